What follows belongs to an exercise in optimizing a design on an open flow for a short achievable clock period; a production flow would make more cautious choices. RTL that was checked went through simulation tests only; none was proved equivalent to the original. Runs are listed by start time; runs that overlapped did not see each other's results, and the first one shown may already differ from the original design. The series may have gaps, and a smaller design here may also do less where the tests do not look. No functional check of the RTL was part of runs 1, 3 to 7, 9 to 13, 21, 24 and 25. No activity file was given, so power comes from the tool's default toggle rates.

==> flow/design.v <==
`timescale 1 ps / 1 ps
module new_component (
		input  wire [7:0]  	s0_address,     
		input  wire        	s0_read,        
		output reg  [31:0] 	s0_readdata,    
		input  wire        	s0_write,       
		input  wire [31:0] 	s0_writedata,   
		input  wire        	clk,          	 
		input  wire        	reset,			 
		output wire	[7:0]		led				 
	);
	reg [31:0] count;
	reg [31:0] duty;
	reg [31:0] period;
	always @(posedge clk)
	begin
		case(s0_address)
			8'h00   : s0_readdata <= period;
			8'h01   : s0_readdata <= duty;
			8'h02   : s0_readdata <= count;
			default : s0_readdata <= 0;
		endcase
	end
	always @(posedge clk)
	begin
		if(reset)
		begin
			duty  <= 0;
			period <= 0;
		end
		else if(s0_write)
		begin
			case(s0_address)
				8'h00   : period <= s0_writedata;
				8'h01   : duty   <= s0_writedata;
			endcase
		end
	end
	always @(posedge clk)
	begin
		if(reset)
			count <= 0;
		else if(s0_write && s0_address==8'h02)
			count <= s0_writedata;
		else if(count>=period)
			count <= 0;
		else
			count <= count+1;
	end
	assign led = (count<=duty) ? 8'hff : 8'h00;
endmodule
==> flow/run.sh <==
#!/bin/bash
# synth_recipe.tcl (not shown) runs the flow's synth.tcl, then flattens the netlist and writes it again
# the make line also repeats each setting of config.mk as NAME=value (left out here)
make -C /OpenROAD-flow-scripts/flow DESIGN_CONFIG=/design/flow/config.mk WORK_HOME=/design/flow/orfs CLKGATE_MAP_FILE= SYNTH_SCRIPT=/design/flow/synth_recipe.tcl finish
==> flow/config.mk <==
export PLATFORM = sky130hd
export DESIGN_NAME = new_component
export DESIGN_NICKNAME = new_component
export VERILOG_FILES = /design/flow/design.v
export SDC_FILE = /design/flow/constraint.sdc
export NUM_CORES = 4
export LEC_CHECK = 0
export CAP_MARGIN = 20
export CORE_MARGIN = 2
export CORE_UTILIZATION = 40
export SLEW_MARGIN = 20
==> flow/constraint.sdc <==
create_clock -name core_clock -period 3.2 [get_ports {clk}]
set_input_delay 0.6400 -clock core_clock [delete_from_list [all_inputs] [get_ports {clk}]]
set_output_delay 0.6400 -clock core_clock [all_outputs]
set_load 0.01 [all_outputs]
==> results of run 1 <==
-- cells by family (layout without fill, tap and decap cells) --
logic type,Yosys count,after routing,synth area share
AND/OR/NAND/NOR,305,305,0.195
adder cells (fa/ha/maj),65,65,0.117
AO/OA/AOI/OAI,145,145,0.118
XOR/XNOR,30,30,0.0379
flip-flops,128,128,0.370
multiplexers,64,64,0.0925
buffers and inverters,111,225,0.0696
-- per-layer routing --
layer / GRT usage / part of all wire
met5: 0 / 0
met1: 0.292 / 0.50
met4: 0.0689 / 0.014
met2: 0.326 / 0.45
met3: 0.0352 / 0.042
-- state kept, by name (all words and copies together) (netlist names) --
register,count
count,32
duty,32
period,32
s0_readdata,32
-- worst max-delay path: stages (launching register included) --
cell       delay [ns]
dfxtp_1          0.35
inv_1            0.05
ha_1             0.30
a21oi_1          0.16
nor2_1           0.09
a2111oi_4        0.31
buf_4            0.17
o221ai_2         0.09
o21ai_2          0.23
buf_6            0.18
buf_6            0.11
-- where the power goes --
part	total [mW]	internal, mW	leakage [nW]	switching, mW
sequential	1.60	1.60	1.03	0.00113
clock	1.85	1.14	0.278	0.709
combinational	0.183	0.0860	2.37	0.0969
total	3.63	2.83	3.68	0.807
-- stage by stage --
step	util	instances	setup WS (ns)	instance area, um2	hold WS [ns]
after detailed placement	0.477	1155	-0.334	8160	0.463
after global placement	0.477	1155	-0.319	8160	0.458
after CTS	0.510	1187	0.0427	8730	0.471
after floorplan	-	848	0.184	6930	0.450
after global routing	0.517	1187	0.0103	8850	0.491
final	0.517	1187	0.0897	8850	0.466
-- cell usage in the layout, fill, tap and decap left out, types with 2 or more instances in the layout --
master / Yosys / layout
o21ai_1: 8 / 8
and3_1: 9 / 8
a21oi_1: 78 / 77
buf_12: 0 / 2
buf_4: 8 / 43
nor3_1: 3 / 2
clkbuf_1: 25 / 5
a21o_1: 4 / 4
clkinv_2: 0 / 5
nand2_1: 119 / 119
o21ai_2: 2 / 3
inv_1: 65 / 64
a211oi_1: 5 / 4
clkbuf_8: 0 / 4
o21ai_0: 32 / 31
nand3_1: 19 / 18
and3_2: 3 / 3
and4_1: 3 / 3
mux2i_1: 64 / 64
ha_4: 0 / 3
xor2_1: 20 / 20
buf_2: 10 / 2
clkdlybuf4s50_1: 0 / 72
dfxtp_1: 128 / 121
nand4_1: 16 / 16
nor2_1: 120 / 119
clkbuf_16: 0 / 17
o21a_1: 4 / 4
dfxtp_2: 0 / 7
buf_6: 3 / 9
xnor2_1: 10 / 10
ha_1: 65 / 62
-- final cells by class --
| cell class | count | area, um2 | share of cell area |
|---|---|---|---|
| multi-input cells | 609 | 4000 | 0.452 |
| flip-flops and latches | 128 | 2570 | 0.291 |
| repair buffers | 128 | 1190 | 0.135 |
| clock buffers | 26 | 499 | 0.0564 |
| well taps | 225 | 282 | 0.0318 |
| inverters | 65 | 244 | 0.0276 |
| clock inverters | 6 | 55.1 | 0.00622 |
-- timing repair --
item / 4_1_cts / 5_1_grt
gates resized for setup: 47 / 22
setup endpoints to repair: 8 / 8
cloned: 0 / 0
pin swaps: 3 / 10
-- worst paths after layout --
| path | end | slack [ns] | depth (start not counted) |
|---|---|---|---|
| max | led[2] | 0.09 | 10 |
| min | duty[31] | 0.47 | 2 |
| max reg2reg | count[23] | 0.61 | 8 |
| min reg2reg | duty[31] | 0.47 | 2 |
==> impl_metrics.ini, run 1 <==
[status]
outcome = complete, no violations

[global_route]
first_global_vias = 5749
overflow = 0
first_pass_grt_wire_length_um = 29900
number_of_antenna_violations_at_the_first_check_in_global_routing = 0
pin_count_of_the_biggest_net_entering_global_routing = 66
track_usage = 0.209

[clocking]
max_buffers_root_to_sink = 2
cts_tree = built
postCtsSetupBuffers = 0
cts.reportedPaths.clkPinSlew_ns = 0.06
post_cts_hold_buffer_count = 0
clock_tree.root_cell = clkbuf_16
worst_skew_pair.late_latency_ns = 0.43
cts_made_buffers = 17
htreeDepth = 4
tritoncts_num_sinks = 128

[logic_synthesis]
ys_seq_area_frac = 0.370
ys_top_cells_by_area = dfxtp_1 37%, ha_1 12%, mux2i_1 9.3%, nor2_1 6.5%, nand2_1 6.4%
synth_top_area_cell = dfxtp_1
async_reset_ff_frac = 0
post-synth-top-count-cell = dfxtp_1
synth.ff_latch_count = 128
synth_ff_type = dfxtp_1
synthTopCellsByCount = 128 x dfxtp_1, 120 x nor2_1, 119 x nand2_1
synth.net_count = 957
synth.avg_cell_area_um2 = 8.17
synth_cells = 848
syn_area_um2 = 6930
synth_enable_flop_cells = 0
number_of_distinct_library_cells_after_synthesis = 47
synthesis_warning_total = 1
synth_largest_type_area_fraction = 0.370

[power]
power_density_nw_per_um2 = 410
overall_power_mw = 3.63
power.leakage_nw = 3.68
peakVddDrop_mv = 0.375

[detailed_routing]
finalWirelength_um = 18500
drt.antenna.violating_nets = 0
routed_via_density = 5.10
routedWlPerCell_um = 15.6
drc = 0
drt-pass1-iter-count = 5
drtIter0Drc = 297
vias = 6058

[placement]
dp_hpwl_um = 12800
gp_congestion = 0.829
io_buffers = 82

[timing]
finalSetupViolCount = 0
timing.clock.skew_ns = 0.00913
totalNegativeSetupSlack_ns = 0
max_clock_freq_mhz = 322
max_slew_margin = 0.477
hold_violations = 0
tightest_slew_ns = 0.785
post-route-period-util = 0.972
timing.final.max_slew_violations = 0
final_critical_period_ns = 3.11
rsz_0062_raised_after_global_routing = false

[floorplanning]
design.die.area_um2 = 18400
die_width_um = 136
fp.coreArea_um2 = 17100
floorplan.initialDensity = 0.405
rows = 48
io_pins = 84
die_height_um = 136

[worst_hold_path]
worstHoldPathType = flop to flop
hold_path_startpoint = duty[31]

[layout]
finish.net_count = 1058
proportion_of_layout_cells_with_a_drive_suffix_above_1 = 0.125
area.growth.synth_to_final_pct = 27.8
fillerInstances = 1687
antenna_cells = 0

[job]
drv.max_cap_violation_count = 0

[critical_path]
critPathRequiredTime_ns = 2.56
worstSetupEndpointType = primary output
cp-startpoint = duty[25]
worstSetupStartpointType = flop
worst_r2r_startpoint = count[29]
cp_data_arrival_time_ns = 2.47
crit_path_max_fanout = 8
path_class = flop to primary output
==> run 2: changes to the inputs <==
--- a/flow/design.v
+++ b/flow/design.v
@@ -12,6 +12,34 @@
 	reg [31:0] count;
 	reg [31:0] duty;
 	reg [31:0] period;
+	reg        wrap;	 
+	reg        le;		 
+	wire [31:0] wd  = s0_writedata;
+	wire        wr0 = s0_write && s0_address == 8'h00;
+	wire        wr1 = s0_write && s0_address == 8'h01;
+	wire        wr2 = s0_write && s0_address == 8'h02;
+	function inc_eq;
+		input [31:0] a;
+		input [31:0] b;
+		reg   [32:0] d;
+		reg          ok;
+		integer      i;
+		begin
+			d  = {1'b0, a ^ b};
+			ok = d[0];
+			for (i = 0; i < 32; i = i + 1)
+				ok = ok & (~d[i+1] | d[i]) & (~d[i] | (a[i] == d[i+1]));
+			inc_eq = ok;
+		end
+	endfunction
+	wire wd_ge_p  = wd >= period;
+	wire wd_le_d  = wd <= duty;
+	wire c_ge_wd  = count >= wd;
+	wire wd_zero  = wd == 32'd0;
+	wire c1_eq_wd = inc_eq(count, wd);
+	wire c1_eq_p  = inc_eq(count, period);
+	wire p_zero   = period == 32'd0;
+	wire c_ne_d   = count != duty;
 	always @(posedge clk)
 	begin
 		case(s0_address)
@@ -25,27 +53,44 @@
 	begin
 		if(reset)
 		begin
-			duty  <= 0;
+			duty   <= 0;
 			period <= 0;
 		end
-		else if(s0_write)
+		else
 		begin
-			case(s0_address)
-				8'h00   : period <= s0_writedata;
-				8'h01   : duty   <= s0_writedata;
-			endcase
+			if(wr0) period <= wd;
+			if(wr1) duty   <= wd;
 		end
 	end
 	always @(posedge clk)
 	begin
 		if(reset)
+		begin
 			count <= 0;
-		else if(s0_write && s0_address==8'h02)
-			count <= s0_writedata;
-		else if(count>=period)
-			count <= 0;
+			wrap  <= 1'b1;
+			le    <= 1'b1;
+		end
 		else
-			count <= count+1;
+		begin
+			if(wr2)
+				count <= wd;
+			else if(wrap)
+				count <= 0;
+			else
+				count <= count + 32'd1;
+			if(wr2)
+				wrap <= wd_ge_p;
+			else if(wr0)
+				wrap <= wrap ? wd_zero : (c_ge_wd | c1_eq_wd);
+			else
+				wrap <= wrap ? p_zero : c1_eq_p;
+			if(wr2)
+				le <= wd_le_d;
+			else if(wr1)
+				le <= wrap | ~c_ge_wd;
+			else
+				le <= wrap | (le & c_ne_d);
+		end
 	end
-	assign led = (count<=duty) ? 8'hff : 8'h00;
+	assign led = {8{le}};
 endmodule
==> impl_metrics.ini, run 2 <==
[status]
outcome = complete, no violations

[critical_path]
critPathRequiredTime_ns = 3.56
path_class = primary input to flop
setup.reg_to_reg.worst_slack_ns = 0.57
worstSetupStartpointType = primary input
critical_path.cell_chain = clkdlybuf4s50_1 -> inv_1 -> ha_1 -> a21o_1 -> a221o_1 -> a221oi_1 -> a21oi_1 -> a31oi_1 -> o31a_1 -> buf_4 -> a21oi_1 -> a31oi_1
crit_slowest_cell = clkdlybuf4s50_1
cp_data_arrival_time_ns = 3.33
worst_r2r_startpoint = count[9]
crit_path_max_fanout = 3
cp_num_buf_inv = 3
reg2reg_to = le
path_delay_family = compound AO/OA/AOI/OAI gates
reg2reg_path_depth = 10
worstSetupEndpointType = flop
worst_path_max_stage_delay_ns = 0.47

[worst_hold_path]
hold_path_startpoint = duty[12]
min_delay_worst_endpoint = duty[12]
worstHoldPathType = flop to flop
timing.hold.worst_path_depth = 2

[floorplanning]
rows = 57
floorplan.initialDensity = 0.406
fp.coreArea_um2 = 24200
die_width_um = 161
io_pins = 84
design.die.area_um2 = 25900
die_height_um = 161

[detailed_routing]
finalWirelength_um = 35600
drtIter0Drc = 872
drt.antenna.violating_nets = 0
routedWlPerCell_um = 20.1
routed_via_density = 5.62
drt-pass1-iter-count = 5
vias = 9944
drc = 0

[timing]
post-route-period-util = 0.929
timing.clock.skew_ns = 0.00611
final_critical_period_ns = 2.97
hold_violations = 0
timing.hold.ws_ns = 0.499
rsz_0062_raised_after_global_routing = false
crit_path_setup_slack_layout_ns = 0.226
tightest_slew_ns = 0.638
max_clock_freq_mhz = 336
max_slew_margin = 0.571
totalNegativeSetupSlack_ns = 0
timing.final.max_slew_violations = 0
finalSetupViolCount = 0

[logic_synthesis]
synthTopCellsByCount = 184 x nand2_1, 138 x a21oi_1, 130 x dfxtp_1
synth_compound_gate_area_share = 0.171
synthesis_warning_total = 1
post_synth_fa_ha_maj_area_fraction = 0.125
dominant_combinational_cell_family_by_area_after_synthesis = simple AND/OR/NAND/NOR gates
ys_seq_area_frac = 0.264
number_of_distinct_library_cells_after_synthesis = 67
synth.avg_cell_area_um2 = 7.54
synth_largest_type_area_fraction = 0.264
synth-simple-area-share = 0.227
synth_cells = 1306
post-synth-top-count-cell = nand2_1
ys_top_cells_by_area = dfxtp_1 26%, ha_1 12%, a21oi_1 7.0%, nand2_1 7.0%, xnor2_1 5.9%
async_reset_ff_frac = 0
synth_enable_flop_cells = 0
synth.area.mux_share = 0.0358
synth.ff_latch_count = 130
synth_top_area_cell = dfxtp_1
synth_ff_type = dfxtp_1
synth.net_count = 1448
yosys.area_share.xor_xnor = 0.0872
syn_area_um2 = 9850

[layout]
multiInputGateArea_um2 = 6370
proportion_of_layout_cells_with_a_drive_suffix_above_1 = 0.115
layoutNonFillerInstCount = 1770
final_core_util = 0.496
finish.net_count = 1575
antenna_cells = 0
register_area_um2 = 2600
layout_common_cells = 184 x nand2_1, 138 x a21oi_1, 130 x dfxtp_1, 114 x nor2_1, 114 x buf_4
fillerInstances = 2398
mostFrequentLayoutCell = nand2_1
area.growth.synth_to_final_pct = 22.2

[global_route]
pin_count_of_the_biggest_net_entering_global_routing = 47
number_of_antenna_violations_at_the_first_check_in_global_routing = 0
overflow = 0
first_pass_grt_wire_length_um = 55000
track_usage = 0.277
first_global_vias = 9392

[placement]
dp_hpwl_um = 27600
placement.setup.worst_slack_ns = -0.206
place.detailed.instances = 1738
io_buffers = 82
gp_congestion = 0.991

[clocking]
cts.reportedPaths.clkPinSlew_ns = 0.06
max_buffers_root_to_sink = 2
tritoncts_num_sinks = 130
worst_skew_pair.late_latency_ns = 0.43
cts_tree = built
cts_resized = 0
htreeDepth = 4
post_cts_hold_buffer_count = 0
cts_made_buffers = 17
postCtsSetupBuffers = 0
clock_tree.root_cell = clkbuf_16

[job]
drv.max_cap_violation_count = 0

[power]
power_density_nw_per_um2 = 341
peakVddDrop_mv = 0.306
power.leakage_nw = 4.67
run 2: changes by cell type after synthesis, moves of 18 or more:
| cell | previous run | this run |
|---|---|---|
| nor4_1 | 1 | 20 |
| nand2_1 | 119 | 184 |
| clkbuf_1 | 25 | 43 |
| nor3_1 | 3 | 26 |
| inv_1 | 65 | 102 |
| ha_1 | 65 | 98 |
| a21oi_1 | 78 | 138 |
| xnor2_1 | 10 | 66 |
| mux2i_1 | 64 | 33 |
run 2: worst max-delay path by stage:
stage	slack (ns)	cells after the start	to	from
floorplan	0.74	9	wrap	s0_writedata[17]
global placement	-0.15	12	le	s0_writedata[2]
detailed placement	-0.21	12	le	s0_writedata[2]
CTS	0.24	12	le	s0_writedata[2]
global route	0.11	12	le	s0_writedata[2]
finish	0.23	12	le	s0_writedata[2]
run 2: report_power, final:
part	switching [mW]	internal, mW	total (mW)
Sequential	0.00363	1.62	1.62
Clock	0.885	1.11	2.00
Combinational	0.275	0.212	0.487
run 2: layout make-up:
| type | count | share of cell area |
|---|---|---|
| Timing Repair Buffer | 197 | 0.140 |
| Clock buffer | 18 | 0.0365 |
| Multi-Input combinational cell | 985 | 0.530 |
| Inverter | 102 | 0.0318 |
| Sequential cell | 130 | 0.216 |
| Tap cell | 324 | 0.0337 |
| Clock inverter | 14 | 0.0118 |
run 2: layer usage:
metal  vias to the layer above  global-route usage  wire (um)
met4                         0               0.115       1310
met5                         -                   0          0
met2                       408               0.433      15800
li1                       4765                   -          -
met1                      4699               0.383      15800
met3                        72              0.0393       2640
run 2: kinds of logic after synthesis:
kind of cell,Yosys count
xor gates and xnor gates,98
DFF,130
AOI/OAI and AO/OA,278
adders and majority gates,98
and+or+nand+nor,476
muxes,35
buffers and inverters,191
run 2: metrics by stage:
stage	power (mW)	cell area, um2
floorplan	1.88	9850
global placement	2.13	11400
detailed placement	2.14	11400
CTS	4.11	12000
global route	4.23	12000
finish	4.11	12000
run 2: worst min-delay path, stage by stage (launching register included):
cell and delay (ns):
dfxtp_1 0.34, nand2_1 0.06, a21oi_1 0.05
==> run 3: changes to the inputs <==
--- a/flow/design.v
+++ b/flow/design.v
@@ -32,9 +32,28 @@
 			inc_eq = ok;
 		end
 	endfunction
-	wire wd_ge_p  = wd >= period;
-	wire wd_le_d  = wd <= duty;
-	wire c_ge_wd  = count >= wd;
+	function ge;
+		input [31:0] a;
+		input [31:0] b;
+		reg   [31:0] g;
+		reg   [31:0] e;
+		integer      w;
+		integer      i;
+		begin
+			g = a & ~b;
+			e = ~(g | (~a & b));
+			for (w = 16; w >= 1; w = w / 2)
+				for (i = 0; i < w; i = i + 1)
+				begin
+					g[i] = g[2*i+1] | (e[2*i+1] & g[2*i]);
+					e[i] = e[2*i+1] & e[2*i];
+				end
+			ge = g[0] | e[0];
+		end
+	endfunction
+	wire wd_ge_p  = ge(wd, period);
+	wire wd_le_d  = ge(duty, wd);
+	wire c_ge_wd  = ge(count, wd);
 	wire wd_zero  = wd == 32'd0;
 	wire c1_eq_wd = inc_eq(count, wd);
 	wire c1_eq_p  = inc_eq(count, period);
--- a/flow/config.mk
+++ b/flow/config.mk
@@ -5,7 +5,9 @@
 export SDC_FILE = /design/flow/constraint.sdc
 export NUM_CORES = 4
 export LEC_CHECK = 0
+export ABC_CLOCK_PERIOD_IN_PS = 1000
 export CAP_MARGIN = 20
 export CORE_MARGIN = 2
 export CORE_UTILIZATION = 40
+export SETUP_SLACK_MARGIN = 2.2
 export SLEW_MARGIN = 20
==> impl_metrics.ini, run 3 <==
[status]
outcome = complete, no violations

[logic_synthesis]
ys_top_cells_by_area = dfxtp_1 27%, ha_1 13%, nor2_1 8.4%, xnor2_1 6.9%, mux2i_1 6.3%
post-synth-top-count-cell = nor2_1
syn_area_um2 = 9660
synth_top_area_cell = dfxtp_1
number_of_distinct_library_cells_after_synthesis = 65
synth.avg_cell_area_um2 = 7.78
synth_ff_type = dfxtp_1
synth_cells = 1241
synth.net_count = 1383
synth_enable_flop_cells = 0
synthesis_warning_total = 1
ys_seq_area_frac = 0.269
synth_largest_type_area_fraction = 0.269
synthTopCellsByCount = 217 x nor2_1, 130 x dfxtp_1, 116 x a21oi_1
synth.ff_latch_count = 130
async_reset_ff_frac = 0

[worst_hold_path]
timing.hold.worst_path_depth = 3
worstHoldPathType = primary input to flop

[critical_path]
crit_path_frequent_cell = buf_4
path_depth = 13
crit_path_max_fanout = 2
cp_data_arrival_time_ns = 2.85
worstSetupEndpointType = flop
worst_path_max_stage_delay_ns = 0.35
path_delay_family = compound AO/OA/AOI/OAI gates
critical_path.cell_chain = buf_6 -> buf_6 -> buf_4 -> buf_4 -> ha_4 -> nand2_2 -> a2111oi_4 -> o41ai_2 -> o211a_1 -> o41ai_2 -> buf_4 -> a21oi_4 -> o221ai_2
reg2reg_path_depth = 10
cp_num_buf_inv = 5
worstSetupStartpointType = primary input
critPathRequiredTime_ns = 3.57
path_class = primary input to flop
crit_slowest_cell = a2111oi_4
setup.reg_to_reg.worst_slack_ns = 0.72

[detailed_routing]
routed_via_density = 5.80
drt.antenna.violating_nets = 0
drc = 0
routedWlPerCell_um = 23.3
vias = 10400
drtIter0Drc = 894
drt-pass1-iter-count = 5
finalWirelength_um = 41900

[power]
power.leakage_nw = 6.04
peakVddDrop_mv = 0.214
power_density_nw_per_um2 = 267

[global_route]
overflow = 0
pin_count_of_the_biggest_net_entering_global_routing = 36
first_global_vias = 9900
track_usage = 0.303
number_of_antenna_violations_at_the_first_check_in_global_routing = 0
first_pass_grt_wire_length_um = 59000

[floorplanning]
fp.coreArea_um2 = 23600
design.die.area_um2 = 25400
floorplan.initialDensity = 0.409
rows = 56
io_pins = 84
die_height_um = 159
die_width_um = 159

[clocking]
htreeDepth = 4
cts.reportedPaths.clkPinSlew_ns = 0.06
tritoncts_num_sinks = 130
max_buffers_root_to_sink = 2
cts_tree = built
worst_skew_pair.late_latency_ns = 0.44
cts_made_buffers = 17
post_cts_hold_buffer_count = 0
clock_tree.root_cell = clkbuf_16

[job]
drv.max_cap_violation_count = 0

[timing]
hold_violations = 0
rsz_0062_raised_after_global_routing = true
max_clock_freq_mhz = 402
tightest_slew_ns = 0.652
max_slew_margin = 0.562
post-route-period-util = 0.777
timing.hold.ws_ns = 0.460
timing.final.max_slew_violations = 0
finalSetupViolCount = 0
final_critical_period_ns = 2.49
timing.clock.skew_ns = 0.0104

[layout]
mostFrequentLayoutCell = nor2_1
proportion_of_layout_cells_with_a_drive_suffix_above_1 = 0.429
layout_common_cells = 136 x nor2_1, 130 x buf_4, 88 x dfxtp_1, 71 x xnor2_1, 66 x ha_1
area.growth.synth_to_final_pct = 57.0
antenna_cells = 0
fillerInstances = 1935
finish.net_count = 1605
layoutNonFillerInstCount = 1795
final_core_util = 0.642

[placement]
dp_hpwl_um = 26400
io_buffers = 82
gp_congestion = 0.954
place.detailed.instances = 1663
==> run 3: cell type report <==
class                           instances  area (um2)  area share
Sequential cell                       130        2690       0.178
Inverter                               79         317      0.0209
Timing Repair Buffer                  286        3060       0.202
Clock inverter                          9        58.8     0.00388
Multi-Input combinational cell        949        8170       0.539
Tap cell                              319         399      0.0263
Clock buffer                           23         468      0.0309
==> run 3: final timing paths <==
path                                       from         end
worst max-delay path            s0_writedata[6]        wrap
worst min-delay path            s0_writedata[3]   period[3]
worst max register to register        period[9]        wrap
worst min register to register       period[12]  period[12]
==> run 3: kinds of logic after synthesis <==
family,share of synthesized area
AND/OR/NAND/NOR,0.207
buffers and inverters,0.0702
multiplexers,0.0671
adder cells (fa/ha/maj),0.127
flip-flops,0.269
XOR/XNOR,0.0934
AO/OA/AOI/OAI,0.166
==> run 3: per-stage QoR <==
| step | area [um2] | TNS [ns] | power, mW | worst slack (ns) |
|---|---|---|---|---|
| 2_1_floorplan | 10500 | 0 | 1.90 | 0.787 |
| 3_3_place_gp | 11800 | -0.0345 | 2.11 | -0.0282 |
| 3_5_place_dp | 11800 | -0.120 | 2.12 | -0.0653 |
| 4_1_cts | 13500 | 0 | 3.99 | 0.763 |
| 5_1_grt | 15200 | 0 | 4.16 | 0.628 |
| 6_report | 15200 | 0 | 4.05 | 0.714 |
==> run 3: worst min-delay path: stages <==
cell and delay [ns]:
buf_6 0.09, mux2i_1 0.06, nor2_1 0.07
==> run 3: per-layer routing <==
layer  track usage  wire [um]  vias up
met3        0.0518       2890      137
met5             0          0        -
met2         0.502      19500      465
li1              -          -     4770
met1         0.385      17100     5034
met4         0.138       2410        0
==> run 3: what timing repair did <==
action,4_1_cts,5_1_grt
setup buffers,30,50
gates cloned,16,4
pin swaps,30,92
setup endpoints to repair,170,170
resized for setup,419,319
==> run 3: power breakdown <==
group          internal [mW]  switching [mW]  leakage, nW  total (mW)
combinational          0.270           0.338         4.72       0.608
sequential              1.61         0.00396         1.07        1.61
clock                   1.02           0.804        0.249        1.83
total                   2.90            1.15         6.04        4.05
==> run 4: changes to the inputs <==
--- a/flow/config.mk
+++ b/flow/config.mk
@@ -9,5 +9,7 @@
 export CAP_MARGIN = 20
 export CORE_MARGIN = 2
 export CORE_UTILIZATION = 40
+export CTS_CLUSTER_DIAMETER = 300
+export CTS_CLUSTER_SIZE = 60
 export SETUP_SLACK_MARGIN = 2.2
 export SLEW_MARGIN = 20
==> impl_metrics.ini, run 4 <==
[status]
outcome = complete, no violations

[detailed_routing]
drc = 0
vias = 10400
routed_via_density = 5.80
drt-pass1-iter-count = 5
drtIter0Drc = 894
routedWlPerCell_um = 23.3
drt.antenna.violating_nets = 0
finalWirelength_um = 41900

[layout]
mostFrequentLayoutCell = nor2_1
antenna_cells = 0
proportion_of_layout_cells_with_a_drive_suffix_above_1 = 0.429
finish.net_count = 1605
layout_common_cells = 136 x nor2_1, 130 x buf_4, 88 x dfxtp_1, 71 x xnor2_1, 66 x ha_1
area.growth.synth_to_final_pct = 57.0
layoutNonFillerInstCount = 1795

[logic_synthesis]
synth.ff_latch_count = 130
ys_top_cells_by_area = dfxtp_1 27%, ha_1 13%, nor2_1 8.4%, xnor2_1 6.9%, mux2i_1 6.3%
synth_compound_gate_area_share = 0.166
yosys.area_share.xor_xnor = 0.0934
synthesis_warning_total = 1
synth_cells = 1241
synth_enable_flop_cells = 0
synth-simple-area-share = 0.207
post_synth_fa_ha_maj_area_fraction = 0.127
synth.area.mux_share = 0.0671
post-synth-top-count-cell = nor2_1
async_reset_ff_frac = 0
ys_seq_area_frac = 0.269
synth.net_count = 1383
synth_top_area_cell = dfxtp_1
synth_ff_type = dfxtp_1
syn_area_um2 = 9660
dominant_combinational_cell_family_by_area_after_synthesis = simple AND/OR/NAND/NOR gates
synth_largest_type_area_fraction = 0.269
synthTopCellsByCount = 217 x nor2_1, 130 x dfxtp_1, 116 x a21oi_1
synth.avg_cell_area_um2 = 7.78
number_of_distinct_library_cells_after_synthesis = 65

[floorplanning]
fp.coreArea_um2 = 23600
floorplan.initialDensity = 0.409
die_height_um = 159
design.die.area_um2 = 25400
io_pins = 84
rows = 56
die_width_um = 159

[critical_path]
worst_path_max_stage_delay_ns = 0.35
cp-startpoint = s0_writedata[6]
cp_num_buf_inv = 5
crit_path_frequent_cell = buf_4
worstSetupStartpointType = primary input
crit_path_max_fanout = 2
crit_slowest_cell = a2111oi_4
path_class = primary input to flop
cp_data_arrival_time_ns = 2.85
path_delay_family = compound AO/OA/AOI/OAI gates
setup.reg_to_reg.worst_slack_ns = 0.72
worst_r2r_startpoint = period[9]
worstSetupEndpointType = flop
critical_path.cell_chain = buf_6 -> buf_6 -> buf_4 -> buf_4 -> ha_4 -> nand2_2 -> a2111oi_4 -> o41ai_2 -> o211a_1 -> o41ai_2 -> buf_4 -> a21oi_4 -> o221ai_2
critPathRequiredTime_ns = 3.57

[global_route]
track_usage = 0.303
pin_count_of_the_biggest_net_entering_global_routing = 36
overflow = 0
first_pass_grt_wire_length_um = 59000
first_global_vias = 9900
number_of_antenna_violations_at_the_first_check_in_global_routing = 0

[worst_hold_path]
hold_path_startpoint = s0_writedata[3]
worstHoldPathType = primary input to flop

[clocking]
cts.reportedPaths.clkPinSlew_ns = 0.06
tritoncts_num_sinks = 130
cts_tree = built
cts_made_buffers = 17
clock_tree.root_cell = clkbuf_16
htreeDepth = 4
worst_skew_pair.late_latency_ns = 0.44
max_buffers_root_to_sink = 2

[timing]
tightest_slew_ns = 0.652
crit_path_setup_slack_layout_ns = 0.714
final_critical_period_ns = 2.49
timing.clock.skew_ns = 0.0104
totalNegativeSetupSlack_ns = 0
max_slew_margin = 0.562
hold_violations = 0
rsz_0062_raised_after_global_routing = true
post-route-period-util = 0.777
finalSetupViolCount = 0
max_clock_freq_mhz = 402
timing.final.max_slew_violations = 0

[placement]
place.detailed.instances = 1663
gp_congestion = 0.954
dp_hpwl_um = 26400
io_buffers = 82
placement.setup.worst_slack_ns = -0.0653

[power]
intPower_mw = 2.90
power_density_nw_per_um2 = 267
power.share.sequential = 0.398
p_clk_frac = 0.452
peakVddDrop_mv = 0.214
comb_power_share = 0.150
power.leakage_nw = 6.04
switching_power_mw = 1.15
p_sw_frac = 0.283

[job]
drv.max_cap_violation_count = 0
## run 4: cell counts after synthesis
Identical to the previous run, type by type.
## run 4: final timing paths
kind | end | cells after the start
worst min-delay path | period[3] | 3
worst min register to register | period[12] | 2
worst max register to register | wrap | 10
worst max-delay path | wrap | 13
## run 4: timing repair
item / 4_1_cts / 5_1_grt
buffers inserted: 30 / 50
hold buffers: 0 / 0
resized for setup: 419 / 319
gates cloned: 16 / 4
pin swaps: 30 / 92
endpoints found under the setup margin: 170 / 170
## run 4: layer usage
metal / track usage / vias up / part of all wire
met2: 0.502 / 465 / 0.46
met4: 0.138 / 0 / 0.057
li1: - / 4770 / -
met5: 0 / - / 0
met3: 0.0518 / 137 / 0.069
met1: 0.385 / 5034 / 0.41
## run 4: power by group through the flow
stage / Sequential, mW / Combinational, mW / Clock, mW
2_1_floorplan: 1.66 / 0.245 / 0
3_3_place_gp: 1.66 / 0.454 / 0
3_5_place_dp: 1.66 / 0.455 / 0
4_1_cts: 1.62 / 0.544 / 1.82
5_1_grt: 1.61 / 0.638 / 1.91
6_report: 1.61 / 0.608 / 1.83
## run 4: per-stage QoR
stage               instance area (um2)  power, mW  utilization  hold WS [ns]
global route                      15200       4.16        0.642         0.476
floorplan                         10500       1.90            -         0.505
detailed placement                11800       2.12        0.500         0.553
global placement                  11800       2.11        0.500         0.537
finish                            15200       4.05        0.642         0.460
CTS                               13500       3.99        0.572         0.555
## run 4: kinds of logic after synthesis
group	after synthesis
adder cells (fa/ha/maj)	98
AO/OA/AOI/OAI	258
buffers and inverters	162
XOR/XNOR	103
flip-flops	130
multiplexers	64
AND/OR/NAND/NOR	426
## run 4: final cells by class
type / count / area (um2)
clock buffers: 23 / 468
clock inverters: 9 / 58.8
fillers: 1935 / 8450
inverters: 79 / 317
multi-input cells: 949 / 8170
flip-flops and latches: 130 / 2690
well taps: 319 / 399
repair buffers: 286 / 3060
## run 4: tightest hold or removal path, stage by stage
cell,delay [ns]
buf_6,0.09
mux2i_1,0.06
nor2_1,0.07
==> run 5: changes to the inputs <==
==> flow/design.v (replaced) <==
`timescale 1 ps / 1 ps
module new_component (
		input  wire [7:0]  	s0_address,     
		input  wire        	s0_read,        
		output reg  [31:0] 	s0_readdata,    
		input  wire        	s0_write,       
		input  wire [31:0] 	s0_writedata,   
		input  wire        	clk,          	 
		input  wire        	reset,			 
		output wire	[7:0]		led				 
	);
	reg [31:0] count;
	reg [31:0] duty;
	reg [31:0] period;
	reg        wrap;	 
	reg        le;		 
	wire [31:0] wd  = s0_writedata;
	wire        hi0 = s0_address[7:2] == 6'd0;
	wire        wr0 = s0_write && hi0 && s0_address[1:0] == 2'd0;
	wire        wr1 = s0_write && hi0 && s0_address[1:0] == 2'd1;
	wire        wr2 = s0_write && hi0 && s0_address[1:0] == 2'd2;
	function [2:0] cmp;
		input [31:0] a;
		input [31:0] b;
		reg   [31:0] g;
		reg   [31:0] l;
		reg   [31:0] m;
		reg   [31:0] o;
		integer      w;
		integer      i;
		begin
			g = a & ~b;
			l = ~a & b;
			m = l;
			o = g;
			for (w = 16; w >= 1; w = w / 2)
				for (i = 0; i < w; i = i + 1)
				begin
					m[i] = (~g[2*i+1] & ~l[2*i+1] & m[2*i]) | (m[2*i+1] & o[2*i]);
					o[i] = o[2*i+1] & o[2*i];
					g[i] = g[2*i+1] | (~l[2*i+1] & g[2*i]);
					l[i] = l[2*i+1] | (~g[2*i+1] & l[2*i]);
				end
			cmp = {g[0], l[0], m[0]};
		end
	endfunction
	wire [2:0] c_wp = cmp(wd, period);
	wire [2:0] c_dw = cmp(duty, wd);
	wire [2:0] c_cw = cmp(count, wd);
	wire [2:0] c_cp = cmp(count, period);
	wire wd_lt_p  = c_wp[1];	 
	wire d_lt_wd  = c_dw[1];	 
	wire c_lt_wd  = c_cw[1];	 
	wire c1_eq_wd = c_cw[0];	 
	wire c1_eq_p  = c_cp[0];	 
	wire wd_zero  = wd == 32'd0;
	wire p_zero   = period == 32'd0;
	wire c_ne_d   = count != duty;
	always @(posedge clk)
	begin
		case(s0_address)
			8'h00   : s0_readdata <= period;
			8'h01   : s0_readdata <= duty;
			8'h02   : s0_readdata <= count;
			default : s0_readdata <= 0;
		endcase
	end
	always @(posedge clk)
	begin
		if(reset)
		begin
			duty   <= 0;
			period <= 0;
		end
		else
		begin
			if(wr0) period <= wd;
			if(wr1) duty   <= wd;
		end
	end
	always @(posedge clk)
	begin
		if(reset)
		begin
			count <= 0;
			wrap  <= 1'b1;
			le    <= 1'b1;
		end
		else
		begin
			if(wr2)
				count <= wd;
			else if(wrap)
				count <= 0;
			else
				count <= count + 32'd1;
			if(wr2)
				wrap <= ~wd_lt_p;
			else if(wr0)
				wrap <= wrap ? wd_zero : (~c_lt_wd | c1_eq_wd);
			else
				wrap <= wrap ? p_zero : c1_eq_p;
			if(wr2)
				le <= ~d_lt_wd;
			else if(wr1)
				le <= wrap | c_lt_wd;
			else
				le <= wrap | (le & c_ne_d);
		end
	end
	assign led = {8{le}};
endmodule
--- a/flow/config.mk
+++ b/flow/config.mk
@@ -9,7 +9,5 @@
 export CAP_MARGIN = 20
 export CORE_MARGIN = 2
 export CORE_UTILIZATION = 40
-export CTS_CLUSTER_DIAMETER = 300
-export CTS_CLUSTER_SIZE = 60
 export SETUP_SLACK_MARGIN = 2.2
 export SLEW_MARGIN = 20
==> impl_metrics.ini, run 5 <==
[status]
outcome = complete, no violations

[floorplanning]
io_pins = 84
design.die.area_um2 = 27200
die_width_um = 165
fp.coreArea_um2 = 25300
rows = 58
floorplan.initialDensity = 0.410
die_height_um = 165

[critical_path]
worstSetupEndpointType = flop
cp-startpoint = count[7]
reg2reg_path_depth = 11
setup.reg_to_reg.worst_slack_ns = 0.61
critPathRequiredTime_ns = 3.56
critical_path.endpoint = wrap
worstSetupStartpointType = flop
path_class = flop to flop
cp_data_arrival_time_ns = 2.96
crit_path_max_fanout = 5
reg2reg_to = wrap
worst_r2r_startpoint = count[7]

[logic_synthesis]
synth.ff_latch_count = 130
synth_top_area_cell = dfxtp_1
async_reset_ff_frac = 0
synth_largest_type_area_fraction = 0.252
synth_ff_type = dfxtp_1
synth.net_count = 1515
synth.avg_cell_area_um2 = 7.36
synth_cells = 1405
syn_area_um2 = 10300
ys_seq_area_frac = 0.252
synth_enable_flop_cells = 0
synthTopCellsByCount = 175 x nand2_1, 145 x nor2_1, 142 x a21oi_1
number_of_distinct_library_cells_after_synthesis = 83
post-synth-top-count-cell = nand2_1
ys_top_cells_by_area = dfxtp_1 25%, ha_1 8.0%, a21oi_1 6.9%, nand2_1 6.4%, nor2_1 5.3%
synthesis_warning_total = 1

[layout]
layout_common_cells = 156 x buf_4, 108 x nand2_1, 107 x nor2_1, 94 x dfxtp_1, 80 x a21oi_1
finish.net_count = 1747
antenna_cells = 0
mostFrequentLayoutCell = buf_4
final_core_util = 0.630
area.growth.synth_to_final_pct = 53.9
proportion_of_layout_cells_with_a_drive_suffix_above_1 = 0.410
finish.instance_area_um2 = 15900

[job]
drv.max_cap_violation_count = 0

[global_route]
number_of_antenna_violations_at_the_first_check_in_global_routing = 0
track_usage = 0.313
first_global_vias = 11100
first_pass_grt_wire_length_um = 64300
overflow = 0
pin_count_of_the_biggest_net_entering_global_routing = 74

[clocking]
max_buffers_root_to_sink = 2
worst_skew_pair.late_latency_ns = 0.44
cts_tree = built
clock_tree.root_cell = clkbuf_16
htreeDepth = 4
cts.reportedPaths.clkPinSlew_ns = 0.06
tritoncts_num_sinks = 130
cts_made_buffers = 17
post_cts_hold_buffer_count = 0

[power]
overall_power_mw = 4.63
power.leakage_nw = 5.99
power_density_nw_per_um2 = 291
peakVddDrop_mv = 0.317

[timing]
max_slew_margin = 0.294
finalSetupViolCount = 0
timing.hold.ws_ns = 0.514
timing.clock.skew_ns = 0.0145
hold_violations = 0
rsz_0062_raised_after_global_routing = true
tightest_slew_ns = 1.06
final_critical_period_ns = 2.59
timing.final.max_slew_violations = 0
post-route-period-util = 0.810
max_clock_freq_mhz = 386

[worst_hold_path]
worstHoldPathType = flop to flop

[placement]
placedInstanceArea_um2 = 12400
gp_congestion = 0.942
io_buffers = 82
dp_hpwl_um = 27200

[detailed_routing]
vias = 11800
drt.antenna.violating_nets = 0
drtIter0Drc = 1124
drc = 0
routedWlPerCell_um = 22.9
finalWirelength_um = 45300
drt-pass1-iter-count = 7
routed_via_density = 5.98
## run 5: changes by cell type after synthesis, moves of 18 or more
cell,delta
clkbuf_1,+26
nand3b_1,+42
nor2_1,-72
mux2i_1,-29
a21oi_1,+26
xnor2_1,-18
maj3_1,+21
ha_1,-32
nand2_1,+123
## run 5: logic make-up (layout without fill, tap and decap cells)
family                   Yosys count  count (layout)  share of synthesized area
AO/OA/AOI/OAI                    315             315                      0.196
XOR/XNOR                          76              76                     0.0644
adder cells (fa/ha/maj)           95              95                      0.109
buffers and inverters            187             432                     0.0757
flip-flops                       130             130                      0.252
multiplexers                      32              32                     0.0310
AND/OR/NAND/NOR                  570             570                      0.273
## run 5: final cells by class
class                      instances  area, um2
clock buffer                      21        482
clock inverter                    11        151
fill                            2121       9340
inverter                          80        319
multi-input combinational       1088       8520
sequential                       130       2690
tap                              330        413
timing repair buffer             320       3340
## run 5: routing by layer
metal	GRT usage	up-vias	share of wire
met4	0.149	0	0.056
li1	-	5394	-
met5	0	-	0
met3	0.0633	182	0.088
met2	0.492	614	0.45
met1	0.411	5643	0.40
## run 5: report_power, final
part / switching (mW) / internal (mW) / total, mW
clock: 0.845 / 1.32 / 2.16
combinational: 0.439 / 0.389 / 0.828
sequential: 0.0274 / 1.61 / 1.64
## run 5: through the flow
stage               std cells  setup TNS [ns]  setup WS, ns
floorplan                1405               0         0.643
global placement         1839          -0.237        -0.171
detailed placement       1839          -0.267        -0.166
CTS                      1929               0         0.724
global route             1980               0         0.455
finish                   1980               0         0.607
## run 5: worst min-delay path by stage
stage,from,end,slack (ns),cells past startpoint
CTS,duty[10],duty[10],0.51,2
global placement,duty[22],duty[22],0.49,2
floorplan,duty[0],duty[0],0.47,2
detailed placement,duty[0],duty[0],0.49,2
finish,duty[5],duty[5],0.51,2
global route,duty[8],duty[8],0.54,2
## run 5: timing repair
action	in CTS	in global routing
hold endpoints to repair	0	0
gates cloned	14	9
gates resized for setup	488	276
pin swaps	69	124
endpoints found under the setup margin	170	170
buffers inserted	44	42
## run 5: worst max-delay path, cell delays in order (launching register included)
cell and delay [ns]:
dfxtp_4 0.39, inv_1 0.10, ha_2 0.21, buf_4 0.15, nor4_1 0.52, nand3_1 0.16, o22ai_1 0.31, o21ai_1 0.12
buf_4 0.16, a31oi_1 0.17, o31ai_1 0.11, nand4b_1 0.12
==> run 6: changes to the inputs <==
--- a/flow/design.v
+++ b/flow/design.v
@@ -13,7 +13,7 @@
 	reg [31:0] duty;
 	reg [31:0] period;
 	reg        wrap;	 
-	reg        le;		 
+	reg  [7:0] le;		 
 	wire [31:0] wd  = s0_writedata;
 	wire        hi0 = s0_address[7:2] == 6'd0;
 	wire        wr0 = s0_write && hi0 && s0_address[1:0] == 2'd0;
@@ -84,7 +84,7 @@
 		begin
 			count <= 0;
 			wrap  <= 1'b1;
-			le    <= 1'b1;
+			le    <= 8'hff;
 		end
 		else
 		begin
@@ -101,12 +101,12 @@
 			else
 				wrap <= wrap ? p_zero : c1_eq_p;
 			if(wr2)
-				le <= ~d_lt_wd;
+				le <= {8{~d_lt_wd}};
 			else if(wr1)
-				le <= wrap | c_lt_wd;
+				le <= {8{wrap | c_lt_wd}};
 			else
-				le <= wrap | (le & c_ne_d);
+				le <= {8{wrap}} | (le & {8{c_ne_d}});
 		end
 	end
-	assign led = {8{le}};
+	assign led = le;
 endmodule
==> flow/flow/run.sh (new file) <==
#!/bin/bash
# Own flow: the standard layout (standard.sh), with the synthesis script swapped for
# flow/my_synth.tcl (standard synthesis with a different ABC mapping script).
set -euo pipefail
W=$PWD
export FLOW_SYNTH_TCL=$W/synth_recipe.tcl
export ABC_SCRIPT_OVERRIDE=$W/flow/abc.script
sed "s|SYNTH_SCRIPT=[^ ]*|SYNTH_SCRIPT=$W/flow/my_synth.tcl|" standard.sh > my_standard.sh
grep -q "SYNTH_SCRIPT=$W/flow/my_synth.tcl" my_standard.sh
bash my_standard.sh finish > $W/make_finish.log 2>&1
==> flow/flow/abc.script (new file) <==
strash
dch
map
buffer -c
topo
stime -c
upsize -c
dnsize -c
==> flow/flow/my_synth.tcl (new file) <==
# The standard synthesis (synth_recipe.tcl), with two changes to the mapping of the logic
# between the registers: Yosys's adder extraction is skipped, so ABC sees every gate, and the
# final ABC run uses the script in ABC_SCRIPT_OVERRIDE. Registers are mapped as in the
# standard synthesis.
proc extract_fa {args} { puts "extract_fa skipped" }
proc abc {args} {
  set i [lsearch -exact $args -script]
  if { $i >= 0 } { lset args [expr { $i + 1 }] $::env(ABC_SCRIPT_OVERRIDE) }
  yosys abc {*}$args
}
source $::env(FLOW_SYNTH_TCL)
==> flow/standard.sh (new file) <==
#!/bin/bash
# synth_recipe.tcl (not shown) runs the flow's synth.tcl, then flattens the netlist and writes it again
# the make line also repeats each setting of config.mk as NAME=value (left out here)
make -C /OpenROAD-flow-scripts/flow DESIGN_CONFIG=/design/flow/config.mk WORK_HOME=/design/flow/orfs CLKGATE_MAP_FILE= SYNTH_SCRIPT=/design/flow/synth_recipe.tcl "${@:-finish}"
removed: flow/run.sh
==> impl_metrics.ini, run 6 <==
[layout]
area.growth.synth_to_final_pct = 56.6
layout_common_cells = 275 x nand2_1, 126 x buf_4, 110 x a21oi_1, 95 x inv_1, 92 x dfxtp_1
fillerInstances = 1977
mostFrequentLayoutCell = nand2_1
final_core_util = 0.636
layoutNonFillerInstCount = 2076
finish.net_count = 1787
proportion_of_layout_cells_with_a_drive_suffix_above_1 = 0.379

[logic_synthesis]
synthTopCellsByCount = 327 x nand2_1, 158 x o21ai_0, 150 x a21oi_1
ys_seq_area_frac = 0.288
synthesis_warning_total = 1
post-synth-top-count-cell = nand2_1
ys_top_cells_by_area = dfxtp_1 29%, nand2_1 13%, o21ai_0 8.3%, a21oi_1 7.9%, inv_1 5.5%
syn_area_um2 = 9510
synth_largest_type_area_fraction = 0.288
synth_cells = 1497
synth_enable_flop_cells = 0
synth_ff_type = dfxtp_1
synth_top_area_cell = dfxtp_1
synth.ff_latch_count = 137
synth.net_count = 1541
async_reset_ff_frac = 0
number_of_distinct_library_cells_after_synthesis = 52
synth.avg_cell_area_um2 = 6.35

[clocking]
cts_tree = built
post_cts_hold_buffer_count = 0
worst_skew_pair.late_latency_ns = 0.44
cts_made_buffers = 17
tritoncts_num_sinks = 137
cts.reportedPaths.clkPinSlew_ns = 0.06
htreeDepth = 4
clock_tree.root_cell = clkbuf_16
max_buffers_root_to_sink = 2

[status]
outcome = complete, no violations

[timing]
post-route-period-util = 0.814
hold_violations = 0
timing.clock.skew_ns = 0.0117
tightest_slew_ns = 0.893
max_slew_margin = 0.404
final_critical_period_ns = 2.61
max_clock_freq_mhz = 384
finalSetupViolCount = 0
rsz_0062_raised_after_global_routing = true
timing.final.max_slew_violations = 0

[critical_path]
critPathRequiredTime_ns = 3.58
reg2reg_path_depth = 10
setup.reg_to_reg.worst_slack_ns = 0.72
cp_num_buf_inv = 2
worst_r2r_startpoint = count[25]
cp_data_arrival_time_ns = 2.99
path_class = primary input to flop
worstSetupEndpointType = flop
path_delay_family = compound AO/OA/AOI/OAI gates
crit_path_max_fanout = 4
reg2reg_to = wrap
worstSetupStartpointType = primary input
worst_path_max_stage_delay_ns = 0.46
critical_path.cell_chain = dlygate4sd2_1 -> inv_1 -> nand2_1 -> nor2_1 -> nand3_1 -> a21oi_1 -> o2111ai_1 -> a21oi_2 -> o21bai_1 -> a41oi_2 -> a21oi_1 -> nand2_1
crit_slowest_cell = o2111ai_1

[placement]
place.detailed.instances = 1905
dp_hpwl_um = 28300
gp_congestion = 0.960
io_buffers = 82

[global_route]
track_usage = 0.360
first_pass_grt_wire_length_um = 68000
first_global_vias = 11800
overflow = 0
pin_count_of_the_biggest_net_entering_global_routing = 34
number_of_antenna_violations_at_the_first_check_in_global_routing = 1

[detailed_routing]
finalWirelength_um = 46800
drc = 0
routed_via_density = 6.26
drt-pass1-iter-count = 7
routedWlPerCell_um = 22.5
drtIter0Drc = 1697
drt.antenna.violating_nets = 0
vias = 13000

[floorplanning]
design.die.area_um2 = 25000
io_pins = 84
die_height_um = 158
rows = 56
fp.coreArea_um2 = 23400
floorplan.initialDensity = 0.406
die_width_um = 158

[power]
power.leakage_nw = 5.97
power_density_nw_per_um2 = 291
peakVddDrop_mv = 0.302

[job]
drv.max_cap_violation_count = 0

[worst_hold_path]
min_delay_worst_endpoint = s0_readdata[8]
hold_path_startpoint = period[8]
worstHoldPathType = flop to flop
timing.hold.worst_path_depth = 2
-- run 6: cells by family after synthesis --
| logic type | synth area share |
|---|---|
| compound gates | 0.300 |
| xor+xnor | 0.0193 |
| buf+inv | 0.0863 |
| flops | 0.288 |
| simple gates | 0.306 |
-- run 6: worst min-delay path, stage by stage (launching register included) --
cell and delay (ns):
dfxtp_1 0.34, nand2_2 0.07, o221ai_4 0.05
-- run 6: layer usage --
layer,vias to the layer above,GRT usage,share of wire
li1,5844,-,-
met1,6020,0.453,0.38
met2,864,0.565,0.44
met3,271,0.0723,0.11
met4,0,0.224,0.075
met5,-,0,0
-- run 6: final cells by class --
type	instances	area, um2	area share
multi-input cells	1148	7400	0.497
repair buffers	290	3010	0.202
flip-flops and latches	137	2830	0.190
inverters	146	613	0.0412
clock buffers	19	433	0.0291
well taps	319	399	0.0268
clock inverters	13	169	0.0113
repair inverters	3	37.5	0.00252
diodes	1	2.50	0.000168
-- run 6: power by group --
group / total [mW] / internal (mW) / switching, mW / leakage, nW
logic: 0.514 / 0.198 / 0.315 / 4.55
registers: 1.71 / 1.70 / 0.0112 / 1.12
clock network: 2.11 / 1.24 / 0.876 / 0.292
total: 4.34 / 3.14 / 1.20 / 5.97
-- run 6: how the worst max path moves through the flow --
stage | startpoint | end | slack [ns] | cells after the start
detailed placement | s0_writedata[1] | wrap | -0.008 | 14
global placement | s0_writedata[1] | wrap | 0.005 | 14
CTS | count[3] | wrap | 0.90 | 13
floorplan | s0_writedata[7] | le[0] | 1.02 | 13
global route | s0_writedata[24] | wrap | 0.58 | 12
finish | s0_writedata[24] | wrap | 0.59 | 12
-- run 6: per-stage QoR --
stage / setup slack (ns) / hold slack (ns) / TNS, ns / total power, mW / area (um2)
2_1_floorplan: 1.02 / 0.436 / 0 / 1.97 / 9900
3_3_place_gp: 0.00495 / 0.478 / 0 / 2.16 / 11300
3_5_place_dp: -0.00759 / 0.478 / -0.00759 / 2.17 / 11300
4_1_cts: 0.903 / 0.488 / 0 / 4.31 / 14000
5_1_grt: 0.584 / 0.529 / 0 / 4.45 / 14900
6_report: 0.594 / 0.497 / 0 / 4.34 / 14900
-- run 6: timing repair --
item                                    in CTS  in global routing
cloned                                      19                  0
pin swaps                                   74                 58
gates resized for setup                    590                168
endpoints found under the setup margin     177                177
setup buffers                               83                 36
==> run 7: changes to the inputs <==
==> flow/run.sh (new file) <==
#!/bin/bash
# synth_recipe.tcl (not shown) runs the flow's synth.tcl, then flattens the netlist and writes it again
# the make line also repeats each setting of config.mk as NAME=value (left out here)
make -C /OpenROAD-flow-scripts/flow DESIGN_CONFIG=/design/flow/config.mk WORK_HOME=/design/flow/orfs CLKGATE_MAP_FILE= SYNTH_SCRIPT=/design/flow/synth_recipe.tcl finish
--- a/flow/config.mk
+++ b/flow/config.mk
@@ -5,9 +5,9 @@
 export SDC_FILE = /design/flow/constraint.sdc
 export NUM_CORES = 4
 export LEC_CHECK = 0
-export ABC_CLOCK_PERIOD_IN_PS = 1000
 export CAP_MARGIN = 20
 export CORE_MARGIN = 2
 export CORE_UTILIZATION = 40
-export SETUP_SLACK_MARGIN = 2.2
+export SETUP_SLACK_MARGIN = 1.6
 export SLEW_MARGIN = 20
+export TNS_END_PERCENT = 10
removed: flow/flow/run.sh
removed: flow/flow/abc.script
removed: flow/flow/my_synth.tcl
removed: flow/standard.sh
==> impl_metrics.ini, run 7 <==
[layout]
proportion_of_layout_cells_with_a_drive_suffix_above_1 = 0.234
mostFrequentLayoutCell = nand2_1
area.growth.synth_to_final_pct = 35.7
layoutNonFillerInstCount = 1950
finish.net_count = 1718
fillerInstances = 2371
register_area_um2 = 2800
multiInputGateArea_um2 = 7460
finish.instance_area_um2 = 14000
layout_common_cells = 202 x nand2_1, 164 x buf_4, 152 x nor2_1, 128 x a21oi_1, 111 x dfxtp_1

[floorplanning]
die_width_um = 164
die_height_um = 164
design.die.area_um2 = 27000
rows = 58
fp.coreArea_um2 = 25300
floorplan.initialDensity = 0.408
io_pins = 84

[critical_path]
worstSetupEndpointType = flop
worst_r2r_startpoint = count[5]
reg2reg_to = le[5]
worstSetupStartpointType = flop
reg2reg_path_depth = 10
critPathRequiredTime_ns = 3.58
path_class = flop to flop
critical_path.endpoint = le[5]
cp_data_arrival_time_ns = 2.95
cp-startpoint = count[5]
crit_path_max_fanout = 8
setup.reg_to_reg.worst_slack_ns = 0.63

[logic_synthesis]
ys_top_cells_by_area = dfxtp_1 27%, ha_1 8.0%, nand2_1 7.6%, a21oi_1 6.6%, nor2_1 5.8%
synth_top_area_cell = dfxtp_1
synthesis_warning_total = 1
synthTopCellsByCount = 208 x nand2_1, 160 x nor2_1, 137 x dfxtp_1
synth_ff_type = dfxtp_1
synth.ff_latch_count = 137
syn_area_um2 = 10300
synth_cells = 1419
ys_seq_area_frac = 0.266
async_reset_ff_frac = 0
number_of_distinct_library_cells_after_synthesis = 72
synth.net_count = 1529
post-synth-top-count-cell = nand2_1
synth_enable_flop_cells = 0
synth.avg_cell_area_um2 = 7.26
synth_largest_type_area_fraction = 0.266

[clocking]
cts.reportedPaths.clkPinSlew_ns = 0.06
post_cts_hold_buffer_count = 0
cts_tree = built
clock_tree.root_cell = clkbuf_16
htreeDepth = 4
worst_skew_pair.late_latency_ns = 0.44
max_buffers_root_to_sink = 2
tritoncts_num_sinks = 137
cts_made_buffers = 17

[detailed_routing]
routedWlPerCell_um = 20.2
drtIter0Drc = 957
drt-pass1-iter-count = 8
drc = 0
routed_via_density = 5.74
drt.antenna.violating_nets = 0
vias = 11200
finalWirelength_um = 39500

[timing]
post-route-period-util = 0.804
timing.final.max_slew_violations = 0
tightest_slew_ns = 0.602
hold_violations = 0
final_critical_period_ns = 2.57
max_slew_margin = 0.595
timing.hold.ws_ns = 0.503
rsz_0062_raised_after_global_routing = true
finalSetupViolCount = 0
max_clock_freq_mhz = 388
timing.clock.skew_ns = 0.0102

[power]
peakVddDrop_mv = 0.237
power_density_nw_per_um2 = 321
power.leakage_nw = 5.31

[global_route]
pin_count_of_the_biggest_net_entering_global_routing = 47
first_global_vias = 10800
track_usage = 0.286
overflow = 0
first_pass_grt_wire_length_um = 59500
number_of_antenna_violations_at_the_first_check_in_global_routing = 0

[worst_hold_path]
worstHoldPathType = flop to flop

[placement]
gp_congestion = 0.917
placedInstanceArea_um2 = 12300
dp_hpwl_um = 27200
place.detailed.instances = 1872
io_buffers = 82

[status]
outcome = complete, no violations

[job]
drv.max_cap_violation_count = 0
-- run 7: cell count changes after synthesis, sizes merged, moves of 25 or more --
cell	change
nor2b	+48
xnor2	+38
nand3	-52
nand2	-122
mux2i	+32
o221ai	-29
inv	-54
ha	+66
clkbuf	+31
nand4	-48
a22oi	+25
o21ai	-153
nor2	+48
-- run 7: what timing repair did --
item	4_1_cts	5_1_grt
setup endpoints to repair	164	177
gates cloned	1	4
resized for setup	147	99
buffers inserted	29	13
pin swaps	46	28
-- run 7: worst min path at each step --
stage,to,depth (start not counted),slack (ns),from
2_1_floorplan,duty[0],2,0.47,duty[0]
3_3_place_gp,duty[1],2,0.49,duty[1]
3_5_place_dp,duty[1],2,0.50,duty[1]
4_1_cts,period[29],3,0.49,s0_writedata[29]
5_1_grt,period[29],3,0.52,s0_writedata[29]
6_report,duty[1],2,0.50,duty[1]
-- run 7: logic make-up after synthesis --
kind of cell	synth area share
and+or+nand+nor	0.269
adders and majority gates	0.101
DFF	0.266
muxes	0.0311
xor gates and xnor gates	0.0595
AOI/OAI and AO/OA	0.202
buffers and inverters	0.0704
-- run 7: final cells by class --
type | instances | area share
Timing Repair Buffer | 264 | 0.163
Antenna cell | 1 | 0.000179
Inverter | 91 | 0.0253
Sequential cell | 137 | 0.201
Clock buffer | 19 | 0.0317
Multi-Input combinational cell | 1097 | 0.534
Tap cell | 330 | 0.0295
Clock inverter | 11 | 0.0158
-- run 7: power by group --
| part | internal, mW | total, mW | leakage (nW) | switching [mW] |
|---|---|---|---|---|
| Clock | 1.48 | 2.30 | 0.315 | 0.822 |
| Sequential | 1.70 | 1.71 | 1.12 | 0.00516 |
| Combinational | 0.200 | 0.481 | 3.88 | 0.281 |
-- run 7: metrics by stage --
| stage | util | setup TNS [ns] | power (mW) | worst slack, ns |
|---|---|---|---|---|
| floorplan | - | 0 | 1.98 | 0.548 |
| global placement | 0.487 | -1.80 | 2.20 | -0.214 |
| detailed placement | 0.487 | -2.42 | 2.20 | -0.282 |
| CTS | 0.535 | 0 | 4.48 | 0.663 |
| global route | 0.553 | 0 | 4.60 | 0.572 |
| finish | 0.553 | 0 | 4.49 | 0.626 |
-- run 7: critical path: stages, from the launching register on --
cell	delay, ns
dfxtp_4	0.36
ha_4	0.15
or4_4	0.53
a221oi_2	0.21
a221oi_2	0.08
buf_4	0.16
a41oi_2	0.16
a41oi_2	0.16
o2111a_2	0.33
nor2_4	0.23
a21o_1	0.14
-- run 7: routing by layer --
metal,global-route usage,part of all wire,vias to the layer above
li1,-,-,5312
met1,0.374,0.43,5269
met2,0.461,0.45,506
met3,0.0522,0.079,104
met4,0.125,0.043,0
met5,0,0,-
==> run 8: changes to the inputs <==
==> flow/design.v (replaced) <==
`timescale 1 ps / 1 ps
module new_component (
		input  wire [7:0]  	s0_address,     
		input  wire        	s0_read,        
		output reg  [31:0] 	s0_readdata,    
		input  wire        	s0_write,       
		input  wire [31:0] 	s0_writedata,   
		input  wire        	clk,          	 
		input  wire        	reset,			 
		output wire	[7:0]		led				 
	);
	reg [31:0] count;
	reg [31:0] duty;
	reg [31:0] period;
	reg        wrap;	 
	reg        le;		 
	wire [31:0] wd  = s0_writedata;
	wire        wr0 = s0_write && s0_address == 8'h00;
	wire        wr1 = s0_write && s0_address == 8'h01;
	wire        wr2 = s0_write && s0_address == 8'h02;
	function inc_eq;
		input [31:0] a;
		input [31:0] b;
		reg   [32:0] d;
		reg          ok;
		integer      i;
		begin
			d  = {1'b0, a ^ b};
			ok = d[0];
			for (i = 0; i < 32; i = i + 1)
				ok = ok & (~d[i+1] | d[i]) & (~d[i] | (a[i] == d[i+1]));
			inc_eq = ok;
		end
	endfunction
	wire wd_ge_p  = wd >= period;
	wire wd_le_d  = wd <= duty;
	wire c_ge_wd  = count >= wd;
	wire wd_zero  = wd == 32'd0;
	wire c1_eq_wd = inc_eq(count, wd);
	wire c1_eq_p  = inc_eq(count, period);
	wire p_zero   = period == 32'd0;
	wire c_ne_d   = count != duty;
	always @(posedge clk)
	begin
		case(s0_address)
			8'h00   : s0_readdata <= period;
			8'h01   : s0_readdata <= duty;
			8'h02   : s0_readdata <= count;
			default : s0_readdata <= 0;
		endcase
	end
	always @(posedge clk)
	begin
		if(reset)
		begin
			duty   <= 0;
			period <= 0;
		end
		else
		begin
			if(wr0) period <= wd;
			if(wr1) duty   <= wd;
		end
	end
	always @(posedge clk)
	begin
		if(reset)
		begin
			count <= 0;
			wrap  <= 1'b1;
			le    <= 1'b1;
		end
		else
		begin
			if(wr2)
				count <= wd;
			else if(wrap)
				count <= 0;
			else
				count <= count + 32'd1;
			if(wr2)
				wrap <= wd_ge_p;
			else if(wr0)
				wrap <= wrap ? wd_zero : (c_ge_wd | c1_eq_wd);
			else
				wrap <= wrap ? p_zero : c1_eq_p;
			if(wr2)
				le <= wd_le_d;
			else if(wr1)
				le <= wrap | ~c_ge_wd;
			else
				le <= wrap | (le & c_ne_d);
		end
	end
	assign led = {8{le}};
endmodule
--- a/flow/config.mk
+++ b/flow/config.mk
@@ -5,9 +5,9 @@
 export SDC_FILE = /design/flow/constraint.sdc
 export NUM_CORES = 4
 export LEC_CHECK = 0
+export ABC_CLOCK_PERIOD_IN_PS = 1000
 export CAP_MARGIN = 20
 export CORE_MARGIN = 2
 export CORE_UTILIZATION = 40
-export SETUP_SLACK_MARGIN = 1.6
+export SETUP_SLACK_MARGIN = 2.2
 export SLEW_MARGIN = 20
-export TNS_END_PERCENT = 10
==> impl_metrics.ini, run 8 <==
[logic_synthesis]
synth_ff_type = dfxtp_1
synthesis_warning_total = 1
number_of_distinct_library_cells_after_synthesis = 67
synth.net_count = 1448
synth_top_area_cell = dfxtp_1
syn_area_um2 = 9850
post-synth-top-count-cell = nand2_1
synth.avg_cell_area_um2 = 7.54
synth_cells = 1306
synthTopCellsByCount = 184 x nand2_1, 138 x a21oi_1, 130 x dfxtp_1
ys_top_cells_by_area = dfxtp_1 26%, ha_1 12%, a21oi_1 7.0%, nand2_1 7.0%, xnor2_1 5.9%
ys_seq_area_frac = 0.264
async_reset_ff_frac = 0
synth_largest_type_area_fraction = 0.264
synth_enable_flop_cells = 0
synth.ff_latch_count = 130

[timing]
timing.final.max_slew_violations = 0
hold_violations = 0
finalSetupViolCount = 0
rsz_0062_raised_after_global_routing = true
final_critical_period_ns = 2.40
timing.clock.skew_ns = 0.00859
totalNegativeSetupSlack_ns = 0
tightest_slew_ns = 0.569
post-route-period-util = 0.750
timing.hold.ws_ns = 0.492
max_slew_margin = 0.611
max_clock_freq_mhz = 416

[floorplanning]
io_pins = 84
design.die.area_um2 = 25900
die_width_um = 161
rows = 57
fp.coreArea_um2 = 24200
die_height_um = 161
floorplan.initialDensity = 0.406

[clocking]
tritoncts_num_sinks = 130
cts_made_buffers = 17
max_buffers_root_to_sink = 2
clock_tree.root_cell = clkbuf_16
htreeDepth = 4
cts_tree = built
cts.reportedPaths.clkPinSlew_ns = 0.07
post_cts_hold_buffer_count = 0
worst_skew_pair.late_latency_ns = 0.44

[worst_hold_path]
timing.hold.worst_path_depth = 2
hold_path_startpoint = duty[17]
worstHoldPathType = flop to flop
min_delay_worst_endpoint = duty[17]

[critical_path]
path_class = primary input to flop
reg2reg_to = wrap
worstSetupStartpointType = primary input
worstSetupEndpointType = flop
critPathRequiredTime_ns = 3.52
setup.reg_to_reg.worst_slack_ns = 0.83
cp_data_arrival_time_ns = 2.72
reg2reg_path_depth = 7
worst_r2r_startpoint = count[28]
crit_path_max_fanout = 5

[detailed_routing]
finalWirelength_um = 43300
routedWlPerCell_um = 23.5
routed_via_density = 5.90
drtIter0Drc = 1061
vias = 10900
drt.antenna.violating_nets = 0
drt-pass1-iter-count = 5
drc = 0

[power]
power_density_nw_per_um2 = 287
peakVddDrop_mv = 0.341
power.leakage_nw = 5.81

[layout]
mostFrequentLayoutCell = nand2_1
finish.net_count = 1647
layout_common_cells = 123 x nand2_1, 108 x buf_4, 106 x nor2_1, 87 x inv_1, 87 x dfxtp_1
register_area_um2 = 2680
antenna_cells = 0
proportion_of_layout_cells_with_a_drive_suffix_above_1 = 0.402
area.growth.synth_to_final_pct = 51.1
finish.instance_area_um2 = 14900
fillerInstances = 2032
multiInputGateArea_um2 = 7970
layoutNonFillerInstCount = 1842

[placement]
io_buffers = 82
dp_hpwl_um = 27300
place.detailed.instances = 1719
placedInstanceArea_um2 = 11800
gp_congestion = 0.970

[global_route]
first_global_vias = 10300
global_route.usage.met1 = 0.417
grt_busiest_layer = met2
grt_use_met2 = 0.507
pin_count_of_the_biggest_net_entering_global_routing = 75
track_usage = 0.314
overflow = 0
number_of_antenna_violations_at_the_first_check_in_global_routing = 0
first_pass_grt_wire_length_um = 61600
grt_util_met3 = 0.0511

[job]
drv.max_cap_violation_count = 0

[status]
outcome = complete, no violations
-- run 8: changes by cell type after synthesis, sizes merged, moves of 21 or more --
cell and delta:
ha +32, a22oi -25, nand2 -23, nor2 -46, nor2b -35, maj3 -21, clkbuf -25
-- run 8: kinds of logic (layout without fill, tap and decap cells) --
logic type	Yosys count	after routing	synth area share
AND/OR/NAND/NOR	476	476	0.227
multiplexers	35	35	0.0358
adder cells (fa/ha/maj)	98	98	0.125
XOR/XNOR	98	98	0.0872
flip-flops	130	130	0.264
AO/OA/AOI/OAI	278	278	0.171
buffers and inverters	191	403	0.0899
-- run 8: worst max-delay path by stage --
stage,startpoint,end,slack [ns],depth (start not counted)
finish,s0_writedata[9],wrap,0.80,11
global route,s0_writedata[9],wrap,0.71,11
CTS,count[0],wrap,0.89,10
detailed placement,s0_writedata[17],wrap,-0.06,11
global placement,s0_writedata[17],wrap,-0.07,11
floorplan,s0_writedata[17],wrap,0.91,9
-- run 8: routing by layer --
metal,wire length (um),vias up
met3,4090,139
li1,-,4929
met1,17200,5187
met5,0,-
met2,19700,604
met4,2320,0
-- run 8: layout make-up --
class,instances,share of cell area
multi-input cells,985,0.536
repair buffers,269,0.192
flip-flops and latches,130,0.180
clock buffers,18,0.0295
well taps,324,0.0272
inverters,102,0.0259
clock inverters,14,0.00967
-- run 8: where the power goes --
group / switching [mW] / internal, mW
logic: 0.353 / 0.289
registers: 0.00625 / 1.61
clock network: 0.900 / 1.12
-- run 8: through the flow --
stage                util  worst slack (ns)  total power [mW]
floorplan               -             0.907              1.91
global placement    0.485           -0.0729              2.15
detailed placement  0.485           -0.0603              2.15
CTS                 0.570             0.887              4.22
global route        0.614             0.707              4.39
finish              0.614             0.798              4.28
-- run 8: worst max-delay path, cell delays in order --
cell             delay [ns]
clkdlybuf4s15_1        0.22
buf_6                  0.17
ha_1                   0.33
a21oi_2                0.16
nor2_1                 0.08
a211oi_1               0.24
o21ai_0                0.11
a21o_1                 0.21
a31o_2                 0.26
a311oi_2               0.20
o21ai_1                0.09
-- run 8: timing repair --
| item | CTS | global route |
|---|---|---|
| endpoints found under the setup margin | 170 | 170 |
| cloned | 15 | 4 |
| setup buffers | 42 | 30 |
| pin swaps | 47 | 87 |
| resized for setup | 464 | 205 |
==> run 9: changes to the inputs <==
==> flow/design.v: back to that of run 6 <==
==> flow/flow/run.sh (new file) <==
#!/bin/bash
# Own flow: the standard layout (standard.sh), with the synthesis script swapped for
# flow/my_synth.tcl (standard synthesis with a different ABC mapping script).
set -euo pipefail
W=$PWD
export FLOW_SYNTH_TCL=$W/synth_recipe.tcl
export ABC_SCRIPT_OVERRIDE=$W/flow/abc.script
sed "s|SYNTH_SCRIPT=[^ ]*|SYNTH_SCRIPT=$W/flow/my_synth.tcl|" standard.sh > my_standard.sh
grep -q "SYNTH_SCRIPT=$W/flow/my_synth.tcl" my_standard.sh
bash my_standard.sh finish > $W/make_finish.log 2>&1
==> flow/flow/abc.script (new file) <==
strash
dch
map
buffer -c
topo
stime -c
upsize -c
dnsize -c
==> flow/flow/my_synth.tcl (new file) <==
# The standard synthesis (synth_recipe.tcl), with two changes to the mapping of the logic
# between the registers: Yosys's adder extraction is skipped, so ABC sees every gate, and the
# final ABC run uses the script in ABC_SCRIPT_OVERRIDE. Registers are mapped as in the
# standard synthesis.
proc extract_fa {args} { puts "extract_fa skipped" }
proc abc {args} {
  set i [lsearch -exact $args -script]
  if { $i >= 0 } { lset args [expr { $i + 1 }] $::env(ABC_SCRIPT_OVERRIDE) }
  yosys abc {*}$args
}
source $::env(FLOW_SYNTH_TCL)
==> flow/standard.sh (new file) <==
#!/bin/bash
# synth_recipe.tcl (not shown) runs the flow's synth.tcl, then flattens the netlist and writes it again
# the make line also repeats each setting of config.mk as NAME=value (left out here)
make -C /OpenROAD-flow-scripts/flow DESIGN_CONFIG=/design/flow/config.mk WORK_HOME=/design/flow/orfs CLKGATE_MAP_FILE= SYNTH_SCRIPT=/design/flow/synth_recipe.tcl "${@:-finish}"
--- a/flow/config.mk
+++ b/flow/config.mk
@@ -5,9 +5,9 @@
 export SDC_FILE = /design/flow/constraint.sdc
 export NUM_CORES = 4
 export LEC_CHECK = 0
-export ABC_CLOCK_PERIOD_IN_PS = 1000
 export CAP_MARGIN = 20
 export CORE_MARGIN = 2
 export CORE_UTILIZATION = 40
-export SETUP_SLACK_MARGIN = 2.2
+export SETUP_SLACK_MARGIN = 1.6
 export SLEW_MARGIN = 20
+export TNS_END_PERCENT = 10
removed: flow/run.sh
==> impl_metrics.ini, run 9 <==
[detailed_routing]
routed_via_density = 5.87
drt-pass1-iter-count = 5
routedWlPerCell_um = 19.7
drc = 0
drtIter0Drc = 1367
vias = 11900
drt.antenna.violating_nets = 0
finalWirelength_um = 39800

[floorplanning]
die_width_um = 158
die_height_um = 158
io_pins = 84
floorplan.initialDensity = 0.406
fp.coreArea_um2 = 23400
rows = 56
design.die.area_um2 = 25000

[placement]
io_buffers = 82
placedInstanceArea_um2 = 11100
dp_hpwl_um = 28300
gp_congestion = 0.961

[power]
switching_power_mw = 1.10
peakVddDrop_mv = 0.306
comb_power_share = 0.102
power_density_nw_per_um2 = 331
power.share.sequential = 0.392
p_sw_frac = 0.252
power.leakage_nw = 5.04
p_clk_frac = 0.506
intPower_mw = 3.27

[logic_synthesis]
ys_top_cells_by_area = dfxtp_1 29%, nand2_1 13%, o21ai_0 8.3%, a21oi_1 7.9%, inv_1 5.5%
synthesis_warning_total = 1
synth.net_count = 1541
synth_cells = 1497
synth_ff_type = dfxtp_1
synth.ff_latch_count = 137
synth_largest_type_area_fraction = 0.288
number_of_distinct_library_cells_after_synthesis = 52
syn_area_um2 = 9510
synth.avg_cell_area_um2 = 6.35
async_reset_ff_frac = 0
synthTopCellsByCount = 327 x nand2_1, 158 x o21ai_0, 150 x a21oi_1
synth_enable_flop_cells = 0
ys_seq_area_frac = 0.288
synth_top_area_cell = dfxtp_1
post-synth-top-count-cell = nand2_1

[layout]
proportion_of_layout_cells_with_a_drive_suffix_above_1 = 0.253
antenna_cells = 0
mostFrequentLayoutCell = nand2_1
final_core_util = 0.564
finish.net_count = 1732
area.growth.synth_to_final_pct = 38.8
fillerInstances = 2318
finish.instance_area_um2 = 13200
layout_common_cells = 308 x nand2_1, 130 x a21oi_1, 129 x buf_4, 124 x o21ai_0, 108 x dfxtp_1

[critical_path]
path_class = flop to flop
crit_slowest_cell = dfxtp_4
cp-startpoint = count[1]
worstSetupStartpointType = flop
critPathRequiredTime_ns = 3.55
worstSetupEndpointType = flop
cp_data_arrival_time_ns = 2.53
critical_path.cell_chain = nand2_8 -> nor4_4 -> nand2_2 -> nor2_4 -> nand3_4 -> nor3_4 -> nand2_4 -> buf_6 -> nor4_4 -> o21ai_1 -> a21oi_1
worst_r2r_startpoint = count[1]
crit_path_max_fanout = 5
crit_path_frequent_cell = nor4_4
worst_path_max_stage_delay_ns = 0.40

[timing]
finalSetupViolCount = 0
totalNegativeSetupSlack_ns = 0
rsz_0062_raised_after_global_routing = true
timing.final.max_slew_violations = 0
hold_violations = 0
post-route-period-util = 0.682
max_slew_margin = 0.546
timing.hold.ws_ns = 0.510
tightest_slew_ns = 0.674
final_critical_period_ns = 2.18
timing.clock.skew_ns = 0.00877
max_clock_freq_mhz = 458

[clocking]
cts.reportedPaths.clkPinSlew_ns = 0.06
cts_made_buffers = 17
tritoncts_num_sinks = 137
clock_tree.root_cell = clkbuf_16
max_buffers_root_to_sink = 2
cts_tree = built
htreeDepth = 4
worst_skew_pair.late_latency_ns = 0.43
post_cts_hold_buffer_count = 0

[global_route]
grt_busiest_layer = met2
first_pass_grt_wire_length_um = 60400
grt_util_met3 = 0.0591
track_usage = 0.315
pin_count_of_the_biggest_net_entering_global_routing = 42
first_global_vias = 10800
grt_use_met2 = 0.504
global_route.usage.met1 = 0.415
overflow = 0
number_of_antenna_violations_at_the_first_check_in_global_routing = 0

[worst_hold_path]
hold_path_startpoint = period[16]
worstHoldPathType = flop to flop

[job]
drv.max_cap_violation_count = 0

[status]
outcome = complete, no violations
## run 9: worst paths after layout
check	end	slack, ns	depth (start not counted)
hold / removal	s0_readdata[16]	0.51	2
hold reg to reg	s0_readdata[16]	0.51	2
setup reg to reg	count[30]	1.02	11
setup / recovery	count[30]	1.02	11
## run 9: cells by family (layout without fill, tap and decap cells)
kind of cell	count (synthesis)	count (layout)	synth area share
and+or+nand+nor	643	643	0.306
xor gates and xnor gates	21	21	0.0193
AOI/OAI and AO/OA	484	484	0.300
buffers and inverters	212	415	0.0863
DFF	137	137	0.288
## run 9: layout make-up
type / count / area (um2) / share of cell area
clock inverter: 13 / 201 / 0.0153
timing repair buffer: 238 / 2070 / 0.157
sequential: 137 / 2810 / 0.213
tap: 319 / 399 / 0.0302
multi-input combinational: 1148 / 6680 / 0.506
inverter: 146 / 599 / 0.0454
clock buffer: 18 / 439 / 0.0333
## run 9: critical path: cells and delay by family (launching register included)
kind                   cells  cell delay [ns]
flip-flops                 1             0.40
AND/OR/NAND/NOR            8             1.27
buffers and inverters      1             0.13
AO/OA/AOI/OAI              2             0.29
## run 9: power groups by stage
stage	logic, mW	clock network, mW	registers (mW)
global route	0.480	2.31	1.71
finish	0.445	2.21	1.71
detailed placement	0.398	0	1.76
global placement	0.397	0	1.76
CTS	0.416	2.24	1.72
floorplan	0.195	0	1.76
## run 9: per-layer routing
layer	share of wire	wire length, um
met3	0.073	2910
met1	0.43	16900
met5	0	0
met2	0.46	18300
met4	0.042	1680
## run 9: through the flow
step	setup slack, ns	std cells	power, mW
floorplan	0.996	1497	1.95
CTS	0.873	1982	4.37
global route	0.876	2019	4.50
global placement	0.0861	1915	2.16
detailed placement	0.0848	1915	2.16
finish	1.02	2019	4.37
## run 9: timing repair
item	4_1_cts	5_1_grt
gates cloned	2	0
endpoints found under the setup margin	177	177
resized for setup	198	172
setup buffers	34	37
pin swaps	46	54
==> run 10: changes to the inputs <==
--- a/flow/design.v
+++ b/flow/design.v
@@ -13,6 +13,9 @@
 	reg [31:0] duty;
 	reg [31:0] period;
 	reg        wrap;	 
+	reg [31:0] pm1;		 
+	reg        pz;		 
+	reg  [2:0] ones;	 
 	reg  [7:0] le;		 
 	wire [31:0] wd  = s0_writedata;
 	wire        hi0 = s0_address[7:2] == 6'd0;
@@ -47,15 +50,26 @@
 	wire [2:0] c_wp = cmp(wd, period);
 	wire [2:0] c_dw = cmp(duty, wd);
 	wire [2:0] c_cw = cmp(count, wd);
-	wire [2:0] c_cp = cmp(count, period);
 	wire wd_lt_p  = c_wp[1];	 
 	wire d_lt_wd  = c_dw[1];	 
 	wire c_lt_wd  = c_cw[1];	 
 	wire c1_eq_wd = c_cw[0];	 
-	wire c1_eq_p  = c_cp[0];	 
+	wire c1_eq_p  = count == pm1;	 
 	wire wd_zero  = wd == 32'd0;
-	wire p_zero   = period == 32'd0;
+	wire p_zero   = pz;
 	wire c_ne_d   = count != duty;
+	wire [3:0]  cin = {&ones[2:0], &ones[1:0], ones[0], 1'b1};
+	reg  [31:0] inc;
+	reg  [3:0]  inc_ones;	 
+	integer     k;
+	always @*
+	begin
+		for (k = 0; k < 4; k = k + 1)
+		begin
+			inc[8*k +: 8] = count[8*k +: 8] + {7'd0, cin[k]};
+			inc_ones[k]   = cin[k] ? (count[8*k +: 8] == 8'hfe) : (count[8*k +: 8] == 8'hff);
+		end
+	end
 	always @(posedge clk)
 	begin
 		case(s0_address)
@@ -71,10 +85,17 @@
 		begin
 			duty   <= 0;
 			period <= 0;
+			pm1    <= 32'hffffffff;
+			pz     <= 1'b1;
 		end
 		else
 		begin
-			if(wr0) period <= wd;
+			if(wr0)
+			begin
+				period <= wd;
+				pm1    <= wd - 32'd1;
+				pz     <= wd_zero;
+			end
 			if(wr1) duty   <= wd;
 		end
 	end
@@ -83,17 +104,27 @@
 		if(reset)
 		begin
 			count <= 0;
+			ones  <= 3'b000;
 			wrap  <= 1'b1;
 			le    <= 8'hff;
 		end
 		else
 		begin
 			if(wr2)
+			begin
 				count <= wd;
+				ones  <= {wd[23:16] == 8'hff, wd[15:8] == 8'hff, wd[7:0] == 8'hff};
+			end
 			else if(wrap)
+			begin
 				count <= 0;
+				ones  <= 3'b000;
+			end
 			else
-				count <= count + 32'd1;
+			begin
+				count <= inc;
+				ones  <= inc_ones[2:0];
+			end
 			if(wr2)
 				wrap <= ~wd_lt_p;
 			else if(wr0)
==> flow/flow/run.sh (replaced) <==
#!/bin/bash
# Own flow: the standard layout (standard.sh), with
#  - the synthesis script swapped for flow/my_synth.tcl (standard synthesis, but no adder
#    extraction and a delay-oriented ABC mapping script, flow/abc.script);
#  - ports buffered with buf_4 instead of the smallest buffer, and repair allowed to change a
#    cell's footprint when it resizes.
set -euo pipefail
W=$PWD
export FLOW_SYNTH_TCL=$W/synth_recipe.tcl
export ABC_SCRIPT_OVERRIDE=$W/flow/abc.script
sed "s|SYNTH_SCRIPT=[^ ]*|SYNTH_SCRIPT=$W/flow/my_synth.tcl|" standard.sh > my_standard.sh
grep -q "SYNTH_SCRIPT=$W/flow/my_synth.tcl" my_standard.sh
bash my_standard.sh "BUFFER_PORTS_ARGS=-buffer_cell sky130_fd_sc_hd__buf_4" MATCH_CELL_FOOTPRINT=0 finish > $W/make_finish.log 2>&1
==> impl_metrics.ini, run 10 <==
[logic_synthesis]
synth_cells = 1587
syn_area_um2 = 10700
synth.avg_cell_area_um2 = 6.72
async_reset_ff_frac = 0
number_of_distinct_library_cells_after_synthesis = 56
synth_largest_type_area_fraction = 0.325
post-synth-top-count-cell = nand2_1
synth.net_count = 1631
synth.ff_latch_count = 173
synthTopCellsByCount = 260 x nand2_1, 173 x dfxtp_1, 169 x nor2_1
synthesis_warning_total = 1
synth_top_area_cell = dfxtp_1
synth_enable_flop_cells = 0
ys_seq_area_frac = 0.325
ys_top_cells_by_area = dfxtp_1 32%, nand2_1 9.1%, o21ai_0 6.1%, a21oi_1 6.0%, nor2_1 5.9%
synth_ff_type = dfxtp_1

[critical_path]
worst_r2r_startpoint = count[0]
critical_path.cell_chain = buf_4 -> inv_1 -> nor2_1 -> inv_1 -> nor2_4 -> buf_4 -> inv_1 -> o221ai_1
critPathRequiredTime_ns = 3.52
crit_path_frequent_cell = inv_1
cp-startpoint = s0_address[1]
reg2reg_path_depth = 10
cp_data_arrival_time_ns = 2.46
path_class = primary input to flop
crit_slowest_cell = buf_4
worstSetupStartpointType = primary input
crit_path_max_fanout = 26
worst_path_max_stage_delay_ns = 0.42
worstSetupEndpointType = flop

[worst_hold_path]
worstHoldPathType = flop to flop
timing.hold.worst_path_depth = 2
hold_path_startpoint = pm1[0]

[timing]
timing.clock.skew_ns = 0.00946
timing.final.max_slew_violations = 0
max_clock_freq_mhz = 467
final_critical_period_ns = 2.14
finalSetupViolCount = 0
max_slew_margin = 0.358
post-route-period-util = 0.670
rsz_0062_raised_after_global_routing = true
tightest_slew_ns = 0.961
totalNegativeSetupSlack_ns = 0
hold_violations = 0

[clocking]
tritoncts_num_sinks = 173
clock_tree.root_cell = clkbuf_16
htreeDepth = 4
worst_skew_pair.late_latency_ns = 0.44
max_buffers_root_to_sink = 2
cts.reportedPaths.clkPinSlew_ns = 0.07
cts_made_buffers = 17
cts_tree = built

[detailed_routing]
routed_via_density = 5.97
finalWirelength_um = 42600
drt-pass1-iter-count = 17
drt.antenna.violating_nets = 0
drtIter0Drc = 1466
vias = 12200
routedWlPerCell_um = 20.8
drc = 0

[global_route]
first_global_vias = 11200
number_of_antenna_violations_at_the_first_check_in_global_routing = 1
overflow = 0
pin_count_of_the_biggest_net_entering_global_routing = 86
track_usage = 0.299
first_pass_grt_wire_length_um = 65200

[floorplanning]
io_pins = 84
fp.coreArea_um2 = 26100
die_width_um = 167
design.die.area_um2 = 28000
rows = 59
die_height_um = 167
floorplan.initialDensity = 0.408

[layout]
fillerInstances = 2663
layout_common_cells = 227 x nand2_1, 173 x buf_4, 156 x nor2_1, 139 x dfxtp_1, 104 x a21oi_1
mostFrequentLayoutCell = nand2_1
finish.net_count = 1748
final_core_util = 0.527
proportion_of_layout_cells_with_a_drive_suffix_above_1 = 0.266
area.growth.synth_to_final_pct = 29.2

[power]
peakVddDrop_mv = 0.327
power.leakage_nw = 4.97
power_density_nw_per_um2 = 338

[placement]
gp_congestion = 0.990
io_buffers = 82
dp_hpwl_um = 29800

[job]
drv.max_cap_violation_count = 0

[status]
outcome = complete, no violations
-- run 10: cell count changes in the layout (fill, tap and decap cells not counted), sizes merged, moves of 33 or more --
| cell | previous run | this run |
|---|---|---|
| nor2 | 113 | 178 |
| clkdlybuf4s50 | 44 | 0 |
| nand3 | 69 | 106 |
| a211oi | 5 | 40 |
| dfxtp | 137 | 173 |
| o21ai | 172 | 139 |
| nand2 | 330 | 263 |
-- run 10: metal layers --
metal / routed length, um / global-route usage
met2: 18700 / 0.459
met4: 1360 / 0.105
met1: 18400 / 0.419
met3: 4170 / 0.0572
met5: 0 / 0
-- run 10: final timing paths --
| path | end | slack (ns) |
|---|---|---|
| max | s0_readdata[15] | 1.06 |
| min reg2reg | pm1[0] | 0.48 |
| max reg2reg | wrap | 1.13 |
| min | pm1[0] | 0.48 |
-- run 10: area by class of cell --
| cell class | instances | area [um2] | share of cell area |
|---|---|---|---|
| Timing Repair Buffer | 189 | 1530 | 0.111 |
| Multi-Input combinational cell | 1168 | 6980 | 0.506 |
| Sequential cell | 173 | 3570 | 0.259 |
| Clock inverter | 10 | 120 | 0.00872 |
| Antenna cell | 1 | 2.50 | 0.000182 |
| Tap cell | 335 | 419 | 0.0304 |
| Clock buffer | 19 | 443 | 0.0321 |
| Inverter | 155 | 713 | 0.0518 |
-- run 10: worst max-delay path: cells and delay by family --
| family | cells | cell delay (ns) |
|---|---|---|
| buffers and inverters | 5 | 1.16 |
| AO/OA/AOI/OAI | 1 | 0.39 |
| AND/OR/NAND/NOR | 2 | 0.25 |
-- run 10: cells by family (layout without fill, tap and decap cells) --
logic type      after synthesis  after routing  synth area share
other cells                   0              1                 0
simple gates                660            660             0.281
compound gates              468            468             0.270
buf+inv                     246            373            0.0917
flops                       173            173             0.325
xor+xnor                     40             40            0.0328
-- run 10: what timing repair did --
action                                  in CTS  in global routing
setup buffers                               54                 28
hold buffers                                 0                  0
gates cloned                                 0                  0
endpoints found under the setup margin     173                165
pin swaps                                   40                 33
gates resized for setup                    182                 76
-- run 10: stage by stage --
stage	std cells	instance area (um2)	hold WS, ns	worst slack, ns	power, mW
6_report	2050	13800	0.477	1.06	4.66
5_1_grt	2049	13800	0.501	1.02	4.80
4_1_cts	2021	13300	0.472	1.04	4.66
3_5_place_dp	1938	11800	0.460	0.367	2.58
3_3_place_gp	1938	11800	0.456	0.358	2.57
2_1_floorplan	1587	11000	0.442	0.981	2.45
-- run 10: where the power goes --
| group | total, mW | switching (mW) | internal [mW] |
|---|---|---|---|
| Combinational | 0.436 | 0.299 | 0.137 |
| Sequential | 2.14 | 0.00409 | 2.13 |
| Clock | 2.09 | 0.931 | 1.16 |
| Total | 4.66 | 1.23 | 3.43 |
==> run 11: changes to the inputs <==
--- a/flow/design.v
+++ b/flow/design.v
@@ -17,6 +17,9 @@
 	reg        pz;		 
 	reg  [2:0] ones;	 
 	reg  [7:0] le;		 
+	reg        ceq;		 
+	reg [31:0] dm1;		 
+	reg        dz;		 
 	wire [31:0] wd  = s0_writedata;
 	wire        hi0 = s0_address[7:2] == 6'd0;
 	wire        wr0 = s0_write && hi0 && s0_address[1:0] == 2'd0;
@@ -57,7 +60,8 @@
 	wire c1_eq_p  = count == pm1;	 
 	wire wd_zero  = wd == 32'd0;
 	wire p_zero   = pz;
-	wire c_ne_d   = count != duty;
+	wire wd_eq_d  = ~c_dw[2] & ~c_dw[1];	 
+	wire c1_eq_d  = count == dm1;	 
 	wire [3:0]  cin = {&ones[2:0], &ones[1:0], ones[0], 1'b1};
 	reg  [31:0] inc;
 	reg  [3:0]  inc_ones;	 
@@ -87,6 +91,8 @@
 			period <= 0;
 			pm1    <= 32'hffffffff;
 			pz     <= 1'b1;
+			dm1    <= 32'hffffffff;
+			dz     <= 1'b1;
 		end
 		else
 		begin
@@ -96,7 +102,12 @@
 				pm1    <= wd - 32'd1;
 				pz     <= wd_zero;
 			end
-			if(wr1) duty   <= wd;
+			if(wr1)
+			begin
+				duty   <= wd;
+				dm1    <= wd - 32'd1;
+				dz     <= wd_zero;
+			end
 		end
 	end
 	always @(posedge clk)
@@ -107,6 +118,7 @@
 			ones  <= 3'b000;
 			wrap  <= 1'b1;
 			le    <= 8'hff;
+			ceq   <= 1'b1;
 		end
 		else
 		begin
@@ -136,7 +148,13 @@
 			else if(wr1)
 				le <= {8{wrap | c_lt_wd}};
 			else
-				le <= {8{wrap}} | (le & {8{c_ne_d}});
+				le <= {8{wrap}} | (le & {8{~ceq}});
+			if(wr2)
+				ceq <= wd_eq_d;
+			else if(wr1)
+				ceq <= wrap ? wd_zero : c1_eq_wd;
+			else
+				ceq <= wrap ? dz : c1_eq_d;
 		end
 	end
 	assign led = le;
==> impl_metrics.ini, run 11 <==
[status]
outcome = complete, no violations

[logic_synthesis]
ys_seq_area_frac = 0.349
synth_enable_flop_cells = 0
synth-simple-area-share = 0.237
synth.net_count = 1786
syn_area_um2 = 11900
synth.area.mux_share = 0
synth.avg_cell_area_um2 = 6.82
synth_largest_type_area_fraction = 0.349
post_synth_fa_ha_maj_area_fraction = 0
synth_top_area_cell = dfxtp_1
number_of_distinct_library_cells_after_synthesis = 69
synthesis_warning_total = 1
ys_top_cells_by_area = dfxtp_1 35%, nand2_1 11%, a21oi_1 8.8%, o21ai_0 7.8%, inv_1 5.0%
synth_cells = 1742
dominant_combinational_cell_family_by_area_after_synthesis = compound AO/OA/AOI/OAI gates
synth.ff_latch_count = 207
post-synth-top-count-cell = nand2_1
synth_compound_gate_area_share = 0.287
yosys.area_share.xor_xnor = 0.0250
async_reset_ff_frac = 0
synth_ff_type = dfxtp_1
synthTopCellsByCount = 337 x nand2_1, 210 x a21oi_1, 207 x dfxtp_1

[timing]
finalSetupViolCount = 0
max_clock_freq_mhz = 477
final_critical_period_ns = 2.10
post-route-period-util = 0.656
timing.final.max_slew_violations = 0
tightest_slew_ns = 0.949
totalNegativeSetupSlack_ns = 0
timing.clock.skew_ns = 0.00709
hold_violations = 0
rsz_0062_raised_after_global_routing = true
max_slew_margin = 0.367

[placement]
placedInstanceArea_um2 = 12800
dp_hpwl_um = 28300
gp_congestion = 0.948
io_buffers = 82

[clocking]
cts_made_buffers = 26
htreeDepth = 1
clock_tree.root_cell = clkbuf_16
tritoncts_num_sinks = 207
worst_skew_pair.late_latency_ns = 0.53
cts.reportedPaths.clkPinSlew_ns = 0.06
max_buffers_root_to_sink = 3
cts_tree = built

[floorplanning]
io_pins = 84
rows = 63
design.die.area_um2 = 31100
die_width_um = 176
die_height_um = 176
floorplan.initialDensity = 0.403
fp.coreArea_um2 = 29500

[layout]
fillerInstances = 2893
antenna_cells = 0
layout_common_cells = 314 x nand2_1, 190 x a21oi_1, 173 x dfxtp_1, 163 x o21ai_0, 147 x buf_4
finish.net_count = 1892
finish.instance_area_um2 = 15100
area.growth.synth_to_final_pct = 27.1
final_core_util = 0.512
mostFrequentLayoutCell = nand2_1
proportion_of_layout_cells_with_a_drive_suffix_above_1 = 0.240

[critical_path]
path_class = flop to flop
cp_data_arrival_time_ns = 2.54
worstSetupStartpointType = flop
critPathRequiredTime_ns = 3.64
reg2reg_to = ceq
setup.reg_to_reg.worst_slack_ns = 1.10
reg2reg_path_depth = 10
cp-startpoint = count[16]
worst_r2r_startpoint = count[16]
crit_path_max_fanout = 7
worstSetupEndpointType = flop

[detailed_routing]
drtIter0Drc = 1089
drt.antenna.violating_nets = 0
finalWirelength_um = 42500
routedWlPerCell_um = 18.9
vias = 12900
drc = 0
routed_via_density = 5.72
drt-pass1-iter-count = 6

[power]
power_density_nw_per_um2 = 379
overall_power_mw = 5.72
power.leakage_nw = 5.68
peakVddDrop_mv = 0.353

[global_route]
number_of_antenna_violations_at_the_first_check_in_global_routing = 0
first_pass_grt_wire_length_um = 66300
overflow = 0
pin_count_of_the_biggest_net_entering_global_routing = 87
first_global_vias = 12100
track_usage = 0.269

[job]
drv.max_cap_violation_count = 0

[worst_hold_path]
min_delay_worst_endpoint = count[0]
hold_path_startpoint = s0_writedata[0]
timing.hold.worst_path_depth = 3
worstHoldPathType = primary input to flop
run 11: cell types whose count changed after synthesis, moves of 19 or more:
cell      delta
o21ai_1     +19
nand2_1     +77
o21ai_0     +55
nand3_1     -39
nor2_1      -51
a21oi_1     +83
dfxtp_1     +34
a211oi_1    -38
run 11: cells by family (layout without fill, tap and decap cells):
group           count (synthesis)  after routing
compound gates                592            592
xor+xnor                       34             34
buf+inv                       282            402
flops                         207            207
simple gates                  627            627
run 11: worst max-delay path: stages (launching register included):
cell and delay, ns:
dfxtp_4 0.38, inv_2 0.08, nand2_1 0.07, o21ai_0 0.12, a221oi_2 0.25, nand4_1 0.22
nor4_4 0.22, nand4_1 0.18, o32ai_2 0.24, a21oi_1 0.08, o22ai_1 0.18
run 11: repair_timing:
action,4_1_cts,5_1_grt
endpoints found under the setup margin,240,246
resized for setup,195,85
buffers inserted,63,8
gates cloned,3,0
endpoints found under the hold margin,0,0
pin swaps,46,34
hold buffers,0,0
run 11: layer usage:
metal | track usage | share of wire
met1 | 0.363 | 0.44
met2 | 0.432 | 0.45
met3 | 0.0398 | 0.065
met4 | 0.107 | 0.037
met5 | 0 | 0
run 11: worst max-delay path by stage:
| stage | end | depth (start not counted) |
|---|---|---|
| after floorplan | dm1[29] | 13 |
| after global placement | wrap | 12 |
| after detailed placement | wrap | 12 |
| after CTS | wrap | 12 |
| after global routing | wrap | 12 |
| final | ceq | 10 |
run 11: area by class of cell:
cell class,instances,area (um2),share of cell area
Timing Repair Buffer,180,1610,0.107
Multi-Input combinational cell,1253,7240,0.479
Clock inverter,9,45.0,0.00298
Tap cell,390,488,0.0323
Inverter,178,779,0.0516
Timing Repair inverter,2,17.5,0.00116
Clock buffer,33,708,0.0469
Sequential cell,207,4220,0.279
run 11: where the power goes:
part,switching [mW],internal (mW)
logic,0.302,0.158
clock network,1.15,1.54
registers,0.00410,2.57
run 11: metrics by stage:
stage	cells	worst slack [ns]	hold slack, ns
6_report	2252	1.10	0.392
5_1_grt	2252	1.02	0.398
4_1_cts	2244	1.10	0.377
3_5_place_dp	2136	0.273	0.468
3_3_place_gp	2136	0.305	0.462
2_1_floorplan	1742	1.05	0.431
==> run 12: changes to the inputs <==
==> flow/flow/abc.script (replaced) <==
strash
&get -n
&st
&syn2
&if -g -K 6
&synch2
&put
dch
map
buffer -c
topo
stime -c
upsize -c
dnsize -c
==> impl_metrics.ini, run 12 <==
[status]
outcome = complete, no violations

[layout]
layout_common_cells = 243 x nand2_1, 223 x a21oi_1, 185 x buf_4, 172 x dfxtp_1, 167 x o21ai_0
mostFrequentLayoutCell = nand2_1
proportion_of_layout_cells_with_a_drive_suffix_above_1 = 0.264
finish.net_count = 1841
finish.instance_area_um2 = 14900
antenna_cells = 0
area.growth.synth_to_final_pct = 30.8

[logic_synthesis]
synth_compound_gate_area_share = 0.295
yosys.area_share.xor_xnor = 0.0376
syn_area_um2 = 11400
synth_ff_type = dfxtp_1
ys_top_cells_by_area = dfxtp_1 36%, a21oi_1 11%, nand2_1 8.6%, o21ai_0 8.4%, nor2_1 4.8%
synth.avg_cell_area_um2 = 6.89
synth.ff_latch_count = 207
synth_enable_flop_cells = 0
post_synth_fa_ha_maj_area_fraction = 0
synth-simple-area-share = 0.220
synth_top_area_cell = dfxtp_1
synthTopCellsByCount = 263 x nand2_1, 249 x a21oi_1, 207 x dfxtp_1
synth_cells = 1659
synth.net_count = 1703
synth.area.mux_share = 0
synth_largest_type_area_fraction = 0.363
number_of_distinct_library_cells_after_synthesis = 62
post-synth-top-count-cell = nand2_1
synthesis_warning_total = 1
dominant_combinational_cell_family_by_area_after_synthesis = compound AO/OA/AOI/OAI gates
async_reset_ff_frac = 0
ys_seq_area_frac = 0.363

[critical_path]
crit_path_max_fanout = 8
setup.reg_to_reg.worst_slack_ns = 1.11
worstSetupEndpointType = flop
worstSetupStartpointType = primary input
critPathRequiredTime_ns = 3.66
reg2reg_path_depth = 9
path_class = primary input to flop
cp_data_arrival_time_ns = 2.61

[global_route]
pin_count_of_the_biggest_net_entering_global_routing = 70
overflow = 0
number_of_antenna_violations_at_the_first_check_in_global_routing = 0
first_pass_grt_wire_length_um = 66500
first_global_vias = 11800
track_usage = 0.276

[worst_hold_path]
worstHoldPathType = primary input to flop
timing.hold.worst_path_depth = 2

[timing]
tightest_slew_ns = 0.864
final_critical_period_ns = 2.14
finalSetupViolCount = 0
max_slew_margin = 0.418
timing.clock.skew_ns = 0.0152
post-route-period-util = 0.669
totalNegativeSetupSlack_ns = 0
timing.hold.ws_ns = 0.349
rsz_0062_raised_after_global_routing = true
hold_violations = 0
timing.final.max_slew_violations = 0
max_clock_freq_mhz = 467

[job]
drv.max_cap_violation_count = 0

[power]
power_density_nw_per_um2 = 396
intPower_mw = 4.44
peakVddDrop_mv = 0.439
power.leakage_nw = 5.67
power.share.sequential = 0.435
p_sw_frac = 0.249
p_clk_frac = 0.482
switching_power_mw = 1.47
comb_power_share = 0.083

[floorplanning]
io_pins = 84
die_height_um = 173
rows = 61
fp.coreArea_um2 = 27900
floorplan.initialDensity = 0.409
die_width_um = 173
design.die.area_um2 = 29900

[clocking]
max_buffers_root_to_sink = 3
worst_skew_pair.late_latency_ns = 0.53
htreeDepth = 1
clock_tree.root_cell = clkbuf_16
cts_tree = built
cts.reportedPaths.clkPinSlew_ns = 0.06
cts_made_buffers = 24
tritoncts_num_sinks = 207

[placement]
io_buffers = 82
gp_congestion = 0.960
dp_hpwl_um = 29900
placedInstanceArea_um2 = 12500

[detailed_routing]
vias = 12700
finalWirelength_um = 43000
routedWlPerCell_um = 19.6
routed_via_density = 5.79
drtIter0Drc = 1181
drt-pass1-iter-count = 5
drc = 0
drt.antenna.violating_nets = 0
[run 12: changes by cell type after synthesis, sizes merged, moves of 9 or more]
cell,delta
xnor2,+9
a21oi,+35
o21ai,-14
o21bai,+11
a31oi,-9
nand2,-76
or2,+11
buf,-20
nand4,-18
inv,-35
clkbuf,+13
nor2,+22
a22oi,-25
[run 12: cells by family (layout without fill, tap and decap cells)]
| kind of cell | count (synthesis) | after routing |
|---|---|---|
| compound gates | 595 | 595 |
| xor+xnor | 49 | 49 |
| flops | 207 | 207 |
| simple gates | 566 | 566 |
| buf+inv | 242 | 398 |
[run 12: repair_timing]
item / 4_1_cts / 5_1_grt
endpoints found under the setup margin: 214 / 215
buffers inserted: 58 / 28
gates resized for setup: 157 / 135
hold buffers: 0 / 0
pin swaps: 45 / 57
hold endpoints to repair: 0 / 0
cloned: 3 / 0
[run 12: path summary, 6_finish.rpt]
path,startpoint,end
setup / recovery,s0_writedata[2],pm1[26]
hold / removal,reset,count[31]
setup reg to reg,ones[0],count[21]
hold reg to reg,pm1[1],pm1[1]
[run 12: metrics by stage]
| step | worst slack [ns] | cells | total power, mW | utilization |
|---|---|---|---|---|
| floorplan | 0.890 | 1659 | 2.88 | - |
| global placement | 0.290 | 2060 | 3.04 | 0.446 |
| detailed placement | 0.245 | 2060 | 3.04 | 0.446 |
| CTS | 1.03 | 2165 | 5.91 | 0.510 |
| global route | 0.925 | 2193 | 6.10 | 0.535 |
| finish | 1.06 | 2193 | 5.91 | 0.535 |
[run 12: area by class of cell]
cell class | count | area, um2
fill | 2776 | 13000
multi-input combinational | 1210 | 7070
sequential | 207 | 4220
timing repair buffer | 207 | 1740
clock buffer | 36 | 717
inverter | 147 | 634
tap | 378 | 473
clock inverter | 8 | 93.8
[run 12: layer usage]
metal / track usage / vias up / routed length (um)
met1: 0.359 / 6057 / 18000
met3: 0.0418 / 100 / 2760
met5: 0 / - / 0
li1: - / 6031 / -
met2: 0.461 / 505 / 20700
met4: 0.105 / 0 / 1550
[run 12: worst max-delay path, cell delays in order]
cell     delay [ns]
buf_4          0.16
inv_8          0.09
nand2_4        0.07
nor4_4         0.34
nand4_4        0.15
nor2_4         0.16
nand2_4        0.08
nor3_4         0.21
buf_4          0.15
nand4_1        0.17
nor2_2         0.18
a21oi_2        0.07
o21ai_1        0.13
[run 12: power by group through the flow]
stage / Combinational, mW / Clock [mW] / Sequential (mW)
after floorplan: 0.233 / 0 / 2.64
after global placement: 0.394 / 0 / 2.64
after detailed placement: 0.398 / 0 / 2.64
after CTS: 0.438 / 2.89 / 2.58
after global routing: 0.524 / 3.01 / 2.57
final: 0.490 / 2.85 / 2.57
==> run 13: changes to the inputs <==
==> flow/design.v (replaced) <==
`timescale 1 ps / 1 ps
module new_component (
		input  wire [7:0]  	s0_address,     
		input  wire        	s0_read,        
		output reg  [31:0] 	s0_readdata,    
		input  wire        	s0_write,       
		input  wire [31:0] 	s0_writedata,   
		input  wire        	clk,          	 
		input  wire        	reset,			 
		output wire	[7:0]		led				 
	);
	reg [31:0] count;
	reg [31:0] duty;
	reg [31:0] period;
	reg        wrap;	 
	reg        ceq;		 
	reg  [7:0] lx;		 
	reg        ly;
	reg        lz;
	reg  [2:0] ones;	 
	reg        pz;		 
	reg        dz;		 
	reg [31:0] pm1;		 
	reg [31:0] dm1;		 
	reg        fp;		 
	reg        fd;		 
	reg        nx;		 
	wire [31:0] wd  = s0_writedata;
	wire        hi0 = s0_address[7:2] == 6'd0;
	wire        wr0 = s0_write && hi0 && s0_address[1:0] == 2'd0;
	wire        wr1 = s0_write && hi0 && s0_address[1:0] == 2'd1;
	wire        wr2 = s0_write && hi0 && s0_address[1:0] == 2'd2;
	function [1:0] cmp16;
		input [15:0] a;
		input [15:0] b;
		reg   [15:0] g;
		reg   [15:0] l;
		integer      w;
		integer      i;
		begin
			g = a & ~b;
			l = ~a & b;
			for (w = 8; w >= 1; w = w / 2)
				for (i = 0; i < w; i = i + 1)
				begin
					g[i] = g[2*i+1] | (~l[2*i+1] & g[2*i]);
					l[i] = l[2*i+1] | (~g[2*i+1] & l[2*i]);
				end
			cmp16 = {g[0], l[0]};
		end
	endfunction
	function inc_eq;
		input [31:0] a;
		input [31:0] b;
		reg   [31:0] e;
		reg   [31:0] m;
		reg   [31:0] o;
		integer      w;
		integer      i;
		begin
			e = ~(a ^ b);
			m = ~a & b;
			o = a & ~b;
			for (w = 16; w >= 1; w = w / 2)
				for (i = 0; i < w; i = i + 1)
				begin
					m[i] = (e[2*i+1] & m[2*i]) | (m[2*i+1] & o[2*i]);
					o[i] = o[2*i+1] & o[2*i];
					e[i] = e[2*i+1] & e[2*i];
				end
			inc_eq = m[0];
		end
	endfunction
	wire [1:0] wp_h = cmp16(wd[31:16], period[31:16]);
	wire [1:0] wp_l = cmp16(wd[15:0],  period[15:0]);
	wire [1:0] wd_h = cmp16(wd[31:16], duty[31:16]);
	wire [1:0] wd_l = cmp16(wd[15:0],  duty[15:0]);
	wire [1:0] cw_h = cmp16(count[31:16], wd[31:16]);
	wire [1:0] cw_l = cmp16(count[15:0],  wd[15:0]);
	wire wd_lt_p  = wp_h[0] | (~wp_h[1] & wp_l[0]);	 
	wire c_lt_wd  = cw_h[0] | (~cw_h[1] & cw_l[0]);	 
	wire wd_eq_d  = ~wd_h[1] & ~wd_h[0] & ~wd_l[1] & ~wd_l[0];
	wire c1_eq_wd = inc_eq(count, wd);			 
	wire c2_eq_wd = (count[0] == wd[0]) & inc_eq({1'b0, count[31:1]}, {1'b0, wd[31:1]});	 
	wire wd_zero  = wd == 32'd0;
	wire wd_one   = wd == 32'd1;
	wire c1_eq_p  = fp ? nx : (count == pm1);
	wire c1_eq_d  = fd ? nx : (count == dm1);
	wire [3:0]  cin = {&ones[2:0], &ones[1:0], ones[0], 1'b1};
	reg  [31:0] inc;
	reg  [3:0]  inc_ones;	 
	integer     k;
	always @*
	begin
		for (k = 0; k < 4; k = k + 1)
		begin
			inc[8*k +: 8] = count[8*k +: 8] + {7'd0, cin[k]};
			inc_ones[k]   = cin[k] ? (count[8*k +: 8] == 8'hfe) : (count[8*k +: 8] == 8'hff);
		end
	end
	wire [7:0] le = ~(lx | {8{ly & lz}});	 
	always @(posedge clk)
	begin
		case(s0_address)
			8'h00   : s0_readdata <= period;
			8'h01   : s0_readdata <= duty;
			8'h02   : s0_readdata <= count;
			default : s0_readdata <= 0;
		endcase
	end
	always @(posedge clk)
	begin
		pm1 <= period - 32'd1;
		dm1 <= duty - 32'd1;
		nx  <= wrap ? wd_one : c2_eq_wd;
	end
	always @(posedge clk)
	begin
		if(reset)
		begin
			duty   <= 0;
			period <= 0;
			pz     <= 1'b1;
			dz     <= 1'b1;
			fp     <= 1'b1;
			fd     <= 1'b1;
		end
		else
		begin
			if(wr0)
			begin
				period <= wd;
				pz     <= wd_zero;
			end
			if(wr1)
			begin
				duty   <= wd;
				dz     <= wd_zero;
			end
			fp <= wr0;
			fd <= wr1;
		end
	end
	always @(posedge clk)
	begin
		if(reset)
		begin
			count <= 0;
			ones  <= 3'b000;
			wrap  <= 1'b1;
			ceq   <= 1'b1;
			lx    <= 8'h00;
			ly    <= 1'b0;
			lz    <= 1'b0;
		end
		else
		begin
			if(wr2)
			begin
				count <= wd;
				ones  <= {wd[23:16] == 8'hff, wd[15:8] == 8'hff, wd[7:0] == 8'hff};
			end
			else if(wrap)
			begin
				count <= 0;
				ones  <= 3'b000;
			end
			else
			begin
				count <= inc;
				ones  <= inc_ones[2:0];
			end
			if(wr2)
				wrap <= ~wd_lt_p;
			else if(wr0)
				wrap <= wrap ? wd_zero : (~c_lt_wd | c1_eq_wd);
			else
				wrap <= wrap ? pz : c1_eq_p;
			if(wr2)
				ceq <= wd_eq_d;
			else if(wr1)
				ceq <= wrap ? wd_zero : c1_eq_wd;
			else
				ceq <= wrap ? dz : c1_eq_d;
			if(wr2)
			begin
				lx <= {8{wd_h[1]}};
				ly <= ~wd_h[1] & ~wd_h[0];
				lz <= wd_l[1];
			end
			else if(wr1)
			begin
				lx <= {8{~wrap & cw_h[1]}};
				ly <= ~wrap & ~cw_h[1] & ~cw_h[0];
				lz <= ~wrap & ~cw_l[0];
			end
			else
			begin
				lx <= ~({8{wrap}} | (le & {8{~ceq}}));
				ly <= 1'b0;
				lz <= 1'b0;
			end
		end
	end
	assign led = le;
endmodule
==> flow/flow/abc.script (replaced) <==
strash
dch
map
buffer -c
topo
stime -c
upsize -c
dnsize -c
==> impl_metrics.ini, run 13 <==
[global_route]
pin_count_of_the_biggest_net_entering_global_routing = 50
first_pass_grt_wire_length_um = 73200
number_of_antenna_violations_at_the_first_check_in_global_routing = 0
overflow = 0
track_usage = 0.308
first_global_vias = 12900

[critical_path]
worst_r2r_startpoint = count[23]
cp_data_arrival_time_ns = 2.46
worstSetupStartpointType = flop
crit_path_max_fanout = 5
worstSetupEndpointType = flop
reg2reg_to = ceq
critPathRequiredTime_ns = 3.60
reg2reg_path_depth = 8
setup.reg_to_reg.worst_slack_ns = 1.14
path_class = flop to flop

[logic_synthesis]
ys_top_cells_by_area = dfxtp_1 36%, nand2_1 13%, nor2_1 5.1%, inv_1 4.8%, o22ai_1 4.5%
ys_seq_area_frac = 0.362
async_reset_ff_frac = 0
synth.net_count = 1756
synth.avg_cell_area_um2 = 6.86
synth_top_area_cell = dfxtp_1
synth_largest_type_area_fraction = 0.362
syn_area_um2 = 11700
synthTopCellsByCount = 395 x nand2_1, 212 x dfxtp_1, 161 x nor2_1
synth.ff_latch_count = 212
synth_enable_flop_cells = 0
synthesis_warning_total = 1
synth_ff_type = dfxtp_1
post-synth-top-count-cell = nand2_1
number_of_distinct_library_cells_after_synthesis = 64
synth_cells = 1712

[timing]
finalSetupViolCount = 0
totalNegativeSetupSlack_ns = 0
hold_violations = 0
final_critical_period_ns = 2.06
max_clock_freq_mhz = 485
timing.hold.ws_ns = 0.400
post-route-period-util = 0.644
tightest_slew_ns = 0.712
timing.final.max_slew_violations = 0
rsz_0062_raised_after_global_routing = true
max_slew_margin = 0.526
timing.clock.skew_ns = 0.0105

[detailed_routing]
drt-pass1-iter-count = 5
finalWirelength_um = 48800
vias = 13600
drtIter0Drc = 1468
drt.antenna.violating_nets = 0
routed_via_density = 5.97
drc = 0
routedWlPerCell_um = 21.4

[floorplanning]
die_height_um = 175
design.die.area_um2 = 30700
fp.coreArea_um2 = 28800
floorplan.initialDensity = 0.408
die_width_um = 175
rows = 62
io_pins = 84

[layout]
antenna_cells = 0
finish.instance_area_um2 = 15600
area.growth.synth_to_final_pct = 32.6
mostFrequentLayoutCell = nand2_1
proportion_of_layout_cells_with_a_drive_suffix_above_1 = 0.271
layout_common_cells = 364 x nand2_1, 171 x buf_4, 170 x dfxtp_1, 133 x nor2_1, 112 x inv_1
finish.net_count = 1927
layoutNonFillerInstCount = 2282

[placement]
gp_congestion = 0.949
place.detailed.instances = 2143
dp_hpwl_um = 34700
io_buffers = 82
placedInstanceArea_um2 = 12800

[power]
peakVddDrop_mv = 0.379
power.leakage_nw = 6.18
power_density_nw_per_um2 = 392

[clocking]
cts.reportedPaths.clkPinSlew_ns = 0.06
worst_skew_pair.late_latency_ns = 0.54
cts_made_buffers = 26
post_cts_hold_buffer_count = 0
htreeDepth = 1
tritoncts_num_sinks = 212
max_buffers_root_to_sink = 3
clock_tree.root_cell = clkbuf_16
cts_tree = built

[status]
outcome = complete, no violations

[worst_hold_path]
worstHoldPathType = primary input to flop
min_delay_worst_endpoint = count[2]
hold_path_startpoint = s0_writedata[2]
timing.hold.worst_path_depth = 3

[job]
drv.max_cap_violation_count = 0
-- run 13: cell count changes in the layout (fill, tap and decap cells not counted), moves of 20 or more --
cell,delta
a21oi_1,-143
nand2_1,+121
o21ai_0,-102
o22ai_1,+68
nand4_1,+49
o221ai_1,+30
inv_2,+23
o211ai_1,-21
nand3_1,+20
xnor2_1,-20
-- run 13: per-stage QoR --
stage          power (mW)   util  worst slack, ns
6_report             6.10  0.541             1.14
5_1_grt              6.27  0.541             1.11
4_1_cts              6.11  0.520             1.20
3_5_place_dp         3.10  0.445            0.428
3_3_place_gp         3.10  0.445            0.487
2_1_floorplan        2.95      -             1.19
-- run 13: logic make-up (layout without fill, tap and decap cells) --
kind of cell           after synthesis  in the layout  share of synthesized area
AND/OR/NAND/NOR                    829            829                      0.320
AO/OA/AOI/OAI                      413            413                      0.220
buffers and inverters              230            416                     0.0778
flip-flops                         212            212                      0.362
XOR/XNOR                            28             28                     0.0209
-- run 13: critical path: stages, from the launching register on --
cell and delay [ns]:
dfxtp_4 0.38, nand2b_4 0.15, nand4_1 0.20, nor3_2 0.23
inv_1 0.10, nor4_4 0.35, o21ai_2 0.13, a21bo_1 0.20
o211ai_1 0.18
-- run 13: final cells by class --
class                   count  area [um2]
well taps                 384         480
inverters                 178         743
clock buffers              35         736
clock inverters             8         120
repair buffers            195        1690
flip-flops and latches    212        4360
multi-input cells        1270        7430
fillers                  2775       13200
-- run 13: worst max path at each step --
stage	startpoint	to	slack [ns]	cells after the start
after detailed placement	s0_address[5]	period[9]	0.43	9
after CTS	count[3]	ceq	1.20	9
after global routing	duty[0]	dm1[25]	1.11	12
final	count[23]	ceq	1.14	8
after global placement	s0_address[5]	period[9]	0.49	9
after floorplan	s0_address[5]	count[17]	1.19	10
-- run 13: power by group --
part | leakage [nW] | switching (mW) | internal, mW
sequential | 1.74 | 0.0153 | 2.64
clock | 0.415 | 1.17 | 1.83
combinational | 4.03 | 0.296 | 0.151
-- run 13: layer usage --
layer	up-vias	track usage	part of all wire	wire length, um
met2	590	0.509	0.47	22800
met3	140	0.0500	0.076	3710
li1	6374	-	-	-
met5	-	0	0	0
met4	0	0.148	0.050	2420
met1	6523	0.392	0.41	19900
-- run 13: repair_timing --
| action | CTS | global route |
|---|---|---|
| cloned | 4 | 0 |
| resized for setup | 227 | 101 |
| setup buffers | 58 | 34 |
| endpoints found under the setup margin | 185 | 231 |
| pin swaps | 52 | 49 |
==> run 14: changes to the inputs <==
==> flow/design.v (replaced) <==
`timescale 1 ps / 1 ps
module new_component (
		input  wire [7:0]  	s0_address,     
		input  wire        	s0_read,        
		output reg  [31:0] 	s0_readdata,    
		input  wire        	s0_write,       
		input  wire [31:0] 	s0_writedata,   
		input  wire        	clk,          	 
		input  wire        	reset,			 
		output wire	[7:0]		led				 
	);
	reg [31:0] count;
	reg [31:0] duty;
	reg [31:0] period;
	reg        wa, wb, wc;	 
	reg        ca, cb, cc;	 
	reg  [7:0] lp;		 
	reg  [7:0] lq;
	reg  [2:0] ones;	 
	reg        pz;		 
	reg        dz;		 
	reg  [2:0] pzb;		 
	reg  [2:0] dzb;		 
	reg [31:0] pm1;		 
	reg [31:0] dm1;		 
	reg        fp;		 
	reg        fd;		 
	reg        na, nb, nc;	 
	wire wrap = wa | (wb & wc);
	wire ceq  = ca | (cb & cc);
	wire nx   = na | (nb & nc);
	wire [31:0] wd  = s0_writedata;
	wire        hi0 = s0_address[7:2] == 6'd0;
	wire        wr0 = s0_write && hi0 && s0_address[1:0] == 2'd0;
	wire        wr1 = s0_write && hi0 && s0_address[1:0] == 2'd1;
	wire        wr2 = s0_write && hi0 && s0_address[1:0] == 2'd2;
	function [3:0] cmp;
		input [15:0] a;
		input [15:0] b;
		reg   [15:0] g;
		reg   [15:0] l;
		reg   [15:0] m;
		reg   [15:0] o;
		integer      w;
		integer      i;
		begin
			g = a & ~b;
			l = ~a & b;
			m = l;
			o = g;
			for (w = 8; w >= 1; w = w / 2)
				for (i = 0; i < w; i = i + 1)
				begin
					m[i] = (~g[2*i+1] & ~l[2*i+1] & m[2*i]) | (m[2*i+1] & o[2*i]);
					o[i] = o[2*i+1] & o[2*i];
					g[i] = g[2*i+1] | (~l[2*i+1] & g[2*i]);
					l[i] = l[2*i+1] | (~g[2*i+1] & l[2*i]);
				end
			cmp = {g[0], l[0], m[0], o[0]};
		end
	endfunction
	wire [3:0] wp_h = cmp(wd[31:16], period[31:16]);
	wire [3:0] wp_l = cmp(wd[15:0],  period[15:0]);
	wire [3:0] wd_h = cmp(wd[31:16], duty[31:16]);
	wire [3:0] wd_l = cmp(wd[15:0],  duty[15:0]);
	wire [3:0] cw_h = cmp(count[31:16], wd[31:16]);
	wire [3:0] cw_l = cmp(count[15:0],  wd[15:0]);
	wire [3:0] c2_h = cmp({1'b0, count[31:17]}, {1'b0, wd[31:17]});
	wire [3:0] c2_l = cmp(count[16:1], wd[16:1]);
	wire       c2_0 = count[0] == wd[0];
	wire wd_zero  = wd == 32'd0;
	wire [2:0] wzb = {wd[23:16] == 8'd0, wd[15:8] == 8'd0, wd[7:0] == 8'd0};
	wire wd_one   = wd == 32'd1;
	wire p1_h = count[31:16] == pm1[31:16];
	wire p1_l = count[15:0]  == pm1[15:0];
	wire d1_h = count[31:16] == dm1[31:16];
	wire d1_l = count[15:0]  == dm1[15:0];
	wire [3:0]  cin = {&ones[2:0], &ones[1:0], ones[0], 1'b1};
	reg  [31:0] inc;
	reg  [3:0]  inc_ones;	 
	integer     k;
	always @*
	begin
		for (k = 0; k < 4; k = k + 1)
		begin
			inc[8*k +: 8] = count[8*k +: 8] + {7'd0, cin[k]};
			inc_ones[k]   = cin[k] ? (count[8*k +: 8] == 8'hfe) : (count[8*k +: 8] == 8'hff);
		end
	end
	wire [7:0] le = ~(lp & lq);	 
	always @(posedge clk)
	begin
		case(s0_address)
			8'h00   : s0_readdata <= period;
			8'h01   : s0_readdata <= duty;
			8'h02   : s0_readdata <= count;
			default : s0_readdata <= 0;
		endcase
	end
	function [31:0] dec;
		input [31:0] x;
		input [2:0]  z;
		reg   [3:0]  bin;
		integer      j;
		begin
			bin = {&z[2:0], &z[1:0], z[0], 1'b1};
			for (j = 0; j < 4; j = j + 1)
				dec[8*j +: 8] = x[8*j +: 8] - {7'd0, bin[j]};
		end
	endfunction
	always @(posedge clk)
	begin
		pm1 <= dec(period, pzb);
		dm1 <= dec(duty, dzb);
		na  <= wrap ? wd_one : (c2_0 & c2_h[1] & c2_l[0]);
		nb  <= ~wrap & c2_0 & ~c2_h[3] & ~c2_h[2];
		nc  <= c2_l[1];
	end
	always @(posedge clk)
	begin
		if(reset)
		begin
			duty   <= 0;
			period <= 0;
			pz     <= 1'b1;
			dz     <= 1'b1;
			pzb    <= 3'b111;
			dzb    <= 3'b111;
			fp     <= 1'b1;
			fd     <= 1'b1;
		end
		else
		begin
			if(wr0)
			begin
				period <= wd;
				pz     <= wd_zero;
				pzb    <= wzb;
			end
			if(wr1)
			begin
				duty   <= wd;
				dz     <= wd_zero;
				dzb    <= wzb;
			end
			fp <= wr0;
			fd <= wr1;
		end
	end
	always @(posedge clk)
	begin
		if(reset)
		begin
			count <= 0;
			ones  <= 3'b000;
			wa    <= 1'b1;
			wb    <= 1'b0;
			wc    <= 1'b0;
			ca    <= 1'b1;
			cb    <= 1'b0;
			cc    <= 1'b0;
			lp    <= 8'h00;
			lq    <= 8'h00;
		end
		else
		begin
			if(wr2)
			begin
				count <= wd;
				ones  <= {wd[23:16] == 8'hff, wd[15:8] == 8'hff, wd[7:0] == 8'hff};
			end
			else if(wrap)
			begin
				count <= 0;
				ones  <= 3'b000;
			end
			else
			begin
				count <= inc;
				ones  <= inc_ones[2:0];
			end
			if(wr2)
			begin
				wa <= wp_h[3];
				wb <= ~wp_h[3] & ~wp_h[2];
				wc <= ~wp_l[2];
			end
			else if(wr0)
			begin
				wa <= wrap ? wd_zero : (cw_h[3] | (cw_h[1] & cw_l[0]));
				wb <= ~wrap & ~cw_h[3] & ~cw_h[2];
				wc <= ~cw_l[2] | cw_l[1];
			end
			else
			begin
				wa <= wrap ? pz : (fp & nx);
				wb <= ~wrap & ~fp & p1_h;
				wc <= p1_l;
			end
			if(wr2)
			begin
				ca <= 1'b0;
				cb <= ~wd_h[3] & ~wd_h[2];
				cc <= ~wd_l[3] & ~wd_l[2];
			end
			else if(wr1)
			begin
				ca <= wrap ? wd_zero : (cw_h[1] & cw_l[0]);
				cb <= ~wrap & ~cw_h[3] & ~cw_h[2];
				cc <= cw_l[1];
			end
			else
			begin
				ca <= wrap ? dz : (fd & nx);
				cb <= ~wrap & ~fd & d1_h;
				cc <= d1_l;
			end
			if(wr2)
			begin
				lp <= {8{~wd_h[2]}};
				lq <= {8{wd_h[3] | wd_l[3]}};
			end
			else if(wr1)
			begin
				lp <= {8{~wrap & ~cw_h[2]}};
				lq <= {8{~wrap & (cw_h[3] | ~cw_l[2])}};
			end
			else
			begin
				lp <= ~({8{wrap}} | (le & {8{~ceq}}));
				lq <= ~({8{wrap}} | (le & {8{~ceq}}));
			end
		end
	end
	assign led = le;
endmodule
==> impl_metrics.ini, run 14 <==
[worst_hold_path]
worstHoldPathType = primary input to flop
hold_path_startpoint = s0_writedata[10]
timing.hold.worst_path_depth = 3
min_delay_worst_endpoint = count[10]

[timing]
timing.clock.skew_ns = 0.0187
totalNegativeSetupSlack_ns = 0
tightest_slew_ns = 0.736
crit_path_setup_slack_layout_ns = 1.34
timing.final.max_slew_violations = 0
max_clock_freq_mhz = 537
hold_violations = 0
final_critical_period_ns = 1.86
max_slew_margin = 0.510
post-route-period-util = 0.582
rsz_0062_raised_after_global_routing = true
finalSetupViolCount = 0

[logic_synthesis]
synthTopCellsByCount = 394 x nand2_1, 230 x dfxtp_1, 194 x a21oi_1
synth.net_count = 1871
dominant_combinational_cell_family_by_area_after_synthesis = compound AO/OA/AOI/OAI gates
syn_area_um2 = 12600
synth_top_area_cell = dfxtp_1
ys_top_cells_by_area = dfxtp_1 37%, nand2_1 12%, a21oi_1 7.7%, o21ai_0 6.9%, nor2_1 4.5%
synth_compound_gate_area_share = 0.259
synth.avg_cell_area_um2 = 6.89
number_of_distinct_library_cells_after_synthesis = 63
yosys.area_share.xor_xnor = 0.0417
synth_largest_type_area_fraction = 0.366
ys_seq_area_frac = 0.366
post-synth-top-count-cell = nand2_1
async_reset_ff_frac = 0
synth.area.mux_share = 0
synth.ff_latch_count = 230
synth-simple-area-share = 0.254
synth_cells = 1827
synthesis_warning_total = 1
post_synth_fa_ha_maj_area_fraction = 0
synth_enable_flop_cells = 0
synth_ff_type = dfxtp_1

[critical_path]
crit_slowest_cell = dfxtp_4
critPathRequiredTime_ns = 3.68
path_delay_family = simple AND/OR/NAND/NOR gates
setup.reg_to_reg.worst_slack_ns = 1.34
crit_path_max_fanout = 7
worstSetupStartpointType = flop
worstSetupEndpointType = flop
cp_data_arrival_time_ns = 2.34
cp-startpoint = count[31]
path_class = flop to flop
reg2reg_to = wb
critical_path.cell_chain = inv_8 -> nor2_2 -> a21oi_2 -> nand4_1 -> nor4_2 -> nand4_1 -> a21oi_2 -> nand2_1 -> a21oi_1
cp_num_buf_inv = 1
worst_path_max_stage_delay_ns = 0.38
worst_r2r_startpoint = count[31]
reg2reg_path_depth = 9

[detailed_routing]
routed_via_density = 5.76
drtIter0Drc = 847
vias = 13700
drt.antenna.violating_nets = 0
finalWirelength_um = 45500
drt-pass1-iter-count = 5
drc = 0
routedWlPerCell_um = 19.1

[clocking]
cts.reportedPaths.clkPinSlew_ns = 0.06
post_cts_hold_buffer_count = 0
clock_tree.root_cell = clkbuf_16
cts_tree = built
htreeDepth = 1
tritoncts_num_sinks = 230
max_buffers_root_to_sink = 3
worst_skew_pair.late_latency_ns = 0.57
cts_made_buffers = 28

[global_route]
first_pass_grt_wire_length_um = 70400
pin_count_of_the_biggest_net_entering_global_routing = 59
track_usage = 0.268
overflow = 0
first_global_vias = 13000
number_of_antenna_violations_at_the_first_check_in_global_routing = 0

[floorplanning]
rows = 64
io_pins = 84
die_width_um = 181
floorplan.initialDensity = 0.408
die_height_um = 181
design.die.area_um2 = 32900
fp.coreArea_um2 = 30800

[placement]
dp_hpwl_um = 32200
io_buffers = 82
gp_congestion = 0.934
place.detailed.instances = 2244
placement.setup.worst_slack_ns = 0.420

[layout]
layout_common_cells = 360 x nand2_1, 188 x dfxtp_1, 169 x a21oi_1, 162 x buf_4, 139 x o21ai_0
mostFrequentLayoutCell = nand2_1
antenna_cells = 0
area.growth.synth_to_final_pct = 32.5
layoutNonFillerInstCount = 2376
proportion_of_layout_cells_with_a_drive_suffix_above_1 = 0.284
final_core_util = 0.541
finish.net_count = 2004

[job]
drv.max_cap_violation_count = 0

[power]
peakVddDrop_mv = 0.366
power_density_nw_per_um2 = 397
power.leakage_nw = 6.27

[status]
outcome = complete, no violations
[run 14: cell types whose count changed after synthesis, moves of 18 or more]
cell,previous run,this run
a21oi_1,96,194
xor2_1,12,45
nand3_1,95,75
o22ai_1,85,20
nand4_1,71,46
o21ai_0,84,173
nor3_1,33,15
dfxtp_1,212,230
[run 14: layout make-up]
class | count | area (um2)
Timing Repair Buffer | 184 | 1530
Inverter | 158 | 716
Sequential cell | 230 | 4730
Tap cell | 396 | 495
Multi-Input combinational cell | 1357 | 8260
Timing Repair inverter | 1 | 5.00
Clock buffer | 39 | 833
Fill cell | 2968 | 14100
Clock inverter | 11 | 111
[run 14: repair_timing]
action                                  in CTS  in global routing
setup buffers                               50                 31
endpoints found under the setup margin     194                179
gates resized for setup                    289                111
cloned                                       1                  0
pin swaps                                   40                 51
[run 14: worst max path at each step]
stage           endpoint  slack [ns]  depth (start not counted)
2_1_floorplan  count[31]        1.18                          9
3_3_place_gp       lp[1]        0.46                          8
3_5_place_dp       lp[7]        0.42                          8
4_1_cts               cb        1.41                          6
5_1_grt               wb        1.28                          8
6_report              wb        1.34                          9
[run 14: worst min-delay path: cells and delay by family]
kind                   cells  cell delay, ns
buffers and inverters      1            0.12
AOI/OAI and AO/OA          1            0.05
and+or+nand+nor            1            0.06
[run 14: kinds of logic (layout without fill, tap and decap cells)]
family          after synthesis  count (layout)
compound gates              556             556
xor+xnor                     60              60
buf+inv                     240             393
flops                       230             230
simple gates                741             741
[run 14: metal layers]
metal | vias up | part of all wire | GRT usage
met1 | 6494 | 0.41 | 0.333
met5 | - | 0 | 0
met4 | 0 | 0.044 | 0.112
met3 | 113 | 0.058 | 0.0335
li1 | 6610 | - | -
met2 | 471 | 0.48 | 0.469
[run 14: where the power goes]
group	internal [mW]	switching, mW	leakage, nW	total (mW)
clock network	1.96	1.31	0.471	3.28
logic	0.164	0.311	3.92	0.475
registers	2.85	0.0118	1.88	2.87
[run 14: metrics by stage]
stage / instance area (um2) / power [mW] / hold WS [ns]
floorplan: 12900 / 3.21 / 0.416
global route: 16700 / 6.83 / 0.371
detailed placement: 13700 / 3.33 / 0.428
finish: 16700 / 6.62 / 0.356
global placement: 13700 / 3.33 / 0.429
CTS: 16000 / 6.62 / 0.372
==> run 15: changes to the inputs <==
--- a/flow/config.mk
+++ b/flow/config.mk
@@ -7,7 +7,7 @@
 export LEC_CHECK = 0
 export CAP_MARGIN = 20
 export CORE_MARGIN = 2
-export CORE_UTILIZATION = 40
-export SETUP_SLACK_MARGIN = 1.6
+export CORE_UTILIZATION = 55
+export SETUP_SLACK_MARGIN = 1.5
 export SLEW_MARGIN = 20
-export TNS_END_PERCENT = 10
+export TNS_END_PERCENT = 5
==> impl_metrics.ini, run 15 <==
[timing]
totalNegativeSetupSlack_ns = 0
max_clock_freq_mhz = 528
timing.clock.skew_ns = 0.00892
tightest_slew_ns = 0.724
crit_path_setup_slack_layout_ns = 1.31
final_critical_period_ns = 1.89
post-route-period-util = 0.592
max_slew_margin = 0.517
timing.final.max_slew_violations = 0
hold_violations = 0
rsz_0062_raised_after_global_routing = true
finalSetupViolCount = 0

[floorplanning]
die_height_um = 155
io_pins = 84
design.die.area_um2 = 24100
rows = 55
die_width_um = 155
floorplan.initialDensity = 0.558
fp.coreArea_um2 = 22600

[logic_synthesis]
synth.ff_latch_count = 230
synth_cells = 1827
synth_largest_type_area_fraction = 0.366
number_of_distinct_library_cells_after_synthesis = 63
synthesis_warning_total = 1
synthTopCellsByCount = 394 x nand2_1, 230 x dfxtp_1, 194 x a21oi_1
synth_enable_flop_cells = 0
synth_ff_type = dfxtp_1
post-synth-top-count-cell = nand2_1
async_reset_ff_frac = 0
ys_seq_area_frac = 0.366
ys_top_cells_by_area = dfxtp_1 37%, nand2_1 12%, a21oi_1 7.7%, o21ai_0 6.9%, nor2_1 4.5%
syn_area_um2 = 12600
synth.net_count = 1871
synth.avg_cell_area_um2 = 6.89
synth_top_area_cell = dfxtp_1

[power]
peakVddDrop_mv = 0.420
power.leakage_nw = 6.06
power_density_nw_per_um2 = 390

[layout]
antenna_cells = 0
mostFrequentLayoutCell = nand2_1
register_area_um2 = 4710
finish.instance_area_um2 = 16200
area.growth.synth_to_final_pct = 28.3
proportion_of_layout_cells_with_a_drive_suffix_above_1 = 0.262
finish.net_count = 1985
final_core_util = 0.716
multiInputGateArea_um2 = 8140
layout_common_cells = 367 x nand2_1, 190 x dfxtp_1, 175 x a21oi_1, 146 x buf_4, 141 x o21ai_0
fillerInstances = 1869

[critical_path]
path_class = primary input to flop
path_delay_family = simple AND/OR/NAND/NOR gates
crit_path_max_fanout = 11
cp_data_arrival_time_ns = 2.38
worst_path_max_stage_delay_ns = 0.30
cp-startpoint = s0_address[2]
reg2reg_path_depth = 6
reg2reg_to = cb
worstSetupEndpointType = flop
crit_slowest_cell = or2_4
path_depth = 10
worstSetupStartpointType = primary input
setup.reg_to_reg.worst_slack_ns = 1.33
critical_path.endpoint = wa
worst_r2r_startpoint = count[22]
cp_num_buf_inv = 4
critPathRequiredTime_ns = 3.69
critical_path.cell_chain = buf_6 -> or2_0 -> or2_4 -> inv_4 -> nand4_1 -> buf_4 -> clkbuf_16 -> a21oi_1 -> o21ai_1 -> nand2_1

[global_route]
number_of_antenna_violations_at_the_first_check_in_global_routing = 0
first_pass_grt_wire_length_um = 68500
first_global_vias = 12800
pin_count_of_the_biggest_net_entering_global_routing = 59
track_usage = 0.358
overflow = 0

[detailed_routing]
finalWirelength_um = 45400
drc = 0
drt-pass1-iter-count = 7
routedWlPerCell_um = 20.3
drtIter0Drc = 1408
drt.antenna.violating_nets = 0
vias = 14000
routed_via_density = 6.23

[worst_hold_path]
worstHoldPathType = primary input to flop
timing.hold.worst_path_depth = 3

[clocking]
htreeDepth = 1
tritoncts_num_sinks = 230
post_cts_hold_buffer_count = 0
cts_made_buffers = 26
clock_tree.root_cell = clkbuf_16
max_buffers_root_to_sink = 3
cts_tree = built
worst_skew_pair.late_latency_ns = 0.54
cts.reportedPaths.clkPinSlew_ns = 0.06

[placement]
placement.setup.worst_slack_ns = 0.334
dp_hpwl_um = 30300
gp_congestion = 0.956
placedInstanceArea_um2 = 13500
io_buffers = 82

[status]
outcome = complete, no violations

[job]
drv.max_cap_violation_count = 0
run 15: cell counts after synthesis:
Identical to the previous run, type by type.
run 15: area by class of cell:
cell class                      count  share of cell area
Clock inverter                      5             0.00310
Inverter                          158              0.0435
Timing Repair inverter              1            0.000465
Multi-Input combinational cell   1357               0.504
Clock buffer                       39              0.0483
Timing Repair Buffer              167              0.0873
Tap cell                          285              0.0221
Sequential cell                   230               0.291
run 15: logic make-up (layout without fill, tap and decap cells):
family                 Yosys count  count (layout)  synth area share
AO/OA/AOI/OAI                  556             556             0.259
AND/OR/NAND/NOR                741             741             0.254
XOR/XNOR                        60              60            0.0417
buffers and inverters          240             370            0.0792
flip-flops                     230             230             0.366
run 15: metal layers:
metal	track usage	wire length, um
met1	0.455	17700
met3	0.0568	3690
met5	0	0
met4	0.185	2800
met2	0.589	21200
run 15: worst min-delay path by stage:
stage	startpoint	to	slack, ns
final	s0_writedata[11]	count[11]	0.41
after global routing	s0_writedata[24]	count[24]	0.41
after CTS	s0_writedata[13]	count[13]	0.39
after detailed placement	period[22]	pm1[22]	0.44
after global placement	duty[10]	dm1[10]	0.43
after floorplan	period[0]	pm1[0]	0.42
run 15: tightest hold or removal path, stage by stage:
cell	delay, ns
buf_6	0.11
a22oi_2	0.07
nor2_1	0.08
run 15: metrics by stage:
step	hold slack, ns	total power [mW]	instances
2_1_floorplan	0.416	3.21	1827
3_3_place_gp	0.427	3.32	2133
3_5_place_dp	0.439	3.32	2133
4_1_cts	0.390	6.25	2213
5_1_grt	0.414	6.44	2242
6_report	0.409	6.30	2242
run 15: where the power goes:
| group | internal (mW) | switching [mW] |
|---|---|---|
| Sequential | 2.86 | 0.0117 |
| Clock | 1.75 | 1.22 |
| Combinational | 0.151 | 0.310 |
run 15: what timing repair did:
| item | CTS | global route |
|---|---|---|
| cloned | 2 | 1 |
| setup endpoints to repair | 116 | 147 |
| pin swaps | 38 | 37 |
| setup buffers | 34 | 28 |
| gates resized for setup | 215 | 150 |
==> run 16: changes to the inputs <==
==> flow/flow/abc.script (replaced) <==
strash
&get -n
&st
&syn2
&if -g -K 6
&synch2
&put
dch
map
buffer -c
topo
stime -c
upsize -c
dnsize -c
--- a/flow/config.mk
+++ b/flow/config.mk
@@ -7,7 +7,7 @@
 export LEC_CHECK = 0
 export CAP_MARGIN = 20
 export CORE_MARGIN = 2
-export CORE_UTILIZATION = 55
-export SETUP_SLACK_MARGIN = 1.5
+export CORE_UTILIZATION = 40
+export SETUP_SLACK_MARGIN = 1.6
 export SLEW_MARGIN = 20
-export TNS_END_PERCENT = 5
+export TNS_END_PERCENT = 10
==> impl_metrics.ini, run 16 <==
[detailed_routing]
drtIter0Drc = 1162
finalWirelength_um = 44500
vias = 13200
routedWlPerCell_um = 19.0
drt.antenna.violating_nets = 0
drt-pass1-iter-count = 6
drc = 0
routed_via_density = 5.64

[timing]
timing.clock.skew_ns = 0.0125
totalNegativeSetupSlack_ns = 0
rsz_0062_raised_after_global_routing = true
finalSetupViolCount = 0
timing.hold.ws_ns = 0.394
max_clock_freq_mhz = 512
max_slew_margin = 0.514
timing.final.max_slew_violations = 0
hold_violations = 0
post-route-period-util = 0.610
tightest_slew_ns = 0.729
final_critical_period_ns = 1.95

[critical_path]
worstSetupStartpointType = flop
path_delay_family = compound AO/OA/AOI/OAI gates
cp_data_arrival_time_ns = 2.38
worst_path_max_stage_delay_ns = 0.38
path_class = flop to flop
critical_path.cell_chain = inv_4 -> o211ai_1 -> nand3_1 -> a31oi_4 -> a31oi_4 -> o211ai_1 -> nand4_1 -> nand2_4 -> a21oi_2
critPathRequiredTime_ns = 3.63
worstSetupEndpointType = flop
cp_num_buf_inv = 1
crit_slowest_cell = dfxtp_4
crit_path_max_fanout = 8

[layout]
layout_common_cells = 300 x nand2_1, 181 x dfxtp_1, 179 x a21oi_1, 176 x buf_4, 148 x o21ai_0
proportion_of_layout_cells_with_a_drive_suffix_above_1 = 0.268
final_core_util = 0.529
layoutNonFillerInstCount = 2347
antenna_cells = 0
area.growth.synth_to_final_pct = 30.1
finish.net_count = 1976
finish.instance_area_um2 = 16200
mostFrequentLayoutCell = nand2_1

[logic_synthesis]
yosys.area_share.xor_xnor = 0.0632
synth_largest_type_area_fraction = 0.369
post-synth-top-count-cell = nand2_1
synthesis_warning_total = 1
synth.area.mux_share = 0
async_reset_ff_frac = 0
synth-simple-area-share = 0.238
ys_top_cells_by_area = dfxtp_1 37%, nand2_1 10%, a21oi_1 8.0%, o21ai_0 6.7%, nor2_1 4.8%
synth_compound_gate_area_share = 0.243
post_synth_fa_ha_maj_area_fraction = 0
synth.ff_latch_count = 230
synth_enable_flop_cells = 0
synth.net_count = 1826
synth.avg_cell_area_um2 = 6.99
number_of_distinct_library_cells_after_synthesis = 63
synthTopCellsByCount = 336 x nand2_1, 230 x dfxtp_1, 198 x a21oi_1
synth_top_area_cell = dfxtp_1
synth_ff_type = dfxtp_1
synth_cells = 1782
ys_seq_area_frac = 0.369
syn_area_um2 = 12500
dominant_combinational_cell_family_by_area_after_synthesis = compound AO/OA/AOI/OAI gates

[floorplanning]
die_width_um = 181
io_pins = 84
floorplan.initialDensity = 0.406
die_height_um = 181
design.die.area_um2 = 32600
fp.coreArea_um2 = 30700
rows = 64

[power]
power.leakage_nw = 6.21
intPower_mw = 4.93
power.share.sequential = 0.439
power_density_nw_per_um2 = 402
peakVddDrop_mv = 0.373
p_sw_frac = 0.244
switching_power_mw = 1.59
comb_power_share = 0.077
p_clk_frac = 0.484

[placement]
dp_hpwl_um = 30900
placedInstanceArea_um2 = 13400
gp_congestion = 0.969
place.detailed.instances = 2209
io_buffers = 82

[job]
drv.max_cap_violation_count = 0

[global_route]
overflow = 0
pin_count_of_the_biggest_net_entering_global_routing = 63
track_usage = 0.260
number_of_antenna_violations_at_the_first_check_in_global_routing = 0
first_pass_grt_wire_length_um = 67900
first_global_vias = 12400

[worst_hold_path]
worstHoldPathType = primary input to flop

[clocking]
worst_skew_pair.late_latency_ns = 0.55
clock_tree.root_cell = clkbuf_16
tritoncts_num_sinks = 230
cts_made_buffers = 28
cts_tree = built
htreeDepth = 1
cts.reportedPaths.clkPinSlew_ns = 0.06
max_buffers_root_to_sink = 3
post_cts_hold_buffer_count = 0

[status]
outcome = complete, no violations
-- run 16: cell count changes after synthesis, sizes merged, moves of 11 or more --
cell	before	now
nand4	46	35
xnor2	15	27
xor2	45	63
a31oi	27	14
a22oi	22	11
nand2	396	337
o221ai	32	7
inv	152	174
-- run 16: power by group through the flow --
stage | logic [mW] | registers [mW] | clock network (mW)
after floorplan | 0.245 | 2.95 | 0
after global placement | 0.405 | 2.95 | 0
after detailed placement | 0.409 | 2.95 | 0
after CTS | 0.461 | 2.88 | 3.22
after global routing | 0.538 | 2.86 | 3.33
final | 0.502 | 2.86 | 3.15
-- run 16: area by class of cell --
type / count / area [um2]
repair buffers: 196 / 1610
multi-input cells: 1294 / 7690
clock inverters: 7 / 91.3
fillers: 2943 / 14500
clock buffers: 42 / 815
flip-flops and latches: 230 / 4740
inverters: 180 / 752
repair inverters: 2 / 17.5
well taps: 396 / 495
-- run 16: final timing paths --
check                       start        to  slack, ns  cells after the start
setup / recovery         duty[13]     lq[1]       1.25                      9
hold reg to reg         period[0]    pm1[0]       0.43                      1
setup reg to reg         duty[13]     lq[1]       1.25                      9
hold / removal    s0_writedata[3]  count[3]       0.39                      3
-- run 16: cells by family after synthesis --
| group | Yosys count |
|---|---|
| AOI/OAI and AO/OA | 527 |
| xor gates and xnor gates | 90 |
| buffers and inverters | 259 |
| DFF | 230 |
| and+or+nand+nor | 676 |
-- run 16: what timing repair did --
action                                  4_1_cts  5_1_grt
cloned                                        2        1
setup buffers                                61       25
resized for setup                           216      153
endpoints found under the setup margin      157      186
pin swaps                                    47       41
-- run 16: per-layer routing --
metal	GRT usage	wire length, um	up-vias
met2	0.441	21100	477
met4	0.101	1810	0
met5	0	0	-
li1	-	-	6393
met3	0.0299	2660	112
met1	0.337	18900	6259
-- run 16: worst min-delay path, stage by stage --
cell and delay (ns):
buf_4 0.13, nand2_1 0.07, o31ai_1 0.06
-- run 16: through the flow --
step / setup WS, ns / power, mW
floorplan: 1.17 / 3.19
global placement: 0.492 / 3.36
detailed placement: 0.488 / 3.36
CTS: 1.30 / 6.56
global route: 1.24 / 6.73
finish: 1.25 / 6.52
==> run 17: changes to the inputs <==
==> flow/flow/abc.script (replaced) <==
strash
&get -n
&st
&syn2
&if -g -K 6
&synch2
&put
dch
map -r
buffer -c
topo
stime -c
upsize -c
dnsize -c
==> impl_metrics.ini, run 17 <==
[logic_synthesis]
synth_top_area_cell = dfxtp_1
yosys.area_share.xor_xnor = 0.00373
post_synth_fa_ha_maj_area_fraction = 0
syn_area_um2 = 18800
synth_largest_type_area_fraction = 0.245
synth-simple-area-share = 0.367
synth.avg_cell_area_um2 = 6.89
synth_cells = 2724
synth_compound_gate_area_share = 0.292
synth_ff_type = dfxtp_1
ys_top_cells_by_area = dfxtp_1 25%, nand2_1 7.6%, nand2b_1 7.2%, nand4_1 6.7%, o2bb2ai_1 4.7%
synth.net_count = 2768
synth.area.mux_share = 0
dominant_combinational_cell_family_by_area_after_synthesis = simple AND/OR/NAND/NOR gates
synth_enable_flop_cells = 0
synthTopCellsByCount = 379 x nand2_1, 230 x dfxtp_1, 215 x nand2b_1
number_of_distinct_library_cells_after_synthesis = 65
post-synth-top-count-cell = nand2_1
synthesis_warning_total = 1
ys_seq_area_frac = 0.245
async_reset_ff_frac = 0
synth.ff_latch_count = 230

[floorplanning]
floorplan.initialDensity = 0.404
rows = 79
fp.coreArea_um2 = 46500
io_pins = 84
die_height_um = 221
die_width_um = 221
design.die.area_um2 = 48700

[critical_path]
cp-startpoint = count[22]
worstSetupEndpointType = flop
worst_path_max_stage_delay_ns = 0.42
cp_data_arrival_time_ns = 2.43
critical_path.endpoint = wa
crit_path_max_fanout = 12
setup.reg_to_reg.worst_slack_ns = 1.28
critPathRequiredTime_ns = 3.71
worstSetupStartpointType = flop
worst_r2r_startpoint = count[22]
path_class = flop to flop
reg2reg_to = wa
critical_path.cell_chain = buf_4 -> nand2_1 -> o31ai_1 -> nand4_1 -> a21oi_2 -> o21bai_1 -> a21oi_2 -> o21bai_1 -> a21oi_1
crit_slowest_cell = dfxtp_4
reg2reg_path_depth = 9

[layout]
proportion_of_layout_cells_with_a_drive_suffix_above_1 = 0.185
antenna_cells = 0
mostFrequentLayoutCell = nand2_1
fillerInstances = 4725
register_area_um2 = 4740
layoutNonFillerInstCount = 3357
multiInputGateArea_um2 = 13200
area.growth.synth_to_final_pct = 18.5
final_core_util = 0.479
layout_common_cells = 374 x nand2_1, 202 x nand4_1, 202 x buf_4, 200 x nand2b_1, 175 x dfxtp_1
finish.instance_area_um2 = 22200
finish.net_count = 2772

[timing]
tightest_slew_ns = 0.933
rsz_0062_raised_after_global_routing = true
timing.final.max_slew_violations = 0
post-route-period-util = 0.600
totalNegativeSetupSlack_ns = 0
crit_path_setup_slack_layout_ns = 1.28
finalSetupViolCount = 0
max_clock_freq_mhz = 521
hold_violations = 0
timing.clock.skew_ns = 0.0176
max_slew_margin = 0.370
final_critical_period_ns = 1.92
timing.hold.ws_ns = 0.397

[clocking]
htreeDepth = 1
tritoncts_num_sinks = 230
clock_tree.root_cell = clkbuf_16
worst_skew_pair.late_latency_ns = 0.58
cts_made_buffers = 29
cts.reportedPaths.clkPinSlew_ns = 0.06
max_buffers_root_to_sink = 3
cts_tree = built

[global_route]
number_of_antenna_violations_at_the_first_check_in_global_routing = 1
overflow = 0
first_pass_grt_wire_length_um = 116000
first_global_vias = 19500
pin_count_of_the_biggest_net_entering_global_routing = 89
track_usage = 0.302

[detailed_routing]
vias = 21200
finalWirelength_um = 75300
routed_via_density = 6.32
drt-pass1-iter-count = 6
routedWlPerCell_um = 22.4
drc = 0
drtIter0Drc = 2201
drt.antenna.violating_nets = 0

[power]
overall_power_mw = 7.36
power_density_nw_per_um2 = 331
peakVddDrop_mv = 0.403
power.leakage_nw = 8.44

[placement]
placement.setup.worst_slack_ns = 0.573
place.detailed.instances = 3226
io_buffers = 82
placedInstanceArea_um2 = 19900
gp_congestion = 0.937
dp_hpwl_um = 52800

[worst_hold_path]
worstHoldPathType = primary input to flop
timing.hold.worst_path_depth = 3

[status]
outcome = complete, no violations

[job]
drv.max_cap_violation_count = 0
## run 17: how the worst min path moves through the flow
stage / from / endpoint
floorplan: dz / dz
CTS: s0_writedata[17] / count[17]
detailed placement: dz / dz
finish: s0_writedata[1] / count[1]
global route: s0_writedata[1] / count[1]
global placement: dz / dz
## run 17: kinds of logic after synthesis
family                 Yosys count
AND/OR/NAND/NOR               1332
XOR/XNOR                         8
buffers and inverters          419
AO/OA/AOI/OAI                  735
flip-flops                     230
## run 17: critical path: cells and delay by family (launching register included)
kind / cells / cell delay, ns
AO/OA/AOI/OAI: 6 / 0.99
buffers and inverters: 1 / 0.18
flip-flops: 1 / 0.42
AND/OR/NAND/NOR: 2 / 0.25
## run 17: final cells by class
type | count | share of cell area
clock buffers | 35 | 0.0364
clock inverters | 18 | 0.0109
inverters | 170 | 0.0315
multi-input cells | 2075 | 0.592
flip-flops and latches | 230 | 0.213
well taps | 607 | 0.0342
repair buffers | 222 | 0.0822
## run 17: repair_timing
item                                    in CTS  in global routing
endpoints found under the setup margin     137                154
hold buffers                                 0                  0
pin swaps                                   34                 18
setup buffers                               59                 19
resized for setup                          171                 49
## run 17: power by group
part,switching (mW),internal [mW],total [mW]
logic,0.594,0.277,0.871
registers,0.0137,2.86,2.87
clock network,1.42,2.20,3.62
## run 17: metal layers
metal / part of all wire / wire length [um] / vias to the layer above / track usage
met5: 0.00017 / 13 / - / 0
met4: 0.047 / 3570 / 2 / 0.136
met3: 0.077 / 5820 / 206 / 0.0396
met2: 0.46 / 34900 / 1003 / 0.494
met1: 0.41 / 31000 / 10100 / 0.397
li1: - / - / 9885 / -
==> run 18: changes to the inputs <==
==> flow/flow/abc.script (replaced) <==
strash
dch
map -r
buffer -c
topo
stime -c
upsize -c
dnsize -c
==> impl_metrics.ini, run 18 <==
[status]
outcome = complete, no violations

[layout]
mostFrequentLayoutCell = nand4_1
finish.instance_area_um2 = 21900
area.growth.synth_to_final_pct = 17.1
finish.net_count = 2765
proportion_of_layout_cells_with_a_drive_suffix_above_1 = 0.171
layoutNonFillerInstCount = 3349
layout_common_cells = 371 x nand4_1, 279 x nand2_1, 239 x nand2b_1, 207 x a21oi_1, 174 x dfxtp_1

[worst_hold_path]
worstHoldPathType = primary input to flop
timing.hold.worst_path_depth = 3

[detailed_routing]
routedWlPerCell_um = 22.5
vias = 21400
drc = 0
drtIter0Drc = 2434
drt.antenna.violating_nets = 0
finalWirelength_um = 75200
routed_via_density = 6.38
drt-pass1-iter-count = 6

[critical_path]
worstSetupEndpointType = flop
critPathRequiredTime_ns = 3.70
crit_path_max_fanout = 11
reg2reg_path_depth = 8
cp_data_arrival_time_ns = 2.45
path_class = flop to flop
worstSetupStartpointType = flop

[power]
power.leakage_nw = 7.98
overall_power_mw = 7.10
power_density_nw_per_um2 = 324
peakVddDrop_mv = 0.353

[logic_synthesis]
synth.avg_cell_area_um2 = 6.83
synth_cells = 2743
synth_largest_type_area_fraction = 0.246
synthTopCellsByCount = 371 x nand4_1, 284 x nand2_1, 261 x nand2b_1
synth_top_area_cell = dfxtp_1
synth.ff_latch_count = 230
async_reset_ff_frac = 0
synth_ff_type = dfxtp_1
ys_top_cells_by_area = dfxtp_1 25%, nand4_1 12%, nand2b_1 8.7%, a21oi_1 5.9%, nand2_1 5.7%
synthesis_warning_total = 1
synth.net_count = 2787
synth_enable_flop_cells = 0
post-synth-top-count-cell = nand4_1
syn_area_um2 = 18700
ys_seq_area_frac = 0.246
number_of_distinct_library_cells_after_synthesis = 62

[floorplanning]
rows = 79
die_width_um = 220
floorplan.initialDensity = 0.404
design.die.area_um2 = 48600
fp.coreArea_um2 = 46400
io_pins = 84
die_height_um = 220

[timing]
post-route-period-util = 0.607
totalNegativeSetupSlack_ns = 0
timing.clock.skew_ns = 0.0340
max_slew_margin = 0.445
rsz_0062_raised_after_global_routing = true
timing.final.max_slew_violations = 0
hold_violations = 0
final_critical_period_ns = 1.94
timing.hold.ws_ns = 0.441
max_clock_freq_mhz = 515
tightest_slew_ns = 0.833
finalSetupViolCount = 0

[clocking]
cts_tree = built
cts.reportedPaths.clkPinSlew_ns = 0.06
cts_made_buffers = 28
max_buffers_root_to_sink = 3
post_cts_hold_buffer_count = 0
clock_tree.root_cell = clkbuf_16
tritoncts_num_sinks = 230
htreeDepth = 1
worst_skew_pair.late_latency_ns = 0.58

[global_route]
grt_busiest_layer = met2
grt_util_met3 = 0.0386
first_global_vias = 19700
grt_use_met2 = 0.488
first_pass_grt_wire_length_um = 113000
track_usage = 0.296
number_of_antenna_violations_at_the_first_check_in_global_routing = 1
global_route.usage.met1 = 0.390
pin_count_of_the_biggest_net_entering_global_routing = 129
overflow = 0

[placement]
place.detailed.instances = 3245
io_buffers = 82
gp_congestion = 0.943
placedInstanceArea_um2 = 19700
dp_hpwl_um = 51500

[job]
drv.max_cap_violation_count = 0
run 18: cell count changes after synthesis, moves of 38 or more:
| cell | before | now |
|---|---|---|
| nand4_1 | 202 | 371 |
| nand2_1 | 379 | 284 |
| a21oi_1 | 144 | 222 |
| o21ai_0 | 20 | 87 |
| o31a_1 | 66 | 0 |
| o41ai_1 | 63 | 0 |
| nand2b_1 | 215 | 261 |
| o21bai_1 | 57 | 102 |
| a22oi_1 | 67 | 29 |
| nor2_1 | 177 | 139 |
run 18: worst paths after layout:
check,startpoint,slack [ns],end
setup reg to reg,count[28],1.26,lq[5]
hold / removal,s0_write,0.44,period[3]
hold reg to reg,pz,0.48,pz
setup / recovery,count[28],1.26,lq[5]
run 18: through the flow:
step | utilization | worst slack (ns)
after floorplan | - | 1.26
after global placement | 0.425 | 0.576
after detailed placement | 0.425 | 0.554
after CTS | 0.460 | 1.24
after global routing | 0.473 | 1.15
final | 0.473 | 1.26
run 18: layout make-up:
class	count	area, um2
Timing Repair Buffer	191	1600
Fill cell	4711	24400
Tap cell	607	759
Clock inverter	12	171
Inverter	150	578
Sequential cell	230	4730
Multi-Input combinational cell	2120	13200
Clock buffer	38	828
Antenna cell	1	2.50
run 18: timing repair:
item                                    CTS  global route
gates cloned                              2             1
endpoints found under the setup margin  204           206
pin swaps                                22            24
buffers inserted                         24            26
resized for setup                       145           113
run 18: power breakdown:
part           switching (mW)  leakage (nW)  total, mW  internal, mW
Clock                    1.33         0.502       3.45          2.12
Sequential            0.00907          1.89       2.86          2.85
Combinational           0.562          5.58      0.778         0.216
Total                    1.90          7.98       7.10          5.19
run 18: worst max-delay path: stages (launching register included):
cell and delay [ns]:
dfxtp_4 0.43, and2b_1 0.24, a21oi_2 0.20, o22ai_2 0.13, a21oi_2 0.17, a21oi_2 0.11, a21oi_4 0.30, o22ai_1 0.11
a21oi_1 0.17
run 18: kinds of logic after synthesis:
kind of cell	count (synthesis)	share of synthesized area
AO/OA/AOI/OAI	707	0.252
XOR/XNOR	3	0.00140
buffers and inverters	395	0.0866
flip-flops	230	0.246
AND/OR/NAND/NOR	1408	0.414
run 18: metal layers:
layer / vias to the layer above / wire length [um]
li1: 9923 / -
met1: 10200 / 31200
met2: 1070 / 34900
met3: 171 / 6000
met4: 2 / 3110
met5: - / 13
==> run 19: changes to the inputs <==
==> flow/flow/abc.script (replaced) <==
strash
dch
map
buffer -c
topo
stime -c
upsize -c
dnsize -c
--- a/flow/config.mk
+++ b/flow/config.mk
@@ -8,6 +8,6 @@
 export CAP_MARGIN = 20
 export CORE_MARGIN = 2
 export CORE_UTILIZATION = 40
-export SETUP_SLACK_MARGIN = 1.6
+export SETUP_SLACK_MARGIN = 1.9
 export SLEW_MARGIN = 20
-export TNS_END_PERCENT = 10
+export TNS_END_PERCENT = 20
==> impl_metrics.ini, run 19 <==
[placement]
gp_congestion = 0.946
io_buffers = 82
dp_hpwl_um = 31800

[logic_synthesis]
synth-simple-area-share = 0.254
synth_ff_type = dfxtp_1
async_reset_ff_frac = 0
synth.ff_latch_count = 230
post-synth-top-count-cell = nand2_1
post_synth_fa_ha_maj_area_fraction = 0
synthesis_warning_total = 1
synth_cells = 1827
synth_top_area_cell = dfxtp_1
synth.avg_cell_area_um2 = 6.89
syn_area_um2 = 12600
yosys.area_share.xor_xnor = 0.0417
synth_enable_flop_cells = 0
synth.net_count = 1871
synth.area.mux_share = 0
synthTopCellsByCount = 394 x nand2_1, 230 x dfxtp_1, 194 x a21oi_1
synth_largest_type_area_fraction = 0.366
ys_top_cells_by_area = dfxtp_1 37%, nand2_1 12%, a21oi_1 7.7%, o21ai_0 6.9%, nor2_1 4.5%
synth_compound_gate_area_share = 0.259
dominant_combinational_cell_family_by_area_after_synthesis = compound AO/OA/AOI/OAI gates
ys_seq_area_frac = 0.366
number_of_distinct_library_cells_after_synthesis = 63

[critical_path]
crit_slowest_cell = dfxtp_4
cp_num_buf_inv = 2
critPathRequiredTime_ns = 3.69
path_delay_family = compound AO/OA/AOI/OAI gates
worstSetupEndpointType = flop
path_class = flop to flop
reg2reg_path_depth = 11
path_depth = 11
crit_path_frequent_cell = nor2_2
cp_data_arrival_time_ns = 2.41
crit_path_max_fanout = 4
worstSetupStartpointType = flop
critical_path.cell_chain = clkinvlp_4 -> buf_6 -> nor2_4 -> nand2_2 -> nor2_2 -> o211ai_1 -> a21oi_2 -> o21ai_2 -> a21oi_4 -> nor2_2 -> o21ai_1
worst_path_max_stage_delay_ns = 0.38

[timing]
final_critical_period_ns = 1.92
rsz_0062_raised_after_global_routing = true
post-route-period-util = 0.601
finalSetupViolCount = 0
timing.final.max_slew_violations = 0
totalNegativeSetupSlack_ns = 0
max_slew_margin = 0.488
timing.clock.skew_ns = 0.0175
tightest_slew_ns = 0.769
max_clock_freq_mhz = 520
hold_violations = 0

[detailed_routing]
drt.antenna.violating_nets = 0
drtIter0Drc = 1026
drc = 0
vias = 14000
drt-pass1-iter-count = 6
routed_via_density = 5.77
finalWirelength_um = 47200
routedWlPerCell_um = 19.5

[status]
outcome = complete, no violations

[layout]
final_core_util = 0.570
finish.net_count = 2043
antenna_cells = 0
area.growth.synth_to_final_pct = 39.7
layout_common_cells = 345 x nand2_1, 185 x buf_4, 181 x dfxtp_1, 160 x a21oi_1, 127 x o21ai_0
mostFrequentLayoutCell = nand2_1
proportion_of_layout_cells_with_a_drive_suffix_above_1 = 0.338

[clocking]
tritoncts_num_sinks = 230
cts_tree = built
max_buffers_root_to_sink = 3
cts.reportedPaths.clkPinSlew_ns = 0.06
clock_tree.root_cell = clkbuf_16
cts_made_buffers = 28
htreeDepth = 1
worst_skew_pair.late_latency_ns = 0.56

[global_route]
global_route.usage.met1 = 0.341
grt_busiest_layer = met2
first_global_vias = 13200
track_usage = 0.273
pin_count_of_the_biggest_net_entering_global_routing = 59
first_pass_grt_wire_length_um = 71900
number_of_antenna_violations_at_the_first_check_in_global_routing = 0
grt_use_met2 = 0.475
grt_util_met3 = 0.0391
overflow = 0

[floorplanning]
fp.coreArea_um2 = 30800
design.die.area_um2 = 32900
floorplan.initialDensity = 0.408
die_height_um = 181
rows = 64
die_width_um = 181
io_pins = 84

[power]
power.leakage_nw = 6.57
intPower_mw = 5.15
p_clk_frac = 0.509
p_sw_frac = 0.247
power.share.sequential = 0.419
power_density_nw_per_um2 = 389
comb_power_share = 0.072
peakVddDrop_mv = 0.360
switching_power_mw = 1.69

[worst_hold_path]
timing.hold.worst_path_depth = 3
worstHoldPathType = primary input to flop

[job]
drv.max_cap_violation_count = 0
[run 19: cell types whose count changed after synthesis, sizes merged, moves of 45 or more]
cell / delta
buf: -50
o21ai: +78
nor2b: -112
clkbuf: -113
nand4: -325
o21bai: -97
xor2: +45
nand2b: -262
nand2: +111
nand3b: -58
o2bb2ai: -78
[run 19: metal layers]
| metal | routed length, um | part of all wire | vias to the layer above |
|---|---|---|---|
| met5 | 0 | 0 | - |
| met1 | 19700 | 0.42 | 6655 |
| met2 | 22700 | 0.48 | 507 |
| met4 | 2240 | 0.047 | 0 |
| met3 | 2620 | 0.056 | 121 |
| li1 | - | - | 6675 |
[run 19: path summary, 6_finish.rpt]
kind	endpoint	start	slack, ns
worst max-delay path	ca	count[26]	1.28
worst min-delay path	count[13]	s0_writedata[13]	0.35
worst max register to register	ca	count[26]	1.28
worst min register to register	pm1[2]	period[2]	0.44
[run 19: kinds of logic after synthesis]
| family | count (synthesis) |
|---|---|
| AO/OA/AOI/OAI | 556 |
| flip-flops | 230 |
| AND/OR/NAND/NOR | 741 |
| XOR/XNOR | 60 |
| buffers and inverters | 240 |
[run 19: power by group through the flow]
stage | registers, mW | clock network (mW) | logic, mW
6_report | 2.86 | 3.48 | 0.494
2_1_floorplan | 2.95 | 0 | 0.261
4_1_cts | 2.87 | 3.52 | 0.434
3_5_place_dp | 2.95 | 0 | 0.379
5_1_grt | 2.86 | 3.65 | 0.533
3_3_place_gp | 2.95 | 0 | 0.376
[run 19: what timing repair did]
item / in CTS / in global routing
endpoints found under the setup margin: 229 / 236
gates cloned: 1 / 0
pin swaps: 69 / 100
resized for setup: 332 / 217
buffers inserted: 66 / 56
hold buffers: 0 / 0
[run 19: cell type report]
cell class,instances,area [um2]
inverters,158,769
repair inverters,1,7.51
multi-input cells,1357,8680
clock inverters,18,233
well taps,396,495
repair buffers,223,1890
flip-flops and latches,230,4750
fillers,2819,13200
clock buffers,34,774
[run 19: through the flow]
step	worst slack (ns)	std cells	hold slack, ns	instance area [um2]	power (mW)
after floorplan	1.19	1827	0.416	12900	3.21
after global routing	1.23	2417	0.338	17600	7.04
after CTS	1.34	2361	0.375	16300	6.83
after global placement	0.470	2242	0.427	13700	3.33
final	1.28	2417	0.352	17600	6.84
after detailed placement	0.445	2242	0.431	13700	3.33
[run 19: worst min-delay path, cell delays in order]
cell	delay (ns)
buf_6	0.12
nand2_2	0.06
a21oi_1	0.05
==> run 20: changes to the inputs <==
--- a/flow/config.mk
+++ b/flow/config.mk
@@ -8,6 +8,7 @@
 export CAP_MARGIN = 20
 export CORE_MARGIN = 2
 export CORE_UTILIZATION = 40
-export SETUP_SLACK_MARGIN = 1.9
+export PLACE_DENSITY = 0.85
+export SETUP_SLACK_MARGIN = 1.6
 export SLEW_MARGIN = 20
-export TNS_END_PERCENT = 20
+export TNS_END_PERCENT = 10
==> impl_metrics.ini, run 20 <==
[global_route]
pin_count_of_the_biggest_net_entering_global_routing = 74
first_pass_grt_wire_length_um = 70100
overflow = 0
first_global_vias = 13300
track_usage = 0.263
number_of_antenna_violations_at_the_first_check_in_global_routing = 0

[critical_path]
reg2reg_path_depth = 9
crit_path_max_fanout = 8
worst_path_max_stage_delay_ns = 0.36
worstSetupEndpointType = flop
crit_slowest_cell = dfxtp_4
critPathRequiredTime_ns = 3.61
cp_num_buf_inv = 1
critical_path.cell_chain = nor2b_2 -> o21ai_4 -> o21ai_2 -> a21oi_2 -> a21oi_4 -> a21oi_4 -> buf_12 -> o22ai_1 -> a21oi_1
path_class = flop to flop
path_depth = 9
crit_path_frequent_cell = a21oi_4
critical_path.endpoint = lq[2]
setup.reg_to_reg.worst_slack_ns = 1.26
cp-startpoint = count[31]
worst_r2r_startpoint = count[31]
reg2reg_to = lq[2]
cp_data_arrival_time_ns = 2.35
path_delay_family = compound AO/OA/AOI/OAI gates
worstSetupStartpointType = flop

[logic_synthesis]
synthesis_warning_total = 1
syn_area_um2 = 12600
synth.ff_latch_count = 230
synth.avg_cell_area_um2 = 6.89
post-synth-top-count-cell = nand2_1
synth_largest_type_area_fraction = 0.366
async_reset_ff_frac = 0
synth_ff_type = dfxtp_1
ys_top_cells_by_area = dfxtp_1 37%, nand2_1 12%, a21oi_1 7.7%, o21ai_0 6.9%, nor2_1 4.5%
synth_top_area_cell = dfxtp_1
synth-simple-area-share = 0.254
ys_seq_area_frac = 0.366
number_of_distinct_library_cells_after_synthesis = 63
synth_cells = 1827
synth_enable_flop_cells = 0
synth.net_count = 1871
dominant_combinational_cell_family_by_area_after_synthesis = compound AO/OA/AOI/OAI gates
yosys.area_share.xor_xnor = 0.0417
synth_compound_gate_area_share = 0.259
synthTopCellsByCount = 394 x nand2_1, 230 x dfxtp_1, 194 x a21oi_1
synth.area.mux_share = 0
post_synth_fa_ha_maj_area_fraction = 0

[worst_hold_path]
worstHoldPathType = primary input to flop

[timing]
totalNegativeSetupSlack_ns = 0
hold_violations = 0
timing.final.max_slew_violations = 0
timing.clock.skew_ns = 0.0235
final_critical_period_ns = 1.94
finalSetupViolCount = 0
post-route-period-util = 0.607
tightest_slew_ns = 0.791
max_slew_margin = 0.473
max_clock_freq_mhz = 515
rsz_0062_raised_after_global_routing = true

[floorplanning]
die_width_um = 181
fp.coreArea_um2 = 30800
io_pins = 84
floorplan.initialDensity = 0.408
die_height_um = 181
design.die.area_um2 = 32900
rows = 64

[layout]
antenna_cells = 0
proportion_of_layout_cells_with_a_drive_suffix_above_1 = 0.260
layout_common_cells = 365 x nand2_1, 192 x dfxtp_1, 172 x a21oi_1, 155 x buf_4, 143 x o21ai_0
area.growth.synth_to_final_pct = 29.1
finish.net_count = 1991
final_core_util = 0.527
mostFrequentLayoutCell = nand2_1
fillerInstances = 2758

[clocking]
cts_made_buffers = 27
worst_skew_pair.late_latency_ns = 0.56
max_buffers_root_to_sink = 3
tritoncts_num_sinks = 230
cts_tree = built
cts.reportedPaths.clkPinSlew_ns = 0.07
clock_tree.root_cell = clkbuf_16
htreeDepth = 1

[detailed_routing]
routed_via_density = 6.12
routedWlPerCell_um = 19.6
finalWirelength_um = 46200
drt-pass1-iter-count = 8
drc = 0
drtIter0Drc = 1768
drt.antenna.violating_nets = 0
vias = 14400

[placement]
io_buffers = 82
dp_hpwl_um = 30100
gp_congestion = 1.00

[power]
power_density_nw_per_um2 = 397
peakVddDrop_mv = 0.393
power.leakage_nw = 6.09

[job]
drv.max_cap_violation_count = 0

[status]
outcome = complete, no violations
==> run 20: final cells by class <==
type / count / area [um2] / area share
clock buffers: 34 / 742 / 0.0456
clock inverters: 12 / 145 / 0.00893
inverters: 158 / 696 / 0.0428
multi-input cells: 1359 / 8100 / 0.498
flip-flops and latches: 230 / 4710 / 0.290
well taps: 396 / 495 / 0.0305
repair buffers: 170 / 1360 / 0.0836
repair inverters: 1 / 7.51 / 0.000462
==> run 20: worst min-delay path: cells and delay by family <==
family | cells | cell delay (ns)
buffers and inverters | 1 | 0.16
and+or+nand+nor | 1 | 0.07
AOI/OAI and AO/OA | 1 | 0.05
==> run 20: through the flow <==
step | hold slack [ns] | instance area (um2) | power [mW] | std cells | worst slack, ns
5_1_grt | 0.406 | 16300 | 6.64 | 2360 | 1.21
4_1_cts | 0.393 | 15400 | 6.42 | 2331 | 1.39
2_1_floorplan | 0.416 | 12900 | 3.21 | 1827 | 1.18
3_3_place_gp | 0.426 | 13600 | 3.31 | 2241 | 0.266
6_report | 0.408 | 16300 | 6.46 | 2360 | 1.26
3_5_place_dp | 0.436 | 13600 | 3.32 | 2241 | 0.171
==> run 20: what timing repair did <==
item / 4_1_cts / 5_1_grt
pin swaps: 32 / 41
hold buffers: 0 / 0
buffers inserted: 41 / 29
cloned: 3 / 0
endpoints found under the setup margin: 161 / 197
resized for setup: 176 / 164
==> run 20: metal layers <==
layer	vias up	global-route usage	part of all wire
met4	0	0.135	0.060
met2	921	0.438	0.47
met1	6722	0.325	0.37
met5	-	0	0
li1	6573	-	-
met3	224	0.0475	0.10
==> run 20: how the worst min path moves through the flow <==
stage,depth (start not counted),start,endpoint
global route,3,s0_writedata[15],count[15]
global placement,2,duty[10],dm1[10]
CTS,3,s0_writedata[13],count[13]
finish,3,s0_writedata[18],count[18]
floorplan,1,period[0],pm1[0]
detailed placement,2,period[2],pm1[2]
==> run 20: cell families after synthesis <==
kind of cell	after synthesis
buf+inv	240
simple gates	741
xor+xnor	60
compound gates	556
flops	230
==> run 20: where the power goes <==
group          internal [mW]  leakage [nW]  switching (mW)
combinational          0.147          3.78           0.307
clock                   1.87         0.428            1.27
sequential              2.86          1.88          0.0116
total                   4.87          6.09            1.59
==> run 21: changes to the inputs <==
--- a/flow/design.v
+++ b/flow/design.v
@@ -14,8 +14,8 @@
 	reg [31:0] period;
 	reg        wa, wb, wc;	 
 	reg        ca, cb, cc;	 
-	reg  [7:0] lp;		 
-	reg  [7:0] lq;
+	reg  [3:0] lp;		 
+	reg  [3:0] lq;
 	reg  [2:0] ones;	 
 	reg        pz;		 
 	reg        dz;		 
@@ -87,7 +87,7 @@
 			inc_ones[k]   = cin[k] ? (count[8*k +: 8] == 8'hfe) : (count[8*k +: 8] == 8'hff);
 		end
 	end
-	wire [7:0] le = ~(lp & lq);	 
+	wire [3:0] le = ~(lp & lq);	 
 	always @(posedge clk)
 	begin
 		case(s0_address)
@@ -159,8 +159,8 @@
 			ca    <= 1'b1;
 			cb    <= 1'b0;
 			cc    <= 1'b0;
-			lp    <= 8'h00;
-			lq    <= 8'h00;
+			lp    <= 4'h0;
+			lq    <= 4'h0;
 		end
 		else
 		begin
@@ -217,20 +217,20 @@
 			end
 			if(wr2)
 			begin
-				lp <= {8{~wd_h[2]}};
-				lq <= {8{wd_h[3] | wd_l[3]}};
+				lp <= {4{~wd_h[2]}};
+				lq <= {4{wd_h[3] | wd_l[3]}};
 			end
 			else if(wr1)
 			begin
-				lp <= {8{~wrap & ~cw_h[2]}};
-				lq <= {8{~wrap & (cw_h[3] | ~cw_l[2])}};
-			end
-			else
-			begin
-				lp <= ~({8{wrap}} | (le & {8{~ceq}}));
-				lq <= ~({8{wrap}} | (le & {8{~ceq}}));
-			end
-		end
-	end
-	assign led = le;
+				lp <= {4{~wrap & ~cw_h[2]}};
+				lq <= {4{~wrap & (cw_h[3] | ~cw_l[2])}};
+			end
+			else
+			begin
+				lp <= ~({4{wrap}} | (le & {4{~ceq}}));
+				lq <= ~({4{wrap}} | (le & {4{~ceq}}));
+			end
+		end
+	end
+	assign led = {le[3], le[3], le[2], le[2], le[1], le[1], le[0], le[0]};
 endmodule
--- a/flow/config.mk
+++ b/flow/config.mk
@@ -8,7 +8,6 @@
 export CAP_MARGIN = 20
 export CORE_MARGIN = 2
 export CORE_UTILIZATION = 40
-export PLACE_DENSITY = 0.85
 export SETUP_SLACK_MARGIN = 1.6
 export SLEW_MARGIN = 20
 export TNS_END_PERCENT = 10
==> impl_metrics.ini, run 21 <==
[timing]
tightest_slew_ns = 0.739
max_clock_freq_mhz = 487
timing.clock.skew_ns = 0.0261
rsz_0062_raised_after_global_routing = true
post-route-period-util = 0.641
timing.final.max_slew_violations = 0
totalNegativeSetupSlack_ns = 0
crit_path_setup_slack_layout_ns = 1.15
finalSetupViolCount = 0
hold_violations = 0
final_critical_period_ns = 2.05
max_slew_margin = 0.506

[global_route]
overflow = 0
number_of_antenna_violations_at_the_first_check_in_global_routing = 0
pin_count_of_the_biggest_net_entering_global_routing = 49
first_pass_grt_wire_length_um = 66000
first_global_vias = 11900
track_usage = 0.265

[critical_path]
path_class = primary input to flop
worstSetupStartpointType = primary input
critPathRequiredTime_ns = 3.68
worstSetupEndpointType = flop
cp_data_arrival_time_ns = 2.53
crit_path_max_fanout = 4

[detailed_routing]
routed_via_density = 5.70
vias = 13100
dr_wl_met3_um = 2960
drt.antenna.violating_nets = 0
drt-pass1-iter-count = 6
routedWlPerCell_um = 18.8
met1Wirelength_um = 19700
drc = 0
drtIter0Drc = 1248
finalWirelength_um = 43200
met2WireLength_um = 19200
topRoutingLayerUsed = met4

[clocking]
cts.reportedPaths.clkPinSlew_ns = 0.07
worst_skew_pair.late_latency_ns = 0.55
clock_tree.root_cell = clkbuf_16
max_buffers_root_to_sink = 3
tritoncts_num_sinks = 222
htreeDepth = 1
cts_made_buffers = 25
post_cts_hold_buffer_count = 0
cts_tree = built

[logic_synthesis]
synth_top_area_cell = dfxtp_1
synth_largest_type_area_fraction = 0.369
synth.avg_cell_area_um2 = 6.87
synth_cells = 1754
post-synth-top-count-cell = nand2_1
syn_area_um2 = 12100
ys_top_cells_by_area = dfxtp_1 37%, nand2_1 11%, a21oi_1 8.1%, o21ai_0 6.8%, inv_1 5.0%
synth_ff_type = dfxtp_1
async_reset_ff_frac = 0
synth_enable_flop_cells = 0
synth.net_count = 1798
synth.ff_latch_count = 222
synthesis_warning_total = 1
synthTopCellsByCount = 362 x nand2_1, 222 x dfxtp_1, 196 x a21oi_1
ys_seq_area_frac = 0.369
number_of_distinct_library_cells_after_synthesis = 57

[floorplanning]
io_pins = 84
fp.coreArea_um2 = 29600
design.die.area_um2 = 31500
floorplan.initialDensity = 0.407
die_width_um = 178
rows = 63
die_height_um = 178

[power]
power.leakage_nw = 5.93
power_density_nw_per_um2 = 398
peakVddDrop_mv = 0.318

[placement]
placement.setup.worst_slack_ns = 0.543
io_buffers = 82
gp_congestion = 0.911
dp_hpwl_um = 29500

[status]
outcome = complete, no violations

[worst_hold_path]
worstHoldPathType = primary input to flop

[layout]
antenna_cells = 0
area.growth.synth_to_final_pct = 26.6
layout_common_cells = 344 x nand2_1, 191 x dfxtp_1, 172 x a21oi_1, 149 x buf_4, 145 x o21ai_0
proportion_of_layout_cells_with_a_drive_suffix_above_1 = 0.217
mostFrequentLayoutCell = nand2_1
finish.net_count = 1927
fillerInstances = 2981

[job]
drv.max_cap_violation_count = 0
==> run 21: cell count changes after synthesis, moves of 8 or more <==
cell | previous run | this run
nor3_1 | 15 | 27
o21ai_0 | 173 | 164
nor2_1 | 151 | 134
a22oi_1 | 22 | 11
buf_2 | 33 | 12
clkbuf_1 | 35 | 56
nor2b_1 | 2 | 12
inv_1 | 142 | 159
dfxtp_1 | 230 | 222
nand2_1 | 394 | 362
==> run 21: cells by family after synthesis <==
logic type	count (synthesis)	synth area share
AO/OA/AOI/OAI	516	0.247
buffers and inverters	244	0.0785
AND/OR/NAND/NOR	707	0.258
XOR/XNOR	65	0.0472
flip-flops	222	0.369
==> run 21: final cells by class <==
| type | count | area (um2) | area share |
|---|---|---|---|
| Clock inverter | 11 | 92.6 | 0.00607 |
| Timing Repair Buffer | 175 | 1490 | 0.0973 |
| Multi-Input combinational cell | 1288 | 7250 | 0.475 |
| Tap cell | 390 | 488 | 0.0320 |
| Sequential cell | 222 | 4500 | 0.295 |
| Inverter | 171 | 713 | 0.0467 |
| Clock buffer | 34 | 729 | 0.0478 |
==> run 21: report_power, final <==
| part | internal [mW] | switching [mW] |
|---|---|---|
| Combinational | 0.126 | 0.261 |
| Sequential | 2.77 | 0.0108 |
| Clock | 1.67 | 1.22 |
==> run 21: final timing paths <==
kind | from | to | slack [ns] | cells past startpoint
setup / recovery | s0_address[5] | lp[0] | 1.15 | 11
setup reg to reg | dzb[0] | dm1[30] | 1.21 | 8
hold / removal | s0_writedata[6] | count[6] | 0.38 | 3
hold reg to reg | period[0] | pm1[0] | 0.46 | 1
==> run 21: per-stage QoR <==
stage          area [um2]  hold slack, ns  std cells  power [mW]  utilization
2_1_floorplan       12100           0.399       1754        3.04            -
3_3_place_gp        13100           0.440       2183        3.18        0.442
3_5_place_dp        13100           0.441       2183        3.19        0.442
4_1_cts             14700           0.364       2267        6.07        0.495
5_1_grt             15300           0.390       2291        6.27        0.515
6_report            15300           0.380       2291        6.07        0.515
==> run 21: repair_timing <==
action | in CTS | in global routing
setup endpoints to repair | 209 | 213
buffers inserted | 34 | 23
pin swaps | 32 | 42
resized for setup | 142 | 112
cloned | 5 | 1
==> run 21: metal layers <==
| layer | track usage | up-vias |
|---|---|---|
| met5 | 0 | - |
| met4 | 0.0837 | 0 |
| met3 | 0.0345 | 88 |
| met2 | 0.420 | 471 |
| met1 | 0.373 | 6203 |
| li1 | - | 6302 |
==> run 21: worst max-delay path: stages <==
cell      delay [ns]
buf_6           0.09
or4_4           0.53
nor2_4          0.17
buf_4           0.14
nand2_2         0.06
nor2_4          0.22
clkinv_4        0.12
buf_4           0.16
nor2_4          0.12
o21ai_0         0.13
a21oi_1         0.14
==> run 22: changes to the inputs <==
--- a/flow/design.v
+++ b/flow/design.v
@@ -14,8 +14,8 @@
 	reg [31:0] period;
 	reg        wa, wb, wc;	 
 	reg        ca, cb, cc;	 
-	reg  [3:0] lp;		 
-	reg  [3:0] lq;
+	reg  [7:0] lp;		 
+	reg  [7:0] lq;
 	reg  [2:0] ones;	 
 	reg        pz;		 
 	reg        dz;		 
@@ -87,7 +87,7 @@
 			inc_ones[k]   = cin[k] ? (count[8*k +: 8] == 8'hfe) : (count[8*k +: 8] == 8'hff);
 		end
 	end
-	wire [3:0] le = ~(lp & lq);	 
+	wire [7:0] le = ~(lp & lq);	 
 	always @(posedge clk)
 	begin
 		case(s0_address)
@@ -159,8 +159,8 @@
 			ca    <= 1'b1;
 			cb    <= 1'b0;
 			cc    <= 1'b0;
-			lp    <= 4'h0;
-			lq    <= 4'h0;
+			lp    <= 8'h00;
+			lq    <= 8'h00;
 		end
 		else
 		begin
@@ -217,20 +217,20 @@
 			end
 			if(wr2)
 			begin
-				lp <= {4{~wd_h[2]}};
-				lq <= {4{wd_h[3] | wd_l[3]}};
+				lp <= {8{~wd_h[2]}};
+				lq <= {8{wd_h[3] | wd_l[3]}};
 			end
 			else if(wr1)
 			begin
-				lp <= {4{~wrap & ~cw_h[2]}};
-				lq <= {4{~wrap & (cw_h[3] | ~cw_l[2])}};
-			end
-			else
-			begin
-				lp <= ~({4{wrap}} | (le & {4{~ceq}}));
-				lq <= ~({4{wrap}} | (le & {4{~ceq}}));
-			end
-		end
-	end
-	assign led = {le[3], le[3], le[2], le[2], le[1], le[1], le[0], le[0]};
+				lp <= {8{~wrap & ~cw_h[2]}};
+				lq <= {8{~wrap & (cw_h[3] | ~cw_l[2])}};
+			end
+			else
+			begin
+				lp <= ~({8{wrap}} | (le & {8{~ceq}}));
+				lq <= ~({8{wrap}} | (le & {8{~ceq}}));
+			end
+		end
+	end
+	assign led = le;
 endmodule
--- a/flow/config.mk
+++ b/flow/config.mk
@@ -8,6 +8,6 @@
 export CAP_MARGIN = 20
 export CORE_MARGIN = 2
 export CORE_UTILIZATION = 40
-export SETUP_SLACK_MARGIN = 1.6
+export SETUP_SLACK_MARGIN = 1.3
 export SLEW_MARGIN = 20
 export TNS_END_PERCENT = 10
==> impl_metrics.ini, run 22 <==
[power]
power_density_nw_per_um2 = 438
intPower_mw = 5.16
power.leakage_nw = 5.83
p_sw_frac = 0.235
power.share.sequential = 0.426
peakVddDrop_mv = 0.416
comb_power_share = 0.062
switching_power_mw = 1.58
p_clk_frac = 0.512

[placement]
io_buffers = 82
dp_hpwl_um = 31800
gp_congestion = 0.921

[detailed_routing]
drt-pass1-iter-count = 5
vias = 13300
drc = 0
drtIter0Drc = 971
drt.antenna.violating_nets = 0
routed_via_density = 5.76
routedWlPerCell_um = 19.2
finalWirelength_um = 44400

[critical_path]
critical_path.cell_chain = nand3_2 -> nor2_4 -> nand4_1 -> or2_2 -> or2_1 -> or2_1 -> xor2_1
cp-startpoint = pzb[1]
cp_num_buf_inv = 0
reg2reg_path_depth = 7
worstSetupEndpointType = flop
worstSetupStartpointType = flop
crit_path_frequent_cell = or2_1
setup.reg_to_reg.worst_slack_ns = 1.20
path_delay_family = simple AND/OR/NAND/NOR gates
worst_path_max_stage_delay_ns = 0.39
reg2reg_to = pm1[31]
path_depth = 7
critPathRequiredTime_ns = 3.63
worst_r2r_startpoint = pzb[1]
cp_data_arrival_time_ns = 2.43
crit_slowest_cell = dfxtp_2
crit_path_max_fanout = 4
path_class = flop to flop
critical_path.endpoint = pm1[31]

[clocking]
max_buffers_root_to_sink = 3
worst_skew_pair.late_latency_ns = 0.55
cts_made_buffers = 27
cts_tree = built
clock_tree.root_cell = clkbuf_16
tritoncts_num_sinks = 230
htreeDepth = 1
post_cts_hold_buffer_count = 0
cts.reportedPaths.clkPinSlew_ns = 0.06

[floorplanning]
die_height_um = 181
io_pins = 84
rows = 64
floorplan.initialDensity = 0.408
fp.coreArea_um2 = 30800
design.die.area_um2 = 32900
die_width_um = 181

[logic_synthesis]
synth_enable_flop_cells = 0
syn_area_um2 = 12600
synth_ff_type = dfxtp_1
synth_largest_type_area_fraction = 0.366
synthTopCellsByCount = 394 x nand2_1, 230 x dfxtp_1, 194 x a21oi_1
post-synth-top-count-cell = nand2_1
synth.net_count = 1871
ys_seq_area_frac = 0.366
synth_top_area_cell = dfxtp_1
synthesis_warning_total = 1
synth_cells = 1827
synth.ff_latch_count = 230
ys_top_cells_by_area = dfxtp_1 37%, nand2_1 12%, a21oi_1 7.7%, o21ai_0 6.9%, nor2_1 4.5%
number_of_distinct_library_cells_after_synthesis = 63
async_reset_ff_frac = 0
synth.avg_cell_area_um2 = 6.89

[job]
drv.max_cap_violation_count = 0

[layout]
layout_common_cells = 378 x nand2_1, 200 x dfxtp_1, 184 x a21oi_1, 148 x o21ai_0
area.growth.synth_to_final_pct = 22.3
proportion_of_layout_cells_with_a_drive_suffix_above_1 = 0.199
mostFrequentLayoutCell = nand2_1
finish.net_count = 1944
final_core_util = 0.499

[global_route]
pin_count_of_the_biggest_net_entering_global_routing = 59
first_pass_grt_wire_length_um = 69000
number_of_antenna_violations_at_the_first_check_in_global_routing = 0
first_global_vias = 12700
overflow = 0
track_usage = 0.263

[timing]
hold_violations = 0
tightest_slew_ns = 1.02
rsz_0062_raised_after_global_routing = true
final_critical_period_ns = 2.00
timing.final.max_slew_violations = 0
post-route-period-util = 0.625
timing.hold.ws_ns = 0.397
max_slew_margin = 0.320
max_clock_freq_mhz = 500
totalNegativeSetupSlack_ns = 0
timing.clock.skew_ns = 0.0107
finalSetupViolCount = 0

[worst_hold_path]
worstHoldPathType = primary input to flop

[status]
outcome = complete, no violations
==> run 22: cell count changes in the layout (fill, tap and decap cells not counted), sizes merged, moves of 8 or more <==
cell and change:
buf -47, nand2 +33, nor2 +24, o21ai +19, nor3 -12, a22oi +11, inv -10, nor2b -10
dfxtp +8
==> run 22: worst min-delay path by stage <==
stage,startpoint,endpoint,slack [ns],depth (start not counted)
6_report,s0_writedata[13],count[13],0.40,3
5_1_grt,s0_writedata[13],count[13],0.40,3
4_1_cts,s0_writedata[28],count[28],0.39,3
3_5_place_dp,duty[10],dm1[10],0.43,2
3_3_place_gp,duty[10],dm1[10],0.43,2
2_1_floorplan,period[0],pm1[0],0.42,1
==> run 22: routing by layer <==
| metal | part of all wire | GRT usage | up-vias |
|---|---|---|---|
| met5 | 0 | 0 | - |
| met4 | 0.044 | 0.113 | 0 |
| met3 | 0.056 | 0.0317 | 104 |
| met2 | 0.48 | 0.454 | 445 |
| met1 | 0.42 | 0.330 | 6327 |
| li1 | - | - | 6459 |
==> run 22: final cells by class <==
cell class	count	area, um2
Fill cell	3020	15400
Multi-Input combinational cell	1357	7610
Sequential cell	230	4680
Timing Repair Buffer	125	967
Clock buffer	33	728
Inverter	158	664
Tap cell	396	495
Clock inverter	14	245
Timing Repair inverter	1	7.51
Antenna cell	1	2.50
==> run 22: worst reg2reg max path, stage by stage, from the launching register on <==
cell and delay, ns:
dfxtp_2 0.39, nand3_2 0.19, nor2_4 0.15, nand4_1 0.15
or2_2 0.34, or2_1 0.27, or2_1 0.25, xor2_1 0.15
==> run 22: kinds of logic after synthesis <==
family                 Yosys count  synth area share
buffers and inverters          240            0.0792
flip-flops                     230             0.366
AO/OA/AOI/OAI                  556             0.259
XOR/XNOR                        60            0.0417
AND/OR/NAND/NOR                741             0.254
==> run 22: timing repair <==
item                                    CTS  global route
pin swaps                                 4            19
resized for setup                        59           123
setup buffers                            10            13
gates cloned                              1             0
endpoints found under the setup margin   82            63
==> run 22: power by group through the flow <==
stage / clock network (mW) / registers, mW / logic [mW]
6_report: 3.45 / 2.88 / 0.416
5_1_grt: 3.61 / 2.88 / 0.456
4_1_cts: 3.50 / 2.89 / 0.385
3_5_place_dp: 0 / 2.95 / 0.378
3_3_place_gp: 0 / 2.95 / 0.375
2_1_floorplan: 0 / 2.95 / 0.258
==> run 22: metrics by stage <==
| stage | total power, mW | setup slack (ns) | instances | area (um2) |
|---|---|---|---|---|
| global route | 6.94 | 1.08 | 2314 | 15400 |
| detailed placement | 3.33 | 0.414 | 2243 | 13700 |
| global placement | 3.33 | 0.466 | 2243 | 13700 |
| finish | 6.75 | 1.20 | 2315 | 15400 |
| floorplan | 3.21 | 1.18 | 1827 | 12900 |
| CTS | 6.77 | 1.22 | 2301 | 14900 |
==> run 23: changes to the inputs <==
--- a/flow/config.mk
+++ b/flow/config.mk
@@ -8,6 +8,6 @@
 export CAP_MARGIN = 20
 export CORE_MARGIN = 2
 export CORE_UTILIZATION = 40
-export SETUP_SLACK_MARGIN = 1.3
+export SETUP_SLACK_MARGIN = 1.6
 export SLEW_MARGIN = 20
-export TNS_END_PERCENT = 10
+export TNS_END_PERCENT = 0
==> impl_metrics.ini, run 23 <==
[status]
outcome = complete, no violations

[critical_path]
cp_data_arrival_time_ns = 2.31
worstSetupEndpointType = flop
worst_r2r_startpoint = count[27]
path_class = flop to flop
critPathRequiredTime_ns = 3.59
cp-startpoint = count[27]
crit_path_max_fanout = 8
worstSetupStartpointType = flop

[clocking]
worst_skew_pair.late_latency_ns = 0.54
cts_made_buffers = 27
clock_tree.root_cell = clkbuf_16
tritoncts_num_sinks = 230
cts_tree = built
post_cts_hold_buffer_count = 0
max_buffers_root_to_sink = 3
cts.reportedPaths.clkPinSlew_ns = 0.07
htreeDepth = 1

[global_route]
overflow = 0
track_usage = 0.257
first_global_vias = 12500
number_of_antenna_violations_at_the_first_check_in_global_routing = 0
pin_count_of_the_biggest_net_entering_global_routing = 59
first_pass_grt_wire_length_um = 68000

[layout]
fillerInstances = 2966
final_core_util = 0.516
register_area_um2 = 4690
mostFrequentLayoutCell = nand2_1
antenna_cells = 0
multiInputGateArea_um2 = 7850
finish.net_count = 1963
area.growth.synth_to_final_pct = 26.3
proportion_of_layout_cells_with_a_drive_suffix_above_1 = 0.235
layout_common_cells = 375 x nand2_1, 192 x dfxtp_1, 171 x a21oi_1, 148 x o21ai_0, 136 x buf_4

[floorplanning]
die_width_um = 181
rows = 64
die_height_um = 181
floorplan.initialDensity = 0.408
fp.coreArea_um2 = 30800
design.die.area_um2 = 32900
io_pins = 84

[logic_synthesis]
synth_enable_flop_cells = 0
ys_top_cells_by_area = dfxtp_1 37%, nand2_1 12%, a21oi_1 7.7%, o21ai_0 6.9%, nor2_1 4.5%
ys_seq_area_frac = 0.366
synthTopCellsByCount = 394 x nand2_1, 230 x dfxtp_1, 194 x a21oi_1
syn_area_um2 = 12600
async_reset_ff_frac = 0
synth_largest_type_area_fraction = 0.366
synth_ff_type = dfxtp_1
synth_top_area_cell = dfxtp_1
synth.net_count = 1871
post-synth-top-count-cell = nand2_1
synth.ff_latch_count = 230
synth.avg_cell_area_um2 = 6.89
synth_cells = 1827
number_of_distinct_library_cells_after_synthesis = 63
synthesis_warning_total = 1

[timing]
timing.hold.ws_ns = 0.408
finalSetupViolCount = 0
tightest_slew_ns = 0.789
rsz_0062_raised_after_global_routing = true
hold_violations = 0
timing.clock.skew_ns = 0.0136
totalNegativeSetupSlack_ns = 0
max_clock_freq_mhz = 520
post-route-period-util = 0.601
max_slew_margin = 0.469
timing.final.max_slew_violations = 0
final_critical_period_ns = 1.92

[placement]
gp_congestion = 0.950
io_buffers = 82
dp_hpwl_um = 31000

[power]
peakVddDrop_mv = 0.423
power.leakage_nw = 6.04
power_density_nw_per_um2 = 438

[detailed_routing]
drt-pass1-iter-count = 5
drc = 0
vias = 13400
finalWirelength_um = 43800
drtIter0Drc = 1084
routed_via_density = 5.73
routedWlPerCell_um = 18.8
drt.antenna.violating_nets = 0

[job]
drv.max_cap_violation_count = 0

[worst_hold_path]
hold_path_startpoint = s0_writedata[13]
worstHoldPathType = primary input to flop
## run 23: final timing paths
path / slack (ns) / depth (start not counted) / to
min reg2reg: 0.45 / 2 / dm1[10]
max: 1.28 / 9 / lp[1]
max reg2reg: 1.28 / 9 / lp[1]
min: 0.41 / 3 / count[13]
## run 23: metrics by stage
stage               total power, mW  instance area [um2]  worst slack, ns  cells
global route                   7.18                15900             1.23   2335
floorplan                      3.19                12600             1.18   1827
detailed placement             3.31                13500            0.475   2242
global placement               3.31                13500            0.498   2242
finish                         6.96                15900             1.28   2335
CTS                            6.98                15000             1.32   2308
## run 23: final cells by class
| cell class | instances | area share |
|---|---|---|
| multi-input combinational | 1357 | 0.494 |
| sequential | 230 | 0.295 |
| timing repair buffer | 144 | 0.0710 |
| clock buffer | 31 | 0.0460 |
| inverter | 158 | 0.0416 |
| tap | 396 | 0.0312 |
| clock inverter | 18 | 0.0207 |
| timing repair inverter | 1 | 0.000315 |
## run 23: what timing repair did
action,in CTS,in global routing
setup buffers,17,26
gates resized for setup,110,198
hold endpoints to repair,0,0
pin swaps,15,42
setup endpoints to repair,182,189
gates cloned,0,1
## run 23: metal layers
| layer | wire length [um] | share of wire | GRT usage |
|---|---|---|---|
| met3 | 2650 | 0.060 | 0.0299 |
| met1 | 18700 | 0.43 | 0.333 |
| met2 | 20600 | 0.47 | 0.440 |
| met5 | 0 | 0 | 0 |
| met4 | 1900 | 0.043 | 0.0940 |
## run 23: kinds of logic (layout without fill, tap and decap cells)
group                     Yosys count  after routing  share of synthesized area
buffers and inverters             240            352                     0.0792
AOI/OAI and AO/OA                 556            556                      0.259
and+or+nand+nor                   741            741                      0.254
DFF                               230            230                      0.366
xor gates and xnor gates           60             60                     0.0417
## run 23: critical path: stages, from the launching register on
cell	delay (ns)
dfxtp_4	0.39
inv_4	0.10
nand2_2	0.09
a21oi_2	0.19
o21ai_0	0.15
a21oi_1	0.23
nand2_1	0.14
and3_4	0.25
o21ai_1	0.15
a21oi_1	0.08
## run 23: where the power goes
group | total [mW] | leakage, nW | internal (mW) | switching, mW
registers | 2.88 | 1.88 | 2.86 | 0.0112
clock network | 3.67 | 0.509 | 2.36 | 1.31
logic | 0.421 | 3.65 | 0.135 | 0.286
==> run 24: changes to the inputs <==
--- a/flow/design.v
+++ b/flow/design.v
@@ -12,8 +12,8 @@
 	reg [31:0] count;
 	reg [31:0] duty;
 	reg [31:0] period;
-	reg        wa, wb, wc;	 
-	reg        ca, cb, cc;	 
+	reg        wa, wb, wc, wx, wy;	 
+	reg        ca, cb, cc, cx, cy;	 
 	reg  [7:0] lp;		 
 	reg  [7:0] lq;
 	reg  [2:0] ones;	 
@@ -26,8 +26,8 @@
 	reg        fp;		 
 	reg        fd;		 
 	reg        na, nb, nc;	 
-	wire wrap = wa | (wb & wc);
-	wire ceq  = ca | (cb & cc);
+	wire wrap = wa | (wb & wc & wx & wy);
+	wire ceq  = ca | (cb & cc & cx & cy);
 	wire nx   = na | (nb & nc);
 	wire [31:0] wd  = s0_writedata;
 	wire        hi0 = s0_address[7:2] == 6'd0;
@@ -71,10 +71,15 @@
 	wire wd_zero  = wd == 32'd0;
 	wire [2:0] wzb = {wd[23:16] == 8'd0, wd[15:8] == 8'd0, wd[7:0] == 8'd0};
 	wire wd_one   = wd == 32'd1;
-	wire p1_h = count[31:16] == pm1[31:16];
-	wire p1_l = count[15:0]  == pm1[15:0];
-	wire d1_h = count[31:16] == dm1[31:16];
-	wire d1_l = count[15:0]  == dm1[15:0];
+	wire [3:0] p1_b, d1_b;	 
+	genvar gb;
+	generate
+		for (gb = 0; gb < 4; gb = gb + 1)
+		begin : eqb
+			assign p1_b[gb] = count[8*gb +: 8] == pm1[8*gb +: 8];
+			assign d1_b[gb] = count[8*gb +: 8] == dm1[8*gb +: 8];
+		end
+	endgenerate
 	wire [3:0]  cin = {&ones[2:0], &ones[1:0], ones[0], 1'b1};
 	reg  [31:0] inc;
 	reg  [3:0]  inc_ones;	 
@@ -156,9 +161,13 @@
 			wa    <= 1'b1;
 			wb    <= 1'b0;
 			wc    <= 1'b0;
+			wx    <= 1'b1;
+			wy    <= 1'b1;
 			ca    <= 1'b1;
 			cb    <= 1'b0;
 			cc    <= 1'b0;
+			cx    <= 1'b1;
+			cy    <= 1'b1;
 			lp    <= 8'h00;
 			lq    <= 8'h00;
 		end
@@ -184,36 +193,48 @@
 				wa <= wp_h[3];
 				wb <= ~wp_h[3] & ~wp_h[2];
 				wc <= ~wp_l[2];
+				wx <= 1'b1;
+				wy <= 1'b1;
 			end
 			else if(wr0)
 			begin
 				wa <= wrap ? wd_zero : (cw_h[3] | (cw_h[1] & cw_l[0]));
 				wb <= ~wrap & ~cw_h[3] & ~cw_h[2];
 				wc <= ~cw_l[2] | cw_l[1];
+				wx <= 1'b1;
+				wy <= 1'b1;
 			end
 			else
 			begin
 				wa <= wrap ? pz : (fp & nx);
-				wb <= ~wrap & ~fp & p1_h;
-				wc <= p1_l;
+				wb <= ~wrap & ~fp & p1_b[3];
+				wc <= p1_b[2];
+				wx <= p1_b[1];
+				wy <= p1_b[0];
 			end
 			if(wr2)
 			begin
 				ca <= 1'b0;
 				cb <= ~wd_h[3] & ~wd_h[2];
 				cc <= ~wd_l[3] & ~wd_l[2];
+				cx <= 1'b1;
+				cy <= 1'b1;
 			end
 			else if(wr1)
 			begin
 				ca <= wrap ? wd_zero : (cw_h[1] & cw_l[0]);
 				cb <= ~wrap & ~cw_h[3] & ~cw_h[2];
 				cc <= cw_l[1];
+				cx <= 1'b1;
+				cy <= 1'b1;
 			end
 			else
 			begin
 				ca <= wrap ? dz : (fd & nx);
-				cb <= ~wrap & ~fd & d1_h;
-				cc <= d1_l;
+				cb <= ~wrap & ~fd & d1_b[3];
+				cc <= d1_b[2];
+				cx <= d1_b[1];
+				cy <= d1_b[0];
 			end
 			if(wr2)
 			begin
==> flow/flow/abc.script (replaced) <==
strash
&get -n
&st
&syn2
&if -g -K 6
&synch2
&put
dch
map
buffer -c
topo
stime -c
upsize -c
dnsize -c
--- a/flow/config.mk
+++ b/flow/config.mk
@@ -10,4 +10,4 @@
 export CORE_UTILIZATION = 40
 export SETUP_SLACK_MARGIN = 1.6
 export SLEW_MARGIN = 20
-export TNS_END_PERCENT = 0
+export TNS_END_PERCENT = 10
==> impl_metrics.ini, run 24 <==
[global_route]
number_of_antenna_violations_at_the_first_check_in_global_routing = 0
track_usage = 0.254
first_global_vias = 12300
overflow = 0
first_pass_grt_wire_length_um = 67100
pin_count_of_the_biggest_net_entering_global_routing = 33

[logic_synthesis]
synthesis_warning_total = 1
synthTopCellsByCount = 419 x nand2_1, 234 x dfxtp_1, 158 x inv_1
synth_compound_gate_area_share = 0.212
synth_top_area_cell = dfxtp_1
synth.area.mux_share = 0
synth_enable_flop_cells = 0
ys_seq_area_frac = 0.368
synth.ff_latch_count = 234
synth.net_count = 1822
synth_cells = 1778
synth_ff_type = dfxtp_1
synth.avg_cell_area_um2 = 7.16
synth-simple-area-share = 0.276
synth_largest_type_area_fraction = 0.368
syn_area_um2 = 12700
post-synth-top-count-cell = nand2_1
number_of_distinct_library_cells_after_synthesis = 68
post_synth_fa_ha_maj_area_fraction = 0
yosys.area_share.xor_xnor = 0.0544
dominant_combinational_cell_family_by_area_after_synthesis = simple AND/OR/NAND/NOR gates
async_reset_ff_frac = 0
ys_top_cells_by_area = dfxtp_1 37%, nand2_1 12%, xor2_1 4.7%, inv_1 4.7%, nor2_1 4.2%

[layout]
layout_common_cells = 398 x nand2_1, 189 x dfxtp_1, 148 x buf_4, 126 x inv_1, 114 x nor2_1
mostFrequentLayoutCell = nand2_1
proportion_of_layout_cells_with_a_drive_suffix_above_1 = 0.259
fillerInstances = 3104
antenna_cells = 0
area.growth.synth_to_final_pct = 24.4
finish.net_count = 1939
final_core_util = 0.503

[detailed_routing]
finalWirelength_um = 43900
vias = 13200
drt.antenna.violating_nets = 0
drc = 0
drtIter0Drc = 1045
drt-pass1-iter-count = 5
routed_via_density = 5.69
routedWlPerCell_um = 19.0

[critical_path]
path_class = flop to flop
cp_data_arrival_time_ns = 2.41
critPathRequiredTime_ns = 3.66
crit_path_max_fanout = 4
worstSetupEndpointType = flop
crit_slowest_cell = nor4_1
worst_path_max_stage_delay_ns = 0.85
critical_path.cell_chain = buf_4 -> xor2_1 -> nor4_1 -> nand3_2 -> o311ai_4
worstSetupStartpointType = flop
cp_num_buf_inv = 1
path_delay_family = simple AND/OR/NAND/NOR gates

[timing]
crit_path_setup_slack_layout_ns = 1.25
final_critical_period_ns = 1.95
tightest_slew_ns = 1.04
hold_violations = 0
post-route-period-util = 0.608
totalNegativeSetupSlack_ns = 0
timing.final.max_slew_violations = 0
timing.hold.ws_ns = 0.443
finalSetupViolCount = 0
rsz_0062_raised_after_global_routing = true
timing.clock.skew_ns = 0.0141
max_clock_freq_mhz = 514
max_slew_margin = 0.297

[floorplanning]
io_pins = 84
floorplan.initialDensity = 0.404
rows = 65
die_width_um = 182
design.die.area_um2 = 33300
die_height_um = 182
fp.coreArea_um2 = 31500

[job]
drv.max_cap_violation_count = 0

[placement]
gp_congestion = 0.917
placement.setup.worst_slack_ns = 0.406
io_buffers = 82
dp_hpwl_um = 30800

[clocking]
cts.reportedPaths.clkPinSlew_ns = 0.06
tritoncts_num_sinks = 234
cts_tree = built
cts_made_buffers = 27
clock_tree.root_cell = clkbuf_16
htreeDepth = 1
worst_skew_pair.late_latency_ns = 0.55
max_buffers_root_to_sink = 3

[power]
power.leakage_nw = 6.16
power_density_nw_per_um2 = 407
peakVddDrop_mv = 0.351

[worst_hold_path]
worstHoldPathType = primary input to flop

[status]
outcome = complete, no violations
## run 24: power by group
group          switching (mW)  internal, mW
clock network            1.25          1.82
logic                   0.316         0.141
registers             0.00793          2.91
total                    1.58          4.87
## run 24: layer usage
| metal | global-route usage | vias up | share of wire | routed length [um] |
|---|---|---|---|---|
| met3 | 0.0327 | 79 | 0.069 | 3030 |
| met4 | 0.0897 | 0 | 0.032 | 1400 |
| met2 | 0.405 | 492 | 0.45 | 19800 |
| met1 | 0.354 | 6246 | 0.45 | 19700 |
| met5 | 0 | - | 0 | 0 |
| li1 | - | 6344 | - | - |
## run 24: cell type report
cell class              count  area (um2)  area share
multi-input cells        1281        7560       0.478
flip-flops and latches    234        4810       0.303
repair buffers            160        1300      0.0823
clock buffers              41         818      0.0517
inverters                 190         779      0.0492
well taps                 402         503      0.0318
clock inverters             5        53.8     0.00340
repair inverters            1        8.76    0.000553
## run 24: per-stage QoR
step | cells | total power [mW] | cell area, um2
2_1_floorplan | 1778 | 3.24 | 12800
3_3_place_gp | 2210 | 3.39 | 13700
3_5_place_dp | 2210 | 3.40 | 13700
4_1_cts | 2268 | 6.47 | 15000
5_1_grt | 2314 | 6.64 | 15800
6_report | 2314 | 6.44 | 15800
## run 24: cells by family after synthesis
kind of cell,after synthesis
flip-flops,234
buffers and inverters,263
XOR/XNOR,79
AO/OA/AOI/OAI,412
AND/OR/NAND/NOR,790
## run 24: path summary, 6_finish.rpt
| path | from | to | slack (ns) | depth (start not counted) |
|---|---|---|---|---|
| worst min-delay path | s0_writedata[3] | count[3] | 0.44 | 3 |
| worst min register to register | duty[24] | dm1[24] | 0.46 | 2 |
| worst max register to register | count[21] | cc | 1.25 | 5 |
| worst max-delay path | count[21] | cc | 1.25 | 5 |
## run 24: worst register-to-register path, cell delays in order, from the launching register on
cell      delay [ns]
dfxtp_4         0.37
buf_4           0.16
xor2_1          0.17
nor4_1          0.85
nand3_2         0.20
o311ai_4        0.12
## run 24: what timing repair did
action | CTS | global route
setup endpoints to repair | 188 | 187
buffers inserted | 11 | 45
pin swaps | 22 | 52
gates cloned | 1 | 1
hold buffers | 0 | 0
resized for setup | 107 | 158
==> run 25: changes to the inputs <==
==> flow/flow/abc.script (replaced) <==
strash
dch
map
buffer -c
topo
stime -c
upsize -c
dnsize -c
==> impl_metrics.ini, run 25 <==
[global_route]
track_usage = 0.255
first_pass_grt_wire_length_um = 67100
number_of_antenna_violations_at_the_first_check_in_global_routing = 0
first_global_vias = 12400
pin_count_of_the_biggest_net_entering_global_routing = 47
overflow = 0

[placement]
io_buffers = 82
dp_hpwl_um = 30200
gp_congestion = 0.915
placement.setup.worst_slack_ns = 0.309
placedInstanceArea_um2 = 13500

[floorplanning]
design.die.area_um2 = 32800
die_width_um = 181
die_height_um = 181
io_pins = 84
floorplan.initialDensity = 0.408
rows = 64
fp.coreArea_um2 = 30700

[timing]
totalNegativeSetupSlack_ns = 0
final_critical_period_ns = 1.94
max_slew_margin = 0.462
post-route-period-util = 0.606
hold_violations = 0
rsz_0062_raised_after_global_routing = true
max_clock_freq_mhz = 516
crit_path_setup_slack_layout_ns = 1.26
tightest_slew_ns = 0.787
timing.final.max_slew_violations = 0
timing.clock.skew_ns = 0.0214
finalSetupViolCount = 0

[detailed_routing]
drc = 0
drtIter0Drc = 1115
vias = 13500
finalWirelength_um = 44500
drt.antenna.violating_nets = 0
routedWlPerCell_um = 18.9
routed_via_density = 5.75
drt-pass1-iter-count = 6

[power]
p_clk_frac = 0.508
power.leakage_nw = 6.32
peakVddDrop_mv = 0.395
overall_power_mw = 6.86
power_density_nw_per_um2 = 413
switching_power_mw = 1.59
intPower_mw = 5.27
power.share.sequential = 0.425
p_sw_frac = 0.231
comb_power_share = 0.067

[critical_path]
worstSetupStartpointType = primary input
setup.reg_to_reg.worst_slack_ns = 1.28
cp-startpoint = s0_writedata[30]
worst_r2r_startpoint = count[29]
critPathRequiredTime_ns = 3.62
cp_data_arrival_time_ns = 2.35
path_class = primary input to flop
crit_path_max_fanout = 8
worstSetupEndpointType = flop

[logic_synthesis]
synth_ff_type = dfxtp_1
syn_area_um2 = 12500
synth_enable_flop_cells = 0
synthesis_warning_total = 1
synth.avg_cell_area_um2 = 6.91
synthTopCellsByCount = 359 x nand2_1, 234 x dfxtp_1, 221 x o21ai_0
async_reset_ff_frac = 0
ys_top_cells_by_area = dfxtp_1 37%, nand2_1 11%, o21ai_0 8.8%, a21oi_1 7.4%, inv_1 4.9%
number_of_distinct_library_cells_after_synthesis = 56
synth_cells = 1814
ys_seq_area_frac = 0.374
post-synth-top-count-cell = nand2_1
synth.net_count = 1858
synth.ff_latch_count = 234
synth_top_area_cell = dfxtp_1
synth_largest_type_area_fraction = 0.374

[layout]
proportion_of_layout_cells_with_a_drive_suffix_above_1 = 0.265
finish.net_count = 1983
antenna_cells = 0
finish.instance_area_um2 = 16600
layout_common_cells = 316 x nand2_1, 192 x dfxtp_1, 170 x o21ai_0, 161 x buf_4, 159 x a21oi_1
mostFrequentLayoutCell = nand2_1
area.growth.synth_to_final_pct = 32.5

[clocking]
htreeDepth = 1
max_buffers_root_to_sink = 3
cts_made_buffers = 27
tritoncts_num_sinks = 234
clock_tree.root_cell = clkbuf_16
worst_skew_pair.late_latency_ns = 0.55
cts_tree = built
cts.reportedPaths.clkPinSlew_ns = 0.06

[worst_hold_path]
hold_path_startpoint = s0_writedata[31]
worstHoldPathType = primary input to flop

[status]
outcome = complete, no violations

[job]
drv.max_cap_violation_count = 0
## run 25: cell count changes in the layout (fill, tap and decap cells not counted), moves of 21 or more
cell | previous run | this run
o21ai_0 | 45 | 170
a21oi_1 | 63 | 159
nand2_1 | 398 | 316
o22ai_1 | 78 | 10
xnor2_1 | 10 | 43
xor2_1 | 69 | 36
nand3_1 | 94 | 63
inv_2 | 44 | 20
a22oi_1 | 23 | 44
a31oi_1 | 37 | 16
## run 25: worst max-delay path, cell delays in order
cell        delay [ns]
buf_12            0.08
clkinvlp_4        0.18
nor2_4            0.21
nand2_2           0.09
a41oi_4           0.29
buf_6             0.14
o21ai_4           0.05
a21oi_4           0.21
a21oi_4           0.10
buf_12            0.15
o22ai_1           0.11
a21oi_1           0.08
## run 25: worst paths after layout
path	end	cells past startpoint
setup / recovery	lq[4]	12
hold / removal	count[31]	3
setup reg to reg	lq[4]	11
hold reg to reg	dm1[23]	1
## run 25: power groups by stage
stage | combinational [mW] | sequential (mW) | clock [mW]
after detailed placement | 0.353 | 3.01 | 0
after global placement | 0.350 | 3.01 | 0
after floorplan | 0.216 | 3.00 | 0
after CTS | 0.394 | 2.92 | 3.53
after global routing | 0.499 | 2.92 | 3.66
final | 0.462 | 2.92 | 3.48
## run 25: cell families after synthesis
group	share of synthesized area
flops	0.374
simple gates	0.232
xor+xnor	0.0552
buf+inv	0.0794
compound gates	0.260
## run 25: layer usage
metal / vias to the layer above / share of wire / global-route usage
li1: 6516 / - / -
met3: 77 / 0.069 / 0.0327
met2: 502 / 0.46 / 0.413
met5: - / 0 / 0
met1: 6445 / 0.44 / 0.350
met4: 0 / 0.029 / 0.0872
## run 25: per-stage QoR
step | util | std cells | hold slack (ns)
3_3_place_gp | 0.438 | 2223 | 0.442
4_1_cts | 0.503 | 2307 | 0.384
2_1_floorplan | - | 1814 | 0.406
5_1_grt | 0.540 | 2353 | 0.373
6_report | 0.540 | 2353 | 0.362
3_5_place_dp | 0.438 | 2223 | 0.449
## run 25: final cells by class
type                       instances  area [um2]
clock buffer                      37         763
clock inverter                    10         228
fill                            2949       14100
inverter                         170         751
multi-input combinational       1326        8050
sequential                       234        4810
tap                              396         495
timing repair buffer             180        1500
## run 25: timing repair
action / in CTS / in global routing
resized for setup: 242 / 210
endpoints found under the hold margin: 0 / 0
pin swaps: 32 / 71
hold buffers: 0 / 0
cloned: 1 / 1
endpoints found under the setup margin: 195 / 223
setup buffers: 36 / 45

## static timing again, ports no longer ideal
The results above use ideal ports. As a check the final layouts listed here were re-extracted and re-timed, cells and wires unchanged.
Step 1 assumes that a clkbuf_16 drives the clock port and a buf_2 every other input.
Step 2, shift: input delay + t, output delay - t, t = (earliest + latest rising clock arrival at the registers) / 2. This alone moves slack from input paths to output paths.
a / b / c = ideal ports / drivers / drivers and shift; a / b = the first two.
run	shift t [ns]	slack for setup (ns)	worst register clock-pin slew, ns	worst data-port slew with drivers (ns)	pins driven straight from the clock port
run 1	0.468	0.090 / 0.048 / 0.352	0.06 / 0.06	0.05	1
run 2	0.480	0.226 / 0.252 / -0.228	0.07 / 0.07	0.03	1
run 3	0.487	0.714 / 0.722 / 0.243	0.07 / 0.07	0.06	1
run 4	0.487	0.714 / 0.722 / 0.243	0.07 / 0.07	0.06	1
run 5	0.485	0.607 / 0.607 / 0.243	0.07 / 0.07	0.09	1
run 6	0.485	0.594 / 0.620 / 0.134	0.07 / 0.07	0.07	1
run 7	0.479	0.626 / 0.626 / 0.182	0.06 / 0.06	0.04	1
run 8	0.482	0.798 / 0.827 / 0.345	0.07 / 0.07	0.14	1
run 9	0.471	1.017 / 1.017 / 0.581	0.07 / 0.07	0.04	1
run 10	0.485	1.057 / 1.085 / 0.600	0.07 / 0.07	0.06	1
run 11	0.585	1.102 / 1.102 / 0.593	0.06 / 0.06	0.07	1
run 12	0.573	1.059 / 1.048 / 0.475	0.06 / 0.06	0.08	1
run 13	0.583	1.140 / 1.140 / 0.590	0.06 / 0.06	0.04	1
run 14	0.611	1.339 / 1.339 / 0.787	0.07 / 0.07	0.04	1
run 15	0.589	1.307 / 1.327 / 0.739	0.06 / 0.06	0.05	1
run 16	0.593	1.247 / 1.247 / 0.782	0.06 / 0.06	0.06	1
run 17	0.631	1.280 / 1.280 / 0.690	0.07 / 0.07	0.06	1
run 18	0.619	1.259 / 1.259 / 0.689	0.07 / 0.07	0.11	1
run 19	0.603	1.276 / 1.276 / 0.755	0.07 / 0.07	0.05	1
run 20	0.591	1.259 / 1.259 / 0.715	0.07 / 0.07	0.05	1
run 21	0.589	1.148 / 1.162 / 0.573	0.07 / 0.07	0.05	1
run 22	0.593	1.198 / 1.198 / 0.725	0.06 / 0.06	0.04	1
run 23	0.587	1.277 / 1.277 / 0.755	0.07 / 0.07	0.04	1
run 24	0.590	1.253 / 1.253 / 0.778	0.06 / 0.06	0.04	1
run 25	0.593	1.262 / 1.254 / 0.661	0.06 / 0.06	0.06	1
Met with ideal ports but missed after step 2: setup timing in run 2. For run 25, which loses most, drivers alone change the setup slack by -0.008 ns; drivers and shift together by -0.601 ns.
